From an optimization exercise on the open Yosys and OpenROAD flow, aimed at small area; shortcuts taken in it are not production practice. In this exercise RTL edits were held to simulation tests only and were not proved equivalent to the original. Order is by start time. A run may have started before the one above it ended, and the first run may already hold edits. Not every run is shown, and edits may drop behaviour that the tests do not exercise. Power is estimated from default activity; no workload was simulated.

--- design/flow/run.sh ---
#!/bin/bash
# synth_recipe.tcl (not shown) runs the flow's synth.tcl, then flattens the netlist and writes it again
# the make line also repeats each setting of config.mk as NAME=value (left out here)
make -C /OpenROAD-flow-scripts/flow DESIGN_CONFIG=/design/flow/config.mk WORK_HOME=/design/flow/orfs CLKGATE_MAP_FILE= SYNTH_SCRIPT=/design/flow/synth_recipe.tcl finish
--- design/flow/constraint.sdc ---
create_clock -name core_clock -period 10.0 [get_ports {CLK_50MHz}]
set_input_delay 2.0000 -clock core_clock [delete_from_list [all_inputs] [get_ports {CLK_50MHz}]]
set_output_delay 2.0000 -clock core_clock [all_outputs]
set_load 0.01 [all_outputs]
--- design/flow/design.v ---
`timescale 1ns / 1ps
module ascii_rom(
  input [7:0] CHAR,    
  input [5:0] POS,     
  output PIXEL        
  );
  logic [59:0] rom [0:94];  
  initial begin
    $readmemh("ascii.mem", rom, 0, 94);
  end
  logic out;
  assign PIXEL = out;
  always_comb begin
    if (CHAR < 32 || CHAR > 126) begin
      out = 0;
    end
    else begin
      if (POS > 59) begin
        out = 0;
      end
      else begin
        out = rom[CHAR-32][POS];
      end
    end
  end
endmodule
`timescale 1ns / 1ps
module ram256_8_13x6(
    input CLK_50MHz,
    input RESET,
    input WE,            
    input [6:0] WA,     
    input [6:0] RA,     
    input [7:0] WD,      
    output [7:0] RD    
    );
    logic [7:0] r_memory [92:0];   
    integer i;
    always_ff @(posedge CLK_50MHz) begin
        if (RESET) begin
            for (i = 0; i < 93; i++) begin
                r_memory[i] <= 32;
            end
        end
        else if (WE) begin
            r_memory[WA] <= WD;
        end
    end
    assign RD = (RA < 93) ? r_memory[RA] : 8'd0;
endmodule
`timescale 1ns / 1ps
module text_driver_80x60 (
  input CLK_50MHz,
  input RESET,
  input [7:0] CHAR,
  input WE,
  output [12:0] DISP_ADDR,  
  output [7:0] DISP_DATA,
  output DISP_WE
  );
  logic [12:0] addr;
  logic [7:0] data;
  logic send;
  logic s_reset;
  logic [6:0] write_cursor;
  logic [3:0] write_col;  
  logic [2:0] write_row;  
  logic [7:0] write_char;
  logic write_en;
  logic [6:0] read_cursor;
  logic [3:0] read_col;  
  logic [2:0] read_row;  
  logic [7:0] read_char;
  logic [5:0] pos;
  logic pixel_status;
  logic [6:0] out_col;  
  logic [5:0] out_row;  
  logic [2:0] px_col;  
  logic [3:0] px_row;  
  assign write_cursor = {write_row, write_col};
  assign read_cursor = {read_row, read_col};
  assign DISP_ADDR = addr;
  assign DISP_DATA = data;
  assign DISP_WE = send;
  ram256_8_13x6 char_buffer(.CLK_50MHz(CLK_50MHz), .RESET(s_reset), .WE(write_en), .WA(write_cursor), 
                            .RA(read_cursor), .WD(write_char), .RD(read_char));
  ascii_rom bitmap(.CHAR(read_char), .POS(pos), .PIXEL(pixel_status));
  always_ff @(posedge CLK_50MHz) begin
    if (RESET || CHAR == 127) begin
      s_reset <= 1;
      write_col <= 0;
      write_row <= 0;
      read_col <= 0;
      read_row <= 0;
      out_col <= 0;
      out_row <= 0;
      px_col <= 0;
      px_row <= 0;
      write_char <= 0;
      pos <= 59;
      send <= 0;
    end
    else begin
      s_reset <= 0;
      write_en <= 0;
      if (WE) begin
        write_char <= CHAR;
        write_en <= 1;
        if (write_char == 10) begin
          if (write_row < 5) begin
            write_row <= write_row + 1;
          end
          else begin
            write_row <= 0;
          end
          write_col <= 0;
        end
        else if (write_char == 13) begin
          write_col <= 0;
        end
        else if (write_char == 9) begin
          if (write_col < 11) begin
            write_col <= write_col + 2;
          end
        end
        else if (write_char == 32) begin
          if (write_col < 12) begin
            write_col <= write_col + 1;
          end
        end
        else if (write_char == 8) begin
          if (write_col > 0) begin
            write_col <= write_col - 1;
          end
        end
        else if (write_char >= 32 && write_char <= 126 && write_col < 13 && write_row < 6) begin
          write_col <= write_col + 1;
        end
      end
      if (pixel_status) begin
        data <= 8'h00;
      end
      else begin
        data <= 8'hFF;
      end
      addr <= {out_row+px_row, out_col+px_col};
      send <= 1;
      if (pos > 0) begin
        pos <= pos - 1;
        px_col <= px_col + 1;
        if (px_col >= 5) begin  
          px_row <= px_row + 1;
          px_col <= 0;
          if (px_row >= 9) begin  
            px_row <= 0;
          end
        end
      end
      else begin
        pos <= 59;
        px_col <= 0;
        px_row <= 0;
        read_col <= read_col + 1;
        out_col <= out_col + 6;  
        if (read_col > 12) begin  
          read_row <= read_row + 1;
          out_row <= out_row + 10;  
          read_col <= 0;
          out_col <= 0;
          if (read_row > 5) begin  
            read_row <= 0;
            out_row <= 0;
          end
        end
      end
    end
  end
endmodule
--- design/flow/config.mk ---
export PLATFORM = sky130hd
export DESIGN_NAME = text_driver_80x60
export DESIGN_NICKNAME = text_driver_80x60
export VERILOG_FILES = /design/flow/design.v
export SDC_FILE = /design/flow/constraint.sdc
export NUM_CORES = 4
export LEC_CHECK = 0
export CAP_MARGIN = 20
export CORE_MARGIN = 2
export CORE_UTILIZATION = 40
export SLEW_MARGIN = 20
export SYNTH_MEMORY_MAX_BITS = 16384
--- design/flow/ascii.mem ---
000000000000000
008208200208000
00a294000000000
01453e53e514000
00021ea1c2bc200
034d08410b2c000
0188207a4918000
004108000000000
004208208204000
008104104108000
028428000000000
00000823e208000
000000000208400
00000001c000000
000000000208000
002084208410000
00001c9aac9c000
00003820823e000
00001c88c43e000
00001c88270289c
00000431493e104
00003e820f020bc
00c420f2289c000
00003e084210410
01c8a272289c000
00001c8a2782118
000008200208000
000008200208400
000004210204000
000000f80f80000
000008102108000
01c882300208000
01c8aedbe81e000
01c8a28be8a2000
03c8a2f228bc000
01c8a082089c000
03c8a28a28bc000
03e820f2083e000
03e820f20820000
01c8a082689e000
0228a2fa28a2000
03e20820823e000
03c104104918000
0228a4e248a2000
02082082083e000
022db6aaa8a2000
022caaaa68a2000
01c8a28a289c000
03c8a28bc820000
01c8a28a2a9c204
03c8a2f248a2000
01e8207020bc000
03e208208208000
0228a28a289c000
0228a2894508000
022aaaaaa514000
0228942148a2000
0228a2508208000
03e08421083e000
00c20820820c000
010408104082000
00c10410410c000
214000000000000
00000000003e000
818000000000000
00001c09e89e000
02082cca28bc000
00001c8a089c000
00209e8a299a000
00001c8be81e000
00621e20823e000
00001e8a299a09c
02083c8a28a2000
00803820823e000
00201e08208289c
020824938922000
03820820823e000
00002afaaaaa000
00002cca28a2000
00001c8a289c000
00002cca28bc820
00001e8a299a082
00003661043c000
00001e81c0bc000
00023e208206000
0000228a299a000
000022894508000
000022aaa514000
00002289c8a2000
000022894508230
00003e10843e000
004208408204000
008208208208000
008104084108000
000010a84000000
==> impl_metrics.toml, run 1 <==
[sta]
period_share_pct = 77.22
clock.fmax_mhz = 129.5
maxSlewHeadroom_pct = 26.87
worst_pin_slew_ps = 1093
setup_viol = 0
rsz0062_at_grt = "no"
finalMaxSlewViolations = 0
skew_ps = 40.28
finalSetupTns_ps = 0
period_needed_ps = 7722
hold_viol = 0

[grt]
grt_pass1_wl_mm = 209.0
grt_use_total_pct = 25.34
gr-total-overflow = 0
grt_max_degree = 87
antenna_found_initial = 0
grt_pass1_vias = 29060

[logic_synthesis]
async_reset_ff_share_pct = 0
syn_avg_cell_area_um2 = 12.38
synth_area_um2 = 43760
synth_edf_count = 783
synthFlopType = "edfxtp_1"
yosysUniqueCellTypes = 99
synth_cells = 3536
syn_nets = 3587
ys_warn_count = 3
ys_seq_elements = 831
ys_seq_area_share_pct = 55.93

[placed_design]
gp_congestion = 1.058
io_buffer_count = 32
dp_hpwl_mm = 93.96

[critical_path]
crit_chain = "buf_4, mux4_2, mux2i_1, nor2_1, o32ai_1, and3_1, nor2_2, inv_2, ha_1, clkinv_1, o211ai_1, a31oi_1, o32ai_1, a2111oi_0, a221oi_1, o32a_1, o2111ai_1, o311a_1"
crit_path_max_incr_delay_ps = 900
startpoint = "read_col[1]"
crit_type = "reg2reg"
startpoint_type = "register"
arrival_ps = 8170
path_buf_inv = 3
crit_top_cell = "o32ai_1"
worstReg2RegStart = "read_col[1]"
end_kind = "register"
crit_path_max_fanout = 50
cp.required_ps = 10450
critPathTopFamily = "compound AO/OA/AOI/OAI gates"
slowest_stage = "dfxtp_4"

[floorplan]
rows = 121
core_um2 = 108700
initial_utilization_pct = 40.26
die_w_um = 334.8
dieHeight_um = 334.8
dieArea_um2 = 112100
ios = 33

[detailed_routing]
drt_iter0_markers = 3778
final_antenna_net_count = 0
wl_per_cell_um = 29.14
viasPerCell = 6.088
drt-pass1-iter-count = 6
vias = 29950
wl_mm = 143.4
remaining_drc_errors = 0

[job]
drv_cap = 0

[final_layout]
area_growth_pct = 9.204
final_core_util_pct = 43.96
antennaDiodeCount = 0
final_cell_mix = "edfxtp_1 (783), and2_1 (655), nor2_1 (244), nand2_1 (159), mux4_2 (146)"
final.fill_count = 9886
final_common_cell = "edfxtp_1"
final_nets = 3485
layout-drive-gt1-share_pct = 15.04

[min_path]
hp-start = "px_col[0]"
hold_path.class = "reg2reg"

[clock_network]
cts_resized = 0
clk_latency_ps = 690
cts_tree = "built"
cts_root_buf = "clkbuf_16"
clk_pin_slew_ps = 90
cts_buffer_depth = 3
postCtsHoldBufs = 0
cts.sinks = 831
cts_max_level = 3
numCtsBuffers = 90
postCtsSetupBuffers = 0

[pwr]
pwr_density_cell_nw_per_um2 = 167.9
switchingPower_mw = 2.029
comb_power_share_pct = 9.5
seqPwrFrac_pct = 49.3
clkPwrFrac_pct = 41.1
p_int_mw = 5.996
p_leak_nw = 15.90
max-vdd-ir-drop_mv = 0.1247
switching_share_pct = 25.28

[status]
status = "finished clean"
## layer usage
layer	up-vias	track usage [%]	part of all wire, %
met5	-	0	0
met4	0	9.579	4.1
met3	357	4.557	8.3
met2	1475	39.39	45
met1	15150	35.43	42
li1	12960	-	-
## sequential cells by signal, indices dropped and copies added (netlist names)
name                  cells
write_en                  1
out_col                   6
write_char                8
write_row                 3
data                      1
write_col                 4
addr                     13
px_col                    3
read_col                  4
s_reset                   1
out_row                   5
px_row                    4
char_buffer.r_memory    768
send                      1
pos                       6
read_row                  3
## logic make-up after synthesis
family,Yosys count,share of synthesized area [%]
buf+inv,335,4.029
mux,285,10.95
flops,831,55.93
compound gates,520,8.286
xor+xnor,22,0.4403
simple gates,1503,19.22
fa+ha+maj,40,1.144
## cell type report
type                       count  area [um2]  share of cell area (%)
inverter                      36       135.1                  0.2828
timing repair buffer         105       938.4                   1.964
clock inverter                52       495.5                   1.037
tap                         1414        1769                   3.702
multi-input combinational   2370       17560                   36.74
sequential                   831       24520                   51.31
clock buffer                 111        2374                   4.967
## per-stage QoR
step           instance area (um2)  setup WS (ps)  hold slack (ps)  cells  total power, mW
4_1_cts                      47780           2463            500.1   4919            8.030
6_report                     47790           2278            488.0   4919            8.025
2_1_floorplan                43760           4506            441.0   3536            4.441
3_5_place_dp                 44920           2459            484.5   4756            4.761
3_3_place_gp                 44890           2474            469.2   4755            4.779
5_1_grt                      47790           2058            511.8   4919            8.222
## cell usage after synthesis, drive strengths merged (7+ instances only)
cell,number,area (um2)
a2111oi,14,141.4
a211oi,30,242.7
a21oi,112,564.3
a221oi,16,146.4
a22o,8,70.07
a22oi,27,202.7
a31o,7,61.31
a31oi,26,162.7
and2,656,4104
and3,12,75.07
buf,119,948.4
clkbuf,180,679.4
dfxtp,48,960.9
edfxtp,783,23510
ha,40,500.5
inv,33,123.9
mux2,25,281.5
mux2i,109,1091
mux4,151,3420
nand2,161,609.3
nand2b,15,93.84
nand3,66,357.9
nand4,17,106.4
nor2,254,987.2
nor2b,34,212.7
nor3,34,201.5
nor4,23,158.9
o2111ai,8,70.07
o211ai,29,217.7
o21ai,93,469.2
o221ai,18,157.7
o22ai,23,143.9
o311a,7,70.07
o31ai,14,105.1
or2,100,625.6
or3,104,650.6
or4,7,52.55
xnor2,13,113.9
xor2,9,78.83
## power by group through the flow
stage / Clock [mW] / Combinational [mW] / Sequential [mW]
floorplan: 0 / 0.448 / 3.99
global placement: 0 / 0.748 / 4.03
detailed placement: 0 / 0.729 / 4.03
CTS: 3.34 / 0.731 / 3.96
global route: 3.47 / 0.781 / 3.97
finish: 3.30 / 0.764 / 3.96
## worst paths after layout
check,endpoint,slack (ps),depth (start not counted)
max,data[6],2280,18
min reg2reg,px_col[0],490,1
max reg2reg,data[6],2280,18
min,px_col[0],490,1
==> run 2: changes to the inputs <==
==> design/flow/design.v (replaced) <==
module ascii_rom(input [6:0] CODE, input [3:0] ROW, input [2:0] COL, output PIXEL);
  reg [5:0] rowbits;
  always @* begin
    case ({CODE, ROW})
      11'd0: rowbits = 6'h00;
      11'd1: rowbits = 6'h0e;
      11'd2: rowbits = 6'h11;
      11'd3: rowbits = 6'h1d;
      11'd4: rowbits = 6'h1b;
      11'd5: rowbits = 6'h1f;
      11'd6: rowbits = 6'h01;
      11'd7: rowbits = 6'h1e;
      11'd8: rowbits = 6'h00;
      11'd9: rowbits = 6'h00;
      11'd10: rowbits = 6'h00;
      11'd11: rowbits = 6'h00;
      11'd12: rowbits = 6'h00;
      11'd13: rowbits = 6'h00;
      11'd14: rowbits = 6'h00;
      11'd15: rowbits = 6'h00;
      11'd16: rowbits = 6'h00;
      11'd17: rowbits = 6'h0e;
      11'd18: rowbits = 6'h11;
      11'd19: rowbits = 6'h11;
      11'd20: rowbits = 6'h11;
      11'd21: rowbits = 6'h1f;
      11'd22: rowbits = 6'h11;
      11'd23: rowbits = 6'h11;
      11'd24: rowbits = 6'h00;
      11'd25: rowbits = 6'h00;
      11'd26: rowbits = 6'h00;
      11'd27: rowbits = 6'h00;
      11'd28: rowbits = 6'h00;
      11'd29: rowbits = 6'h00;
      11'd30: rowbits = 6'h00;
      11'd31: rowbits = 6'h00;
      11'd32: rowbits = 6'h00;
      11'd33: rowbits = 6'h0f;
      11'd34: rowbits = 6'h11;
      11'd35: rowbits = 6'h11;
      11'd36: rowbits = 6'h0f;
      11'd37: rowbits = 6'h11;
      11'd38: rowbits = 6'h11;
      11'd39: rowbits = 6'h0f;
      11'd40: rowbits = 6'h00;
      11'd41: rowbits = 6'h00;
      11'd42: rowbits = 6'h00;
      11'd43: rowbits = 6'h00;
      11'd44: rowbits = 6'h00;
      11'd45: rowbits = 6'h00;
      11'd46: rowbits = 6'h00;
      11'd47: rowbits = 6'h00;
      11'd48: rowbits = 6'h00;
      11'd49: rowbits = 6'h0e;
      11'd50: rowbits = 6'h11;
      11'd51: rowbits = 6'h01;
      11'd52: rowbits = 6'h01;
      11'd53: rowbits = 6'h01;
      11'd54: rowbits = 6'h11;
      11'd55: rowbits = 6'h0e;
      11'd56: rowbits = 6'h00;
      11'd57: rowbits = 6'h00;
      11'd58: rowbits = 6'h00;
      11'd59: rowbits = 6'h00;
      11'd60: rowbits = 6'h00;
      11'd61: rowbits = 6'h00;
      11'd62: rowbits = 6'h00;
      11'd63: rowbits = 6'h00;
      11'd64: rowbits = 6'h00;
      11'd65: rowbits = 6'h0f;
      11'd66: rowbits = 6'h11;
      11'd67: rowbits = 6'h11;
      11'd68: rowbits = 6'h11;
      11'd69: rowbits = 6'h11;
      11'd70: rowbits = 6'h11;
      11'd71: rowbits = 6'h0f;
      11'd72: rowbits = 6'h00;
      11'd73: rowbits = 6'h00;
      11'd74: rowbits = 6'h00;
      11'd75: rowbits = 6'h00;
      11'd76: rowbits = 6'h00;
      11'd77: rowbits = 6'h00;
      11'd78: rowbits = 6'h00;
      11'd79: rowbits = 6'h00;
      11'd80: rowbits = 6'h00;
      11'd81: rowbits = 6'h1f;
      11'd82: rowbits = 6'h01;
      11'd83: rowbits = 6'h01;
      11'd84: rowbits = 6'h0f;
      11'd85: rowbits = 6'h01;
      11'd86: rowbits = 6'h01;
      11'd87: rowbits = 6'h1f;
      11'd88: rowbits = 6'h00;
      11'd89: rowbits = 6'h00;
      11'd90: rowbits = 6'h00;
      11'd91: rowbits = 6'h00;
      11'd92: rowbits = 6'h00;
      11'd93: rowbits = 6'h00;
      11'd94: rowbits = 6'h00;
      11'd95: rowbits = 6'h00;
      11'd96: rowbits = 6'h00;
      11'd97: rowbits = 6'h1f;
      11'd98: rowbits = 6'h01;
      11'd99: rowbits = 6'h01;
      11'd100: rowbits = 6'h0f;
      11'd101: rowbits = 6'h01;
      11'd102: rowbits = 6'h01;
      11'd103: rowbits = 6'h01;
      11'd104: rowbits = 6'h00;
      11'd105: rowbits = 6'h00;
      11'd106: rowbits = 6'h00;
      11'd107: rowbits = 6'h00;
      11'd108: rowbits = 6'h00;
      11'd109: rowbits = 6'h00;
      11'd110: rowbits = 6'h00;
      11'd111: rowbits = 6'h00;
      11'd112: rowbits = 6'h00;
      11'd113: rowbits = 6'h0e;
      11'd114: rowbits = 6'h11;
      11'd115: rowbits = 6'h01;
      11'd116: rowbits = 6'h01;
      11'd117: rowbits = 6'h19;
      11'd118: rowbits = 6'h11;
      11'd119: rowbits = 6'h1e;
      11'd120: rowbits = 6'h00;
      11'd121: rowbits = 6'h00;
      11'd122: rowbits = 6'h00;
      11'd123: rowbits = 6'h00;
      11'd124: rowbits = 6'h00;
      11'd125: rowbits = 6'h00;
      11'd126: rowbits = 6'h00;
      11'd127: rowbits = 6'h00;
      11'd128: rowbits = 6'h00;
      11'd129: rowbits = 6'h11;
      11'd130: rowbits = 6'h11;
      11'd131: rowbits = 6'h11;
      11'd132: rowbits = 6'h1f;
      11'd133: rowbits = 6'h11;
      11'd134: rowbits = 6'h11;
      11'd135: rowbits = 6'h11;
      11'd136: rowbits = 6'h00;
      11'd137: rowbits = 6'h00;
      11'd138: rowbits = 6'h00;
      11'd139: rowbits = 6'h00;
      11'd140: rowbits = 6'h00;
      11'd141: rowbits = 6'h00;
      11'd142: rowbits = 6'h00;
      11'd143: rowbits = 6'h00;
      11'd144: rowbits = 6'h00;
      11'd145: rowbits = 6'h1f;
      11'd146: rowbits = 6'h04;
      11'd147: rowbits = 6'h04;
      11'd148: rowbits = 6'h04;
      11'd149: rowbits = 6'h04;
      11'd150: rowbits = 6'h04;
      11'd151: rowbits = 6'h1f;
      11'd152: rowbits = 6'h00;
      11'd153: rowbits = 6'h00;
      11'd154: rowbits = 6'h00;
      11'd155: rowbits = 6'h00;
      11'd156: rowbits = 6'h00;
      11'd157: rowbits = 6'h00;
      11'd158: rowbits = 6'h00;
      11'd159: rowbits = 6'h00;
      11'd160: rowbits = 6'h00;
      11'd161: rowbits = 6'h0f;
      11'd162: rowbits = 6'h08;
      11'd163: rowbits = 6'h08;
      11'd164: rowbits = 6'h08;
      11'd165: rowbits = 6'h08;
      11'd166: rowbits = 6'h09;
      11'd167: rowbits = 6'h06;
      11'd168: rowbits = 6'h00;
      11'd169: rowbits = 6'h00;
      11'd170: rowbits = 6'h00;
      11'd171: rowbits = 6'h00;
      11'd172: rowbits = 6'h00;
      11'd173: rowbits = 6'h00;
      11'd174: rowbits = 6'h00;
      11'd175: rowbits = 6'h00;
      11'd176: rowbits = 6'h00;
      11'd177: rowbits = 6'h11;
      11'd178: rowbits = 6'h11;
      11'd179: rowbits = 6'h09;
      11'd180: rowbits = 6'h07;
      11'd181: rowbits = 6'h09;
      11'd182: rowbits = 6'h11;
      11'd183: rowbits = 6'h11;
      11'd184: rowbits = 6'h00;
      11'd185: rowbits = 6'h00;
      11'd186: rowbits = 6'h00;
      11'd187: rowbits = 6'h00;
      11'd188: rowbits = 6'h00;
      11'd189: rowbits = 6'h00;
      11'd190: rowbits = 6'h00;
      11'd191: rowbits = 6'h00;
      11'd192: rowbits = 6'h00;
      11'd193: rowbits = 6'h01;
      11'd194: rowbits = 6'h01;
      11'd195: rowbits = 6'h01;
      11'd196: rowbits = 6'h01;
      11'd197: rowbits = 6'h01;
      11'd198: rowbits = 6'h01;
      11'd199: rowbits = 6'h1f;
      11'd200: rowbits = 6'h00;
      11'd201: rowbits = 6'h00;
      11'd202: rowbits = 6'h00;
      11'd203: rowbits = 6'h00;
      11'd204: rowbits = 6'h00;
      11'd205: rowbits = 6'h00;
      11'd206: rowbits = 6'h00;
      11'd207: rowbits = 6'h00;
      11'd208: rowbits = 6'h00;
      11'd209: rowbits = 6'h11;
      11'd210: rowbits = 6'h1b;
      11'd211: rowbits = 6'h1b;
      11'd212: rowbits = 6'h15;
      11'd213: rowbits = 6'h15;
      11'd214: rowbits = 6'h11;
      11'd215: rowbits = 6'h11;
      11'd216: rowbits = 6'h00;
      11'd217: rowbits = 6'h00;
      11'd218: rowbits = 6'h00;
      11'd219: rowbits = 6'h00;
      11'd220: rowbits = 6'h00;
      11'd221: rowbits = 6'h00;
      11'd222: rowbits = 6'h00;
      11'd223: rowbits = 6'h00;
      11'd224: rowbits = 6'h00;
      11'd225: rowbits = 6'h11;
      11'd226: rowbits = 6'h13;
      11'd227: rowbits = 6'h15;
      11'd228: rowbits = 6'h15;
      11'd229: rowbits = 6'h19;
      11'd230: rowbits = 6'h11;
      11'd231: rowbits = 6'h11;
      11'd232: rowbits = 6'h00;
      11'd233: rowbits = 6'h00;
      11'd234: rowbits = 6'h00;
      11'd235: rowbits = 6'h00;
      11'd236: rowbits = 6'h00;
      11'd237: rowbits = 6'h00;
      11'd238: rowbits = 6'h00;
      11'd239: rowbits = 6'h00;
      11'd240: rowbits = 6'h00;
      11'd241: rowbits = 6'h0e;
      11'd242: rowbits = 6'h11;
      11'd243: rowbits = 6'h11;
      11'd244: rowbits = 6'h11;
      11'd245: rowbits = 6'h11;
      11'd246: rowbits = 6'h11;
      11'd247: rowbits = 6'h0e;
      11'd248: rowbits = 6'h00;
      11'd249: rowbits = 6'h00;
      11'd250: rowbits = 6'h00;
      11'd251: rowbits = 6'h00;
      11'd252: rowbits = 6'h00;
      11'd253: rowbits = 6'h00;
      11'd254: rowbits = 6'h00;
      11'd255: rowbits = 6'h00;
      11'd256: rowbits = 6'h00;
      11'd257: rowbits = 6'h0f;
      11'd258: rowbits = 6'h11;
      11'd259: rowbits = 6'h11;
      11'd260: rowbits = 6'h11;
      11'd261: rowbits = 6'h0f;
      11'd262: rowbits = 6'h01;
      11'd263: rowbits = 6'h01;
      11'd264: rowbits = 6'h00;
      11'd265: rowbits = 6'h00;
      11'd266: rowbits = 6'h00;
      11'd267: rowbits = 6'h00;
      11'd268: rowbits = 6'h00;
      11'd269: rowbits = 6'h00;
      11'd270: rowbits = 6'h00;
      11'd271: rowbits = 6'h00;
      11'd272: rowbits = 6'h00;
      11'd273: rowbits = 6'h0e;
      11'd274: rowbits = 6'h11;
      11'd275: rowbits = 6'h11;
      11'd276: rowbits = 6'h11;
      11'd277: rowbits = 6'h11;
      11'd278: rowbits = 6'h15;
      11'd279: rowbits = 6'h0e;
      11'd280: rowbits = 6'h04;
      11'd281: rowbits = 6'h08;
      11'd282: rowbits = 6'h00;
      11'd283: rowbits = 6'h00;
      11'd284: rowbits = 6'h00;
      11'd285: rowbits = 6'h00;
      11'd286: rowbits = 6'h00;
      11'd287: rowbits = 6'h00;
      11'd288: rowbits = 6'h00;
      11'd289: rowbits = 6'h0f;
      11'd290: rowbits = 6'h11;
      11'd291: rowbits = 6'h11;
      11'd292: rowbits = 6'h0f;
      11'd293: rowbits = 6'h09;
      11'd294: rowbits = 6'h11;
      11'd295: rowbits = 6'h11;
      11'd296: rowbits = 6'h00;
      11'd297: rowbits = 6'h00;
      11'd298: rowbits = 6'h00;
      11'd299: rowbits = 6'h00;
      11'd300: rowbits = 6'h00;
      11'd301: rowbits = 6'h00;
      11'd302: rowbits = 6'h00;
      11'd303: rowbits = 6'h00;
      11'd304: rowbits = 6'h00;
      11'd305: rowbits = 6'h1e;
      11'd306: rowbits = 6'h01;
      11'd307: rowbits = 6'h01;
      11'd308: rowbits = 6'h0e;
      11'd309: rowbits = 6'h10;
      11'd310: rowbits = 6'h10;
      11'd311: rowbits = 6'h0f;
      11'd312: rowbits = 6'h00;
      11'd313: rowbits = 6'h00;
      11'd314: rowbits = 6'h00;
      11'd315: rowbits = 6'h00;
      11'd316: rowbits = 6'h00;
      11'd317: rowbits = 6'h00;
      11'd318: rowbits = 6'h00;
      11'd319: rowbits = 6'h00;
      11'd320: rowbits = 6'h00;
      11'd321: rowbits = 6'h1f;
      11'd322: rowbits = 6'h04;
      11'd323: rowbits = 6'h04;
      11'd324: rowbits = 6'h04;
      11'd325: rowbits = 6'h04;
      11'd326: rowbits = 6'h04;
      11'd327: rowbits = 6'h04;
      11'd328: rowbits = 6'h00;
      11'd329: rowbits = 6'h00;
      11'd330: rowbits = 6'h00;
      11'd331: rowbits = 6'h00;
      11'd332: rowbits = 6'h00;
      11'd333: rowbits = 6'h00;
      11'd334: rowbits = 6'h00;
      11'd335: rowbits = 6'h00;
      11'd336: rowbits = 6'h00;
      11'd337: rowbits = 6'h11;
      11'd338: rowbits = 6'h11;
      11'd339: rowbits = 6'h11;
      11'd340: rowbits = 6'h11;
      11'd341: rowbits = 6'h11;
      11'd342: rowbits = 6'h11;
      11'd343: rowbits = 6'h0e;
      11'd344: rowbits = 6'h00;
      11'd345: rowbits = 6'h00;
      11'd346: rowbits = 6'h00;
      11'd347: rowbits = 6'h00;
      11'd348: rowbits = 6'h00;
      11'd349: rowbits = 6'h00;
      11'd350: rowbits = 6'h00;
      11'd351: rowbits = 6'h00;
      11'd352: rowbits = 6'h00;
      11'd353: rowbits = 6'h11;
      11'd354: rowbits = 6'h11;
      11'd355: rowbits = 6'h11;
      11'd356: rowbits = 6'h11;
      11'd357: rowbits = 6'h0a;
      11'd358: rowbits = 6'h0a;
      11'd359: rowbits = 6'h04;
      11'd360: rowbits = 6'h00;
      11'd361: rowbits = 6'h00;
      11'd362: rowbits = 6'h00;
      11'd363: rowbits = 6'h00;
      11'd364: rowbits = 6'h00;
      11'd365: rowbits = 6'h00;
      11'd366: rowbits = 6'h00;
      11'd367: rowbits = 6'h00;
      11'd368: rowbits = 6'h00;
      11'd369: rowbits = 6'h11;
      11'd370: rowbits = 6'h15;
      11'd371: rowbits = 6'h15;
      11'd372: rowbits = 6'h15;
      11'd373: rowbits = 6'h15;
      11'd374: rowbits = 6'h0a;
      11'd375: rowbits = 6'h0a;
      11'd376: rowbits = 6'h00;
      11'd377: rowbits = 6'h00;
      11'd378: rowbits = 6'h00;
      11'd379: rowbits = 6'h00;
      11'd380: rowbits = 6'h00;
      11'd381: rowbits = 6'h00;
      11'd382: rowbits = 6'h00;
      11'd383: rowbits = 6'h00;
      11'd384: rowbits = 6'h00;
      11'd385: rowbits = 6'h11;
      11'd386: rowbits = 6'h11;
      11'd387: rowbits = 6'h0a;
      11'd388: rowbits = 6'h04;
      11'd389: rowbits = 6'h0a;
      11'd390: rowbits = 6'h11;
      11'd391: rowbits = 6'h11;
      11'd392: rowbits = 6'h00;
      11'd393: rowbits = 6'h00;
      11'd394: rowbits = 6'h00;
      11'd395: rowbits = 6'h00;
      11'd396: rowbits = 6'h00;
      11'd397: rowbits = 6'h00;
      11'd398: rowbits = 6'h00;
      11'd399: rowbits = 6'h00;
      11'd400: rowbits = 6'h00;
      11'd401: rowbits = 6'h11;
      11'd402: rowbits = 6'h11;
      11'd403: rowbits = 6'h11;
      11'd404: rowbits = 6'h0a;
      11'd405: rowbits = 6'h04;
      11'd406: rowbits = 6'h04;
      11'd407: rowbits = 6'h04;
      11'd408: rowbits = 6'h00;
      11'd409: rowbits = 6'h00;
      11'd410: rowbits = 6'h00;
      11'd411: rowbits = 6'h00;
      11'd412: rowbits = 6'h00;
      11'd413: rowbits = 6'h00;
      11'd414: rowbits = 6'h00;
      11'd415: rowbits = 6'h00;
      11'd416: rowbits = 6'h00;
      11'd417: rowbits = 6'h1f;
      11'd418: rowbits = 6'h10;
      11'd419: rowbits = 6'h08;
      11'd420: rowbits = 6'h04;
      11'd421: rowbits = 6'h02;
      11'd422: rowbits = 6'h01;
      11'd423: rowbits = 6'h1f;
      11'd424: rowbits = 6'h00;
      11'd425: rowbits = 6'h00;
      11'd426: rowbits = 6'h00;
      11'd427: rowbits = 6'h00;
      11'd428: rowbits = 6'h00;
      11'd429: rowbits = 6'h00;
      11'd430: rowbits = 6'h00;
      11'd431: rowbits = 6'h00;
      11'd432: rowbits = 6'h00;
      11'd433: rowbits = 6'h0c;
      11'd434: rowbits = 6'h04;
      11'd435: rowbits = 6'h04;
      11'd436: rowbits = 6'h04;
      11'd437: rowbits = 6'h04;
      11'd438: rowbits = 6'h04;
      11'd439: rowbits = 6'h0c;
      11'd440: rowbits = 6'h00;
      11'd441: rowbits = 6'h00;
      11'd442: rowbits = 6'h00;
      11'd443: rowbits = 6'h00;
      11'd444: rowbits = 6'h00;
      11'd445: rowbits = 6'h00;
      11'd446: rowbits = 6'h00;
      11'd447: rowbits = 6'h00;
      11'd448: rowbits = 6'h00;
      11'd449: rowbits = 6'h02;
      11'd450: rowbits = 6'h02;
      11'd451: rowbits = 6'h04;
      11'd452: rowbits = 6'h08;
      11'd453: rowbits = 6'h08;
      11'd454: rowbits = 6'h10;
      11'd455: rowbits = 6'h10;
      11'd456: rowbits = 6'h00;
      11'd457: rowbits = 6'h00;
      11'd458: rowbits = 6'h00;
      11'd459: rowbits = 6'h00;
      11'd460: rowbits = 6'h00;
      11'd461: rowbits = 6'h00;
      11'd462: rowbits = 6'h00;
      11'd463: rowbits = 6'h00;
      11'd464: rowbits = 6'h00;
      11'd465: rowbits = 6'h0c;
      11'd466: rowbits = 6'h08;
      11'd467: rowbits = 6'h08;
      11'd468: rowbits = 6'h08;
      11'd469: rowbits = 6'h08;
      11'd470: rowbits = 6'h08;
      11'd471: rowbits = 6'h0c;
      11'd472: rowbits = 6'h00;
      11'd473: rowbits = 6'h00;
      11'd474: rowbits = 6'h00;
      11'd475: rowbits = 6'h00;
      11'd476: rowbits = 6'h00;
      11'd477: rowbits = 6'h00;
      11'd478: rowbits = 6'h00;
      11'd479: rowbits = 6'h00;
      11'd480: rowbits = 6'h04;
      11'd481: rowbits = 6'h0a;
      11'd482: rowbits = 6'h00;
      11'd483: rowbits = 6'h00;
      11'd484: rowbits = 6'h00;
      11'd485: rowbits = 6'h00;
      11'd486: rowbits = 6'h00;
      11'd487: rowbits = 6'h00;
      11'd488: rowbits = 6'h00;
      11'd489: rowbits = 6'h00;
      11'd490: rowbits = 6'h00;
      11'd491: rowbits = 6'h00;
      11'd492: rowbits = 6'h00;
      11'd493: rowbits = 6'h00;
      11'd494: rowbits = 6'h00;
      11'd495: rowbits = 6'h00;
      11'd496: rowbits = 6'h00;
      11'd497: rowbits = 6'h00;
      11'd498: rowbits = 6'h00;
      11'd499: rowbits = 6'h00;
      11'd500: rowbits = 6'h00;
      11'd501: rowbits = 6'h00;
      11'd502: rowbits = 6'h00;
      11'd503: rowbits = 6'h1f;
      11'd504: rowbits = 6'h00;
      11'd505: rowbits = 6'h00;
      11'd506: rowbits = 6'h00;
      11'd507: rowbits = 6'h00;
      11'd508: rowbits = 6'h00;
      11'd509: rowbits = 6'h00;
      11'd510: rowbits = 6'h00;
      11'd511: rowbits = 6'h00;
      11'd512: rowbits = 6'h00;
      11'd513: rowbits = 6'h00;
      11'd514: rowbits = 6'h00;
      11'd515: rowbits = 6'h00;
      11'd516: rowbits = 6'h00;
      11'd517: rowbits = 6'h00;
      11'd518: rowbits = 6'h00;
      11'd519: rowbits = 6'h00;
      11'd520: rowbits = 6'h00;
      11'd521: rowbits = 6'h00;
      11'd522: rowbits = 6'h00;
      11'd523: rowbits = 6'h00;
      11'd524: rowbits = 6'h00;
      11'd525: rowbits = 6'h00;
      11'd526: rowbits = 6'h00;
      11'd527: rowbits = 6'h00;
      11'd528: rowbits = 6'h00;
      11'd529: rowbits = 6'h04;
      11'd530: rowbits = 6'h04;
      11'd531: rowbits = 6'h04;
      11'd532: rowbits = 6'h04;
      11'd533: rowbits = 6'h00;
      11'd534: rowbits = 6'h04;
      11'd535: rowbits = 6'h04;
      11'd536: rowbits = 6'h00;
      11'd537: rowbits = 6'h00;
      11'd538: rowbits = 6'h00;
      11'd539: rowbits = 6'h00;
      11'd540: rowbits = 6'h00;
      11'd541: rowbits = 6'h00;
      11'd542: rowbits = 6'h00;
      11'd543: rowbits = 6'h00;
      11'd544: rowbits = 6'h00;
      11'd545: rowbits = 6'h14;
      11'd546: rowbits = 6'h14;
      11'd547: rowbits = 6'h0a;
      11'd548: rowbits = 6'h00;
      11'd549: rowbits = 6'h00;
      11'd550: rowbits = 6'h00;
      11'd551: rowbits = 6'h00;
      11'd552: rowbits = 6'h00;
      11'd553: rowbits = 6'h00;
      11'd554: rowbits = 6'h00;
      11'd555: rowbits = 6'h00;
      11'd556: rowbits = 6'h00;
      11'd557: rowbits = 6'h00;
      11'd558: rowbits = 6'h00;
      11'd559: rowbits = 6'h00;
      11'd560: rowbits = 6'h00;
      11'd561: rowbits = 6'h0a;
      11'd562: rowbits = 6'h0a;
      11'd563: rowbits = 6'h1f;
      11'd564: rowbits = 6'h0a;
      11'd565: rowbits = 6'h1f;
      11'd566: rowbits = 6'h0a;
      11'd567: rowbits = 6'h0a;
      11'd568: rowbits = 6'h00;
      11'd569: rowbits = 6'h00;
      11'd570: rowbits = 6'h00;
      11'd571: rowbits = 6'h00;
      11'd572: rowbits = 6'h00;
      11'd573: rowbits = 6'h00;
      11'd574: rowbits = 6'h00;
      11'd575: rowbits = 6'h00;
      11'd576: rowbits = 6'h00;
      11'd577: rowbits = 6'h00;
      11'd578: rowbits = 6'h04;
      11'd579: rowbits = 6'h1e;
      11'd580: rowbits = 6'h05;
      11'd581: rowbits = 6'h0e;
      11'd582: rowbits = 6'h14;
      11'd583: rowbits = 6'h0f;
      11'd584: rowbits = 6'h04;
      11'd585: rowbits = 6'h00;
      11'd586: rowbits = 6'h00;
      11'd587: rowbits = 6'h00;
      11'd588: rowbits = 6'h00;
      11'd589: rowbits = 6'h00;
      11'd590: rowbits = 6'h00;
      11'd591: rowbits = 6'h00;
      11'd592: rowbits = 6'h00;
      11'd593: rowbits = 6'h0b;
      11'd594: rowbits = 6'h0b;
      11'd595: rowbits = 6'h04;
      11'd596: rowbits = 6'h02;
      11'd597: rowbits = 6'h02;
      11'd598: rowbits = 6'h0d;
      11'd599: rowbits = 6'h0d;
      11'd600: rowbits = 6'h00;
      11'd601: rowbits = 6'h00;
      11'd602: rowbits = 6'h00;
      11'd603: rowbits = 6'h00;
      11'd604: rowbits = 6'h00;
      11'd605: rowbits = 6'h00;
      11'd606: rowbits = 6'h00;
      11'd607: rowbits = 6'h00;
      11'd608: rowbits = 6'h00;
      11'd609: rowbits = 6'h06;
      11'd610: rowbits = 6'h01;
      11'd611: rowbits = 6'h01;
      11'd612: rowbits = 6'h1e;
      11'd613: rowbits = 6'h09;
      11'd614: rowbits = 6'h09;
      11'd615: rowbits = 6'h06;
      11'd616: rowbits = 6'h00;
      11'd617: rowbits = 6'h00;
      11'd618: rowbits = 6'h00;
      11'd619: rowbits = 6'h00;
      11'd620: rowbits = 6'h00;
      11'd621: rowbits = 6'h00;
      11'd622: rowbits = 6'h00;
      11'd623: rowbits = 6'h00;
      11'd624: rowbits = 6'h00;
      11'd625: rowbits = 6'h08;
      11'd626: rowbits = 6'h08;
      11'd627: rowbits = 6'h04;
      11'd628: rowbits = 6'h00;
      11'd629: rowbits = 6'h00;
      11'd630: rowbits = 6'h00;
      11'd631: rowbits = 6'h00;
      11'd632: rowbits = 6'h00;
      11'd633: rowbits = 6'h00;
      11'd634: rowbits = 6'h00;
      11'd635: rowbits = 6'h00;
      11'd636: rowbits = 6'h00;
      11'd637: rowbits = 6'h00;
      11'd638: rowbits = 6'h00;
      11'd639: rowbits = 6'h00;
      11'd640: rowbits = 6'h00;
      11'd641: rowbits = 6'h08;
      11'd642: rowbits = 6'h04;
      11'd643: rowbits = 6'h04;
      11'd644: rowbits = 6'h04;
      11'd645: rowbits = 6'h04;
      11'd646: rowbits = 6'h04;
      11'd647: rowbits = 6'h08;
      11'd648: rowbits = 6'h00;
      11'd649: rowbits = 6'h00;
      11'd650: rowbits = 6'h00;
      11'd651: rowbits = 6'h00;
      11'd652: rowbits = 6'h00;
      11'd653: rowbits = 6'h00;
      11'd654: rowbits = 6'h00;
      11'd655: rowbits = 6'h00;
      11'd656: rowbits = 6'h00;
      11'd657: rowbits = 6'h04;
      11'd658: rowbits = 6'h08;
      11'd659: rowbits = 6'h08;
      11'd660: rowbits = 6'h08;
      11'd661: rowbits = 6'h08;
      11'd662: rowbits = 6'h08;
      11'd663: rowbits = 6'h04;
      11'd664: rowbits = 6'h00;
      11'd665: rowbits = 6'h00;
      11'd666: rowbits = 6'h00;
      11'd667: rowbits = 6'h00;
      11'd668: rowbits = 6'h00;
      11'd669: rowbits = 6'h00;
      11'd670: rowbits = 6'h00;
      11'd671: rowbits = 6'h00;
      11'd672: rowbits = 6'h00;
      11'd673: rowbits = 6'h05;
      11'd674: rowbits = 6'h02;
      11'd675: rowbits = 6'h05;
      11'd676: rowbits = 6'h00;
      11'd677: rowbits = 6'h00;
      11'd678: rowbits = 6'h00;
      11'd679: rowbits = 6'h00;
      11'd680: rowbits = 6'h00;
      11'd681: rowbits = 6'h00;
      11'd682: rowbits = 6'h00;
      11'd683: rowbits = 6'h00;
      11'd684: rowbits = 6'h00;
      11'd685: rowbits = 6'h00;
      11'd686: rowbits = 6'h00;
      11'd687: rowbits = 6'h00;
      11'd688: rowbits = 6'h00;
      11'd689: rowbits = 6'h00;
      11'd690: rowbits = 6'h00;
      11'd691: rowbits = 6'h04;
      11'd692: rowbits = 6'h04;
      11'd693: rowbits = 6'h1f;
      11'd694: rowbits = 6'h04;
      11'd695: rowbits = 6'h04;
      11'd696: rowbits = 6'h00;
      11'd697: rowbits = 6'h00;
      11'd698: rowbits = 6'h00;
      11'd699: rowbits = 6'h00;
      11'd700: rowbits = 6'h00;
      11'd701: rowbits = 6'h00;
      11'd702: rowbits = 6'h00;
      11'd703: rowbits = 6'h00;
      11'd704: rowbits = 6'h00;
      11'd705: rowbits = 6'h00;
      11'd706: rowbits = 6'h00;
      11'd707: rowbits = 6'h00;
      11'd708: rowbits = 6'h00;
      11'd709: rowbits = 6'h00;
      11'd710: rowbits = 6'h04;
      11'd711: rowbits = 6'h04;
      11'd712: rowbits = 6'h02;
      11'd713: rowbits = 6'h00;
      11'd714: rowbits = 6'h00;
      11'd715: rowbits = 6'h00;
      11'd716: rowbits = 6'h00;
      11'd717: rowbits = 6'h00;
      11'd718: rowbits = 6'h00;
      11'd719: rowbits = 6'h00;
      11'd720: rowbits = 6'h00;
      11'd721: rowbits = 6'h00;
      11'd722: rowbits = 6'h00;
      11'd723: rowbits = 6'h00;
      11'd724: rowbits = 6'h00;
      11'd725: rowbits = 6'h0e;
      11'd726: rowbits = 6'h00;
      11'd727: rowbits = 6'h00;
      11'd728: rowbits = 6'h00;
      11'd729: rowbits = 6'h00;
      11'd730: rowbits = 6'h00;
      11'd731: rowbits = 6'h00;
      11'd732: rowbits = 6'h00;
      11'd733: rowbits = 6'h00;
      11'd734: rowbits = 6'h00;
      11'd735: rowbits = 6'h00;
      11'd736: rowbits = 6'h00;
      11'd737: rowbits = 6'h00;
      11'd738: rowbits = 6'h00;
      11'd739: rowbits = 6'h00;
      11'd740: rowbits = 6'h00;
      11'd741: rowbits = 6'h00;
      11'd742: rowbits = 6'h04;
      11'd743: rowbits = 6'h04;
      11'd744: rowbits = 6'h00;
      11'd745: rowbits = 6'h00;
      11'd746: rowbits = 6'h00;
      11'd747: rowbits = 6'h00;
      11'd748: rowbits = 6'h00;
      11'd749: rowbits = 6'h00;
      11'd750: rowbits = 6'h00;
      11'd751: rowbits = 6'h00;
      11'd752: rowbits = 6'h00;
      11'd753: rowbits = 6'h10;
      11'd754: rowbits = 6'h10;
      11'd755: rowbits = 6'h08;
      11'd756: rowbits = 6'h04;
      11'd757: rowbits = 6'h04;
      11'd758: rowbits = 6'h02;
      11'd759: rowbits = 6'h02;
      11'd760: rowbits = 6'h00;
      11'd761: rowbits = 6'h00;
      11'd762: rowbits = 6'h00;
      11'd763: rowbits = 6'h00;
      11'd764: rowbits = 6'h00;
      11'd765: rowbits = 6'h00;
      11'd766: rowbits = 6'h00;
      11'd767: rowbits = 6'h00;
      11'd768: rowbits = 6'h00;
      11'd769: rowbits = 6'h00;
      11'd770: rowbits = 6'h00;
      11'd771: rowbits = 6'h0e;
      11'd772: rowbits = 6'h19;
      11'd773: rowbits = 6'h15;
      11'd774: rowbits = 6'h13;
      11'd775: rowbits = 6'h0e;
      11'd776: rowbits = 6'h00;
      11'd777: rowbits = 6'h00;
      11'd778: rowbits = 6'h00;
      11'd779: rowbits = 6'h00;
      11'd780: rowbits = 6'h00;
      11'd781: rowbits = 6'h00;
      11'd782: rowbits = 6'h00;
      11'd783: rowbits = 6'h00;
      11'd784: rowbits = 6'h00;
      11'd785: rowbits = 6'h00;
      11'd786: rowbits = 6'h00;
      11'd787: rowbits = 6'h07;
      11'd788: rowbits = 6'h04;
      11'd789: rowbits = 6'h04;
      11'd790: rowbits = 6'h04;
      11'd791: rowbits = 6'h1f;
      11'd792: rowbits = 6'h00;
      11'd793: rowbits = 6'h00;
      11'd794: rowbits = 6'h00;
      11'd795: rowbits = 6'h00;
      11'd796: rowbits = 6'h00;
      11'd797: rowbits = 6'h00;
      11'd798: rowbits = 6'h00;
      11'd799: rowbits = 6'h00;
      11'd800: rowbits = 6'h00;
      11'd801: rowbits = 6'h00;
      11'd802: rowbits = 6'h00;
      11'd803: rowbits = 6'h0e;
      11'd804: rowbits = 6'h11;
      11'd805: rowbits = 6'h0c;
      11'd806: rowbits = 6'h02;
      11'd807: rowbits = 6'h1f;
      11'd808: rowbits = 6'h00;
      11'd809: rowbits = 6'h00;
      11'd810: rowbits = 6'h00;
      11'd811: rowbits = 6'h00;
      11'd812: rowbits = 6'h00;
      11'd813: rowbits = 6'h00;
      11'd814: rowbits = 6'h00;
      11'd815: rowbits = 6'h00;
      11'd816: rowbits = 6'h00;
      11'd817: rowbits = 6'h00;
      11'd818: rowbits = 6'h00;
      11'd819: rowbits = 6'h0e;
      11'd820: rowbits = 6'h11;
      11'd821: rowbits = 6'h10;
      11'd822: rowbits = 6'h0e;
      11'd823: rowbits = 6'h10;
      11'd824: rowbits = 6'h11;
      11'd825: rowbits = 6'h0e;
      11'd826: rowbits = 6'h00;
      11'd827: rowbits = 6'h00;
      11'd828: rowbits = 6'h00;
      11'd829: rowbits = 6'h00;
      11'd830: rowbits = 6'h00;
      11'd831: rowbits = 6'h00;
      11'd832: rowbits = 6'h00;
      11'd833: rowbits = 6'h00;
      11'd834: rowbits = 6'h00;
      11'd835: rowbits = 6'h08;
      11'd836: rowbits = 6'h0c;
      11'd837: rowbits = 6'h0a;
      11'd838: rowbits = 6'h09;
      11'd839: rowbits = 6'h1f;
      11'd840: rowbits = 6'h08;
      11'd841: rowbits = 6'h08;
      11'd842: rowbits = 6'h00;
      11'd843: rowbits = 6'h00;
      11'd844: rowbits = 6'h00;
      11'd845: rowbits = 6'h00;
      11'd846: rowbits = 6'h00;
      11'd847: rowbits = 6'h00;
      11'd848: rowbits = 6'h00;
      11'd849: rowbits = 6'h00;
      11'd850: rowbits = 6'h00;
      11'd851: rowbits = 6'h1f;
      11'd852: rowbits = 6'h01;
      11'd853: rowbits = 6'h01;
      11'd854: rowbits = 6'h0f;
      11'd855: rowbits = 6'h10;
      11'd856: rowbits = 6'h10;
      11'd857: rowbits = 6'h0f;
      11'd858: rowbits = 6'h00;
      11'd859: rowbits = 6'h00;
      11'd860: rowbits = 6'h00;
      11'd861: rowbits = 6'h00;
      11'd862: rowbits = 6'h00;
      11'd863: rowbits = 6'h00;
      11'd864: rowbits = 6'h00;
      11'd865: rowbits = 6'h0c;
      11'd866: rowbits = 6'h02;
      11'd867: rowbits = 6'h01;
      11'd868: rowbits = 6'h0f;
      11'd869: rowbits = 6'h11;
      11'd870: rowbits = 6'h11;
      11'd871: rowbits = 6'h0e;
      11'd872: rowbits = 6'h00;
      11'd873: rowbits = 6'h00;
      11'd874: rowbits = 6'h00;
      11'd875: rowbits = 6'h00;
      11'd876: rowbits = 6'h00;
      11'd877: rowbits = 6'h00;
      11'd878: rowbits = 6'h00;
      11'd879: rowbits = 6'h00;
      11'd880: rowbits = 6'h00;
      11'd881: rowbits = 6'h00;
      11'd882: rowbits = 6'h00;
      11'd883: rowbits = 6'h1f;
      11'd884: rowbits = 6'h10;
      11'd885: rowbits = 6'h08;
      11'd886: rowbits = 6'h04;
      11'd887: rowbits = 6'h02;
      11'd888: rowbits = 6'h02;
      11'd889: rowbits = 6'h02;
      11'd890: rowbits = 6'h00;
      11'd891: rowbits = 6'h00;
      11'd892: rowbits = 6'h00;
      11'd893: rowbits = 6'h00;
      11'd894: rowbits = 6'h00;
      11'd895: rowbits = 6'h00;
      11'd896: rowbits = 6'h00;
      11'd897: rowbits = 6'h0e;
      11'd898: rowbits = 6'h11;
      11'd899: rowbits = 6'h11;
      11'd900: rowbits = 6'h0e;
      11'd901: rowbits = 6'h11;
      11'd902: rowbits = 6'h11;
      11'd903: rowbits = 6'h0e;
      11'd904: rowbits = 6'h00;
      11'd905: rowbits = 6'h00;
      11'd906: rowbits = 6'h00;
      11'd907: rowbits = 6'h00;
      11'd908: rowbits = 6'h00;
      11'd909: rowbits = 6'h00;
      11'd910: rowbits = 6'h00;
      11'd911: rowbits = 6'h00;
      11'd912: rowbits = 6'h00;
      11'd913: rowbits = 6'h00;
      11'd914: rowbits = 6'h00;
      11'd915: rowbits = 6'h0e;
      11'd916: rowbits = 6'h11;
      11'd917: rowbits = 6'h11;
      11'd918: rowbits = 6'h1e;
      11'd919: rowbits = 6'h10;
      11'd920: rowbits = 6'h08;
      11'd921: rowbits = 6'h06;
      11'd922: rowbits = 6'h00;
      11'd923: rowbits = 6'h00;
      11'd924: rowbits = 6'h00;
      11'd925: rowbits = 6'h00;
      11'd926: rowbits = 6'h00;
      11'd927: rowbits = 6'h00;
      11'd928: rowbits = 6'h00;
      11'd929: rowbits = 6'h00;
      11'd930: rowbits = 6'h00;
      11'd931: rowbits = 6'h04;
      11'd932: rowbits = 6'h04;
      11'd933: rowbits = 6'h00;
      11'd934: rowbits = 6'h04;
      11'd935: rowbits = 6'h04;
      11'd936: rowbits = 6'h00;
      11'd937: rowbits = 6'h00;
      11'd938: rowbits = 6'h00;
      11'd939: rowbits = 6'h00;
      11'd940: rowbits = 6'h00;
      11'd941: rowbits = 6'h00;
      11'd942: rowbits = 6'h00;
      11'd943: rowbits = 6'h00;
      11'd944: rowbits = 6'h00;
      11'd945: rowbits = 6'h00;
      11'd946: rowbits = 6'h00;
      11'd947: rowbits = 6'h04;
      11'd948: rowbits = 6'h04;
      11'd949: rowbits = 6'h00;
      11'd950: rowbits = 6'h04;
      11'd951: rowbits = 6'h04;
      11'd952: rowbits = 6'h02;
      11'd953: rowbits = 6'h00;
      11'd954: rowbits = 6'h00;
      11'd955: rowbits = 6'h00;
      11'd956: rowbits = 6'h00;
      11'd957: rowbits = 6'h00;
      11'd958: rowbits = 6'h00;
      11'd959: rowbits = 6'h00;
      11'd960: rowbits = 6'h00;
      11'd961: rowbits = 6'h00;
      11'd962: rowbits = 6'h00;
      11'd963: rowbits = 6'h08;
      11'd964: rowbits = 6'h04;
      11'd965: rowbits = 6'h02;
      11'd966: rowbits = 6'h04;
      11'd967: rowbits = 6'h08;
      11'd968: rowbits = 6'h00;
      11'd969: rowbits = 6'h00;
      11'd970: rowbits = 6'h00;
      11'd971: rowbits = 6'h00;
      11'd972: rowbits = 6'h00;
      11'd973: rowbits = 6'h00;
      11'd974: rowbits = 6'h00;
      11'd975: rowbits = 6'h00;
      11'd976: rowbits = 6'h00;
      11'd977: rowbits = 6'h00;
      11'd978: rowbits = 6'h00;
      11'd979: rowbits = 6'h00;
      11'd980: rowbits = 6'h1f;
      11'd981: rowbits = 6'h00;
      11'd982: rowbits = 6'h1f;
      11'd983: rowbits = 6'h00;
      11'd984: rowbits = 6'h00;
      11'd985: rowbits = 6'h00;
      11'd986: rowbits = 6'h00;
      11'd987: rowbits = 6'h00;
      11'd988: rowbits = 6'h00;
      11'd989: rowbits = 6'h00;
      11'd990: rowbits = 6'h00;
      11'd991: rowbits = 6'h00;
      11'd992: rowbits = 6'h00;
      11'd993: rowbits = 6'h00;
      11'd994: rowbits = 6'h00;
      11'd995: rowbits = 6'h04;
      11'd996: rowbits = 6'h08;
      11'd997: rowbits = 6'h10;
      11'd998: rowbits = 6'h08;
      11'd999: rowbits = 6'h04;
      11'd1000: rowbits = 6'h00;
      11'd1001: rowbits = 6'h00;
      11'd1002: rowbits = 6'h00;
      11'd1003: rowbits = 6'h00;
      11'd1004: rowbits = 6'h00;
      11'd1005: rowbits = 6'h00;
      11'd1006: rowbits = 6'h00;
      11'd1007: rowbits = 6'h00;
      11'd1008: rowbits = 6'h00;
      11'd1009: rowbits = 6'h0e;
      11'd1010: rowbits = 6'h11;
      11'd1011: rowbits = 6'h10;
      11'd1012: rowbits = 6'h0c;
      11'd1013: rowbits = 6'h00;
      11'd1014: rowbits = 6'h04;
      11'd1015: rowbits = 6'h04;
      11'd1016: rowbits = 6'h00;
      11'd1017: rowbits = 6'h00;
      11'd1018: rowbits = 6'h00;
      11'd1019: rowbits = 6'h00;
      11'd1020: rowbits = 6'h00;
      11'd1021: rowbits = 6'h00;
      11'd1022: rowbits = 6'h00;
      11'd1023: rowbits = 6'h00;
      11'd1024: rowbits = 6'h00;
      11'd1025: rowbits = 6'h0e;
      11'd1026: rowbits = 6'h11;
      11'd1027: rowbits = 6'h1d;
      11'd1028: rowbits = 6'h1b;
      11'd1029: rowbits = 6'h1f;
      11'd1030: rowbits = 6'h01;
      11'd1031: rowbits = 6'h1e;
      11'd1032: rowbits = 6'h00;
      11'd1033: rowbits = 6'h00;
      11'd1034: rowbits = 6'h00;
      11'd1035: rowbits = 6'h00;
      11'd1036: rowbits = 6'h00;
      11'd1037: rowbits = 6'h00;
      11'd1038: rowbits = 6'h00;
      11'd1039: rowbits = 6'h00;
      11'd1040: rowbits = 6'h00;
      11'd1041: rowbits = 6'h0e;
      11'd1042: rowbits = 6'h11;
      11'd1043: rowbits = 6'h11;
      11'd1044: rowbits = 6'h11;
      11'd1045: rowbits = 6'h1f;
      11'd1046: rowbits = 6'h11;
      11'd1047: rowbits = 6'h11;
      11'd1048: rowbits = 6'h00;
      11'd1049: rowbits = 6'h00;
      11'd1050: rowbits = 6'h00;
      11'd1051: rowbits = 6'h00;
      11'd1052: rowbits = 6'h00;
      11'd1053: rowbits = 6'h00;
      11'd1054: rowbits = 6'h00;
      11'd1055: rowbits = 6'h00;
      11'd1056: rowbits = 6'h00;
      11'd1057: rowbits = 6'h0f;
      11'd1058: rowbits = 6'h11;
      11'd1059: rowbits = 6'h11;
      11'd1060: rowbits = 6'h0f;
      11'd1061: rowbits = 6'h11;
      11'd1062: rowbits = 6'h11;
      11'd1063: rowbits = 6'h0f;
      11'd1064: rowbits = 6'h00;
      11'd1065: rowbits = 6'h00;
      11'd1066: rowbits = 6'h00;
      11'd1067: rowbits = 6'h00;
      11'd1068: rowbits = 6'h00;
      11'd1069: rowbits = 6'h00;
      11'd1070: rowbits = 6'h00;
      11'd1071: rowbits = 6'h00;
      11'd1072: rowbits = 6'h00;
      11'd1073: rowbits = 6'h0e;
      11'd1074: rowbits = 6'h11;
      11'd1075: rowbits = 6'h01;
      11'd1076: rowbits = 6'h01;
      11'd1077: rowbits = 6'h01;
      11'd1078: rowbits = 6'h11;
      11'd1079: rowbits = 6'h0e;
      11'd1080: rowbits = 6'h00;
      11'd1081: rowbits = 6'h00;
      11'd1082: rowbits = 6'h00;
      11'd1083: rowbits = 6'h00;
      11'd1084: rowbits = 6'h00;
      11'd1085: rowbits = 6'h00;
      11'd1086: rowbits = 6'h00;
      11'd1087: rowbits = 6'h00;
      11'd1088: rowbits = 6'h00;
      11'd1089: rowbits = 6'h0f;
      11'd1090: rowbits = 6'h11;
      11'd1091: rowbits = 6'h11;
      11'd1092: rowbits = 6'h11;
      11'd1093: rowbits = 6'h11;
      11'd1094: rowbits = 6'h11;
      11'd1095: rowbits = 6'h0f;
      11'd1096: rowbits = 6'h00;
      11'd1097: rowbits = 6'h00;
      11'd1098: rowbits = 6'h00;
      11'd1099: rowbits = 6'h00;
      11'd1100: rowbits = 6'h00;
      11'd1101: rowbits = 6'h00;
      11'd1102: rowbits = 6'h00;
      11'd1103: rowbits = 6'h00;
      11'd1104: rowbits = 6'h00;
      11'd1105: rowbits = 6'h1f;
      11'd1106: rowbits = 6'h01;
      11'd1107: rowbits = 6'h01;
      11'd1108: rowbits = 6'h0f;
      11'd1109: rowbits = 6'h01;
      11'd1110: rowbits = 6'h01;
      11'd1111: rowbits = 6'h1f;
      11'd1112: rowbits = 6'h00;
      11'd1113: rowbits = 6'h00;
      11'd1114: rowbits = 6'h00;
      11'd1115: rowbits = 6'h00;
      11'd1116: rowbits = 6'h00;
      11'd1117: rowbits = 6'h00;
      11'd1118: rowbits = 6'h00;
      11'd1119: rowbits = 6'h00;
      11'd1120: rowbits = 6'h00;
      11'd1121: rowbits = 6'h1f;
      11'd1122: rowbits = 6'h01;
      11'd1123: rowbits = 6'h01;
      11'd1124: rowbits = 6'h0f;
      11'd1125: rowbits = 6'h01;
      11'd1126: rowbits = 6'h01;
      11'd1127: rowbits = 6'h01;
      11'd1128: rowbits = 6'h00;
      11'd1129: rowbits = 6'h00;
      11'd1130: rowbits = 6'h00;
      11'd1131: rowbits = 6'h00;
      11'd1132: rowbits = 6'h00;
      11'd1133: rowbits = 6'h00;
      11'd1134: rowbits = 6'h00;
      11'd1135: rowbits = 6'h00;
      11'd1136: rowbits = 6'h00;
      11'd1137: rowbits = 6'h0e;
      11'd1138: rowbits = 6'h11;
      11'd1139: rowbits = 6'h01;
      11'd1140: rowbits = 6'h01;
      11'd1141: rowbits = 6'h19;
      11'd1142: rowbits = 6'h11;
      11'd1143: rowbits = 6'h1e;
      11'd1144: rowbits = 6'h00;
      11'd1145: rowbits = 6'h00;
      11'd1146: rowbits = 6'h00;
      11'd1147: rowbits = 6'h00;
      11'd1148: rowbits = 6'h00;
      11'd1149: rowbits = 6'h00;
      11'd1150: rowbits = 6'h00;
      11'd1151: rowbits = 6'h00;
      11'd1152: rowbits = 6'h00;
      11'd1153: rowbits = 6'h11;
      11'd1154: rowbits = 6'h11;
      11'd1155: rowbits = 6'h11;
      11'd1156: rowbits = 6'h1f;
      11'd1157: rowbits = 6'h11;
      11'd1158: rowbits = 6'h11;
      11'd1159: rowbits = 6'h11;
      11'd1160: rowbits = 6'h00;
      11'd1161: rowbits = 6'h00;
      11'd1162: rowbits = 6'h00;
      11'd1163: rowbits = 6'h00;
      11'd1164: rowbits = 6'h00;
      11'd1165: rowbits = 6'h00;
      11'd1166: rowbits = 6'h00;
      11'd1167: rowbits = 6'h00;
      11'd1168: rowbits = 6'h00;
      11'd1169: rowbits = 6'h1f;
      11'd1170: rowbits = 6'h04;
      11'd1171: rowbits = 6'h04;
      11'd1172: rowbits = 6'h04;
      11'd1173: rowbits = 6'h04;
      11'd1174: rowbits = 6'h04;
      11'd1175: rowbits = 6'h1f;
      11'd1176: rowbits = 6'h00;
      11'd1177: rowbits = 6'h00;
      11'd1178: rowbits = 6'h00;
      11'd1179: rowbits = 6'h00;
      11'd1180: rowbits = 6'h00;
      11'd1181: rowbits = 6'h00;
      11'd1182: rowbits = 6'h00;
      11'd1183: rowbits = 6'h00;
      11'd1184: rowbits = 6'h00;
      11'd1185: rowbits = 6'h0f;
      11'd1186: rowbits = 6'h08;
      11'd1187: rowbits = 6'h08;
      11'd1188: rowbits = 6'h08;
      11'd1189: rowbits = 6'h08;
      11'd1190: rowbits = 6'h09;
      11'd1191: rowbits = 6'h06;
      11'd1192: rowbits = 6'h00;
      11'd1193: rowbits = 6'h00;
      11'd1194: rowbits = 6'h00;
      11'd1195: rowbits = 6'h00;
      11'd1196: rowbits = 6'h00;
      11'd1197: rowbits = 6'h00;
      11'd1198: rowbits = 6'h00;
      11'd1199: rowbits = 6'h00;
      11'd1200: rowbits = 6'h00;
      11'd1201: rowbits = 6'h11;
      11'd1202: rowbits = 6'h11;
      11'd1203: rowbits = 6'h09;
      11'd1204: rowbits = 6'h07;
      11'd1205: rowbits = 6'h09;
      11'd1206: rowbits = 6'h11;
      11'd1207: rowbits = 6'h11;
      11'd1208: rowbits = 6'h00;
      11'd1209: rowbits = 6'h00;
      11'd1210: rowbits = 6'h00;
      11'd1211: rowbits = 6'h00;
      11'd1212: rowbits = 6'h00;
      11'd1213: rowbits = 6'h00;
      11'd1214: rowbits = 6'h00;
      11'd1215: rowbits = 6'h00;
      11'd1216: rowbits = 6'h00;
      11'd1217: rowbits = 6'h01;
      11'd1218: rowbits = 6'h01;
      11'd1219: rowbits = 6'h01;
      11'd1220: rowbits = 6'h01;
      11'd1221: rowbits = 6'h01;
      11'd1222: rowbits = 6'h01;
      11'd1223: rowbits = 6'h1f;
      11'd1224: rowbits = 6'h00;
      11'd1225: rowbits = 6'h00;
      11'd1226: rowbits = 6'h00;
      11'd1227: rowbits = 6'h00;
      11'd1228: rowbits = 6'h00;
      11'd1229: rowbits = 6'h00;
      11'd1230: rowbits = 6'h00;
      11'd1231: rowbits = 6'h00;
      11'd1232: rowbits = 6'h00;
      11'd1233: rowbits = 6'h11;
      11'd1234: rowbits = 6'h1b;
      11'd1235: rowbits = 6'h1b;
      11'd1236: rowbits = 6'h15;
      11'd1237: rowbits = 6'h15;
      11'd1238: rowbits = 6'h11;
      11'd1239: rowbits = 6'h11;
      11'd1240: rowbits = 6'h00;
      11'd1241: rowbits = 6'h00;
      11'd1242: rowbits = 6'h00;
      11'd1243: rowbits = 6'h00;
      11'd1244: rowbits = 6'h00;
      11'd1245: rowbits = 6'h00;
      11'd1246: rowbits = 6'h00;
      11'd1247: rowbits = 6'h00;
      11'd1248: rowbits = 6'h00;
      11'd1249: rowbits = 6'h11;
      11'd1250: rowbits = 6'h13;
      11'd1251: rowbits = 6'h15;
      11'd1252: rowbits = 6'h15;
      11'd1253: rowbits = 6'h19;
      11'd1254: rowbits = 6'h11;
      11'd1255: rowbits = 6'h11;
      11'd1256: rowbits = 6'h00;
      11'd1257: rowbits = 6'h00;
      11'd1258: rowbits = 6'h00;
      11'd1259: rowbits = 6'h00;
      11'd1260: rowbits = 6'h00;
      11'd1261: rowbits = 6'h00;
      11'd1262: rowbits = 6'h00;
      11'd1263: rowbits = 6'h00;
      11'd1264: rowbits = 6'h00;
      11'd1265: rowbits = 6'h0e;
      11'd1266: rowbits = 6'h11;
      11'd1267: rowbits = 6'h11;
      11'd1268: rowbits = 6'h11;
      11'd1269: rowbits = 6'h11;
      11'd1270: rowbits = 6'h11;
      11'd1271: rowbits = 6'h0e;
      11'd1272: rowbits = 6'h00;
      11'd1273: rowbits = 6'h00;
      11'd1274: rowbits = 6'h00;
      11'd1275: rowbits = 6'h00;
      11'd1276: rowbits = 6'h00;
      11'd1277: rowbits = 6'h00;
      11'd1278: rowbits = 6'h00;
      11'd1279: rowbits = 6'h00;
      11'd1280: rowbits = 6'h00;
      11'd1281: rowbits = 6'h0f;
      11'd1282: rowbits = 6'h11;
      11'd1283: rowbits = 6'h11;
      11'd1284: rowbits = 6'h11;
      11'd1285: rowbits = 6'h0f;
      11'd1286: rowbits = 6'h01;
      11'd1287: rowbits = 6'h01;
      11'd1288: rowbits = 6'h00;
      11'd1289: rowbits = 6'h00;
      11'd1290: rowbits = 6'h00;
      11'd1291: rowbits = 6'h00;
      11'd1292: rowbits = 6'h00;
      11'd1293: rowbits = 6'h00;
      11'd1294: rowbits = 6'h00;
      11'd1295: rowbits = 6'h00;
      11'd1296: rowbits = 6'h00;
      11'd1297: rowbits = 6'h0e;
      11'd1298: rowbits = 6'h11;
      11'd1299: rowbits = 6'h11;
      11'd1300: rowbits = 6'h11;
      11'd1301: rowbits = 6'h11;
      11'd1302: rowbits = 6'h15;
      11'd1303: rowbits = 6'h0e;
      11'd1304: rowbits = 6'h04;
      11'd1305: rowbits = 6'h08;
      11'd1306: rowbits = 6'h00;
      11'd1307: rowbits = 6'h00;
      11'd1308: rowbits = 6'h00;
      11'd1309: rowbits = 6'h00;
      11'd1310: rowbits = 6'h00;
      11'd1311: rowbits = 6'h00;
      11'd1312: rowbits = 6'h00;
      11'd1313: rowbits = 6'h0f;
      11'd1314: rowbits = 6'h11;
      11'd1315: rowbits = 6'h11;
      11'd1316: rowbits = 6'h0f;
      11'd1317: rowbits = 6'h09;
      11'd1318: rowbits = 6'h11;
      11'd1319: rowbits = 6'h11;
      11'd1320: rowbits = 6'h00;
      11'd1321: rowbits = 6'h00;
      11'd1322: rowbits = 6'h00;
      11'd1323: rowbits = 6'h00;
      11'd1324: rowbits = 6'h00;
      11'd1325: rowbits = 6'h00;
      11'd1326: rowbits = 6'h00;
      11'd1327: rowbits = 6'h00;
      11'd1328: rowbits = 6'h00;
      11'd1329: rowbits = 6'h1e;
      11'd1330: rowbits = 6'h01;
      11'd1331: rowbits = 6'h01;
      11'd1332: rowbits = 6'h0e;
      11'd1333: rowbits = 6'h10;
      11'd1334: rowbits = 6'h10;
      11'd1335: rowbits = 6'h0f;
      11'd1336: rowbits = 6'h00;
      11'd1337: rowbits = 6'h00;
      11'd1338: rowbits = 6'h00;
      11'd1339: rowbits = 6'h00;
      11'd1340: rowbits = 6'h00;
      11'd1341: rowbits = 6'h00;
      11'd1342: rowbits = 6'h00;
      11'd1343: rowbits = 6'h00;
      11'd1344: rowbits = 6'h00;
      11'd1345: rowbits = 6'h1f;
      11'd1346: rowbits = 6'h04;
      11'd1347: rowbits = 6'h04;
      11'd1348: rowbits = 6'h04;
      11'd1349: rowbits = 6'h04;
      11'd1350: rowbits = 6'h04;
      11'd1351: rowbits = 6'h04;
      11'd1352: rowbits = 6'h00;
      11'd1353: rowbits = 6'h00;
      11'd1354: rowbits = 6'h00;
      11'd1355: rowbits = 6'h00;
      11'd1356: rowbits = 6'h00;
      11'd1357: rowbits = 6'h00;
      11'd1358: rowbits = 6'h00;
      11'd1359: rowbits = 6'h00;
      11'd1360: rowbits = 6'h00;
      11'd1361: rowbits = 6'h11;
      11'd1362: rowbits = 6'h11;
      11'd1363: rowbits = 6'h11;
      11'd1364: rowbits = 6'h11;
      11'd1365: rowbits = 6'h11;
      11'd1366: rowbits = 6'h11;
      11'd1367: rowbits = 6'h0e;
      11'd1368: rowbits = 6'h00;
      11'd1369: rowbits = 6'h00;
      11'd1370: rowbits = 6'h00;
      11'd1371: rowbits = 6'h00;
      11'd1372: rowbits = 6'h00;
      11'd1373: rowbits = 6'h00;
      11'd1374: rowbits = 6'h00;
      11'd1375: rowbits = 6'h00;
      11'd1376: rowbits = 6'h00;
      11'd1377: rowbits = 6'h11;
      11'd1378: rowbits = 6'h11;
      11'd1379: rowbits = 6'h11;
      11'd1380: rowbits = 6'h11;
      11'd1381: rowbits = 6'h0a;
      11'd1382: rowbits = 6'h0a;
      11'd1383: rowbits = 6'h04;
      11'd1384: rowbits = 6'h00;
      11'd1385: rowbits = 6'h00;
      11'd1386: rowbits = 6'h00;
      11'd1387: rowbits = 6'h00;
      11'd1388: rowbits = 6'h00;
      11'd1389: rowbits = 6'h00;
      11'd1390: rowbits = 6'h00;
      11'd1391: rowbits = 6'h00;
      11'd1392: rowbits = 6'h00;
      11'd1393: rowbits = 6'h11;
      11'd1394: rowbits = 6'h15;
      11'd1395: rowbits = 6'h15;
      11'd1396: rowbits = 6'h15;
      11'd1397: rowbits = 6'h15;
      11'd1398: rowbits = 6'h0a;
      11'd1399: rowbits = 6'h0a;
      11'd1400: rowbits = 6'h00;
      11'd1401: rowbits = 6'h00;
      11'd1402: rowbits = 6'h00;
      11'd1403: rowbits = 6'h00;
      11'd1404: rowbits = 6'h00;
      11'd1405: rowbits = 6'h00;
      11'd1406: rowbits = 6'h00;
      11'd1407: rowbits = 6'h00;
      11'd1408: rowbits = 6'h00;
      11'd1409: rowbits = 6'h11;
      11'd1410: rowbits = 6'h11;
      11'd1411: rowbits = 6'h0a;
      11'd1412: rowbits = 6'h04;
      11'd1413: rowbits = 6'h0a;
      11'd1414: rowbits = 6'h11;
      11'd1415: rowbits = 6'h11;
      11'd1416: rowbits = 6'h00;
      11'd1417: rowbits = 6'h00;
      11'd1418: rowbits = 6'h00;
      11'd1419: rowbits = 6'h00;
      11'd1420: rowbits = 6'h00;
      11'd1421: rowbits = 6'h00;
      11'd1422: rowbits = 6'h00;
      11'd1423: rowbits = 6'h00;
      11'd1424: rowbits = 6'h00;
      11'd1425: rowbits = 6'h11;
      11'd1426: rowbits = 6'h11;
      11'd1427: rowbits = 6'h11;
      11'd1428: rowbits = 6'h0a;
      11'd1429: rowbits = 6'h04;
      11'd1430: rowbits = 6'h04;
      11'd1431: rowbits = 6'h04;
      11'd1432: rowbits = 6'h00;
      11'd1433: rowbits = 6'h00;
      11'd1434: rowbits = 6'h00;
      11'd1435: rowbits = 6'h00;
      11'd1436: rowbits = 6'h00;
      11'd1437: rowbits = 6'h00;
      11'd1438: rowbits = 6'h00;
      11'd1439: rowbits = 6'h00;
      11'd1440: rowbits = 6'h00;
      11'd1441: rowbits = 6'h1f;
      11'd1442: rowbits = 6'h10;
      11'd1443: rowbits = 6'h08;
      11'd1444: rowbits = 6'h04;
      11'd1445: rowbits = 6'h02;
      11'd1446: rowbits = 6'h01;
      11'd1447: rowbits = 6'h1f;
      11'd1448: rowbits = 6'h00;
      11'd1449: rowbits = 6'h00;
      11'd1450: rowbits = 6'h00;
      11'd1451: rowbits = 6'h00;
      11'd1452: rowbits = 6'h00;
      11'd1453: rowbits = 6'h00;
      11'd1454: rowbits = 6'h00;
      11'd1455: rowbits = 6'h00;
      11'd1456: rowbits = 6'h00;
      11'd1457: rowbits = 6'h0c;
      11'd1458: rowbits = 6'h04;
      11'd1459: rowbits = 6'h04;
      11'd1460: rowbits = 6'h04;
      11'd1461: rowbits = 6'h04;
      11'd1462: rowbits = 6'h04;
      11'd1463: rowbits = 6'h0c;
      11'd1464: rowbits = 6'h00;
      11'd1465: rowbits = 6'h00;
      11'd1466: rowbits = 6'h00;
      11'd1467: rowbits = 6'h00;
      11'd1468: rowbits = 6'h00;
      11'd1469: rowbits = 6'h00;
      11'd1470: rowbits = 6'h00;
      11'd1471: rowbits = 6'h00;
      11'd1472: rowbits = 6'h00;
      11'd1473: rowbits = 6'h02;
      11'd1474: rowbits = 6'h02;
      11'd1475: rowbits = 6'h04;
      11'd1476: rowbits = 6'h08;
      11'd1477: rowbits = 6'h08;
      11'd1478: rowbits = 6'h10;
      11'd1479: rowbits = 6'h10;
      11'd1480: rowbits = 6'h00;
      11'd1481: rowbits = 6'h00;
      11'd1482: rowbits = 6'h00;
      11'd1483: rowbits = 6'h00;
      11'd1484: rowbits = 6'h00;
      11'd1485: rowbits = 6'h00;
      11'd1486: rowbits = 6'h00;
      11'd1487: rowbits = 6'h00;
      11'd1488: rowbits = 6'h00;
      11'd1489: rowbits = 6'h0c;
      11'd1490: rowbits = 6'h08;
      11'd1491: rowbits = 6'h08;
      11'd1492: rowbits = 6'h08;
      11'd1493: rowbits = 6'h08;
      11'd1494: rowbits = 6'h08;
      11'd1495: rowbits = 6'h0c;
      11'd1496: rowbits = 6'h00;
      11'd1497: rowbits = 6'h00;
      11'd1498: rowbits = 6'h00;
      11'd1499: rowbits = 6'h00;
      11'd1500: rowbits = 6'h00;
      11'd1501: rowbits = 6'h00;
      11'd1502: rowbits = 6'h00;
      11'd1503: rowbits = 6'h00;
      11'd1504: rowbits = 6'h04;
      11'd1505: rowbits = 6'h0a;
      11'd1506: rowbits = 6'h00;
      11'd1507: rowbits = 6'h00;
      11'd1508: rowbits = 6'h00;
      11'd1509: rowbits = 6'h00;
      11'd1510: rowbits = 6'h00;
      11'd1511: rowbits = 6'h00;
      11'd1512: rowbits = 6'h00;
      11'd1513: rowbits = 6'h00;
      11'd1514: rowbits = 6'h00;
      11'd1515: rowbits = 6'h00;
      11'd1516: rowbits = 6'h00;
      11'd1517: rowbits = 6'h00;
      11'd1518: rowbits = 6'h00;
      11'd1519: rowbits = 6'h00;
      11'd1520: rowbits = 6'h00;
      11'd1521: rowbits = 6'h00;
      11'd1522: rowbits = 6'h00;
      11'd1523: rowbits = 6'h00;
      11'd1524: rowbits = 6'h00;
      11'd1525: rowbits = 6'h00;
      11'd1526: rowbits = 6'h00;
      11'd1527: rowbits = 6'h1f;
      11'd1528: rowbits = 6'h00;
      11'd1529: rowbits = 6'h00;
      11'd1530: rowbits = 6'h00;
      11'd1531: rowbits = 6'h00;
      11'd1532: rowbits = 6'h00;
      11'd1533: rowbits = 6'h00;
      11'd1534: rowbits = 6'h00;
      11'd1535: rowbits = 6'h00;
      11'd1536: rowbits = 6'h01;
      11'd1537: rowbits = 6'h06;
      11'd1538: rowbits = 6'h00;
      11'd1539: rowbits = 6'h00;
      11'd1540: rowbits = 6'h00;
      11'd1541: rowbits = 6'h00;
      11'd1542: rowbits = 6'h00;
      11'd1543: rowbits = 6'h00;
      11'd1544: rowbits = 6'h00;
      11'd1545: rowbits = 6'h00;
      11'd1546: rowbits = 6'h00;
      11'd1547: rowbits = 6'h00;
      11'd1548: rowbits = 6'h00;
      11'd1549: rowbits = 6'h00;
      11'd1550: rowbits = 6'h00;
      11'd1551: rowbits = 6'h00;
      11'd1552: rowbits = 6'h00;
      11'd1553: rowbits = 6'h00;
      11'd1554: rowbits = 6'h00;
      11'd1555: rowbits = 6'h0e;
      11'd1556: rowbits = 6'h10;
      11'd1557: rowbits = 6'h1e;
      11'd1558: rowbits = 6'h11;
      11'd1559: rowbits = 6'h1e;
      11'd1560: rowbits = 6'h00;
      11'd1561: rowbits = 6'h00;
      11'd1562: rowbits = 6'h00;
      11'd1563: rowbits = 6'h00;
      11'd1564: rowbits = 6'h00;
      11'd1565: rowbits = 6'h00;
      11'd1566: rowbits = 6'h00;
      11'd1567: rowbits = 6'h00;
      11'd1568: rowbits = 6'h00;
      11'd1569: rowbits = 6'h01;
      11'd1570: rowbits = 6'h01;
      11'd1571: rowbits = 6'h0d;
      11'd1572: rowbits = 6'h13;
      11'd1573: rowbits = 6'h11;
      11'd1574: rowbits = 6'h11;
      11'd1575: rowbits = 6'h0f;
      11'd1576: rowbits = 6'h00;
      11'd1577: rowbits = 6'h00;
      11'd1578: rowbits = 6'h00;
      11'd1579: rowbits = 6'h00;
      11'd1580: rowbits = 6'h00;
      11'd1581: rowbits = 6'h00;
      11'd1582: rowbits = 6'h00;
      11'd1583: rowbits = 6'h00;
      11'd1584: rowbits = 6'h00;
      11'd1585: rowbits = 6'h00;
      11'd1586: rowbits = 6'h00;
      11'd1587: rowbits = 6'h0e;
      11'd1588: rowbits = 6'h11;
      11'd1589: rowbits = 6'h01;
      11'd1590: rowbits = 6'h11;
      11'd1591: rowbits = 6'h0e;
      11'd1592: rowbits = 6'h00;
      11'd1593: rowbits = 6'h00;
      11'd1594: rowbits = 6'h00;
      11'd1595: rowbits = 6'h00;
      11'd1596: rowbits = 6'h00;
      11'd1597: rowbits = 6'h00;
      11'd1598: rowbits = 6'h00;
      11'd1599: rowbits = 6'h00;
      11'd1600: rowbits = 6'h00;
      11'd1601: rowbits = 6'h10;
      11'd1602: rowbits = 6'h10;
      11'd1603: rowbits = 6'h1e;
      11'd1604: rowbits = 6'h11;
      11'd1605: rowbits = 6'h11;
      11'd1606: rowbits = 6'h19;
      11'd1607: rowbits = 6'h16;
      11'd1608: rowbits = 6'h00;
      11'd1609: rowbits = 6'h00;
      11'd1610: rowbits = 6'h00;
      11'd1611: rowbits = 6'h00;
      11'd1612: rowbits = 6'h00;
      11'd1613: rowbits = 6'h00;
      11'd1614: rowbits = 6'h00;
      11'd1615: rowbits = 6'h00;
      11'd1616: rowbits = 6'h00;
      11'd1617: rowbits = 6'h00;
      11'd1618: rowbits = 6'h00;
      11'd1619: rowbits = 6'h0e;
      11'd1620: rowbits = 6'h11;
      11'd1621: rowbits = 6'h1f;
      11'd1622: rowbits = 6'h01;
      11'd1623: rowbits = 6'h1e;
      11'd1624: rowbits = 6'h00;
      11'd1625: rowbits = 6'h00;
      11'd1626: rowbits = 6'h00;
      11'd1627: rowbits = 6'h00;
      11'd1628: rowbits = 6'h00;
      11'd1629: rowbits = 6'h00;
      11'd1630: rowbits = 6'h00;
      11'd1631: rowbits = 6'h00;
      11'd1632: rowbits = 6'h00;
      11'd1633: rowbits = 6'h18;
      11'd1634: rowbits = 6'h04;
      11'd1635: rowbits = 6'h1e;
      11'd1636: rowbits = 6'h04;
      11'd1637: rowbits = 6'h04;
      11'd1638: rowbits = 6'h04;
      11'd1639: rowbits = 6'h1f;
      11'd1640: rowbits = 6'h00;
      11'd1641: rowbits = 6'h00;
      11'd1642: rowbits = 6'h00;
      11'd1643: rowbits = 6'h00;
      11'd1644: rowbits = 6'h00;
      11'd1645: rowbits = 6'h00;
      11'd1646: rowbits = 6'h00;
      11'd1647: rowbits = 6'h00;
      11'd1648: rowbits = 6'h00;
      11'd1649: rowbits = 6'h00;
      11'd1650: rowbits = 6'h00;
      11'd1651: rowbits = 6'h1e;
      11'd1652: rowbits = 6'h11;
      11'd1653: rowbits = 6'h11;
      11'd1654: rowbits = 6'h19;
      11'd1655: rowbits = 6'h16;
      11'd1656: rowbits = 6'h10;
      11'd1657: rowbits = 6'h0e;
      11'd1658: rowbits = 6'h00;
      11'd1659: rowbits = 6'h00;
      11'd1660: rowbits = 6'h00;
      11'd1661: rowbits = 6'h00;
      11'd1662: rowbits = 6'h00;
      11'd1663: rowbits = 6'h00;
      11'd1664: rowbits = 6'h00;
      11'd1665: rowbits = 6'h01;
      11'd1666: rowbits = 6'h01;
      11'd1667: rowbits = 6'h0f;
      11'd1668: rowbits = 6'h11;
      11'd1669: rowbits = 6'h11;
      11'd1670: rowbits = 6'h11;
      11'd1671: rowbits = 6'h11;
      11'd1672: rowbits = 6'h00;
      11'd1673: rowbits = 6'h00;
      11'd1674: rowbits = 6'h00;
      11'd1675: rowbits = 6'h00;
      11'd1676: rowbits = 6'h00;
      11'd1677: rowbits = 6'h00;
      11'd1678: rowbits = 6'h00;
      11'd1679: rowbits = 6'h00;
      11'd1680: rowbits = 6'h00;
      11'd1681: rowbits = 6'h04;
      11'd1682: rowbits = 6'h00;
      11'd1683: rowbits = 6'h07;
      11'd1684: rowbits = 6'h04;
      11'd1685: rowbits = 6'h04;
      11'd1686: rowbits = 6'h04;
      11'd1687: rowbits = 6'h1f;
      11'd1688: rowbits = 6'h00;
      11'd1689: rowbits = 6'h00;
      11'd1690: rowbits = 6'h00;
      11'd1691: rowbits = 6'h00;
      11'd1692: rowbits = 6'h00;
      11'd1693: rowbits = 6'h00;
      11'd1694: rowbits = 6'h00;
      11'd1695: rowbits = 6'h00;
      11'd1696: rowbits = 6'h00;
      11'd1697: rowbits = 6'h10;
      11'd1698: rowbits = 6'h00;
      11'd1699: rowbits = 6'h1e;
      11'd1700: rowbits = 6'h10;
      11'd1701: rowbits = 6'h10;
      11'd1702: rowbits = 6'h10;
      11'd1703: rowbits = 6'h10;
      11'd1704: rowbits = 6'h11;
      11'd1705: rowbits = 6'h0e;
      11'd1706: rowbits = 6'h00;
      11'd1707: rowbits = 6'h00;
      11'd1708: rowbits = 6'h00;
      11'd1709: rowbits = 6'h00;
      11'd1710: rowbits = 6'h00;
      11'd1711: rowbits = 6'h00;
      11'd1712: rowbits = 6'h00;
      11'd1713: rowbits = 6'h01;
      11'd1714: rowbits = 6'h01;
      11'd1715: rowbits = 6'h09;
      11'd1716: rowbits = 6'h09;
      11'd1717: rowbits = 6'h07;
      11'd1718: rowbits = 6'h09;
      11'd1719: rowbits = 6'h11;
      11'd1720: rowbits = 6'h00;
      11'd1721: rowbits = 6'h00;
      11'd1722: rowbits = 6'h00;
      11'd1723: rowbits = 6'h00;
      11'd1724: rowbits = 6'h00;
      11'd1725: rowbits = 6'h00;
      11'd1726: rowbits = 6'h00;
      11'd1727: rowbits = 6'h00;
      11'd1728: rowbits = 6'h00;
      11'd1729: rowbits = 6'h07;
      11'd1730: rowbits = 6'h04;
      11'd1731: rowbits = 6'h04;
      11'd1732: rowbits = 6'h04;
      11'd1733: rowbits = 6'h04;
      11'd1734: rowbits = 6'h04;
      11'd1735: rowbits = 6'h1f;
      11'd1736: rowbits = 6'h00;
      11'd1737: rowbits = 6'h00;
      11'd1738: rowbits = 6'h00;
      11'd1739: rowbits = 6'h00;
      11'd1740: rowbits = 6'h00;
      11'd1741: rowbits = 6'h00;
      11'd1742: rowbits = 6'h00;
      11'd1743: rowbits = 6'h00;
      11'd1744: rowbits = 6'h00;
      11'd1745: rowbits = 6'h00;
      11'd1746: rowbits = 6'h00;
      11'd1747: rowbits = 6'h15;
      11'd1748: rowbits = 6'h1f;
      11'd1749: rowbits = 6'h15;
      11'd1750: rowbits = 6'h15;
      11'd1751: rowbits = 6'h15;
      11'd1752: rowbits = 6'h00;
      11'd1753: rowbits = 6'h00;
      11'd1754: rowbits = 6'h00;
      11'd1755: rowbits = 6'h00;
      11'd1756: rowbits = 6'h00;
      11'd1757: rowbits = 6'h00;
      11'd1758: rowbits = 6'h00;
      11'd1759: rowbits = 6'h00;
      11'd1760: rowbits = 6'h00;
      11'd1761: rowbits = 6'h00;
      11'd1762: rowbits = 6'h00;
      11'd1763: rowbits = 6'h0d;
      11'd1764: rowbits = 6'h13;
      11'd1765: rowbits = 6'h11;
      11'd1766: rowbits = 6'h11;
      11'd1767: rowbits = 6'h11;
      11'd1768: rowbits = 6'h00;
      11'd1769: rowbits = 6'h00;
      11'd1770: rowbits = 6'h00;
      11'd1771: rowbits = 6'h00;
      11'd1772: rowbits = 6'h00;
      11'd1773: rowbits = 6'h00;
      11'd1774: rowbits = 6'h00;
      11'd1775: rowbits = 6'h00;
      11'd1776: rowbits = 6'h00;
      11'd1777: rowbits = 6'h00;
      11'd1778: rowbits = 6'h00;
      11'd1779: rowbits = 6'h0e;
      11'd1780: rowbits = 6'h11;
      11'd1781: rowbits = 6'h11;
      11'd1782: rowbits = 6'h11;
      11'd1783: rowbits = 6'h0e;
      11'd1784: rowbits = 6'h00;
      11'd1785: rowbits = 6'h00;
      11'd1786: rowbits = 6'h00;
      11'd1787: rowbits = 6'h00;
      11'd1788: rowbits = 6'h00;
      11'd1789: rowbits = 6'h00;
      11'd1790: rowbits = 6'h00;
      11'd1791: rowbits = 6'h00;
      11'd1792: rowbits = 6'h00;
      11'd1793: rowbits = 6'h00;
      11'd1794: rowbits = 6'h00;
      11'd1795: rowbits = 6'h0d;
      11'd1796: rowbits = 6'h13;
      11'd1797: rowbits = 6'h11;
      11'd1798: rowbits = 6'h11;
      11'd1799: rowbits = 6'h0f;
      11'd1800: rowbits = 6'h01;
      11'd1801: rowbits = 6'h01;
      11'd1802: rowbits = 6'h00;
      11'd1803: rowbits = 6'h00;
      11'd1804: rowbits = 6'h00;
      11'd1805: rowbits = 6'h00;
      11'd1806: rowbits = 6'h00;
      11'd1807: rowbits = 6'h00;
      11'd1808: rowbits = 6'h00;
      11'd1809: rowbits = 6'h00;
      11'd1810: rowbits = 6'h00;
      11'd1811: rowbits = 6'h1e;
      11'd1812: rowbits = 6'h11;
      11'd1813: rowbits = 6'h11;
      11'd1814: rowbits = 6'h19;
      11'd1815: rowbits = 6'h16;
      11'd1816: rowbits = 6'h10;
      11'd1817: rowbits = 6'h10;
      11'd1818: rowbits = 6'h00;
      11'd1819: rowbits = 6'h00;
      11'd1820: rowbits = 6'h00;
      11'd1821: rowbits = 6'h00;
      11'd1822: rowbits = 6'h00;
      11'd1823: rowbits = 6'h00;
      11'd1824: rowbits = 6'h00;
      11'd1825: rowbits = 6'h00;
      11'd1826: rowbits = 6'h00;
      11'd1827: rowbits = 6'h1b;
      11'd1828: rowbits = 6'h06;
      11'd1829: rowbits = 6'h02;
      11'd1830: rowbits = 6'h02;
      11'd1831: rowbits = 6'h0f;
      11'd1832: rowbits = 6'h00;
      11'd1833: rowbits = 6'h00;
      11'd1834: rowbits = 6'h00;
      11'd1835: rowbits = 6'h00;
      11'd1836: rowbits = 6'h00;
      11'd1837: rowbits = 6'h00;
      11'd1838: rowbits = 6'h00;
      11'd1839: rowbits = 6'h00;
      11'd1840: rowbits = 6'h00;
      11'd1841: rowbits = 6'h00;
      11'd1842: rowbits = 6'h00;
      11'd1843: rowbits = 6'h1e;
      11'd1844: rowbits = 6'h01;
      11'd1845: rowbits = 6'h0e;
      11'd1846: rowbits = 6'h10;
      11'd1847: rowbits = 6'h0f;
      11'd1848: rowbits = 6'h00;
      11'd1849: rowbits = 6'h00;
      11'd1850: rowbits = 6'h00;
      11'd1851: rowbits = 6'h00;
      11'd1852: rowbits = 6'h00;
      11'd1853: rowbits = 6'h00;
      11'd1854: rowbits = 6'h00;
      11'd1855: rowbits = 6'h00;
      11'd1856: rowbits = 6'h00;
      11'd1857: rowbits = 6'h00;
      11'd1858: rowbits = 6'h04;
      11'd1859: rowbits = 6'h1f;
      11'd1860: rowbits = 6'h04;
      11'd1861: rowbits = 6'h04;
      11'd1862: rowbits = 6'h04;
      11'd1863: rowbits = 6'h18;
      11'd1864: rowbits = 6'h00;
      11'd1865: rowbits = 6'h00;
      11'd1866: rowbits = 6'h00;
      11'd1867: rowbits = 6'h00;
      11'd1868: rowbits = 6'h00;
      11'd1869: rowbits = 6'h00;
      11'd1870: rowbits = 6'h00;
      11'd1871: rowbits = 6'h00;
      11'd1872: rowbits = 6'h00;
      11'd1873: rowbits = 6'h00;
      11'd1874: rowbits = 6'h00;
      11'd1875: rowbits = 6'h11;
      11'd1876: rowbits = 6'h11;
      11'd1877: rowbits = 6'h11;
      11'd1878: rowbits = 6'h19;
      11'd1879: rowbits = 6'h16;
      11'd1880: rowbits = 6'h00;
      11'd1881: rowbits = 6'h00;
      11'd1882: rowbits = 6'h00;
      11'd1883: rowbits = 6'h00;
      11'd1884: rowbits = 6'h00;
      11'd1885: rowbits = 6'h00;
      11'd1886: rowbits = 6'h00;
      11'd1887: rowbits = 6'h00;
      11'd1888: rowbits = 6'h00;
      11'd1889: rowbits = 6'h00;
      11'd1890: rowbits = 6'h00;
      11'd1891: rowbits = 6'h11;
      11'd1892: rowbits = 6'h11;
      11'd1893: rowbits = 6'h0a;
      11'd1894: rowbits = 6'h0a;
      11'd1895: rowbits = 6'h04;
      11'd1896: rowbits = 6'h00;
      11'd1897: rowbits = 6'h00;
      11'd1898: rowbits = 6'h00;
      11'd1899: rowbits = 6'h00;
      11'd1900: rowbits = 6'h00;
      11'd1901: rowbits = 6'h00;
      11'd1902: rowbits = 6'h00;
      11'd1903: rowbits = 6'h00;
      11'd1904: rowbits = 6'h00;
      11'd1905: rowbits = 6'h00;
      11'd1906: rowbits = 6'h00;
      11'd1907: rowbits = 6'h11;
      11'd1908: rowbits = 6'h15;
      11'd1909: rowbits = 6'h15;
      11'd1910: rowbits = 6'h0a;
      11'd1911: rowbits = 6'h0a;
      11'd1912: rowbits = 6'h00;
      11'd1913: rowbits = 6'h00;
      11'd1914: rowbits = 6'h00;
      11'd1915: rowbits = 6'h00;
      11'd1916: rowbits = 6'h00;
      11'd1917: rowbits = 6'h00;
      11'd1918: rowbits = 6'h00;
      11'd1919: rowbits = 6'h00;
      11'd1920: rowbits = 6'h00;
      11'd1921: rowbits = 6'h00;
      11'd1922: rowbits = 6'h00;
      11'd1923: rowbits = 6'h11;
      11'd1924: rowbits = 6'h11;
      11'd1925: rowbits = 6'h0e;
      11'd1926: rowbits = 6'h11;
      11'd1927: rowbits = 6'h11;
      11'd1928: rowbits = 6'h00;
      11'd1929: rowbits = 6'h00;
      11'd1930: rowbits = 6'h00;
      11'd1931: rowbits = 6'h00;
      11'd1932: rowbits = 6'h00;
      11'd1933: rowbits = 6'h00;
      11'd1934: rowbits = 6'h00;
      11'd1935: rowbits = 6'h00;
      11'd1936: rowbits = 6'h00;
      11'd1937: rowbits = 6'h00;
      11'd1938: rowbits = 6'h00;
      11'd1939: rowbits = 6'h11;
      11'd1940: rowbits = 6'h11;
      11'd1941: rowbits = 6'h0a;
      11'd1942: rowbits = 6'h0a;
      11'd1943: rowbits = 6'h04;
      11'd1944: rowbits = 6'h04;
      11'd1945: rowbits = 6'h03;
      11'd1946: rowbits = 6'h00;
      11'd1947: rowbits = 6'h00;
      11'd1948: rowbits = 6'h00;
      11'd1949: rowbits = 6'h00;
      11'd1950: rowbits = 6'h00;
      11'd1951: rowbits = 6'h00;
      11'd1952: rowbits = 6'h00;
      11'd1953: rowbits = 6'h00;
      11'd1954: rowbits = 6'h00;
      11'd1955: rowbits = 6'h1f;
      11'd1956: rowbits = 6'h08;
      11'd1957: rowbits = 6'h04;
      11'd1958: rowbits = 6'h02;
      11'd1959: rowbits = 6'h1f;
      11'd1960: rowbits = 6'h00;
      11'd1961: rowbits = 6'h00;
      11'd1962: rowbits = 6'h00;
      11'd1963: rowbits = 6'h00;
      11'd1964: rowbits = 6'h00;
      11'd1965: rowbits = 6'h00;
      11'd1966: rowbits = 6'h00;
      11'd1967: rowbits = 6'h00;
      11'd1968: rowbits = 6'h00;
      11'd1969: rowbits = 6'h08;
      11'd1970: rowbits = 6'h04;
      11'd1971: rowbits = 6'h04;
      11'd1972: rowbits = 6'h02;
      11'd1973: rowbits = 6'h04;
      11'd1974: rowbits = 6'h04;
      11'd1975: rowbits = 6'h08;
      11'd1976: rowbits = 6'h00;
      11'd1977: rowbits = 6'h00;
      11'd1978: rowbits = 6'h00;
      11'd1979: rowbits = 6'h00;
      11'd1980: rowbits = 6'h00;
      11'd1981: rowbits = 6'h00;
      11'd1982: rowbits = 6'h00;
      11'd1983: rowbits = 6'h00;
      11'd1984: rowbits = 6'h00;
      11'd1985: rowbits = 6'h04;
      11'd1986: rowbits = 6'h04;
      11'd1987: rowbits = 6'h04;
      11'd1988: rowbits = 6'h04;
      11'd1989: rowbits = 6'h04;
      11'd1990: rowbits = 6'h04;
      11'd1991: rowbits = 6'h04;
      11'd1992: rowbits = 6'h00;
      11'd1993: rowbits = 6'h00;
      11'd1994: rowbits = 6'h00;
      11'd1995: rowbits = 6'h00;
      11'd1996: rowbits = 6'h00;
      11'd1997: rowbits = 6'h00;
      11'd1998: rowbits = 6'h00;
      11'd1999: rowbits = 6'h00;
      11'd2000: rowbits = 6'h00;
      11'd2001: rowbits = 6'h04;
      11'd2002: rowbits = 6'h08;
      11'd2003: rowbits = 6'h08;
      11'd2004: rowbits = 6'h10;
      11'd2005: rowbits = 6'h08;
      11'd2006: rowbits = 6'h08;
      11'd2007: rowbits = 6'h04;
      11'd2008: rowbits = 6'h00;
      11'd2009: rowbits = 6'h00;
      11'd2010: rowbits = 6'h00;
      11'd2011: rowbits = 6'h00;
      11'd2012: rowbits = 6'h00;
      11'd2013: rowbits = 6'h00;
      11'd2014: rowbits = 6'h00;
      11'd2015: rowbits = 6'h00;
      11'd2016: rowbits = 6'h00;
      11'd2017: rowbits = 6'h00;
      11'd2018: rowbits = 6'h00;
      11'd2019: rowbits = 6'h02;
      11'd2020: rowbits = 6'h15;
      11'd2021: rowbits = 6'h08;
      11'd2022: rowbits = 6'h00;
      11'd2023: rowbits = 6'h00;
      11'd2024: rowbits = 6'h00;
      11'd2025: rowbits = 6'h00;
      11'd2026: rowbits = 6'h00;
      11'd2027: rowbits = 6'h00;
      11'd2028: rowbits = 6'h00;
      11'd2029: rowbits = 6'h00;
      11'd2030: rowbits = 6'h00;
      11'd2031: rowbits = 6'h00;
      11'd2032: rowbits = 6'h00;
      11'd2033: rowbits = 6'h00;
      11'd2034: rowbits = 6'h00;
      11'd2035: rowbits = 6'h02;
      11'd2036: rowbits = 6'h15;
      11'd2037: rowbits = 6'h08;
      11'd2038: rowbits = 6'h00;
      11'd2039: rowbits = 6'h00;
      11'd2040: rowbits = 6'h00;
      11'd2041: rowbits = 6'h00;
      11'd2042: rowbits = 6'h00;
      11'd2043: rowbits = 6'h00;
      11'd2044: rowbits = 6'h00;
      11'd2045: rowbits = 6'h00;
      11'd2046: rowbits = 6'h00;
      11'd2047: rowbits = 6'h00;
    endcase
  end
  assign PIXEL = rowbits[COL];
endmodule
module ram256_8_13x6(
    input CLK_50MHz,
    input FILL,
    input WE,
    input [2:0] WROW,
    input [3:0] WCOL,
    input [6:0] WD,
    input [2:0] RROW,
    input [3:0] RCOL,
    output [6:0] RD
    );
    wire [6:0] mem [0:5][0:13];
    genvar r, c;
    generate
      for (r = 0; r < 6; r++) begin : g_row
        for (c = 0; c < 14; c++) begin : g_col
          if (r < 5 || c < 13) begin : g_cell
            logic [6:0] q;
            always_ff @(posedge CLK_50MHz)
              if (FILL || (WE && WROW == r && WCOL == c))
                q <= WD;
            assign mem[r][c] = q;
          end
          else begin : g_none
            assign mem[r][c] = 7'd32;
          end
        end
      end
    endgenerate
    assign RD = (RROW < 6 && RCOL < 14) ? mem[RROW][RCOL] : 7'd32;
endmodule
module text_driver_80x60 (
  input CLK_50MHz,
  input RESET,
  input [7:0] CHAR,
  input WE,
  output [12:0] DISP_ADDR,  
  output [7:0] DISP_DATA,
  output DISP_WE
  );
  wire clear = RESET || CHAR == 8'd127;
  logic send;
  logic data;
  logic [6:0] last;
  logic wen;
  logic [2:0] wrow;  
  logic [3:0] wcol;  
  logic [2:0] px_col;  
  logic [3:0] px_row;  
  logic [3:0] rcol;    
  logic [2:0] rrow;    
  wire printable = CHAR[7] == 1'b0 && CHAR[6:5] != 2'b00;
  wire ctl = CHAR == 8'd8 || CHAR == 8'd9 || CHAR == 8'd10 || CHAR == 8'd13;
  wire [6:0] code = printable ? CHAR[6:0] : (ctl ? {3'b000, CHAR[3:0]} : 7'd0);
  wire l_lf  = last == 7'd10;
  wire l_cr  = last == 7'd13;
  wire l_tab = last == 7'd9;
  wire l_sp  = last == 7'd32;
  wire l_bs  = last == 7'd8;
  wire l_chr = last[6:5] != 2'b00 && !l_sp;
  always_ff @(posedge CLK_50MHz) begin
    wen <= WE;
    if (clear) begin
      wrow <= 0;
      wcol <= 0;
      last <= 0;
    end
    else if (WE) begin
      last <= code;
      if (l_lf) begin
        wrow <= (wrow == 5) ? 3'd0 : wrow + 3'd1;
        wcol <= 0;
      end
      else if (l_cr)
        wcol <= 0;
      else if (l_tab) begin
        if (wcol < 11) wcol <= wcol + 4'd2;
      end
      else if (l_sp) begin
        if (wcol < 12) wcol <= wcol + 4'd1;
      end
      else if (l_bs) begin
        if (wcol > 0) wcol <= wcol - 4'd1;
      end
      else if (l_chr) begin
        if (wcol < 13) wcol <= wcol + 4'd1;
      end
    end
  end
  wire [6:0] wd = (!send || last[6:5] == 2'b00) ? 7'd32 : last;
  logic [3:0] n_rcol;
  logic [2:0] n_rrow;
  wire [6:0] rd;
  ram256_8_13x6 char_buffer(.CLK_50MHz(CLK_50MHz), .FILL(!send), .WE(wen),
                            .WROW(wrow), .WCOL(wcol), .WD(wd),
                            .RROW(n_rrow), .RCOL(n_rcol), .RD(rd));
  logic [2:0] n_px_col;
  logic [3:0] n_px_row;
  always_comb begin
    n_px_col = px_col + 3'd1;
    n_px_row = px_row;
    n_rcol = rcol;
    n_rrow = rrow;
    if (px_col == 5) begin
      n_px_col = 0;
      n_px_row = px_row + 4'd1;
      if (px_row == 9) begin
        n_px_row = 0;
        n_rcol = rcol + 4'd1;
        if (rcol == 13) begin
          n_rcol = 0;
          n_rrow = (rrow == 6) ? 3'd0 : rrow + 3'd1;
        end
      end
    end
    if (!send) begin
      n_px_col = 0;
      n_px_row = 0;
      n_rcol = 0;
      n_rrow = 0;
    end
  end
  wire pixel;
  ascii_rom bitmap(.CODE(rd), .ROW(n_px_row), .COL(n_px_col), .PIXEL(pixel));
  always_ff @(posedge CLK_50MHz) begin
    send <= !clear;
    data <= pixel;
    px_col <= n_px_col;
    px_row <= n_px_row;
    rcol <= n_rcol;
    rrow <= n_rrow;
  end
  wire [6:0] out_col = {rcol, 1'b0} + {rcol, 2'b00} + {4'b0000, px_col};
  wire [5:0] out_row = {rrow, 1'b0} + {rrow, 3'b000} + {2'b00, px_row};
  assign DISP_ADDR = {out_row, out_col};
  assign DISP_DATA = {8{~data}};
  assign DISP_WE = send;
endmodule
--- a/design/flow/config.mk
+++ b/design/flow/config.mk
@@ -5,6 +5,7 @@
 export SDC_FILE = /design/flow/constraint.sdc
 export NUM_CORES = 4
 export LEC_CHECK = 0
+export ABC_AREA = 1
 export CAP_MARGIN = 20
 export CORE_MARGIN = 2
 export CORE_UTILIZATION = 40
removed: design/flow/ascii.mem
==> impl_metrics.toml, run 2 <==
[logic_synthesis]
synth_top_area_cell = "edfxtp_1"
synth_area_leaders = "edfxtp_1 (59%), nand2_1 (12%), nand3_1 (6.2%)"
synth-simple-area-share_pct = 24.65
synth_area_um2 = 29790
yosys.area.top_type_share_pct = 58.56
syn_nets = 3142
yosys.cell_count.top_type = "nand2_1"
synth_adder_area_share_pct = 2.511
ys_warn_count = 3
synthFlopType = "edfxtp_1"
synth_top_family_by_area = "simple AND/OR/NAND/NOR gates"
synth_commonest_cells = "nand2_1 (917), edfxtp_1 (581), nand3_1 (367)"
ys_seq_elements = 612
async_reset_ff_share_pct = 0
synth_compound_area_share_pct = 7.194
synthMuxAreaShare_pct = 0
syn_avg_cell_area_um2 = 9.686
yosysUniqueCellTypes = 55
synth_cells = 3076
ys_seq_area_share_pct = 60.64
synth_xor_xnor_area_share_pct = 0.3822
synth_edf_count = 581

[critical_path]
cp.required_ps = 10580
crit_path_max_fanout = 24
slowest_stage = "nor2_1"
arrival_ps = 9050
startpoint_type = "register"
path_buf_inv = 7
crit_path_max_incr_delay_ps = 870
crit_top_cell = "nand2_1"
end_kind = "register"
crit_type = "reg2reg"
critPathTopFamily = "simple AND/OR/NAND/NOR gates"

[final_layout]
area_growth_pct = 12.71
regMostFlops = "char_buffer.g_row.g_col.g_cell.q"
fin_cells = 4180
final_common_cell = "nand2_1"
final_cell_mix = "nand2_1 (917), edfxtp_1 (581), nand3_1 (367), nor2_1 (319), inv_1 (189)"
layout-drive-gt1-share_pct = 8.383
reg_top3 = "char_buffer.g_row.g_col.g_cell.q: 581 flops, last: 7 flops"
final.fill_count = 7076
largest_reg_flops = 581
final_nets = 3237

[placed_design]
dp.cells = 4078
dp_hpwl_mm = 87.19
io_buffer_count = 32
gp_congestion = 1.043

[floorplan]
dieArea_um2 = 76680
dieHeight_um = 276.9
core_um2 = 74070
ios = 33
die_w_um = 276.9
rows = 100
initial_utilization_pct = 40.22

[sta]
clock.fmax_mhz = 118.0
finalSetupTns_ps = 0
whs_ps = 496.4
setup_viol = 0
period_needed_ps = 8476
skew_ps = 28.13
finalMaxSlewViolations = 0
maxSlewHeadroom_pct = 15.38
rsz0062_at_grt = "no"
hold_viol = 0
period_share_pct = 84.76
worst_pin_slew_ps = 1261

[detailed_routing]
final_antenna_net_count = 0
wl_per_cell_um = 29.58
drt_iter0_markers = 4312
wl_mm = 123.6
remaining_drc_errors = 0
drt-pass1-iter-count = 6
viasPerCell = 5.996
vias = 25060

[clock_network]
cts_max_level = 2
cts_root_buf = "clkbuf_16"
cts_buffer_depth = 3
clk_latency_ps = 640
clk_pin_slew_ps = 70
numCtsBuffers = 60
cts_tree = "built"
postCtsHoldBufs = 0
postCtsSetupBuffers = 0
cts.sinks = 612
cts_resized = 0

[grt]
grt_pass1_wl_mm = 172.4
gr-total-overflow = 0
antenna_found_initial = 4
grt_pass1_vias = 23160
grt_max_degree = 84
grt_use_total_pct = 31.54

[min_path]
hold_path.class = "reg2reg"

[job]
drv_cap = 0

[pwr]
pwr_density_cell_nw_per_um2 = 166.9
p_total_mw = 5.604
max-vdd-ir-drop_mv = 0.1800
p_leak_nw = 13.80

[status]
status = "finished clean"
## run 2: cell count changes in the layout (fill, tap and decap cells not counted), moves of 38 or more
cell	previous run	this run
nand2_1	159	917
and2_1	655	0
nand3_1	62	367
edfxtp_1	783	581
inv_1	30	189
mux4_2	146	0
mux2i_1	109	0
or3_1	104	0
or2_2	99	0
nor2_1	244	319
buf_4	67	113
a21oi_1	110	67
o21ai_1	10	48
## run 2: final cells by class
type	instances	area, um2	area share [%]
flip-flops and latches	612	18070	53.81
multi-input cells	2149	10490	31.22
clock buffers	75	1639	4.881
well taps	969	1212	3.610
repair buffers	146	1180	3.514
inverters	202	758.2	2.258
clock inverters	25	232.7	0.6930
diodes	2	5.005	0.01490
## run 2: path summary, 6_finish.rpt
check / slack [ps] / to / start / cells past startpoint
setup / recovery: 1520 / data / px_row[0] / 42
hold / removal: 500 / last[6] / last[6] / 2
setup reg to reg: 1520 / data / px_row[0] / 42
hold reg to reg: 500 / last[6] / last[6] / 2
## run 2: metal layers
metal  vias up  share of wire (%)  track usage, %
met4         4                5.8           15.76
met2      1933                 42           46.03
met5         -              0.022               0
met1     11970                 37           42.49
li1      10830                  -               -
met3       330                 14           9.702
## run 2: where the power goes
part | internal [mW] | total, mW | switching [mW]
clock network | 1.23 | 2.22 | 0.991
logic | 0.112 | 0.433 | 0.321
registers | 2.91 | 2.95 | 0.0381
## run 2: stage by stage
| step | setup WS [ps] | util (%) | area, um2 |
|---|---|---|---|
| 2_1_floorplan | 4338 | - | 29790 |
| 3_3_place_gp | 1801 | 42.73 | 31650 |
| 3_5_place_dp | 1739 | 42.78 | 31680 |
| 4_1_cts | 1707 | 45.30 | 33560 |
| 5_1_grt | 830.2 | 45.33 | 33580 |
| 6_report | 1524 | 45.34 | 33580 |
## run 2: cell families after synthesis
| logic type | Yosys count |
|---|---|
| AO/OA/AOI/OAI | 343 |
| XOR/XNOR | 13 |
| adder cells (fa/ha/maj) | 55 |
| buffers and inverters | 315 |
| flip-flops | 612 |
| AND/OR/NAND/NOR | 1738 |
## run 2: worst min-delay path: cells and delay by family, from the launching register on
family | cells | cell delay (ps)
simple gates | 1 | 70
flops | 1 | 330
compound gates | 1 | 50
==> run 3: changes to the inputs <==
==> design/flow/flow/run.sh (new file) <==
#!/bin/bash
# The standard layout, with one change: synthesis maps the logic with an
# area-only ABC script (flow/abc_area.script) in place of ORFS's.
set -euo pipefail
rm -rf scripts_area
cp -r "$FLOW_HOME/scripts" scripts_area
cp flow/abc_area.script scripts_area/abc_area.script
bash standard.sh SCRIPTS_DIR="$PWD/scripts_area" synth > synth.log 2>&1
bash standard.sh > layout.log 2>&1
==> design/flow/flow/abc_area.script (new file) <==
&get -n
&st
&dch -f
&nf -a -F 20 -A 20 -E 100
&put
topo
==> design/flow/standard.sh (new file) <==
#!/bin/bash
# synth_recipe.tcl (not shown) runs the flow's synth.tcl, then flattens the netlist and writes it again
# the make line also repeats each setting of config.mk as NAME=value (left out here)
make -C /OpenROAD-flow-scripts/flow DESIGN_CONFIG=/design/flow/config.mk WORK_HOME=/design/flow/orfs CLKGATE_MAP_FILE= SYNTH_SCRIPT=/design/flow/synth_recipe.tcl "${@:-finish}"
removed: design/flow/run.sh
==> impl_metrics.toml, run 3 <==
[clock_network]
cts_tree = "built"
postCtsHoldBufs = 0
cts.sinks = 612
clk_pin_slew_ps = 70
clk_latency_ps = 640
postCtsSetupBuffers = 0
numCtsBuffers = 61
cts_root_buf = "clkbuf_16"
cts_max_level = 2
cts_resized = 0
cts_buffer_depth = 3

[final_layout]
regMostFlops = "char_buffer.g_row.g_col.g_cell.q"
area_growth_pct = 16.30
final_nets = 2349
post-route-cell-area_um2 = 31950
final_core_util_pct = 46.74
reg_top3 = "char_buffer.g_row.g_col.g_cell.q: 581 flops, last: 7 flops"
layout-drive-gt1-share_pct = 10.12
final_cell_mix = "edfxtp_1 (581), nor2_1 (142), nand2_1 (131), nor3_1 (121), o21ai_0 (120)"
largest_reg_flops = 581
fin_cells = 3214
final_common_cell = "edfxtp_1"
antennaDiodeCount = 0
final.fill_count = 6008

[critical_path]
arrival_ps = 10190
critPathTopFamily = "compound AO/OA/AOI/OAI gates"
crit_path_max_fanout = 56
cp.required_ps = 10570
r2r_slack_ps = 390
crit_type = "reg2reg"
path_buf_inv = 3
slowest_stage = "a2111oi_0"
timing.rr.end = "data"
worstReg2RegStart = "px_col[1]"
crit_path_max_incr_delay_ps = 1010
end_kind = "register"
reg2reg_depth = 29
startpoint_type = "register"

[placed_design]
dp_hpwl_mm = 62.16
placed_cell_area_um2 = 29880
gp_congestion = 0.9928
io_buffer_count = 32
dp.cells = 3100

[logic_synthesis]
synth_cells = 2097
synth_edf_count = 581
ys_warn_count = 3
synth_top_area_cell = "edfxtp_1"
ys_seq_elements = 612
synthFlopType = "edfxtp_1"
yosysUniqueCellTypes = 66
synth_commonest_cells = "edfxtp_1 (581), o21ai_0 (170), nor2_1 (143)"
synth_area_um2 = 27470
yosys.cell_count.top_type = "edfxtp_1"
ys_seq_area_share_pct = 65.77
syn_nets = 2163
synth_area_leaders = "edfxtp_1 (64%), a222oi_1 (3.1%), o21ai_0 (3.1%)"
yosys.area.top_type_share_pct = 63.51
syn_avg_cell_area_um2 = 13.10
async_reset_ff_share_pct = 0

[sta]
setup_viol = 0
clock.fmax_mhz = 104.0
finalMaxSlewViolations = 0
rsz0062_at_grt = "no"
period_share_pct = 96.15
skew_ps = 22.16
maxSlewHeadroom_pct = 23.20
worst_pin_slew_ps = 1140
period_needed_ps = 9615
hold_viol = 0

[status]
status = "finished clean"

[pwr]
p_leak_nw = 10.69
max-vdd-ir-drop_mv = 0.1272
p_total_mw = 5.692
pwr_density_cell_nw_per_um2 = 178.2

[floorplan]
die_w_um = 266.1
dieHeight_um = 266.1
rows = 96
initial_utilization_pct = 40.19
ios = 33
dieArea_um2 = 70790
core_um2 = 68350

[detailed_routing]
drt_iter0_markers = 3031
final_antenna_net_count = 0
viasPerCell = 6.582
wl_mm = 93.02
drt-pass1-iter-count = 6
vias = 21160
wl_per_cell_um = 28.94
remaining_drc_errors = 0

[grt]
gr-total-overflow = 0
grt_max_degree = 84
antenna_found_initial = 4
grt_pass1_vias = 19910
grt_use_total_pct = 25.79
grt_pass1_wl_mm = 135.4

[min_path]
hold_path.class = "reg2reg"
min_delay_worst_endpoint = "last[4]"
hp-start = "last[4]"
hold-path-cell-count = 2

[job]
drv_cap = 0
## run 3: cell types whose count changed in the layout (fill, tap and decap cells not counted), sizes merged, moves of 19 or more
cell	before	now
nand3	372	51
nor4	4	43
a22oi	0	30
inv	198	3
mux2i	0	20
nand2	932	133
a222oi	0	86
a2111oi	1	31
nor2	347	143
nor4b	0	19
o21ai	151	170
nor3	30	128
clkinv	25	124
## run 3: where the power goes
part           switching [mW]  internal, mW  total [mW]
Combinational           0.275         0.113       0.388
Clock                   0.990          1.36        2.36
Sequential             0.0385          2.91        2.95
Total                    1.30          4.39        5.69
## run 3: layout make-up
class	count	area [um2]	share of cell area, %
flip-flops and latches	612	18080	56.58
multi-input cells	1375	9235	28.91
clock buffers	70	1582	4.950
repair buffers	132	1106	3.462
well taps	882	1104	3.454
clock inverters	42	464.2	1.453
inverters	101	380.4	1.191
## run 3: worst min-delay path, cell delays in order, from the launching register on
cell and delay, ps:
dfxtp_1 340, nand2b_1 80, a21oi_1 50
## run 3: layer usage
| metal | vias up | routed length, um | track usage [%] |
|---|---|---|---|
| li1 | 9089 | - | - |
| met3 | 239 | 8635 | 4.556 |
| met1 | 10530 | 38450 | 36.42 |
| met2 | 1293 | 41830 | 39.73 |
| met4 | 8 | 4039 | 10.04 |
| met5 | - | 69 | 0 |
## run 3: worst max path at each step
| stage | from | endpoint | slack, ps | cells after the start |
|---|---|---|---|---|
| after floorplan | px_row[1] | data | -1610 | 27 |
| after global placement | px_col[1] | data | 750 | 29 |
| after detailed placement | px_col[1] | data | 670 | 29 |
| after CTS | px_col[1] | data | 630 | 29 |
| after global routing | px_col[1] | data | 160 | 29 |
| final | px_col[1] | data | 390 | 29 |
## run 3: logic make-up (layout without fill, tap and decap cells)
kind of cell	Yosys count	after routing	share of synthesized area (%)
compound gates	649	649	17.08
xor+xnor	20	20	0.6377
fa+ha+maj	55	55	2.724
buf+inv	110	345	1.626
flops	612	612	65.77
mux	23	23	0.8518
simple gates	628	628	11.31
## run 3: through the flow
stage	worst slack [ps]	hold WS [ps]	TNS (ps)
after detailed placement	666.0	512.8	0
after floorplan	-1611	468.3	-1611
after global placement	745.7	510.3	0
after CTS	628.8	524.5	0
after global routing	155.3	560.1	0
final	385.2	524.7	0
==> run 4: changes to the inputs <==
==> design/flow/design.v (replaced) <==
module ascii_rom(input [6:0] CODE, input [3:0] ROW, input [2:0] COL, output PIXEL);
  reg [5:0] rowbits;
  always @* begin
    case ({CODE, ROW})
      11'd0: rowbits = 6'h00;
      11'd1: rowbits = 6'h0e;
      11'd2: rowbits = 6'h11;
      11'd3: rowbits = 6'h1d;
      11'd4: rowbits = 6'h1b;
      11'd5: rowbits = 6'h1f;
      11'd6: rowbits = 6'h01;
      11'd7: rowbits = 6'h1e;
      11'd8: rowbits = 6'h00;
      11'd9: rowbits = 6'h00;
      11'd10: rowbits = 6'h11;
      11'd11: rowbits = 6'h1d;
      11'd12: rowbits = 6'h1b;
      11'd13: rowbits = 6'h1f;
      11'd14: rowbits = 6'h01;
      11'd15: rowbits = 6'h1e;
      11'd16: rowbits = 6'h00;
      11'd17: rowbits = 6'h0e;
      11'd18: rowbits = 6'h11;
      11'd19: rowbits = 6'h11;
      11'd20: rowbits = 6'h11;
      11'd21: rowbits = 6'h1f;
      11'd22: rowbits = 6'h11;
      11'd23: rowbits = 6'h11;
      11'd24: rowbits = 6'h00;
      11'd25: rowbits = 6'h00;
      11'd26: rowbits = 6'h11;
      11'd27: rowbits = 6'h11;
      11'd28: rowbits = 6'h11;
      11'd29: rowbits = 6'h1f;
      11'd30: rowbits = 6'h11;
      11'd31: rowbits = 6'h11;
      11'd32: rowbits = 6'h00;
      11'd33: rowbits = 6'h0f;
      11'd34: rowbits = 6'h11;
      11'd35: rowbits = 6'h11;
      11'd36: rowbits = 6'h0f;
      11'd37: rowbits = 6'h11;
      11'd38: rowbits = 6'h11;
      11'd39: rowbits = 6'h0f;
      11'd40: rowbits = 6'h00;
      11'd41: rowbits = 6'h00;
      11'd42: rowbits = 6'h11;
      11'd43: rowbits = 6'h11;
      11'd44: rowbits = 6'h0f;
      11'd45: rowbits = 6'h11;
      11'd46: rowbits = 6'h11;
      11'd47: rowbits = 6'h0f;
      11'd48: rowbits = 6'h00;
      11'd49: rowbits = 6'h0e;
      11'd50: rowbits = 6'h11;
      11'd51: rowbits = 6'h01;
      11'd52: rowbits = 6'h01;
      11'd53: rowbits = 6'h01;
      11'd54: rowbits = 6'h11;
      11'd55: rowbits = 6'h0e;
      11'd56: rowbits = 6'h00;
      11'd57: rowbits = 6'h00;
      11'd58: rowbits = 6'h11;
      11'd59: rowbits = 6'h01;
      11'd60: rowbits = 6'h01;
      11'd61: rowbits = 6'h01;
      11'd62: rowbits = 6'h11;
      11'd63: rowbits = 6'h0e;
      11'd64: rowbits = 6'h00;
      11'd65: rowbits = 6'h0f;
      11'd66: rowbits = 6'h11;
      11'd67: rowbits = 6'h11;
      11'd68: rowbits = 6'h11;
      11'd69: rowbits = 6'h11;
      11'd70: rowbits = 6'h11;
      11'd71: rowbits = 6'h0f;
      11'd72: rowbits = 6'h00;
      11'd73: rowbits = 6'h00;
      11'd74: rowbits = 6'h11;
      11'd75: rowbits = 6'h11;
      11'd76: rowbits = 6'h11;
      11'd77: rowbits = 6'h11;
      11'd78: rowbits = 6'h11;
      11'd79: rowbits = 6'h0f;
      11'd80: rowbits = 6'h00;
      11'd81: rowbits = 6'h1f;
      11'd82: rowbits = 6'h01;
      11'd83: rowbits = 6'h01;
      11'd84: rowbits = 6'h0f;
      11'd85: rowbits = 6'h01;
      11'd86: rowbits = 6'h01;
      11'd87: rowbits = 6'h1f;
      11'd88: rowbits = 6'h00;
      11'd89: rowbits = 6'h00;
      11'd90: rowbits = 6'h01;
      11'd91: rowbits = 6'h01;
      11'd92: rowbits = 6'h0f;
      11'd93: rowbits = 6'h01;
      11'd94: rowbits = 6'h01;
      11'd95: rowbits = 6'h1f;
      11'd96: rowbits = 6'h00;
      11'd97: rowbits = 6'h1f;
      11'd98: rowbits = 6'h01;
      11'd99: rowbits = 6'h01;
      11'd100: rowbits = 6'h0f;
      11'd101: rowbits = 6'h01;
      11'd102: rowbits = 6'h01;
      11'd103: rowbits = 6'h01;
      11'd104: rowbits = 6'h00;
      11'd105: rowbits = 6'h00;
      11'd106: rowbits = 6'h01;
      11'd107: rowbits = 6'h01;
      11'd108: rowbits = 6'h0f;
      11'd109: rowbits = 6'h01;
      11'd110: rowbits = 6'h01;
      11'd111: rowbits = 6'h01;
      11'd112: rowbits = 6'h00;
      11'd113: rowbits = 6'h0e;
      11'd114: rowbits = 6'h11;
      11'd115: rowbits = 6'h01;
      11'd116: rowbits = 6'h01;
      11'd117: rowbits = 6'h19;
      11'd118: rowbits = 6'h11;
      11'd119: rowbits = 6'h1e;
      11'd120: rowbits = 6'h00;
      11'd121: rowbits = 6'h00;
      11'd122: rowbits = 6'h11;
      11'd123: rowbits = 6'h01;
      11'd124: rowbits = 6'h01;
      11'd125: rowbits = 6'h19;
      11'd126: rowbits = 6'h11;
      11'd127: rowbits = 6'h1e;
      11'd128: rowbits = 6'h00;
      11'd129: rowbits = 6'h11;
      11'd130: rowbits = 6'h11;
      11'd131: rowbits = 6'h11;
      11'd132: rowbits = 6'h1f;
      11'd133: rowbits = 6'h11;
      11'd134: rowbits = 6'h11;
      11'd135: rowbits = 6'h11;
      11'd136: rowbits = 6'h00;
      11'd137: rowbits = 6'h00;
      11'd138: rowbits = 6'h11;
      11'd139: rowbits = 6'h11;
      11'd140: rowbits = 6'h1f;
      11'd141: rowbits = 6'h11;
      11'd142: rowbits = 6'h11;
      11'd143: rowbits = 6'h11;
      11'd144: rowbits = 6'h00;
      11'd145: rowbits = 6'h1f;
      11'd146: rowbits = 6'h04;
      11'd147: rowbits = 6'h04;
      11'd148: rowbits = 6'h04;
      11'd149: rowbits = 6'h04;
      11'd150: rowbits = 6'h04;
      11'd151: rowbits = 6'h1f;
      11'd152: rowbits = 6'h00;
      11'd153: rowbits = 6'h00;
      11'd154: rowbits = 6'h04;
      11'd155: rowbits = 6'h04;
      11'd156: rowbits = 6'h04;
      11'd157: rowbits = 6'h04;
      11'd158: rowbits = 6'h04;
      11'd159: rowbits = 6'h1f;
      11'd160: rowbits = 6'h00;
      11'd161: rowbits = 6'h0f;
      11'd162: rowbits = 6'h08;
      11'd163: rowbits = 6'h08;
      11'd164: rowbits = 6'h08;
      11'd165: rowbits = 6'h08;
      11'd166: rowbits = 6'h09;
      11'd167: rowbits = 6'h06;
      11'd168: rowbits = 6'h00;
      11'd169: rowbits = 6'h00;
      11'd170: rowbits = 6'h08;
      11'd171: rowbits = 6'h08;
      11'd172: rowbits = 6'h08;
      11'd173: rowbits = 6'h08;
      11'd174: rowbits = 6'h09;
      11'd175: rowbits = 6'h06;
      11'd176: rowbits = 6'h00;
      11'd177: rowbits = 6'h11;
      11'd178: rowbits = 6'h11;
      11'd179: rowbits = 6'h09;
      11'd180: rowbits = 6'h07;
      11'd181: rowbits = 6'h09;
      11'd182: rowbits = 6'h11;
      11'd183: rowbits = 6'h11;
      11'd184: rowbits = 6'h00;
      11'd185: rowbits = 6'h00;
      11'd186: rowbits = 6'h11;
      11'd187: rowbits = 6'h09;
      11'd188: rowbits = 6'h07;
      11'd189: rowbits = 6'h09;
      11'd190: rowbits = 6'h11;
      11'd191: rowbits = 6'h11;
      11'd192: rowbits = 6'h00;
      11'd193: rowbits = 6'h01;
      11'd194: rowbits = 6'h01;
      11'd195: rowbits = 6'h01;
      11'd196: rowbits = 6'h01;
      11'd197: rowbits = 6'h01;
      11'd198: rowbits = 6'h01;
      11'd199: rowbits = 6'h1f;
      11'd200: rowbits = 6'h00;
      11'd201: rowbits = 6'h00;
      11'd202: rowbits = 6'h01;
      11'd203: rowbits = 6'h01;
      11'd204: rowbits = 6'h01;
      11'd205: rowbits = 6'h01;
      11'd206: rowbits = 6'h01;
      11'd207: rowbits = 6'h1f;
      11'd208: rowbits = 6'h00;
      11'd209: rowbits = 6'h11;
      11'd210: rowbits = 6'h1b;
      11'd211: rowbits = 6'h1b;
      11'd212: rowbits = 6'h15;
      11'd213: rowbits = 6'h15;
      11'd214: rowbits = 6'h11;
      11'd215: rowbits = 6'h11;
      11'd216: rowbits = 6'h00;
      11'd217: rowbits = 6'h00;
      11'd218: rowbits = 6'h1b;
      11'd219: rowbits = 6'h1b;
      11'd220: rowbits = 6'h15;
      11'd221: rowbits = 6'h15;
      11'd222: rowbits = 6'h11;
      11'd223: rowbits = 6'h11;
      11'd224: rowbits = 6'h00;
      11'd225: rowbits = 6'h11;
      11'd226: rowbits = 6'h13;
      11'd227: rowbits = 6'h15;
      11'd228: rowbits = 6'h15;
      11'd229: rowbits = 6'h19;
      11'd230: rowbits = 6'h11;
      11'd231: rowbits = 6'h11;
      11'd232: rowbits = 6'h00;
      11'd233: rowbits = 6'h00;
      11'd234: rowbits = 6'h13;
      11'd235: rowbits = 6'h15;
      11'd236: rowbits = 6'h15;
      11'd237: rowbits = 6'h19;
      11'd238: rowbits = 6'h11;
      11'd239: rowbits = 6'h11;
      11'd240: rowbits = 6'h00;
      11'd241: rowbits = 6'h0e;
      11'd242: rowbits = 6'h11;
      11'd243: rowbits = 6'h11;
      11'd244: rowbits = 6'h11;
      11'd245: rowbits = 6'h11;
      11'd246: rowbits = 6'h11;
      11'd247: rowbits = 6'h0e;
      11'd248: rowbits = 6'h00;
      11'd249: rowbits = 6'h00;
      11'd250: rowbits = 6'h11;
      11'd251: rowbits = 6'h11;
      11'd252: rowbits = 6'h11;
      11'd253: rowbits = 6'h11;
      11'd254: rowbits = 6'h11;
      11'd255: rowbits = 6'h0e;
      11'd256: rowbits = 6'h00;
      11'd257: rowbits = 6'h0f;
      11'd258: rowbits = 6'h11;
      11'd259: rowbits = 6'h11;
      11'd260: rowbits = 6'h11;
      11'd261: rowbits = 6'h0f;
      11'd262: rowbits = 6'h01;
      11'd263: rowbits = 6'h01;
      11'd264: rowbits = 6'h00;
      11'd265: rowbits = 6'h00;
      11'd266: rowbits = 6'h11;
      11'd267: rowbits = 6'h11;
      11'd268: rowbits = 6'h11;
      11'd269: rowbits = 6'h0f;
      11'd270: rowbits = 6'h01;
      11'd271: rowbits = 6'h01;
      11'd272: rowbits = 6'h00;
      11'd273: rowbits = 6'h0e;
      11'd274: rowbits = 6'h11;
      11'd275: rowbits = 6'h11;
      11'd276: rowbits = 6'h11;
      11'd277: rowbits = 6'h11;
      11'd278: rowbits = 6'h15;
      11'd279: rowbits = 6'h0e;
      11'd280: rowbits = 6'h04;
      11'd281: rowbits = 6'h08;
      11'd282: rowbits = 6'h11;
      11'd283: rowbits = 6'h11;
      11'd284: rowbits = 6'h11;
      11'd285: rowbits = 6'h11;
      11'd286: rowbits = 6'h15;
      11'd287: rowbits = 6'h0e;
      11'd288: rowbits = 6'h00;
      11'd289: rowbits = 6'h0f;
      11'd290: rowbits = 6'h11;
      11'd291: rowbits = 6'h11;
      11'd292: rowbits = 6'h0f;
      11'd293: rowbits = 6'h09;
      11'd294: rowbits = 6'h11;
      11'd295: rowbits = 6'h11;
      11'd296: rowbits = 6'h00;
      11'd297: rowbits = 6'h00;
      11'd298: rowbits = 6'h11;
      11'd299: rowbits = 6'h11;
      11'd300: rowbits = 6'h0f;
      11'd301: rowbits = 6'h09;
      11'd302: rowbits = 6'h11;
      11'd303: rowbits = 6'h11;
      11'd304: rowbits = 6'h00;
      11'd305: rowbits = 6'h1e;
      11'd306: rowbits = 6'h01;
      11'd307: rowbits = 6'h01;
      11'd308: rowbits = 6'h0e;
      11'd309: rowbits = 6'h10;
      11'd310: rowbits = 6'h10;
      11'd311: rowbits = 6'h0f;
      11'd312: rowbits = 6'h00;
      11'd313: rowbits = 6'h00;
      11'd314: rowbits = 6'h01;
      11'd315: rowbits = 6'h01;
      11'd316: rowbits = 6'h0e;
      11'd317: rowbits = 6'h10;
      11'd318: rowbits = 6'h10;
      11'd319: rowbits = 6'h0f;
      11'd320: rowbits = 6'h00;
      11'd321: rowbits = 6'h1f;
      11'd322: rowbits = 6'h04;
      11'd323: rowbits = 6'h04;
      11'd324: rowbits = 6'h04;
      11'd325: rowbits = 6'h04;
      11'd326: rowbits = 6'h04;
      11'd327: rowbits = 6'h04;
      11'd328: rowbits = 6'h00;
      11'd329: rowbits = 6'h00;
      11'd330: rowbits = 6'h04;
      11'd331: rowbits = 6'h04;
      11'd332: rowbits = 6'h04;
      11'd333: rowbits = 6'h04;
      11'd334: rowbits = 6'h04;
      11'd335: rowbits = 6'h04;
      11'd336: rowbits = 6'h00;
      11'd337: rowbits = 6'h11;
      11'd338: rowbits = 6'h11;
      11'd339: rowbits = 6'h11;
      11'd340: rowbits = 6'h11;
      11'd341: rowbits = 6'h11;
      11'd342: rowbits = 6'h11;
      11'd343: rowbits = 6'h0e;
      11'd344: rowbits = 6'h00;
      11'd345: rowbits = 6'h00;
      11'd346: rowbits = 6'h11;
      11'd347: rowbits = 6'h11;
      11'd348: rowbits = 6'h11;
      11'd349: rowbits = 6'h11;
      11'd350: rowbits = 6'h11;
      11'd351: rowbits = 6'h0e;
      11'd352: rowbits = 6'h00;
      11'd353: rowbits = 6'h11;
      11'd354: rowbits = 6'h11;
      11'd355: rowbits = 6'h11;
      11'd356: rowbits = 6'h11;
      11'd357: rowbits = 6'h0a;
      11'd358: rowbits = 6'h0a;
      11'd359: rowbits = 6'h04;
      11'd360: rowbits = 6'h00;
      11'd361: rowbits = 6'h00;
      11'd362: rowbits = 6'h11;
      11'd363: rowbits = 6'h11;
      11'd364: rowbits = 6'h11;
      11'd365: rowbits = 6'h0a;
      11'd366: rowbits = 6'h0a;
      11'd367: rowbits = 6'h04;
      11'd368: rowbits = 6'h00;
      11'd369: rowbits = 6'h11;
      11'd370: rowbits = 6'h15;
      11'd371: rowbits = 6'h15;
      11'd372: rowbits = 6'h15;
      11'd373: rowbits = 6'h15;
      11'd374: rowbits = 6'h0a;
      11'd375: rowbits = 6'h0a;
      11'd376: rowbits = 6'h00;
      11'd377: rowbits = 6'h00;
      11'd378: rowbits = 6'h15;
      11'd379: rowbits = 6'h15;
      11'd380: rowbits = 6'h15;
      11'd381: rowbits = 6'h15;
      11'd382: rowbits = 6'h0a;
      11'd383: rowbits = 6'h0a;
      11'd384: rowbits = 6'h00;
      11'd385: rowbits = 6'h11;
      11'd386: rowbits = 6'h11;
      11'd387: rowbits = 6'h0a;
      11'd388: rowbits = 6'h04;
      11'd389: rowbits = 6'h0a;
      11'd390: rowbits = 6'h11;
      11'd391: rowbits = 6'h11;
      11'd392: rowbits = 6'h00;
      11'd393: rowbits = 6'h00;
      11'd394: rowbits = 6'h11;
      11'd395: rowbits = 6'h0a;
      11'd396: rowbits = 6'h04;
      11'd397: rowbits = 6'h0a;
      11'd398: rowbits = 6'h11;
      11'd399: rowbits = 6'h11;
      11'd400: rowbits = 6'h00;
      11'd401: rowbits = 6'h11;
      11'd402: rowbits = 6'h11;
      11'd403: rowbits = 6'h11;
      11'd404: rowbits = 6'h0a;
      11'd405: rowbits = 6'h04;
      11'd406: rowbits = 6'h04;
      11'd407: rowbits = 6'h04;
      11'd408: rowbits = 6'h00;
      11'd409: rowbits = 6'h00;
      11'd410: rowbits = 6'h11;
      11'd411: rowbits = 6'h11;
      11'd412: rowbits = 6'h0a;
      11'd413: rowbits = 6'h04;
      11'd414: rowbits = 6'h04;
      11'd415: rowbits = 6'h04;
      11'd416: rowbits = 6'h00;
      11'd417: rowbits = 6'h1f;
      11'd418: rowbits = 6'h10;
      11'd419: rowbits = 6'h08;
      11'd420: rowbits = 6'h04;
      11'd421: rowbits = 6'h02;
      11'd422: rowbits = 6'h01;
      11'd423: rowbits = 6'h1f;
      11'd424: rowbits = 6'h00;
      11'd425: rowbits = 6'h00;
      11'd426: rowbits = 6'h10;
      11'd427: rowbits = 6'h08;
      11'd428: rowbits = 6'h04;
      11'd429: rowbits = 6'h02;
      11'd430: rowbits = 6'h01;
      11'd431: rowbits = 6'h1f;
      11'd432: rowbits = 6'h00;
      11'd433: rowbits = 6'h0c;
      11'd434: rowbits = 6'h04;
      11'd435: rowbits = 6'h04;
      11'd436: rowbits = 6'h04;
      11'd437: rowbits = 6'h04;
      11'd438: rowbits = 6'h04;
      11'd439: rowbits = 6'h0c;
      11'd440: rowbits = 6'h00;
      11'd441: rowbits = 6'h00;
      11'd442: rowbits = 6'h04;
      11'd443: rowbits = 6'h04;
      11'd444: rowbits = 6'h04;
      11'd445: rowbits = 6'h04;
      11'd446: rowbits = 6'h04;
      11'd447: rowbits = 6'h0c;
      11'd448: rowbits = 6'h00;
      11'd449: rowbits = 6'h02;
      11'd450: rowbits = 6'h02;
      11'd451: rowbits = 6'h04;
      11'd452: rowbits = 6'h08;
      11'd453: rowbits = 6'h08;
      11'd454: rowbits = 6'h10;
      11'd455: rowbits = 6'h10;
      11'd456: rowbits = 6'h00;
      11'd457: rowbits = 6'h00;
      11'd458: rowbits = 6'h02;
      11'd459: rowbits = 6'h04;
      11'd460: rowbits = 6'h08;
      11'd461: rowbits = 6'h08;
      11'd462: rowbits = 6'h10;
      11'd463: rowbits = 6'h10;
      11'd464: rowbits = 6'h00;
      11'd465: rowbits = 6'h0c;
      11'd466: rowbits = 6'h08;
      11'd467: rowbits = 6'h08;
      11'd468: rowbits = 6'h08;
      11'd469: rowbits = 6'h08;
      11'd470: rowbits = 6'h08;
      11'd471: rowbits = 6'h0c;
      11'd472: rowbits = 6'h00;
      11'd473: rowbits = 6'h00;
      11'd474: rowbits = 6'h08;
      11'd475: rowbits = 6'h08;
      11'd476: rowbits = 6'h08;
      11'd477: rowbits = 6'h08;
      11'd478: rowbits = 6'h08;
      11'd479: rowbits = 6'h0c;
      11'd480: rowbits = 6'h04;
      11'd481: rowbits = 6'h0a;
      11'd482: rowbits = 6'h00;
      11'd483: rowbits = 6'h00;
      11'd484: rowbits = 6'h00;
      11'd485: rowbits = 6'h00;
      11'd486: rowbits = 6'h00;
      11'd487: rowbits = 6'h00;
      11'd488: rowbits = 6'h00;
      11'd489: rowbits = 6'h00;
      11'd490: rowbits = 6'h00;
      11'd491: rowbits = 6'h00;
      11'd492: rowbits = 6'h00;
      11'd493: rowbits = 6'h00;
      11'd494: rowbits = 6'h00;
      11'd495: rowbits = 6'h00;
      11'd496: rowbits = 6'h00;
      11'd497: rowbits = 6'h00;
      11'd498: rowbits = 6'h00;
      11'd499: rowbits = 6'h00;
      11'd500: rowbits = 6'h00;
      11'd501: rowbits = 6'h00;
      11'd502: rowbits = 6'h00;
      11'd503: rowbits = 6'h1f;
      11'd504: rowbits = 6'h00;
      11'd505: rowbits = 6'h00;
      11'd506: rowbits = 6'h00;
      11'd507: rowbits = 6'h00;
      11'd508: rowbits = 6'h00;
      11'd509: rowbits = 6'h00;
      11'd510: rowbits = 6'h00;
      11'd511: rowbits = 6'h1f;
      11'd512: rowbits = 6'h01;
      11'd513: rowbits = 6'h06;
      11'd514: rowbits = 6'h00;
      11'd515: rowbits = 6'h00;
      11'd516: rowbits = 6'h00;
      11'd517: rowbits = 6'h00;
      11'd518: rowbits = 6'h00;
      11'd519: rowbits = 6'h00;
      11'd520: rowbits = 6'h00;
      11'd521: rowbits = 6'h00;
      11'd522: rowbits = 6'h00;
      11'd523: rowbits = 6'h00;
      11'd524: rowbits = 6'h00;
      11'd525: rowbits = 6'h00;
      11'd526: rowbits = 6'h00;
      11'd527: rowbits = 6'h00;
      11'd528: rowbits = 6'h00;
      11'd529: rowbits = 6'h04;
      11'd530: rowbits = 6'h04;
      11'd531: rowbits = 6'h04;
      11'd532: rowbits = 6'h04;
      11'd533: rowbits = 6'h00;
      11'd534: rowbits = 6'h04;
      11'd535: rowbits = 6'h04;
      11'd536: rowbits = 6'h00;
      11'd537: rowbits = 6'h00;
      11'd538: rowbits = 6'h04;
      11'd539: rowbits = 6'h04;
      11'd540: rowbits = 6'h04;
      11'd541: rowbits = 6'h00;
      11'd542: rowbits = 6'h04;
      11'd543: rowbits = 6'h04;
      11'd544: rowbits = 6'h00;
      11'd545: rowbits = 6'h14;
      11'd546: rowbits = 6'h14;
      11'd547: rowbits = 6'h0a;
      11'd548: rowbits = 6'h00;
      11'd549: rowbits = 6'h00;
      11'd550: rowbits = 6'h00;
      11'd551: rowbits = 6'h00;
      11'd552: rowbits = 6'h00;
      11'd553: rowbits = 6'h00;
      11'd554: rowbits = 6'h14;
      11'd555: rowbits = 6'h0a;
      11'd556: rowbits = 6'h00;
      11'd557: rowbits = 6'h00;
      11'd558: rowbits = 6'h00;
      11'd559: rowbits = 6'h00;
      11'd560: rowbits = 6'h00;
      11'd561: rowbits = 6'h0a;
      11'd562: rowbits = 6'h0a;
      11'd563: rowbits = 6'h1f;
      11'd564: rowbits = 6'h0a;
      11'd565: rowbits = 6'h1f;
      11'd566: rowbits = 6'h0a;
      11'd567: rowbits = 6'h0a;
      11'd568: rowbits = 6'h00;
      11'd569: rowbits = 6'h00;
      11'd570: rowbits = 6'h0a;
      11'd571: rowbits = 6'h1f;
      11'd572: rowbits = 6'h0a;
      11'd573: rowbits = 6'h1f;
      11'd574: rowbits = 6'h0a;
      11'd575: rowbits = 6'h0a;
      11'd576: rowbits = 6'h00;
      11'd577: rowbits = 6'h00;
      11'd578: rowbits = 6'h04;
      11'd579: rowbits = 6'h1e;
      11'd580: rowbits = 6'h05;
      11'd581: rowbits = 6'h0e;
      11'd582: rowbits = 6'h14;
      11'd583: rowbits = 6'h0f;
      11'd584: rowbits = 6'h04;
      11'd585: rowbits = 6'h00;
      11'd586: rowbits = 6'h04;
      11'd587: rowbits = 6'h1e;
      11'd588: rowbits = 6'h05;
      11'd589: rowbits = 6'h0e;
      11'd590: rowbits = 6'h14;
      11'd591: rowbits = 6'h0f;
      11'd592: rowbits = 6'h00;
      11'd593: rowbits = 6'h0b;
      11'd594: rowbits = 6'h0b;
      11'd595: rowbits = 6'h04;
      11'd596: rowbits = 6'h02;
      11'd597: rowbits = 6'h02;
      11'd598: rowbits = 6'h0d;
      11'd599: rowbits = 6'h0d;
      11'd600: rowbits = 6'h00;
      11'd601: rowbits = 6'h00;
      11'd602: rowbits = 6'h0b;
      11'd603: rowbits = 6'h04;
      11'd604: rowbits = 6'h02;
      11'd605: rowbits = 6'h02;
      11'd606: rowbits = 6'h0d;
      11'd607: rowbits = 6'h0d;
      11'd608: rowbits = 6'h00;
      11'd609: rowbits = 6'h06;
      11'd610: rowbits = 6'h01;
      11'd611: rowbits = 6'h01;
      11'd612: rowbits = 6'h1e;
      11'd613: rowbits = 6'h09;
      11'd614: rowbits = 6'h09;
      11'd615: rowbits = 6'h06;
      11'd616: rowbits = 6'h00;
      11'd617: rowbits = 6'h00;
      11'd618: rowbits = 6'h01;
      11'd619: rowbits = 6'h01;
      11'd620: rowbits = 6'h1e;
      11'd621: rowbits = 6'h09;
      11'd622: rowbits = 6'h09;
      11'd623: rowbits = 6'h06;
      11'd624: rowbits = 6'h00;
      11'd625: rowbits = 6'h08;
      11'd626: rowbits = 6'h08;
      11'd627: rowbits = 6'h04;
      11'd628: rowbits = 6'h00;
      11'd629: rowbits = 6'h00;
      11'd630: rowbits = 6'h00;
      11'd631: rowbits = 6'h00;
      11'd632: rowbits = 6'h00;
      11'd633: rowbits = 6'h00;
      11'd634: rowbits = 6'h08;
      11'd635: rowbits = 6'h04;
      11'd636: rowbits = 6'h00;
      11'd637: rowbits = 6'h00;
      11'd638: rowbits = 6'h00;
      11'd639: rowbits = 6'h00;
      11'd640: rowbits = 6'h00;
      11'd641: rowbits = 6'h08;
      11'd642: rowbits = 6'h04;
      11'd643: rowbits = 6'h04;
      11'd644: rowbits = 6'h04;
      11'd645: rowbits = 6'h04;
      11'd646: rowbits = 6'h04;
      11'd647: rowbits = 6'h08;
      11'd648: rowbits = 6'h00;
      11'd649: rowbits = 6'h00;
      11'd650: rowbits = 6'h04;
      11'd651: rowbits = 6'h04;
      11'd652: rowbits = 6'h04;
      11'd653: rowbits = 6'h04;
      11'd654: rowbits = 6'h04;
      11'd655: rowbits = 6'h08;
      11'd656: rowbits = 6'h00;
      11'd657: rowbits = 6'h04;
      11'd658: rowbits = 6'h08;
      11'd659: rowbits = 6'h08;
      11'd660: rowbits = 6'h08;
      11'd661: rowbits = 6'h08;
      11'd662: rowbits = 6'h08;
      11'd663: rowbits = 6'h04;
      11'd664: rowbits = 6'h00;
      11'd665: rowbits = 6'h00;
      11'd666: rowbits = 6'h08;
      11'd667: rowbits = 6'h08;
      11'd668: rowbits = 6'h08;
      11'd669: rowbits = 6'h08;
      11'd670: rowbits = 6'h08;
      11'd671: rowbits = 6'h04;
      11'd672: rowbits = 6'h00;
      11'd673: rowbits = 6'h05;
      11'd674: rowbits = 6'h02;
      11'd675: rowbits = 6'h05;
      11'd676: rowbits = 6'h00;
      11'd677: rowbits = 6'h00;
      11'd678: rowbits = 6'h00;
      11'd679: rowbits = 6'h00;
      11'd680: rowbits = 6'h00;
      11'd681: rowbits = 6'h00;
      11'd682: rowbits = 6'h02;
      11'd683: rowbits = 6'h05;
      11'd684: rowbits = 6'h00;
      11'd685: rowbits = 6'h00;
      11'd686: rowbits = 6'h00;
      11'd687: rowbits = 6'h00;
      11'd688: rowbits = 6'h00;
      11'd689: rowbits = 6'h00;
      11'd690: rowbits = 6'h00;
      11'd691: rowbits = 6'h04;
      11'd692: rowbits = 6'h04;
      11'd693: rowbits = 6'h1f;
      11'd694: rowbits = 6'h04;
      11'd695: rowbits = 6'h04;
      11'd696: rowbits = 6'h00;
      11'd697: rowbits = 6'h00;
      11'd698: rowbits = 6'h00;
      11'd699: rowbits = 6'h04;
      11'd700: rowbits = 6'h04;
      11'd701: rowbits = 6'h1f;
      11'd702: rowbits = 6'h04;
      11'd703: rowbits = 6'h04;
      11'd704: rowbits = 6'h00;
      11'd705: rowbits = 6'h00;
      11'd706: rowbits = 6'h00;
      11'd707: rowbits = 6'h00;
      11'd708: rowbits = 6'h00;
      11'd709: rowbits = 6'h00;
      11'd710: rowbits = 6'h04;
      11'd711: rowbits = 6'h04;
      11'd712: rowbits = 6'h02;
      11'd713: rowbits = 6'h00;
      11'd714: rowbits = 6'h00;
      11'd715: rowbits = 6'h00;
      11'd716: rowbits = 6'h00;
      11'd717: rowbits = 6'h00;
      11'd718: rowbits = 6'h04;
      11'd719: rowbits = 6'h04;
      11'd720: rowbits = 6'h00;
      11'd721: rowbits = 6'h00;
      11'd722: rowbits = 6'h00;
      11'd723: rowbits = 6'h00;
      11'd724: rowbits = 6'h00;
      11'd725: rowbits = 6'h0e;
      11'd726: rowbits = 6'h00;
      11'd727: rowbits = 6'h00;
      11'd728: rowbits = 6'h00;
      11'd729: rowbits = 6'h00;
      11'd730: rowbits = 6'h00;
      11'd731: rowbits = 6'h00;
      11'd732: rowbits = 6'h00;
      11'd733: rowbits = 6'h0e;
      11'd734: rowbits = 6'h00;
      11'd735: rowbits = 6'h00;
      11'd736: rowbits = 6'h00;
      11'd737: rowbits = 6'h00;
      11'd738: rowbits = 6'h00;
      11'd739: rowbits = 6'h00;
      11'd740: rowbits = 6'h00;
      11'd741: rowbits = 6'h00;
      11'd742: rowbits = 6'h04;
      11'd743: rowbits = 6'h04;
      11'd744: rowbits = 6'h00;
      11'd745: rowbits = 6'h00;
      11'd746: rowbits = 6'h00;
      11'd747: rowbits = 6'h00;
      11'd748: rowbits = 6'h00;
      11'd749: rowbits = 6'h00;
      11'd750: rowbits = 6'h04;
      11'd751: rowbits = 6'h04;
      11'd752: rowbits = 6'h00;
      11'd753: rowbits = 6'h10;
      11'd754: rowbits = 6'h10;
      11'd755: rowbits = 6'h08;
      11'd756: rowbits = 6'h04;
      11'd757: rowbits = 6'h04;
      11'd758: rowbits = 6'h02;
      11'd759: rowbits = 6'h02;
      11'd760: rowbits = 6'h00;
      11'd761: rowbits = 6'h00;
      11'd762: rowbits = 6'h10;
      11'd763: rowbits = 6'h08;
      11'd764: rowbits = 6'h04;
      11'd765: rowbits = 6'h04;
      11'd766: rowbits = 6'h02;
      11'd767: rowbits = 6'h02;
      11'd768: rowbits = 6'h00;
      11'd769: rowbits = 6'h00;
      11'd770: rowbits = 6'h00;
      11'd771: rowbits = 6'h0e;
      11'd772: rowbits = 6'h19;
      11'd773: rowbits = 6'h15;
      11'd774: rowbits = 6'h13;
      11'd775: rowbits = 6'h0e;
      11'd776: rowbits = 6'h00;
      11'd777: rowbits = 6'h00;
      11'd778: rowbits = 6'h00;
      11'd779: rowbits = 6'h0e;
      11'd780: rowbits = 6'h19;
      11'd781: rowbits = 6'h15;
      11'd782: rowbits = 6'h13;
      11'd783: rowbits = 6'h0e;
      11'd784: rowbits = 6'h00;
      11'd785: rowbits = 6'h00;
      11'd786: rowbits = 6'h00;
      11'd787: rowbits = 6'h07;
      11'd788: rowbits = 6'h04;
      11'd789: rowbits = 6'h04;
      11'd790: rowbits = 6'h04;
      11'd791: rowbits = 6'h1f;
      11'd792: rowbits = 6'h00;
      11'd793: rowbits = 6'h00;
      11'd794: rowbits = 6'h00;
      11'd795: rowbits = 6'h07;
      11'd796: rowbits = 6'h04;
      11'd797: rowbits = 6'h04;
      11'd798: rowbits = 6'h04;
      11'd799: rowbits = 6'h1f;
      11'd800: rowbits = 6'h00;
      11'd801: rowbits = 6'h00;
      11'd802: rowbits = 6'h00;
      11'd803: rowbits = 6'h0e;
      11'd804: rowbits = 6'h11;
      11'd805: rowbits = 6'h0c;
      11'd806: rowbits = 6'h02;
      11'd807: rowbits = 6'h1f;
      11'd808: rowbits = 6'h00;
      11'd809: rowbits = 6'h00;
      11'd810: rowbits = 6'h00;
      11'd811: rowbits = 6'h0e;
      11'd812: rowbits = 6'h11;
      11'd813: rowbits = 6'h0c;
      11'd814: rowbits = 6'h02;
      11'd815: rowbits = 6'h1f;
      11'd816: rowbits = 6'h00;
      11'd817: rowbits = 6'h00;
      11'd818: rowbits = 6'h00;
      11'd819: rowbits = 6'h0e;
      11'd820: rowbits = 6'h11;
      11'd821: rowbits = 6'h10;
      11'd822: rowbits = 6'h0e;
      11'd823: rowbits = 6'h10;
      11'd824: rowbits = 6'h11;
      11'd825: rowbits = 6'h0e;
      11'd826: rowbits = 6'h00;
      11'd827: rowbits = 6'h0e;
      11'd828: rowbits = 6'h11;
      11'd829: rowbits = 6'h10;
      11'd830: rowbits = 6'h0e;
      11'd831: rowbits = 6'h10;
      11'd832: rowbits = 6'h00;
      11'd833: rowbits = 6'h00;
      11'd834: rowbits = 6'h00;
      11'd835: rowbits = 6'h08;
      11'd836: rowbits = 6'h0c;
      11'd837: rowbits = 6'h0a;
      11'd838: rowbits = 6'h09;
      11'd839: rowbits = 6'h1f;
      11'd840: rowbits = 6'h08;
      11'd841: rowbits = 6'h08;
      11'd842: rowbits = 6'h00;
      11'd843: rowbits = 6'h08;
      11'd844: rowbits = 6'h0c;
      11'd845: rowbits = 6'h0a;
      11'd846: rowbits = 6'h09;
      11'd847: rowbits = 6'h1f;
      11'd848: rowbits = 6'h00;
      11'd849: rowbits = 6'h00;
      11'd850: rowbits = 6'h00;
      11'd851: rowbits = 6'h1f;
      11'd852: rowbits = 6'h01;
      11'd853: rowbits = 6'h01;
      11'd854: rowbits = 6'h0f;
      11'd855: rowbits = 6'h10;
      11'd856: rowbits = 6'h10;
      11'd857: rowbits = 6'h0f;
      11'd858: rowbits = 6'h00;
      11'd859: rowbits = 6'h1f;
      11'd860: rowbits = 6'h01;
      11'd861: rowbits = 6'h01;
      11'd862: rowbits = 6'h0f;
      11'd863: rowbits = 6'h10;
      11'd864: rowbits = 6'h00;
      11'd865: rowbits = 6'h0c;
      11'd866: rowbits = 6'h02;
      11'd867: rowbits = 6'h01;
      11'd868: rowbits = 6'h0f;
      11'd869: rowbits = 6'h11;
      11'd870: rowbits = 6'h11;
      11'd871: rowbits = 6'h0e;
      11'd872: rowbits = 6'h00;
      11'd873: rowbits = 6'h00;
      11'd874: rowbits = 6'h02;
      11'd875: rowbits = 6'h01;
      11'd876: rowbits = 6'h0f;
      11'd877: rowbits = 6'h11;
      11'd878: rowbits = 6'h11;
      11'd879: rowbits = 6'h0e;
      11'd880: rowbits = 6'h00;
      11'd881: rowbits = 6'h00;
      11'd882: rowbits = 6'h00;
      11'd883: rowbits = 6'h1f;
      11'd884: rowbits = 6'h10;
      11'd885: rowbits = 6'h08;
      11'd886: rowbits = 6'h04;
      11'd887: rowbits = 6'h02;
      11'd888: rowbits = 6'h02;
      11'd889: rowbits = 6'h02;
      11'd890: rowbits = 6'h00;
      11'd891: rowbits = 6'h1f;
      11'd892: rowbits = 6'h10;
      11'd893: rowbits = 6'h08;
      11'd894: rowbits = 6'h04;
      11'd895: rowbits = 6'h02;
      11'd896: rowbits = 6'h00;
      11'd897: rowbits = 6'h0e;
      11'd898: rowbits = 6'h11;
      11'd899: rowbits = 6'h11;
      11'd900: rowbits = 6'h0e;
      11'd901: rowbits = 6'h11;
      11'd902: rowbits = 6'h11;
      11'd903: rowbits = 6'h0e;
      11'd904: rowbits = 6'h00;
      11'd905: rowbits = 6'h00;
      11'd906: rowbits = 6'h11;
      11'd907: rowbits = 6'h11;
      11'd908: rowbits = 6'h0e;
      11'd909: rowbits = 6'h11;
      11'd910: rowbits = 6'h11;
      11'd911: rowbits = 6'h0e;
      11'd912: rowbits = 6'h00;
      11'd913: rowbits = 6'h00;
      11'd914: rowbits = 6'h00;
      11'd915: rowbits = 6'h0e;
      11'd916: rowbits = 6'h11;
      11'd917: rowbits = 6'h11;
      11'd918: rowbits = 6'h1e;
      11'd919: rowbits = 6'h10;
      11'd920: rowbits = 6'h08;
      11'd921: rowbits = 6'h06;
      11'd922: rowbits = 6'h00;
      11'd923: rowbits = 6'h0e;
      11'd924: rowbits = 6'h11;
      11'd925: rowbits = 6'h11;
      11'd926: rowbits = 6'h1e;
      11'd927: rowbits = 6'h10;
      11'd928: rowbits = 6'h00;
      11'd929: rowbits = 6'h00;
      11'd930: rowbits = 6'h00;
      11'd931: rowbits = 6'h04;
      11'd932: rowbits = 6'h04;
      11'd933: rowbits = 6'h00;
      11'd934: rowbits = 6'h04;
      11'd935: rowbits = 6'h04;
      11'd936: rowbits = 6'h00;
      11'd937: rowbits = 6'h00;
      11'd938: rowbits = 6'h00;
      11'd939: rowbits = 6'h04;
      11'd940: rowbits = 6'h04;
      11'd941: rowbits = 6'h00;
      11'd942: rowbits = 6'h04;
      11'd943: rowbits = 6'h04;
      11'd944: rowbits = 6'h00;
      11'd945: rowbits = 6'h00;
      11'd946: rowbits = 6'h00;
      11'd947: rowbits = 6'h04;
      11'd948: rowbits = 6'h04;
      11'd949: rowbits = 6'h00;
      11'd950: rowbits = 6'h04;
      11'd951: rowbits = 6'h04;
      11'd952: rowbits = 6'h02;
      11'd953: rowbits = 6'h00;
      11'd954: rowbits = 6'h00;
      11'd955: rowbits = 6'h04;
      11'd956: rowbits = 6'h04;
      11'd957: rowbits = 6'h00;
      11'd958: rowbits = 6'h04;
      11'd959: rowbits = 6'h04;
      11'd960: rowbits = 6'h00;
      11'd961: rowbits = 6'h00;
      11'd962: rowbits = 6'h00;
      11'd963: rowbits = 6'h08;
      11'd964: rowbits = 6'h04;
      11'd965: rowbits = 6'h02;
      11'd966: rowbits = 6'h04;
      11'd967: rowbits = 6'h08;
      11'd968: rowbits = 6'h00;
      11'd969: rowbits = 6'h00;
      11'd970: rowbits = 6'h00;
      11'd971: rowbits = 6'h08;
      11'd972: rowbits = 6'h04;
      11'd973: rowbits = 6'h02;
      11'd974: rowbits = 6'h04;
      11'd975: rowbits = 6'h08;
      11'd976: rowbits = 6'h00;
      11'd977: rowbits = 6'h00;
      11'd978: rowbits = 6'h00;
      11'd979: rowbits = 6'h00;
      11'd980: rowbits = 6'h1f;
      11'd981: rowbits = 6'h00;
      11'd982: rowbits = 6'h1f;
      11'd983: rowbits = 6'h00;
      11'd984: rowbits = 6'h00;
      11'd985: rowbits = 6'h00;
      11'd986: rowbits = 6'h00;
      11'd987: rowbits = 6'h00;
      11'd988: rowbits = 6'h1f;
      11'd989: rowbits = 6'h00;
      11'd990: rowbits = 6'h1f;
      11'd991: rowbits = 6'h00;
      11'd992: rowbits = 6'h00;
      11'd993: rowbits = 6'h00;
      11'd994: rowbits = 6'h00;
      11'd995: rowbits = 6'h04;
      11'd996: rowbits = 6'h08;
      11'd997: rowbits = 6'h10;
      11'd998: rowbits = 6'h08;
      11'd999: rowbits = 6'h04;
      11'd1000: rowbits = 6'h00;
      11'd1001: rowbits = 6'h00;
      11'd1002: rowbits = 6'h00;
      11'd1003: rowbits = 6'h04;
      11'd1004: rowbits = 6'h08;
      11'd1005: rowbits = 6'h10;
      11'd1006: rowbits = 6'h08;
      11'd1007: rowbits = 6'h04;
      11'd1008: rowbits = 6'h00;
      11'd1009: rowbits = 6'h0e;
      11'd1010: rowbits = 6'h11;
      11'd1011: rowbits = 6'h10;
      11'd1012: rowbits = 6'h0c;
      11'd1013: rowbits = 6'h00;
      11'd1014: rowbits = 6'h04;
      11'd1015: rowbits = 6'h04;
      11'd1016: rowbits = 6'h00;
      11'd1017: rowbits = 6'h00;
      11'd1018: rowbits = 6'h11;
      11'd1019: rowbits = 6'h10;
      11'd1020: rowbits = 6'h0c;
      11'd1021: rowbits = 6'h00;
      11'd1022: rowbits = 6'h04;
      11'd1023: rowbits = 6'h04;
      11'd1024: rowbits = 6'h00;
      11'd1025: rowbits = 6'h0e;
      11'd1026: rowbits = 6'h11;
      11'd1027: rowbits = 6'h1d;
      11'd1028: rowbits = 6'h1b;
      11'd1029: rowbits = 6'h1f;
      11'd1030: rowbits = 6'h01;
      11'd1031: rowbits = 6'h1e;
      11'd1032: rowbits = 6'h00;
      11'd1033: rowbits = 6'h00;
      11'd1034: rowbits = 6'h11;
      11'd1035: rowbits = 6'h1d;
      11'd1036: rowbits = 6'h1b;
      11'd1037: rowbits = 6'h1f;
      11'd1038: rowbits = 6'h01;
      11'd1039: rowbits = 6'h1e;
      11'd1040: rowbits = 6'h00;
      11'd1041: rowbits = 6'h0e;
      11'd1042: rowbits = 6'h11;
      11'd1043: rowbits = 6'h11;
      11'd1044: rowbits = 6'h11;
      11'd1045: rowbits = 6'h1f;
      11'd1046: rowbits = 6'h11;
      11'd1047: rowbits = 6'h11;
      11'd1048: rowbits = 6'h00;
      11'd1049: rowbits = 6'h00;
      11'd1050: rowbits = 6'h11;
      11'd1051: rowbits = 6'h11;
      11'd1052: rowbits = 6'h11;
      11'd1053: rowbits = 6'h1f;
      11'd1054: rowbits = 6'h11;
      11'd1055: rowbits = 6'h11;
      11'd1056: rowbits = 6'h00;
      11'd1057: rowbits = 6'h0f;
      11'd1058: rowbits = 6'h11;
      11'd1059: rowbits = 6'h11;
      11'd1060: rowbits = 6'h0f;
      11'd1061: rowbits = 6'h11;
      11'd1062: rowbits = 6'h11;
      11'd1063: rowbits = 6'h0f;
      11'd1064: rowbits = 6'h00;
      11'd1065: rowbits = 6'h00;
      11'd1066: rowbits = 6'h11;
      11'd1067: rowbits = 6'h11;
      11'd1068: rowbits = 6'h0f;
      11'd1069: rowbits = 6'h11;
      11'd1070: rowbits = 6'h11;
      11'd1071: rowbits = 6'h0f;
      11'd1072: rowbits = 6'h00;
      11'd1073: rowbits = 6'h0e;
      11'd1074: rowbits = 6'h11;
      11'd1075: rowbits = 6'h01;
      11'd1076: rowbits = 6'h01;
      11'd1077: rowbits = 6'h01;
      11'd1078: rowbits = 6'h11;
      11'd1079: rowbits = 6'h0e;
      11'd1080: rowbits = 6'h00;
      11'd1081: rowbits = 6'h00;
      11'd1082: rowbits = 6'h11;
      11'd1083: rowbits = 6'h01;
      11'd1084: rowbits = 6'h01;
      11'd1085: rowbits = 6'h01;
      11'd1086: rowbits = 6'h11;
      11'd1087: rowbits = 6'h0e;
      11'd1088: rowbits = 6'h00;
      11'd1089: rowbits = 6'h0f;
      11'd1090: rowbits = 6'h11;
      11'd1091: rowbits = 6'h11;
      11'd1092: rowbits = 6'h11;
      11'd1093: rowbits = 6'h11;
      11'd1094: rowbits = 6'h11;
      11'd1095: rowbits = 6'h0f;
      11'd1096: rowbits = 6'h00;
      11'd1097: rowbits = 6'h00;
      11'd1098: rowbits = 6'h11;
      11'd1099: rowbits = 6'h11;
      11'd1100: rowbits = 6'h11;
      11'd1101: rowbits = 6'h11;
      11'd1102: rowbits = 6'h11;
      11'd1103: rowbits = 6'h0f;
      11'd1104: rowbits = 6'h00;
      11'd1105: rowbits = 6'h1f;
      11'd1106: rowbits = 6'h01;
      11'd1107: rowbits = 6'h01;
      11'd1108: rowbits = 6'h0f;
      11'd1109: rowbits = 6'h01;
      11'd1110: rowbits = 6'h01;
      11'd1111: rowbits = 6'h1f;
      11'd1112: rowbits = 6'h00;
      11'd1113: rowbits = 6'h00;
      11'd1114: rowbits = 6'h01;
      11'd1115: rowbits = 6'h01;
      11'd1116: rowbits = 6'h0f;
      11'd1117: rowbits = 6'h01;
      11'd1118: rowbits = 6'h01;
      11'd1119: rowbits = 6'h1f;
      11'd1120: rowbits = 6'h00;
      11'd1121: rowbits = 6'h1f;
      11'd1122: rowbits = 6'h01;
      11'd1123: rowbits = 6'h01;
      11'd1124: rowbits = 6'h0f;
      11'd1125: rowbits = 6'h01;
      11'd1126: rowbits = 6'h01;
      11'd1127: rowbits = 6'h01;
      11'd1128: rowbits = 6'h00;
      11'd1129: rowbits = 6'h00;
      11'd1130: rowbits = 6'h01;
      11'd1131: rowbits = 6'h01;
      11'd1132: rowbits = 6'h0f;
      11'd1133: rowbits = 6'h01;
      11'd1134: rowbits = 6'h01;
      11'd1135: rowbits = 6'h01;
      11'd1136: rowbits = 6'h00;
      11'd1137: rowbits = 6'h0e;
      11'd1138: rowbits = 6'h11;
      11'd1139: rowbits = 6'h01;
      11'd1140: rowbits = 6'h01;
      11'd1141: rowbits = 6'h19;
      11'd1142: rowbits = 6'h11;
      11'd1143: rowbits = 6'h1e;
      11'd1144: rowbits = 6'h00;
      11'd1145: rowbits = 6'h00;
      11'd1146: rowbits = 6'h11;
      11'd1147: rowbits = 6'h01;
      11'd1148: rowbits = 6'h01;
      11'd1149: rowbits = 6'h19;
      11'd1150: rowbits = 6'h11;
      11'd1151: rowbits = 6'h1e;
      11'd1152: rowbits = 6'h00;
      11'd1153: rowbits = 6'h11;
      11'd1154: rowbits = 6'h11;
      11'd1155: rowbits = 6'h11;
      11'd1156: rowbits = 6'h1f;
      11'd1157: rowbits = 6'h11;
      11'd1158: rowbits = 6'h11;
      11'd1159: rowbits = 6'h11;
      11'd1160: rowbits = 6'h00;
      11'd1161: rowbits = 6'h00;
      11'd1162: rowbits = 6'h11;
      11'd1163: rowbits = 6'h11;
      11'd1164: rowbits = 6'h1f;
      11'd1165: rowbits = 6'h11;
      11'd1166: rowbits = 6'h11;
      11'd1167: rowbits = 6'h11;
      11'd1168: rowbits = 6'h00;
      11'd1169: rowbits = 6'h1f;
      11'd1170: rowbits = 6'h04;
      11'd1171: rowbits = 6'h04;
      11'd1172: rowbits = 6'h04;
      11'd1173: rowbits = 6'h04;
      11'd1174: rowbits = 6'h04;
      11'd1175: rowbits = 6'h1f;
      11'd1176: rowbits = 6'h00;
      11'd1177: rowbits = 6'h00;
      11'd1178: rowbits = 6'h04;
      11'd1179: rowbits = 6'h04;
      11'd1180: rowbits = 6'h04;
      11'd1181: rowbits = 6'h04;
      11'd1182: rowbits = 6'h04;
      11'd1183: rowbits = 6'h1f;
      11'd1184: rowbits = 6'h00;
      11'd1185: rowbits = 6'h0f;
      11'd1186: rowbits = 6'h08;
      11'd1187: rowbits = 6'h08;
      11'd1188: rowbits = 6'h08;
      11'd1189: rowbits = 6'h08;
      11'd1190: rowbits = 6'h09;
      11'd1191: rowbits = 6'h06;
      11'd1192: rowbits = 6'h00;
      11'd1193: rowbits = 6'h00;
      11'd1194: rowbits = 6'h08;
      11'd1195: rowbits = 6'h08;
      11'd1196: rowbits = 6'h08;
      11'd1197: rowbits = 6'h08;
      11'd1198: rowbits = 6'h09;
      11'd1199: rowbits = 6'h06;
      11'd1200: rowbits = 6'h00;
      11'd1201: rowbits = 6'h11;
      11'd1202: rowbits = 6'h11;
      11'd1203: rowbits = 6'h09;
      11'd1204: rowbits = 6'h07;
      11'd1205: rowbits = 6'h09;
      11'd1206: rowbits = 6'h11;
      11'd1207: rowbits = 6'h11;
      11'd1208: rowbits = 6'h00;
      11'd1209: rowbits = 6'h00;
      11'd1210: rowbits = 6'h11;
      11'd1211: rowbits = 6'h09;
      11'd1212: rowbits = 6'h07;
      11'd1213: rowbits = 6'h09;
      11'd1214: rowbits = 6'h11;
      11'd1215: rowbits = 6'h11;
      11'd1216: rowbits = 6'h00;
      11'd1217: rowbits = 6'h01;
      11'd1218: rowbits = 6'h01;
      11'd1219: rowbits = 6'h01;
      11'd1220: rowbits = 6'h01;
      11'd1221: rowbits = 6'h01;
      11'd1222: rowbits = 6'h01;
      11'd1223: rowbits = 6'h1f;
      11'd1224: rowbits = 6'h00;
      11'd1225: rowbits = 6'h00;
      11'd1226: rowbits = 6'h01;
      11'd1227: rowbits = 6'h01;
      11'd1228: rowbits = 6'h01;
      11'd1229: rowbits = 6'h01;
      11'd1230: rowbits = 6'h01;
      11'd1231: rowbits = 6'h1f;
      11'd1232: rowbits = 6'h00;
      11'd1233: rowbits = 6'h11;
      11'd1234: rowbits = 6'h1b;
      11'd1235: rowbits = 6'h1b;
      11'd1236: rowbits = 6'h15;
      11'd1237: rowbits = 6'h15;
      11'd1238: rowbits = 6'h11;
      11'd1239: rowbits = 6'h11;
      11'd1240: rowbits = 6'h00;
      11'd1241: rowbits = 6'h00;
      11'd1242: rowbits = 6'h1b;
      11'd1243: rowbits = 6'h1b;
      11'd1244: rowbits = 6'h15;
      11'd1245: rowbits = 6'h15;
      11'd1246: rowbits = 6'h11;
      11'd1247: rowbits = 6'h11;
      11'd1248: rowbits = 6'h00;
      11'd1249: rowbits = 6'h11;
      11'd1250: rowbits = 6'h13;
      11'd1251: rowbits = 6'h15;
      11'd1252: rowbits = 6'h15;
      11'd1253: rowbits = 6'h19;
      11'd1254: rowbits = 6'h11;
      11'd1255: rowbits = 6'h11;
      11'd1256: rowbits = 6'h00;
      11'd1257: rowbits = 6'h00;
      11'd1258: rowbits = 6'h13;
      11'd1259: rowbits = 6'h15;
      11'd1260: rowbits = 6'h15;
      11'd1261: rowbits = 6'h19;
      11'd1262: rowbits = 6'h11;
      11'd1263: rowbits = 6'h11;
      11'd1264: rowbits = 6'h00;
      11'd1265: rowbits = 6'h0e;
      11'd1266: rowbits = 6'h11;
      11'd1267: rowbits = 6'h11;
      11'd1268: rowbits = 6'h11;
      11'd1269: rowbits = 6'h11;
      11'd1270: rowbits = 6'h11;
      11'd1271: rowbits = 6'h0e;
      11'd1272: rowbits = 6'h00;
      11'd1273: rowbits = 6'h00;
      11'd1274: rowbits = 6'h11;
      11'd1275: rowbits = 6'h11;
      11'd1276: rowbits = 6'h11;
      11'd1277: rowbits = 6'h11;
      11'd1278: rowbits = 6'h11;
      11'd1279: rowbits = 6'h0e;
      11'd1280: rowbits = 6'h00;
      11'd1281: rowbits = 6'h0f;
      11'd1282: rowbits = 6'h11;
      11'd1283: rowbits = 6'h11;
      11'd1284: rowbits = 6'h11;
      11'd1285: rowbits = 6'h0f;
      11'd1286: rowbits = 6'h01;
      11'd1287: rowbits = 6'h01;
      11'd1288: rowbits = 6'h00;
      11'd1289: rowbits = 6'h00;
      11'd1290: rowbits = 6'h11;
      11'd1291: rowbits = 6'h11;
      11'd1292: rowbits = 6'h11;
      11'd1293: rowbits = 6'h0f;
      11'd1294: rowbits = 6'h01;
      11'd1295: rowbits = 6'h01;
      11'd1296: rowbits = 6'h00;
      11'd1297: rowbits = 6'h0e;
      11'd1298: rowbits = 6'h11;
      11'd1299: rowbits = 6'h11;
      11'd1300: rowbits = 6'h11;
      11'd1301: rowbits = 6'h11;
      11'd1302: rowbits = 6'h15;
      11'd1303: rowbits = 6'h0e;
      11'd1304: rowbits = 6'h04;
      11'd1305: rowbits = 6'h08;
      11'd1306: rowbits = 6'h11;
      11'd1307: rowbits = 6'h11;
      11'd1308: rowbits = 6'h11;
      11'd1309: rowbits = 6'h11;
      11'd1310: rowbits = 6'h15;
      11'd1311: rowbits = 6'h0e;
      11'd1312: rowbits = 6'h00;
      11'd1313: rowbits = 6'h0f;
      11'd1314: rowbits = 6'h11;
      11'd1315: rowbits = 6'h11;
      11'd1316: rowbits = 6'h0f;
      11'd1317: rowbits = 6'h09;
      11'd1318: rowbits = 6'h11;
      11'd1319: rowbits = 6'h11;
      11'd1320: rowbits = 6'h00;
      11'd1321: rowbits = 6'h00;
      11'd1322: rowbits = 6'h11;
      11'd1323: rowbits = 6'h11;
      11'd1324: rowbits = 6'h0f;
      11'd1325: rowbits = 6'h09;
      11'd1326: rowbits = 6'h11;
      11'd1327: rowbits = 6'h11;
      11'd1328: rowbits = 6'h00;
      11'd1329: rowbits = 6'h1e;
      11'd1330: rowbits = 6'h01;
      11'd1331: rowbits = 6'h01;
      11'd1332: rowbits = 6'h0e;
      11'd1333: rowbits = 6'h10;
      11'd1334: rowbits = 6'h10;
      11'd1335: rowbits = 6'h0f;
      11'd1336: rowbits = 6'h00;
      11'd1337: rowbits = 6'h00;
      11'd1338: rowbits = 6'h01;
      11'd1339: rowbits = 6'h01;
      11'd1340: rowbits = 6'h0e;
      11'd1341: rowbits = 6'h10;
      11'd1342: rowbits = 6'h10;
      11'd1343: rowbits = 6'h0f;
      11'd1344: rowbits = 6'h00;
      11'd1345: rowbits = 6'h1f;
      11'd1346: rowbits = 6'h04;
      11'd1347: rowbits = 6'h04;
      11'd1348: rowbits = 6'h04;
      11'd1349: rowbits = 6'h04;
      11'd1350: rowbits = 6'h04;
      11'd1351: rowbits = 6'h04;
      11'd1352: rowbits = 6'h00;
      11'd1353: rowbits = 6'h00;
      11'd1354: rowbits = 6'h04;
      11'd1355: rowbits = 6'h04;
      11'd1356: rowbits = 6'h04;
      11'd1357: rowbits = 6'h04;
      11'd1358: rowbits = 6'h04;
      11'd1359: rowbits = 6'h04;
      11'd1360: rowbits = 6'h00;
      11'd1361: rowbits = 6'h11;
      11'd1362: rowbits = 6'h11;
      11'd1363: rowbits = 6'h11;
      11'd1364: rowbits = 6'h11;
      11'd1365: rowbits = 6'h11;
      11'd1366: rowbits = 6'h11;
      11'd1367: rowbits = 6'h0e;
      11'd1368: rowbits = 6'h00;
      11'd1369: rowbits = 6'h00;
      11'd1370: rowbits = 6'h11;
      11'd1371: rowbits = 6'h11;
      11'd1372: rowbits = 6'h11;
      11'd1373: rowbits = 6'h11;
      11'd1374: rowbits = 6'h11;
      11'd1375: rowbits = 6'h0e;
      11'd1376: rowbits = 6'h00;
      11'd1377: rowbits = 6'h11;
      11'd1378: rowbits = 6'h11;
      11'd1379: rowbits = 6'h11;
      11'd1380: rowbits = 6'h11;
      11'd1381: rowbits = 6'h0a;
      11'd1382: rowbits = 6'h0a;
      11'd1383: rowbits = 6'h04;
      11'd1384: rowbits = 6'h00;
      11'd1385: rowbits = 6'h00;
      11'd1386: rowbits = 6'h11;
      11'd1387: rowbits = 6'h11;
      11'd1388: rowbits = 6'h11;
      11'd1389: rowbits = 6'h0a;
      11'd1390: rowbits = 6'h0a;
      11'd1391: rowbits = 6'h04;
      11'd1392: rowbits = 6'h00;
      11'd1393: rowbits = 6'h11;
      11'd1394: rowbits = 6'h15;
      11'd1395: rowbits = 6'h15;
      11'd1396: rowbits = 6'h15;
      11'd1397: rowbits = 6'h15;
      11'd1398: rowbits = 6'h0a;
      11'd1399: rowbits = 6'h0a;
      11'd1400: rowbits = 6'h00;
      11'd1401: rowbits = 6'h00;
      11'd1402: rowbits = 6'h15;
      11'd1403: rowbits = 6'h15;
      11'd1404: rowbits = 6'h15;
      11'd1405: rowbits = 6'h15;
      11'd1406: rowbits = 6'h0a;
      11'd1407: rowbits = 6'h0a;
      11'd1408: rowbits = 6'h00;
      11'd1409: rowbits = 6'h11;
      11'd1410: rowbits = 6'h11;
      11'd1411: rowbits = 6'h0a;
      11'd1412: rowbits = 6'h04;
      11'd1413: rowbits = 6'h0a;
      11'd1414: rowbits = 6'h11;
      11'd1415: rowbits = 6'h11;
      11'd1416: rowbits = 6'h00;
      11'd1417: rowbits = 6'h00;
      11'd1418: rowbits = 6'h11;
      11'd1419: rowbits = 6'h0a;
      11'd1420: rowbits = 6'h04;
      11'd1421: rowbits = 6'h0a;
      11'd1422: rowbits = 6'h11;
      11'd1423: rowbits = 6'h11;
      11'd1424: rowbits = 6'h00;
      11'd1425: rowbits = 6'h11;
      11'd1426: rowbits = 6'h11;
      11'd1427: rowbits = 6'h11;
      11'd1428: rowbits = 6'h0a;
      11'd1429: rowbits = 6'h04;
      11'd1430: rowbits = 6'h04;
      11'd1431: rowbits = 6'h04;
      11'd1432: rowbits = 6'h00;
      11'd1433: rowbits = 6'h00;
      11'd1434: rowbits = 6'h11;
      11'd1435: rowbits = 6'h11;
      11'd1436: rowbits = 6'h0a;
      11'd1437: rowbits = 6'h04;
      11'd1438: rowbits = 6'h04;
      11'd1439: rowbits = 6'h04;
      11'd1440: rowbits = 6'h00;
      11'd1441: rowbits = 6'h1f;
      11'd1442: rowbits = 6'h10;
      11'd1443: rowbits = 6'h08;
      11'd1444: rowbits = 6'h04;
      11'd1445: rowbits = 6'h02;
      11'd1446: rowbits = 6'h01;
      11'd1447: rowbits = 6'h1f;
      11'd1448: rowbits = 6'h00;
      11'd1449: rowbits = 6'h00;
      11'd1450: rowbits = 6'h10;
      11'd1451: rowbits = 6'h08;
      11'd1452: rowbits = 6'h04;
      11'd1453: rowbits = 6'h02;
      11'd1454: rowbits = 6'h01;
      11'd1455: rowbits = 6'h1f;
      11'd1456: rowbits = 6'h00;
      11'd1457: rowbits = 6'h0c;
      11'd1458: rowbits = 6'h04;
      11'd1459: rowbits = 6'h04;
      11'd1460: rowbits = 6'h04;
      11'd1461: rowbits = 6'h04;
      11'd1462: rowbits = 6'h04;
      11'd1463: rowbits = 6'h0c;
      11'd1464: rowbits = 6'h00;
      11'd1465: rowbits = 6'h00;
      11'd1466: rowbits = 6'h04;
      11'd1467: rowbits = 6'h04;
      11'd1468: rowbits = 6'h04;
      11'd1469: rowbits = 6'h04;
      11'd1470: rowbits = 6'h04;
      11'd1471: rowbits = 6'h0c;
      11'd1472: rowbits = 6'h00;
      11'd1473: rowbits = 6'h02;
      11'd1474: rowbits = 6'h02;
      11'd1475: rowbits = 6'h04;
      11'd1476: rowbits = 6'h08;
      11'd1477: rowbits = 6'h08;
      11'd1478: rowbits = 6'h10;
      11'd1479: rowbits = 6'h10;
      11'd1480: rowbits = 6'h00;
      11'd1481: rowbits = 6'h00;
      11'd1482: rowbits = 6'h02;
      11'd1483: rowbits = 6'h04;
      11'd1484: rowbits = 6'h08;
      11'd1485: rowbits = 6'h08;
      11'd1486: rowbits = 6'h10;
      11'd1487: rowbits = 6'h10;
      11'd1488: rowbits = 6'h00;
      11'd1489: rowbits = 6'h0c;
      11'd1490: rowbits = 6'h08;
      11'd1491: rowbits = 6'h08;
      11'd1492: rowbits = 6'h08;
      11'd1493: rowbits = 6'h08;
      11'd1494: rowbits = 6'h08;
      11'd1495: rowbits = 6'h0c;
      11'd1496: rowbits = 6'h00;
      11'd1497: rowbits = 6'h00;
      11'd1498: rowbits = 6'h08;
      11'd1499: rowbits = 6'h08;
      11'd1500: rowbits = 6'h08;
      11'd1501: rowbits = 6'h08;
      11'd1502: rowbits = 6'h08;
      11'd1503: rowbits = 6'h0c;
      11'd1504: rowbits = 6'h04;
      11'd1505: rowbits = 6'h0a;
      11'd1506: rowbits = 6'h00;
      11'd1507: rowbits = 6'h00;
      11'd1508: rowbits = 6'h00;
      11'd1509: rowbits = 6'h00;
      11'd1510: rowbits = 6'h00;
      11'd1511: rowbits = 6'h00;
      11'd1512: rowbits = 6'h00;
      11'd1513: rowbits = 6'h00;
      11'd1514: rowbits = 6'h00;
      11'd1515: rowbits = 6'h00;
      11'd1516: rowbits = 6'h00;
      11'd1517: rowbits = 6'h00;
      11'd1518: rowbits = 6'h00;
      11'd1519: rowbits = 6'h00;
      11'd1520: rowbits = 6'h00;
      11'd1521: rowbits = 6'h00;
      11'd1522: rowbits = 6'h00;
      11'd1523: rowbits = 6'h00;
      11'd1524: rowbits = 6'h00;
      11'd1525: rowbits = 6'h00;
      11'd1526: rowbits = 6'h00;
      11'd1527: rowbits = 6'h1f;
      11'd1528: rowbits = 6'h00;
      11'd1529: rowbits = 6'h00;
      11'd1530: rowbits = 6'h00;
      11'd1531: rowbits = 6'h00;
      11'd1532: rowbits = 6'h00;
      11'd1533: rowbits = 6'h00;
      11'd1534: rowbits = 6'h00;
      11'd1535: rowbits = 6'h1f;
      11'd1536: rowbits = 6'h01;
      11'd1537: rowbits = 6'h06;
      11'd1538: rowbits = 6'h00;
      11'd1539: rowbits = 6'h00;
      11'd1540: rowbits = 6'h00;
      11'd1541: rowbits = 6'h00;
      11'd1542: rowbits = 6'h00;
      11'd1543: rowbits = 6'h00;
      11'd1544: rowbits = 6'h00;
      11'd1545: rowbits = 6'h00;
      11'd1546: rowbits = 6'h00;
      11'd1547: rowbits = 6'h00;
      11'd1548: rowbits = 6'h00;
      11'd1549: rowbits = 6'h00;
      11'd1550: rowbits = 6'h00;
      11'd1551: rowbits = 6'h00;
      11'd1552: rowbits = 6'h00;
      11'd1553: rowbits = 6'h00;
      11'd1554: rowbits = 6'h00;
      11'd1555: rowbits = 6'h0e;
      11'd1556: rowbits = 6'h10;
      11'd1557: rowbits = 6'h1e;
      11'd1558: rowbits = 6'h11;
      11'd1559: rowbits = 6'h1e;
      11'd1560: rowbits = 6'h00;
      11'd1561: rowbits = 6'h00;
      11'd1562: rowbits = 6'h00;
      11'd1563: rowbits = 6'h0e;
      11'd1564: rowbits = 6'h10;
      11'd1565: rowbits = 6'h1e;
      11'd1566: rowbits = 6'h11;
      11'd1567: rowbits = 6'h1e;
      11'd1568: rowbits = 6'h00;
      11'd1569: rowbits = 6'h01;
      11'd1570: rowbits = 6'h01;
      11'd1571: rowbits = 6'h0d;
      11'd1572: rowbits = 6'h13;
      11'd1573: rowbits = 6'h11;
      11'd1574: rowbits = 6'h11;
      11'd1575: rowbits = 6'h0f;
      11'd1576: rowbits = 6'h00;
      11'd1577: rowbits = 6'h00;
      11'd1578: rowbits = 6'h01;
      11'd1579: rowbits = 6'h0d;
      11'd1580: rowbits = 6'h13;
      11'd1581: rowbits = 6'h11;
      11'd1582: rowbits = 6'h11;
      11'd1583: rowbits = 6'h0f;
      11'd1584: rowbits = 6'h00;
      11'd1585: rowbits = 6'h00;
      11'd1586: rowbits = 6'h00;
      11'd1587: rowbits = 6'h0e;
      11'd1588: rowbits = 6'h11;
      11'd1589: rowbits = 6'h01;
      11'd1590: rowbits = 6'h11;
      11'd1591: rowbits = 6'h0e;
      11'd1592: rowbits = 6'h00;
      11'd1593: rowbits = 6'h00;
      11'd1594: rowbits = 6'h00;
      11'd1595: rowbits = 6'h0e;
      11'd1596: rowbits = 6'h11;
      11'd1597: rowbits = 6'h01;
      11'd1598: rowbits = 6'h11;
      11'd1599: rowbits = 6'h0e;
      11'd1600: rowbits = 6'h00;
      11'd1601: rowbits = 6'h10;
      11'd1602: rowbits = 6'h10;
      11'd1603: rowbits = 6'h1e;
      11'd1604: rowbits = 6'h11;
      11'd1605: rowbits = 6'h11;
      11'd1606: rowbits = 6'h19;
      11'd1607: rowbits = 6'h16;
      11'd1608: rowbits = 6'h00;
      11'd1609: rowbits = 6'h00;
      11'd1610: rowbits = 6'h10;
      11'd1611: rowbits = 6'h1e;
      11'd1612: rowbits = 6'h11;
      11'd1613: rowbits = 6'h11;
      11'd1614: rowbits = 6'h19;
      11'd1615: rowbits = 6'h16;
      11'd1616: rowbits = 6'h00;
      11'd1617: rowbits = 6'h00;
      11'd1618: rowbits = 6'h00;
      11'd1619: rowbits = 6'h0e;
      11'd1620: rowbits = 6'h11;
      11'd1621: rowbits = 6'h1f;
      11'd1622: rowbits = 6'h01;
      11'd1623: rowbits = 6'h1e;
      11'd1624: rowbits = 6'h00;
      11'd1625: rowbits = 6'h00;
      11'd1626: rowbits = 6'h00;
      11'd1627: rowbits = 6'h0e;
      11'd1628: rowbits = 6'h11;
      11'd1629: rowbits = 6'h1f;
      11'd1630: rowbits = 6'h01;
      11'd1631: rowbits = 6'h1e;
      11'd1632: rowbits = 6'h00;
      11'd1633: rowbits = 6'h18;
      11'd1634: rowbits = 6'h04;
      11'd1635: rowbits = 6'h1e;
      11'd1636: rowbits = 6'h04;
      11'd1637: rowbits = 6'h04;
      11'd1638: rowbits = 6'h04;
      11'd1639: rowbits = 6'h1f;
      11'd1640: rowbits = 6'h00;
      11'd1641: rowbits = 6'h00;
      11'd1642: rowbits = 6'h04;
      11'd1643: rowbits = 6'h1e;
      11'd1644: rowbits = 6'h04;
      11'd1645: rowbits = 6'h04;
      11'd1646: rowbits = 6'h04;
      11'd1647: rowbits = 6'h1f;
      11'd1648: rowbits = 6'h00;
      11'd1649: rowbits = 6'h00;
      11'd1650: rowbits = 6'h00;
      11'd1651: rowbits = 6'h1e;
      11'd1652: rowbits = 6'h11;
      11'd1653: rowbits = 6'h11;
      11'd1654: rowbits = 6'h19;
      11'd1655: rowbits = 6'h16;
      11'd1656: rowbits = 6'h10;
      11'd1657: rowbits = 6'h0e;
      11'd1658: rowbits = 6'h00;
      11'd1659: rowbits = 6'h1e;
      11'd1660: rowbits = 6'h11;
      11'd1661: rowbits = 6'h11;
      11'd1662: rowbits = 6'h19;
      11'd1663: rowbits = 6'h16;
      11'd1664: rowbits = 6'h00;
      11'd1665: rowbits = 6'h01;
      11'd1666: rowbits = 6'h01;
      11'd1667: rowbits = 6'h0f;
      11'd1668: rowbits = 6'h11;
      11'd1669: rowbits = 6'h11;
      11'd1670: rowbits = 6'h11;
      11'd1671: rowbits = 6'h11;
      11'd1672: rowbits = 6'h00;
      11'd1673: rowbits = 6'h00;
      11'd1674: rowbits = 6'h01;
      11'd1675: rowbits = 6'h0f;
      11'd1676: rowbits = 6'h11;
      11'd1677: rowbits = 6'h11;
      11'd1678: rowbits = 6'h11;
      11'd1679: rowbits = 6'h11;
      11'd1680: rowbits = 6'h00;
      11'd1681: rowbits = 6'h04;
      11'd1682: rowbits = 6'h00;
      11'd1683: rowbits = 6'h07;
      11'd1684: rowbits = 6'h04;
      11'd1685: rowbits = 6'h04;
      11'd1686: rowbits = 6'h04;
      11'd1687: rowbits = 6'h1f;
      11'd1688: rowbits = 6'h00;
      11'd1689: rowbits = 6'h00;
      11'd1690: rowbits = 6'h00;
      11'd1691: rowbits = 6'h07;
      11'd1692: rowbits = 6'h04;
      11'd1693: rowbits = 6'h04;
      11'd1694: rowbits = 6'h04;
      11'd1695: rowbits = 6'h1f;
      11'd1696: rowbits = 6'h00;
      11'd1697: rowbits = 6'h10;
      11'd1698: rowbits = 6'h00;
      11'd1699: rowbits = 6'h1e;
      11'd1700: rowbits = 6'h10;
      11'd1701: rowbits = 6'h10;
      11'd1702: rowbits = 6'h10;
      11'd1703: rowbits = 6'h10;
      11'd1704: rowbits = 6'h11;
      11'd1705: rowbits = 6'h0e;
      11'd1706: rowbits = 6'h00;
      11'd1707: rowbits = 6'h1e;
      11'd1708: rowbits = 6'h10;
      11'd1709: rowbits = 6'h10;
      11'd1710: rowbits = 6'h10;
      11'd1711: rowbits = 6'h10;
      11'd1712: rowbits = 6'h00;
      11'd1713: rowbits = 6'h01;
      11'd1714: rowbits = 6'h01;
      11'd1715: rowbits = 6'h09;
      11'd1716: rowbits = 6'h09;
      11'd1717: rowbits = 6'h07;
      11'd1718: rowbits = 6'h09;
      11'd1719: rowbits = 6'h11;
      11'd1720: rowbits = 6'h00;
      11'd1721: rowbits = 6'h00;
      11'd1722: rowbits = 6'h01;
      11'd1723: rowbits = 6'h09;
      11'd1724: rowbits = 6'h09;
      11'd1725: rowbits = 6'h07;
      11'd1726: rowbits = 6'h09;
      11'd1727: rowbits = 6'h11;
      11'd1728: rowbits = 6'h00;
      11'd1729: rowbits = 6'h07;
      11'd1730: rowbits = 6'h04;
      11'd1731: rowbits = 6'h04;
      11'd1732: rowbits = 6'h04;
      11'd1733: rowbits = 6'h04;
      11'd1734: rowbits = 6'h04;
      11'd1735: rowbits = 6'h1f;
      11'd1736: rowbits = 6'h00;
      11'd1737: rowbits = 6'h00;
      11'd1738: rowbits = 6'h04;
      11'd1739: rowbits = 6'h04;
      11'd1740: rowbits = 6'h04;
      11'd1741: rowbits = 6'h04;
      11'd1742: rowbits = 6'h04;
      11'd1743: rowbits = 6'h1f;
      11'd1744: rowbits = 6'h00;
      11'd1745: rowbits = 6'h00;
      11'd1746: rowbits = 6'h00;
      11'd1747: rowbits = 6'h15;
      11'd1748: rowbits = 6'h1f;
      11'd1749: rowbits = 6'h15;
      11'd1750: rowbits = 6'h15;
      11'd1751: rowbits = 6'h15;
      11'd1752: rowbits = 6'h00;
      11'd1753: rowbits = 6'h00;
      11'd1754: rowbits = 6'h00;
      11'd1755: rowbits = 6'h15;
      11'd1756: rowbits = 6'h1f;
      11'd1757: rowbits = 6'h15;
      11'd1758: rowbits = 6'h15;
      11'd1759: rowbits = 6'h15;
      11'd1760: rowbits = 6'h00;
      11'd1761: rowbits = 6'h00;
      11'd1762: rowbits = 6'h00;
      11'd1763: rowbits = 6'h0d;
      11'd1764: rowbits = 6'h13;
      11'd1765: rowbits = 6'h11;
      11'd1766: rowbits = 6'h11;
      11'd1767: rowbits = 6'h11;
      11'd1768: rowbits = 6'h00;
      11'd1769: rowbits = 6'h00;
      11'd1770: rowbits = 6'h00;
      11'd1771: rowbits = 6'h0d;
      11'd1772: rowbits = 6'h13;
      11'd1773: rowbits = 6'h11;
      11'd1774: rowbits = 6'h11;
      11'd1775: rowbits = 6'h11;
      11'd1776: rowbits = 6'h00;
      11'd1777: rowbits = 6'h00;
      11'd1778: rowbits = 6'h00;
      11'd1779: rowbits = 6'h0e;
      11'd1780: rowbits = 6'h11;
      11'd1781: rowbits = 6'h11;
      11'd1782: rowbits = 6'h11;
      11'd1783: rowbits = 6'h0e;
      11'd1784: rowbits = 6'h00;
      11'd1785: rowbits = 6'h00;
      11'd1786: rowbits = 6'h00;
      11'd1787: rowbits = 6'h0e;
      11'd1788: rowbits = 6'h11;
      11'd1789: rowbits = 6'h11;
      11'd1790: rowbits = 6'h11;
      11'd1791: rowbits = 6'h0e;
      11'd1792: rowbits = 6'h00;
      11'd1793: rowbits = 6'h00;
      11'd1794: rowbits = 6'h00;
      11'd1795: rowbits = 6'h0d;
      11'd1796: rowbits = 6'h13;
      11'd1797: rowbits = 6'h11;
      11'd1798: rowbits = 6'h11;
      11'd1799: rowbits = 6'h0f;
      11'd1800: rowbits = 6'h01;
      11'd1801: rowbits = 6'h01;
      11'd1802: rowbits = 6'h00;
      11'd1803: rowbits = 6'h0d;
      11'd1804: rowbits = 6'h13;
      11'd1805: rowbits = 6'h11;
      11'd1806: rowbits = 6'h11;
      11'd1807: rowbits = 6'h0f;
      11'd1808: rowbits = 6'h00;
      11'd1809: rowbits = 6'h00;
      11'd1810: rowbits = 6'h00;
      11'd1811: rowbits = 6'h1e;
      11'd1812: rowbits = 6'h11;
      11'd1813: rowbits = 6'h11;
      11'd1814: rowbits = 6'h19;
      11'd1815: rowbits = 6'h16;
      11'd1816: rowbits = 6'h10;
      11'd1817: rowbits = 6'h10;
      11'd1818: rowbits = 6'h00;
      11'd1819: rowbits = 6'h1e;
      11'd1820: rowbits = 6'h11;
      11'd1821: rowbits = 6'h11;
      11'd1822: rowbits = 6'h19;
      11'd1823: rowbits = 6'h16;
      11'd1824: rowbits = 6'h00;
      11'd1825: rowbits = 6'h00;
      11'd1826: rowbits = 6'h00;
      11'd1827: rowbits = 6'h1b;
      11'd1828: rowbits = 6'h06;
      11'd1829: rowbits = 6'h02;
      11'd1830: rowbits = 6'h02;
      11'd1831: rowbits = 6'h0f;
      11'd1832: rowbits = 6'h00;
      11'd1833: rowbits = 6'h00;
      11'd1834: rowbits = 6'h00;
      11'd1835: rowbits = 6'h1b;
      11'd1836: rowbits = 6'h06;
      11'd1837: rowbits = 6'h02;
      11'd1838: rowbits = 6'h02;
      11'd1839: rowbits = 6'h0f;
      11'd1840: rowbits = 6'h00;
      11'd1841: rowbits = 6'h00;
      11'd1842: rowbits = 6'h00;
      11'd1843: rowbits = 6'h1e;
      11'd1844: rowbits = 6'h01;
      11'd1845: rowbits = 6'h0e;
      11'd1846: rowbits = 6'h10;
      11'd1847: rowbits = 6'h0f;
      11'd1848: rowbits = 6'h00;
      11'd1849: rowbits = 6'h00;
      11'd1850: rowbits = 6'h00;
      11'd1851: rowbits = 6'h1e;
      11'd1852: rowbits = 6'h01;
      11'd1853: rowbits = 6'h0e;
      11'd1854: rowbits = 6'h10;
      11'd1855: rowbits = 6'h0f;
      11'd1856: rowbits = 6'h00;
      11'd1857: rowbits = 6'h00;
      11'd1858: rowbits = 6'h04;
      11'd1859: rowbits = 6'h1f;
      11'd1860: rowbits = 6'h04;
      11'd1861: rowbits = 6'h04;
      11'd1862: rowbits = 6'h04;
      11'd1863: rowbits = 6'h18;
      11'd1864: rowbits = 6'h00;
      11'd1865: rowbits = 6'h00;
      11'd1866: rowbits = 6'h04;
      11'd1867: rowbits = 6'h1f;
      11'd1868: rowbits = 6'h04;
      11'd1869: rowbits = 6'h04;
      11'd1870: rowbits = 6'h04;
      11'd1871: rowbits = 6'h18;
      11'd1872: rowbits = 6'h00;
      11'd1873: rowbits = 6'h00;
      11'd1874: rowbits = 6'h00;
      11'd1875: rowbits = 6'h11;
      11'd1876: rowbits = 6'h11;
      11'd1877: rowbits = 6'h11;
      11'd1878: rowbits = 6'h19;
      11'd1879: rowbits = 6'h16;
      11'd1880: rowbits = 6'h00;
      11'd1881: rowbits = 6'h00;
      11'd1882: rowbits = 6'h00;
      11'd1883: rowbits = 6'h11;
      11'd1884: rowbits = 6'h11;
      11'd1885: rowbits = 6'h11;
      11'd1886: rowbits = 6'h19;
      11'd1887: rowbits = 6'h16;
      11'd1888: rowbits = 6'h00;
      11'd1889: rowbits = 6'h00;
      11'd1890: rowbits = 6'h00;
      11'd1891: rowbits = 6'h11;
      11'd1892: rowbits = 6'h11;
      11'd1893: rowbits = 6'h0a;
      11'd1894: rowbits = 6'h0a;
      11'd1895: rowbits = 6'h04;
      11'd1896: rowbits = 6'h00;
      11'd1897: rowbits = 6'h00;
      11'd1898: rowbits = 6'h00;
      11'd1899: rowbits = 6'h11;
      11'd1900: rowbits = 6'h11;
      11'd1901: rowbits = 6'h0a;
      11'd1902: rowbits = 6'h0a;
      11'd1903: rowbits = 6'h04;
      11'd1904: rowbits = 6'h00;
      11'd1905: rowbits = 6'h00;
      11'd1906: rowbits = 6'h00;
      11'd1907: rowbits = 6'h11;
      11'd1908: rowbits = 6'h15;
      11'd1909: rowbits = 6'h15;
      11'd1910: rowbits = 6'h0a;
      11'd1911: rowbits = 6'h0a;
      11'd1912: rowbits = 6'h00;
      11'd1913: rowbits = 6'h00;
      11'd1914: rowbits = 6'h00;
      11'd1915: rowbits = 6'h11;
      11'd1916: rowbits = 6'h15;
      11'd1917: rowbits = 6'h15;
      11'd1918: rowbits = 6'h0a;
      11'd1919: rowbits = 6'h0a;
      11'd1920: rowbits = 6'h00;
      11'd1921: rowbits = 6'h00;
      11'd1922: rowbits = 6'h00;
      11'd1923: rowbits = 6'h11;
      11'd1924: rowbits = 6'h11;
      11'd1925: rowbits = 6'h0e;
      11'd1926: rowbits = 6'h11;
      11'd1927: rowbits = 6'h11;
      11'd1928: rowbits = 6'h00;
      11'd1929: rowbits = 6'h00;
      11'd1930: rowbits = 6'h00;
      11'd1931: rowbits = 6'h11;
      11'd1932: rowbits = 6'h11;
      11'd1933: rowbits = 6'h0e;
      11'd1934: rowbits = 6'h11;
      11'd1935: rowbits = 6'h11;
      11'd1936: rowbits = 6'h00;
      11'd1937: rowbits = 6'h00;
      11'd1938: rowbits = 6'h00;
      11'd1939: rowbits = 6'h11;
      11'd1940: rowbits = 6'h11;
      11'd1941: rowbits = 6'h0a;
      11'd1942: rowbits = 6'h0a;
      11'd1943: rowbits = 6'h04;
      11'd1944: rowbits = 6'h04;
      11'd1945: rowbits = 6'h03;
      11'd1946: rowbits = 6'h00;
      11'd1947: rowbits = 6'h11;
      11'd1948: rowbits = 6'h11;
      11'd1949: rowbits = 6'h0a;
      11'd1950: rowbits = 6'h0a;
      11'd1951: rowbits = 6'h04;
      11'd1952: rowbits = 6'h00;
      11'd1953: rowbits = 6'h00;
      11'd1954: rowbits = 6'h00;
      11'd1955: rowbits = 6'h1f;
      11'd1956: rowbits = 6'h08;
      11'd1957: rowbits = 6'h04;
      11'd1958: rowbits = 6'h02;
      11'd1959: rowbits = 6'h1f;
      11'd1960: rowbits = 6'h00;
      11'd1961: rowbits = 6'h00;
      11'd1962: rowbits = 6'h00;
      11'd1963: rowbits = 6'h1f;
      11'd1964: rowbits = 6'h08;
      11'd1965: rowbits = 6'h04;
      11'd1966: rowbits = 6'h02;
      11'd1967: rowbits = 6'h1f;
      11'd1968: rowbits = 6'h00;
      11'd1969: rowbits = 6'h08;
      11'd1970: rowbits = 6'h04;
      11'd1971: rowbits = 6'h04;
      11'd1972: rowbits = 6'h02;
      11'd1973: rowbits = 6'h04;
      11'd1974: rowbits = 6'h04;
      11'd1975: rowbits = 6'h08;
      11'd1976: rowbits = 6'h00;
      11'd1977: rowbits = 6'h00;
      11'd1978: rowbits = 6'h04;
      11'd1979: rowbits = 6'h04;
      11'd1980: rowbits = 6'h02;
      11'd1981: rowbits = 6'h04;
      11'd1982: rowbits = 6'h04;
      11'd1983: rowbits = 6'h08;
      11'd1984: rowbits = 6'h00;
      11'd1985: rowbits = 6'h04;
      11'd1986: rowbits = 6'h04;
      11'd1987: rowbits = 6'h04;
      11'd1988: rowbits = 6'h04;
      11'd1989: rowbits = 6'h04;
      11'd1990: rowbits = 6'h04;
      11'd1991: rowbits = 6'h04;
      11'd1992: rowbits = 6'h00;
      11'd1993: rowbits = 6'h00;
      11'd1994: rowbits = 6'h04;
      11'd1995: rowbits = 6'h04;
      11'd1996: rowbits = 6'h04;
      11'd1997: rowbits = 6'h04;
      11'd1998: rowbits = 6'h04;
      11'd1999: rowbits = 6'h04;
      11'd2000: rowbits = 6'h00;
      11'd2001: rowbits = 6'h04;
      11'd2002: rowbits = 6'h08;
      11'd2003: rowbits = 6'h08;
      11'd2004: rowbits = 6'h10;
      11'd2005: rowbits = 6'h08;
      11'd2006: rowbits = 6'h08;
      11'd2007: rowbits = 6'h04;
      11'd2008: rowbits = 6'h00;
      11'd2009: rowbits = 6'h00;
      11'd2010: rowbits = 6'h08;
      11'd2011: rowbits = 6'h08;
      11'd2012: rowbits = 6'h10;
      11'd2013: rowbits = 6'h08;
      11'd2014: rowbits = 6'h08;
      11'd2015: rowbits = 6'h04;
      11'd2016: rowbits = 6'h00;
      11'd2017: rowbits = 6'h00;
      11'd2018: rowbits = 6'h00;
      11'd2019: rowbits = 6'h02;
      11'd2020: rowbits = 6'h15;
      11'd2021: rowbits = 6'h08;
      11'd2022: rowbits = 6'h00;
      11'd2023: rowbits = 6'h00;
      11'd2024: rowbits = 6'h00;
      11'd2025: rowbits = 6'h00;
      11'd2026: rowbits = 6'h00;
      11'd2027: rowbits = 6'h02;
      11'd2028: rowbits = 6'h15;
      11'd2029: rowbits = 6'h08;
      11'd2030: rowbits = 6'h00;
      11'd2031: rowbits = 6'h00;
      11'd2032: rowbits = 6'h00;
      11'd2033: rowbits = 6'h00;
      11'd2034: rowbits = 6'h00;
      11'd2035: rowbits = 6'h00;
      11'd2036: rowbits = 6'h00;
      11'd2037: rowbits = 6'h00;
      11'd2038: rowbits = 6'h00;
      11'd2039: rowbits = 6'h00;
      11'd2040: rowbits = 6'h00;
      11'd2041: rowbits = 6'h00;
      11'd2042: rowbits = 6'h00;
      11'd2043: rowbits = 6'h00;
      11'd2044: rowbits = 6'h00;
      11'd2045: rowbits = 6'h00;
      11'd2046: rowbits = 6'h00;
      11'd2047: rowbits = 6'h00;
    endcase
  end
  assign PIXEL = rowbits[COL];
endmodule
module ram256_8_13x6(
    input CLK_50MHz,
    input FILL,
    input WE,
    input [2:0] WROW,
    input [3:0] WCOL,
    input [6:0] WD,
    input [2:0] RROW,
    input [3:0] RCOL,
    output [6:0] RD
    );
    wire [6:0] rowv [0:7];
    genvar r, c;
    generate
      for (r = 0; r < 6; r++) begin : g_row
        wire [6:0] mem [0:15];
        for (c = 0; c < 16; c++) begin : g_col
          if (c < 14 && (r < 5 || c < 13)) begin : g_cell
            logic [6:0] q;
            wire sel = WE && WROW == r && WCOL == c;
            always_ff @(posedge CLK_50MHz)
              q <= (q & {7{~sel}}) | (WD & {7{sel | FILL}});
            assign mem[c] = q;
          end
          else begin : g_none
            assign mem[c] = 7'h7f;
          end
        end
        assign rowv[r] = mem[RCOL];
      end
    endgenerate
    assign rowv[6] = 7'h7f;
    assign rowv[7] = 7'h7f;
    assign RD = rowv[RROW];
endmodule
module text_driver_80x60 (
  input CLK_50MHz,
  input RESET,
  input [7:0] CHAR,
  input WE,
  output [12:0] DISP_ADDR,  
  output [7:0] DISP_DATA,
  output DISP_WE
  );
  wire clear = RESET || CHAR == 8'd127;
  logic send;
  logic data;
  logic [6:0] last;
  logic wen;
  logic [2:0] wrow;  
  logic [3:0] wcol;  
  logic [2:0] px_col;  
  logic [3:0] px_row;  
  logic [3:0] rcol;    
  logic [2:0] rrow;    
  wire printable = CHAR[7] == 1'b0 && CHAR[6:5] != 2'b00;
  wire ctl = CHAR == 8'd8 || CHAR == 8'd9 || CHAR == 8'd10 || CHAR == 8'd13;
  wire [6:0] code = printable ? CHAR[6:0] : (ctl ? {3'b000, CHAR[3:0]} : 7'd0);
  wire l_lf  = last == 7'd10;
  wire l_cr  = last == 7'd13;
  wire l_tab = last == 7'd9;
  wire l_sp  = last == 7'd32;
  wire l_bs  = last == 7'd8;
  wire l_chr = last[6:5] != 2'b00 && !l_sp;
  always_ff @(posedge CLK_50MHz) begin
    wen <= WE;
    if (clear) begin
      wrow <= 0;
      wcol <= 0;
      last <= 0;
    end
    else if (WE) begin
      last <= code;
      if (l_lf) begin
        wrow <= (wrow == 5) ? 3'd0 : wrow + 3'd1;
        wcol <= 0;
      end
      else if (l_cr)
        wcol <= 0;
      else if (l_tab) begin
        if (wcol < 11) wcol <= wcol + 4'd2;
      end
      else if (l_sp) begin
        if (wcol < 12) wcol <= wcol + 4'd1;
      end
      else if (l_bs) begin
        if (wcol > 0) wcol <= wcol - 4'd1;
      end
      else if (l_chr) begin
        if (wcol < 13) wcol <= wcol + 4'd1;
      end
    end
  end
  wire [6:0] wd = (!send || !l_chr) ? 7'h7f : last;
  logic [3:0] n_rcol;
  logic [2:0] n_rrow;
  wire [6:0] rd;
  ram256_8_13x6 char_buffer(.CLK_50MHz(CLK_50MHz), .FILL(!send), .WE(wen),
                            .WROW(wrow), .WCOL(wcol), .WD(wd),
                            .RROW(n_rrow), .RCOL(n_rcol), .RD(rd));
  logic [2:0] n_px_col;
  logic [3:0] n_px_row;
  always_comb begin
    n_px_col = px_col + 3'd1;
    n_px_row = px_row;
    n_rcol = rcol;
    n_rrow = rrow;
    if (px_col == 5) begin
      n_px_col = 0;
      n_px_row = px_row + 4'd1;
      if (px_row == 9) begin
        n_px_row = 0;
        n_rcol = rcol + 4'd1;
        if (rcol == 13) begin
          n_rcol = 0;
          n_rrow = (rrow == 6) ? 3'd0 : rrow + 3'd1;
        end
      end
    end
    if (!send) begin
      n_px_col = 0;
      n_px_row = 0;
      n_rcol = 0;
      n_rrow = 0;
    end
  end
  wire pixel;
  ascii_rom bitmap(.CODE(rd), .ROW(n_px_row), .COL(n_px_col), .PIXEL(pixel));
  always_ff @(posedge CLK_50MHz) begin
    send <= !clear;
    data <= pixel;
    px_col <= n_px_col;
    px_row <= n_px_row;
    rcol <= n_rcol;
    rrow <= n_rrow;
  end
  wire [6:0] out_col = {rcol, 1'b0} + {rcol, 2'b00} + {4'b0000, px_col};
  wire [5:0] out_row = {rrow, 1'b0} + {rrow, 3'b000} + {2'b00, px_row};
  assign DISP_ADDR = {out_row, out_col};
  assign DISP_DATA = {8{~data}};
  assign DISP_WE = send;
endmodule
==> design/flow/flow/run.sh (replaced) <==
#!/bin/bash
# The standard layout with these changes:
#  - synthesis maps the logic with an area-oriented ABC script
#    (flow/abc_area.script) in place of ORFS's, and leaves adders to ABC
#    (no ADDER_MAP_FILE) instead of mapping them to full/half-adder cells;
#  - clock tree synthesis uses clkbuf_8 for the leaf clusters, clkbuf_16
#    above them, and inserts no dummy loads.
set -euo pipefail
rm -rf scripts_area
cp -r "$FLOW_HOME/scripts" scripts_area
cp flow/abc_area.script scripts_area/abc_area.script
bash standard.sh SCRIPTS_DIR="$PWD/scripts_area" ADDER_MAP_FILE= synth > synth.log 2>&1
CTS="-sink_clustering_enable -repair_clock_nets -sink_clustering_size 15 -sink_clustering_max_diameter 50"
CTS="$CTS -buf_list {sky130_fd_sc_hd__clkbuf_16 sky130_fd_sc_hd__clkbuf_8} -root_buf sky130_fd_sc_hd__clkbuf_16"
CTS="$CTS -sink_clustering_buffer sky130_fd_sc_hd__clkbuf_8 -dont_use_dummy_load"
bash standard.sh CTS_ARGS="$CTS" > layout.log 2>&1
==> design/flow/flow/abc_area.script (replaced) <==
&get -n
&st
&deepsyn -T 30
&dch -f
&nf -a
&st
&deepsyn -T 30
&dch -f
&nf -a
&put
topo
--- a/design/flow/config.mk
+++ b/design/flow/config.mk
@@ -6,8 +6,11 @@
 export NUM_CORES = 4
 export LEC_CHECK = 0
 export ABC_AREA = 1
-export CAP_MARGIN = 20
+export CAP_MARGIN = 10
 export CORE_MARGIN = 2
-export CORE_UTILIZATION = 40
-export SLEW_MARGIN = 20
+export CORE_UTILIZATION = 45
+export CTS_BUF_LIST = sky130_fd_sc_hd__clkbuf_8 sky130_fd_sc_hd__clkbuf_4
+export CTS_CLUSTER_DIAMETER = 60
+export CTS_CLUSTER_SIZE = 30
+export SLEW_MARGIN = 10
 export SYNTH_MEMORY_MAX_BITS = 16384
==> impl_metrics.toml, run 4 <==
[status]
status = "finished clean"

[job]
drv_cap = 0

[sta]
skew_ps = 107.6
rsz0062_at_grt = "no"
hold_viol = 0
clock.fmax_mhz = 129.0
finalSetupTns_ps = 0
maxSlewHeadroom_pct = 13.49
worst_pin_slew_ps = 1298
finalMaxSlewViolations = 0
setup_viol = 0
period_needed_ps = 7753
period_share_pct = 77.53

[logic_synthesis]
synth-simple-area-share_pct = 18.31
synth_cells = 3011
ys_seq_elements = 612
ys_warn_count = 3
synth_adder_area_share_pct = 0
synthFlopType = "dfxtp_1"
synth_top_family_by_area = "compound AO/OA/AOI/OAI gates"
synth_area_um2 = 24890
ys_seq_area_share_pct = 49.22
async_reset_ff_share_pct = 0
yosysUniqueCellTypes = 66
yosys.area.top_type_share_pct = 49.22
syn_avg_cell_area_um2 = 8.268
synth_top_area_cell = "dfxtp_1"
yosys.cell_count.top_type = "nor2_1"
synth_edf_count = 0
synth_compound_area_share_pct = 31.39
synth_commonest_cells = "nor2_1 (734), a21oi_1 (690), dfxtp_1 (612)"
syn_nets = 3022
synth_area_leaders = "dfxtp_1 (49%), a21oi_1 (14%), nor2_1 (11%)"
synth_xor_xnor_area_share_pct = 0.4222
synthMuxAreaShare_pct = 0.1206

[critical_path]
slowest_stage = "o41a_2"
path_buf_inv = 1
crit_top_cell = "a211oi_1"
crit_chain = "and4b_1, nand4_1, o21ai_0, nor4_1, and2_2, buf_4, a22oi_1, nand4_1, a2111oi_0, a21oi_1, o41a_2, a21oi_1, a221oi_1, a211oi_1, o311ai_0, a2111oi_0, a211oi_1, a211oi_1, o32ai_1"
critPathTopFamily = "compound AO/OA/AOI/OAI gates"
end_kind = "register"
startpoint_type = "register"
crit_path_max_incr_delay_ps = 860
crit_type = "reg2reg"
crit_path_max_fanout = 33
cp.required_ps = 10370
arrival_ps = 8120

[final_layout]
reg_top3 = "char_buffer.g_row.g_col.g_cell.q: 581 flops, last: 7 flops"
final_nets = 3195
fin_cells = 3886
regMostFlops = "char_buffer.g_row.g_col.g_cell.q"
final_common_cell = "nor2_1"
layout-drive-gt1-share_pct = 5.531
antennaDiodeCount = 0
largest_reg_flops = 581
area_growth_pct = 11.13
final_cell_mix = "nor2_1 (727), a21oi_1 (688), dfxtp_1 (611), o21ai_0 (143), a22oi_1 (127)"
final.fill_count = 5372

[clock_network]
numCtsBuffers = 56
postCtsSetupBuffers = 0
clk_latency_ps = 610
cts_tree = "built"
cts_buffer_depth = 3
cts_root_buf = "clkbuf_16"
cts.sinks = 612
cts_max_level = 2
clk_pin_slew_ps = 60
postCtsHoldBufs = 0
cts_resized = 0

[floorplan]
core_um2 = 54880
die_w_um = 239.2
initial_utilization_pct = 45.36
dieHeight_um = 239.2
dieArea_um2 = 57220
rows = 86
ios = 33

[placed_design]
gp_congestion = 1.026
dp.cells = 3830
io_buffer_count = 32
dp_hpwl_mm = 72.81

[pwr]
p_leak_nw = 9.432
pwr_density_cell_nw_per_um2 = 150.8
max-vdd-ir-drop_mv = 0.1123

[detailed_routing]
drt-pass1-iter-count = 8
remaining_drc_errors = 0
viasPerCell = 6.757
drt_iter0_markers = 3853
wl_per_cell_um = 27.85
vias = 26260
wl_mm = 108.2
final_antenna_net_count = 0

[grt]
grt_use_total_pct = 37.06
grt_pass1_wl_mm = 159.5
gr-total-overflow = 0
grt_max_degree = 84
grt_pass1_vias = 24530
antenna_found_initial = 2

[min_path]
hold_path.class = "reg2reg"
run 4: through the flow:
step / hold WS, ps / util (%) / area, um2 / power (mW) / setup slack [ps]
4_1_cts: 485.5 / 50.41 / 27660 / 4.169 / 2423
2_1_floorplan: 462.6 / - / 24900 / 2.713 / 179.3
3_3_place_gp: 470.4 / 48.90 / 26840 / 2.851 / 2576
3_5_place_dp: 475.6 / 48.90 / 26840 / 2.851 / 2532
5_1_grt: 498.8 / 50.41 / 27660 / 4.287 / 1796
6_report: 490.6 / 50.41 / 27660 / 4.173 / 2247
run 4: cell families after synthesis:
| group | after synthesis |
|---|---|
| AO/OA/AOI/OAI | 1274 |
| XOR/XNOR | 12 |
| buffers and inverters | 27 |
| flip-flops | 612 |
| multiplexers | 3 |
| AND/OR/NAND/NOR | 1083 |
run 4: power breakdown:
part / total, mW / leakage (nW) / switching, mW / internal [mW]
Combinational: 0.295 / 4.04 / 0.221 / 0.0734
Sequential: 2.51 / 4.97 / 0.0343 / 2.48
Clock: 1.37 / 0.428 / 0.819 / 0.546
run 4: final timing paths:
kind                                                                start                                         to  slack (ps)  depth (start not counted)
worst min-delay path            char_buffer.g_row[1].g_col[4].g_cell.q[6]  char_buffer.g_row[1].g_col[4].g_cell.q[6]         490                          2
worst max register to register                                  px_col[0]                                       data        2250                         19
worst max-delay path                                            px_col[0]                                       data        2250                         19
worst min register to register  char_buffer.g_row[1].g_col[4].g_cell.q[6]  char_buffer.g_row[1].g_col[4].g_cell.q[6]         490                          2
run 4: cell type report:
type                    count  area (um2)  area share (%)
flip-flops and latches    612       12250           44.29
well taps                 704       880.8           3.184
clock buffers              56       827.0           2.990
multi-input cells        2372       12620           45.64
inverters                  18       67.56          0.2442
repair buffers            124        1011           3.654
run 4: metal layers:
| layer | wire [um] | global-route usage (%) | vias up | share of wire, % |
|---|---|---|---|---|
| li1 | - | - | 11650 | - |
| met1 | 43220 | 49.73 | 12580 | 40 |
| met2 | 47280 | 56.48 | 1672 | 44 |
| met3 | 11950 | 7.768 | 354 | 11 |
| met4 | 5744 | 18.56 | 4 | 5.3 |
| met5 | 31 | 0 | - | 0.029 |
run 4: worst reg2reg max path: cells and delay by family, from the launching register on:
family                 cells  cell delay, ps
AOI/OAI and AO/OA         13            5320
buffers and inverters      1             330
DFF                        1             450
and+or+nand+nor            5            1460
==> run 5: changes to the inputs <==
==> design/flow/flow/run.sh (replaced) <==
#!/bin/bash
# The standard layout with these changes:
#  - synthesis maps the logic with an area-oriented ABC script
#    (flow/abc_area.script) in place of ORFS's, and leaves adders to ABC
#    (no ADDER_MAP_FILE) instead of mapping them to full/half-adder cells;
#  - clock tree synthesis clusters up to 20 flip-flops per clkbuf_16 and
#    inserts no dummy loads.
set -euo pipefail
rm -rf scripts_area
cp -r "$FLOW_HOME/scripts" scripts_area
cp flow/abc_area.script scripts_area/abc_area.script
bash standard.sh SCRIPTS_DIR="$PWD/scripts_area" ADDER_MAP_FILE= synth > synth.log 2>&1
CTS="-sink_clustering_enable -repair_clock_nets -sink_clustering_size 20 -sink_clustering_max_diameter 60"
CTS="$CTS -buf_list {sky130_fd_sc_hd__clkbuf_16} -dont_use_dummy_load"
bash standard.sh CTS_ARGS="$CTS" > layout.log 2>&1
==> impl_metrics.toml, run 5 <==
[logic_synthesis]
syn_avg_cell_area_um2 = 8.268
yosysUniqueCellTypes = 66
yosys.area.top_type_share_pct = 49.22
synth_cells = 3011
synth_top_area_cell = "dfxtp_1"
ys_seq_area_share_pct = 49.22
synth_area_leaders = "dfxtp_1 (49%), a21oi_1 (14%), nor2_1 (11%)"
synth_edf_count = 0
ys_warn_count = 3
syn_nets = 3022
synth_area_um2 = 24890
yosys.cell_count.top_type = "nor2_1"
synth_commonest_cells = "nor2_1 (734), a21oi_1 (690), dfxtp_1 (612)"
async_reset_ff_share_pct = 0
ys_seq_elements = 612
synthFlopType = "dfxtp_1"

[clock_network]
clk_pin_slew_ps = 70
postCtsSetupBuffers = 0
postCtsHoldBufs = 0
cts_buffer_depth = 3
cts_resized = 0
clk_latency_ps = 620
cts_tree = "built"
cts_root_buf = "clkbuf_16"
numCtsBuffers = 42
cts.sinks = 612
cts_max_level = 2

[critical_path]
crit_chain = "and4b_1, nand4_1, o21ai_0, nor4_1, and2_2, buf_4, a22oi_1, nand4_1, a2111oi_0, a21oi_1, o41a_2, a21oi_1, a221oi_1, a211oi_1, o311ai_0, a2111oi_0, a211oi_1, a211oi_1, o32ai_1"
critPathTopFamily = "compound AO/OA/AOI/OAI gates"
cp.required_ps = 10370
worstReg2RegStart = "px_col[2]"
r2r_slack_ps = 2210
timing.rr.end = "data"
startpoint_type = "register"
crit_type = "reg2reg"
crit_path_max_incr_delay_ps = 870
arrival_ps = 8160
end_kind = "register"
crit_top_cell = "a211oi_1"
crit_path_max_fanout = 33
path_buf_inv = 1
reg2reg_depth = 19
slowest_stage = "o41a_2"

[floorplan]
dieHeight_um = 239.2
die_w_um = 239.2
core_um2 = 54880
dieArea_um2 = 57220
initial_utilization_pct = 45.36
ios = 33
rows = 86

[placed_design]
dp.cells = 3830
placed_cell_area_um2 = 26840
dp_hpwl_mm = 72.81
io_buffer_count = 32
gp_congestion = 1.026

[pwr]
seqPwrFrac_pct = 57.4
p_total_mw = 4.375
comb_power_share_pct = 6.7
switching_share_pct = 24.69
p_leak_nw = 9.521
max-vdd-ir-drop_mv = 0.1514
pwr_density_cell_nw_per_um2 = 156.9
clkPwrFrac_pct = 35.8
switchingPower_mw = 1.080
p_int_mw = 3.295

[grt]
grt_use_total_pct = 37.03
grt_pass1_vias = 24480
antenna_found_initial = 1
grt_pass1_wl_mm = 159.6
grt_max_degree = 84
gr-total-overflow = 0

[sta]
period_share_pct = 77.89
maxSlewHeadroom_pct = 13.63
worst_pin_slew_ps = 1296
skew_ps = 104.9
period_needed_ps = 7789
finalMaxSlewViolations = 0
hold_viol = 0
finalSetupTns_ps = 0
clock.fmax_mhz = 128.4
rsz0062_at_grt = "no"
setup_viol = 0

[min_path]
hp-start = "char_buffer.g_row[5].g_col[0].g_cell.q[1]"
min_delay_worst_endpoint = "char_buffer.g_row[5].g_col[0].g_cell.q[1]"
hold_path.class = "reg2reg"
hold-path-cell-count = 2

[detailed_routing]
final_antenna_net_count = 0
drt-pass1-iter-count = 8
viasPerCell = 6.784
wl_mm = 108.1
vias = 26280
wl_per_cell_um = 27.89
remaining_drc_errors = 0
drt_iter0_markers = 3791

[final_layout]
final_common_cell = "nor2_1"
final.fill_count = 5341
regMostFlops = "char_buffer.g_row.g_col.g_cell.q"
fin_cells = 3874
layout-drive-gt1-share_pct = 5.114
area_growth_pct = 12.05
final_cell_mix = "nor2_1 (727), a21oi_1 (688), dfxtp_1 (611), o21ai_0 (143), a22oi_1 (127)"
reg_top3 = "char_buffer.g_row.g_col.g_cell.q: 581 flops, last: 7 flops"
post-route-cell-area_um2 = 27890
largest_reg_flops = 581
final_nets = 3181
final_core_util_pct = 50.83

[job]
drv_cap = 0

[status]
status = "finished clean"
## run 5: cell count changes in the layout (fill, tap and decap cells not counted)
| cell | delta |
|---|---|
| clkbuf_8 | -51 |
| clkbuf_16 | +37 |
| diode_2 | +2 |
## run 5: kinds of logic after synthesis
| family | count (synthesis) | synth area share, % |
|---|---|---|
| AND/OR/NAND/NOR | 1083 | 18.31 |
| AO/OA/AOI/OAI | 1274 | 31.39 |
| XOR/XNOR | 12 | 0.4222 |
| flip-flops | 612 | 49.22 |
| buffers and inverters | 27 | 0.5428 |
| multiplexers | 3 | 0.1206 |
## run 5: tightest hold or removal path: cells and delay by family, from the launching register on
kind	cells	cell delay [ps]
flip-flops	1	310
AO/OA/AOI/OAI	1	40
AND/OR/NAND/NOR	1	90
## run 5: area by class of cell
cell class	instances	area, um2	area share (%)
timing repair buffer	124	1011	3.624
inverter	18	67.56	0.2422
sequential	612	12250	43.93
clock buffer	42	1051	3.768
multi-input combinational	2372	12620	45.26
tap	704	880.8	3.158
antenna	2	5.005	0.01794
## run 5: power by group through the flow
| stage | sequential, mW | clock (mW) | combinational, mW |
|---|---|---|---|
| 3_5_place_dp | 2.57 | 0 | 0.283 |
| 4_1_cts | 2.51 | 1.58 | 0.285 |
| 5_1_grt | 2.52 | 1.66 | 0.310 |
| 2_1_floorplan | 2.56 | 0 | 0.154 |
| 6_report | 2.51 | 1.57 | 0.294 |
| 3_3_place_gp | 2.57 | 0 | 0.283 |
## run 5: stage by stage
| stage | setup slack [ps] | hold WS [ps] |
|---|---|---|
| 2_1_floorplan | 179.3 | 462.6 |
| 3_3_place_gp | 2576 | 470.4 |
| 3_5_place_dp | 2532 | 475.6 |
| 4_1_cts | 2408 | 488.0 |
| 5_1_grt | 1773 | 496.5 |
| 6_report | 2211 | 487.8 |
## run 5: worst max-delay path by stage
stage,slack (ps),endpoint,cells past startpoint,start
2_1_floorplan,180,data,15,send
3_3_place_gp,2580,data,19,px_col[1]
3_5_place_dp,2530,data,19,px_col[0]
4_1_cts,2410,data,19,px_col[2]
5_1_grt,1770,data,19,px_col[2]
6_report,2210,data,19,px_col[2]
## run 5: routing by layer
metal  share of wire [%]  wire length (um)  global-route usage, %  vias up
met5                   0                 0                      0        -
met4                 5.5              5925                  17.77        0
met3                  10             11260                  7.722      364
met2                  44             47490                  56.92     1596
met1                  40             43390                  49.62    12680
li1                    -                 -                      -    11640
==> run 6: changes to the inputs <==
==> design/flow/flow/run.sh (replaced) <==
#!/bin/bash
# The standard layout with these changes:
#  - synthesis maps the logic with an area-oriented ABC script
#    (flow/abc_area.script) in place of ORFS's, and leaves adders to ABC
#    (no ADDER_MAP_FILE) instead of mapping them to full/half-adder cells;
#  - clock tree synthesis uses clkbuf_8 for the leaf clusters, clkbuf_16
#    above them, and inserts no dummy loads;
#  - every input and output port is buffered with buf_1 (the standard flow
#    picks a larger buffer).
set -euo pipefail
rm -rf scripts_area
cp -r "$FLOW_HOME/scripts" scripts_area
cp flow/abc_area.script scripts_area/abc_area.script
bash standard.sh SCRIPTS_DIR="$PWD/scripts_area" ADDER_MAP_FILE= synth > synth.log 2>&1
CTS="-sink_clustering_enable -repair_clock_nets -sink_clustering_size 15 -sink_clustering_max_diameter 50"
CTS="$CTS -buf_list {sky130_fd_sc_hd__clkbuf_16 sky130_fd_sc_hd__clkbuf_8} -root_buf sky130_fd_sc_hd__clkbuf_16"
CTS="$CTS -sink_clustering_buffer sky130_fd_sc_hd__clkbuf_8 -dont_use_dummy_load"
bash standard.sh CTS_ARGS="$CTS" \
  BUFFER_PORTS_ARGS="-inputs -outputs -buffer_cell sky130_fd_sc_hd__buf_1" > layout.log 2>&1
==> impl_metrics.toml, run 6 <==
[floorplan]
initial_utilization_pct = 45.36
ios = 33
rows = 86
dieArea_um2 = 57220
dieHeight_um = 239.2
die_w_um = 239.2
core_um2 = 54880

[final_layout]
final_core_util_pct = 50.15
final_cell_mix = "nor2_1 (727), a21oi_1 (688), dfxtp_1 (611), o21ai_0 (140), a22oi_1 (127)"
final.fill_count = 5380
area_growth_pct = 10.56
regMostFlops = "char_buffer.g_row.g_col.g_cell.q"
final_nets = 3203
antennaDiodeCount = 0
reg_top3 = "char_buffer.g_row.g_col.g_cell.q: 581 flops, last: 7 flops"
largest_reg_flops = 581
final_common_cell = "nor2_1"
layout-drive-gt1-share_pct = 5.705

[grt]
gr-total-overflow = 0
antenna_found_initial = 1
busiest_layer = "met2"
grtUsageMet1_pct = 49.74
grt_pass1_vias = 24150
grt_use_total_pct = 37.16
grtUsageMet3_pct = 7.272
grt_max_degree = 84
grt_pass1_wl_mm = 159.4
met2_usage_pct = 57.76

[critical_path]
crit_end = "data"
cp.required_ps = 10410
crit_path_max_fanout = 33
startpoint = "px_col[1]"
worstReg2RegStart = "px_col[1]"
r2r_slack_ps = 2080
slowest_stage = "o21ai_0"
reg2reg_depth = 20
timing.rr.end = "data"
end_kind = "register"
crit_path_max_incr_delay_ps = 780
crit_type = "reg2reg"
arrival_ps = 8330
startpoint_type = "register"
crit_chain = "and4b_1, nand4_1, o21ai_0, a211oi_1, and2_2, buf_4, a22oi_1, nand4_1, a2111oi_0, a21oi_1, o41a_2, buf_4, nand2_1, o311ai_0, a221oi_1, o311ai_0, a2111oi_0, a211oi_1, a211oi_1, o32ai_1"
crit_top_cell = "a211oi_1"

[logic_synthesis]
synth_top_area_cell = "dfxtp_1"
synthFlopType = "dfxtp_1"
ys_seq_area_share_pct = 49.22
ys_warn_count = 3
synth_area_um2 = 24890
yosys.area.top_type_share_pct = 49.22
synth_area_leaders = "dfxtp_1 (49%), a21oi_1 (14%), nor2_1 (11%)"
ys_seq_elements = 612
synth_commonest_cells = "nor2_1 (734), a21oi_1 (690), dfxtp_1 (612)"
synth_edf_count = 0
synth_cells = 3011
yosysUniqueCellTypes = 66
yosys.cell_count.top_type = "nor2_1"
syn_nets = 3022
async_reset_ff_share_pct = 0
syn_avg_cell_area_um2 = 8.268

[detailed_routing]
wl_per_cell_um = 27.95
final_antenna_net_count = 0
wl_mm = 108.8
drt_iter0_markers = 3810
remaining_drc_errors = 0
drt-pass1-iter-count = 9
vias = 26070
viasPerCell = 6.695

[sta]
maxSlewHeadroom_pct = 18.04
skew_ps = 85.10
clock.fmax_mhz = 126.2
period_share_pct = 79.24
rsz0062_at_grt = "no"
fin_ws_ps = 2076
finalSetupTns_ps = 0
hold_viol = 0
finalMaxSlewViolations = 0
period_needed_ps = 7924
setup_viol = 0
worst_pin_slew_ps = 1229

[min_path]
hold_path.class = "reg2reg"

[placed_design]
gp_congestion = 1.013
dp_hpwl_mm = 74.08
io_buffer_count = 32
dp_slack_ps = 2544

[clock_network]
cts.sinks = 612
postCtsHoldBufs = 0
cts_resized = 0
cts_max_level = 2
numCtsBuffers = 56
clk_pin_slew_ps = 70
cts_buffer_depth = 3
postCtsSetupBuffers = 0
cts_tree = "built"
cts_root_buf = "clkbuf_16"
clk_latency_ps = 620

[pwr]
pwr_density_cell_nw_per_um2 = 150.8
max-vdd-ir-drop_mv = 0.1136
p_leak_nw = 9.386

[job]
drv_cap = 0

[status]
status = "finished clean"
==> run 6: power breakdown <==
group,leakage (nW),switching [mW],internal (mW)
combinational,3.99,0.216,0.0631
clock,0.428,0.812,0.546
sequential,4.97,0.0352,2.48
total,9.39,1.06,3.09
==> run 6: worst max-delay path: cells and delay by family (launching register included) <==
family / cells / cell delay (ps)
AOI/OAI and AO/OA: 13 / 4670
buffers and inverters: 2 / 600
DFF: 1 / 390
and+or+nand+nor: 5 / 2010
==> run 6: logic make-up after synthesis <==
family | synth area share, %
buffers and inverters | 0.5428
and+or+nand+nor | 18.31
AOI/OAI and AO/OA | 31.39
DFF | 49.22
muxes | 0.1206
xor gates and xnor gates | 0.4222
==> run 6: how the worst min path moves through the flow <==
stage,start,end,slack [ps],depth (start not counted)
6_report,char_buffer.g_row[1].g_col[2].g_cell.q[5],char_buffer.g_row[1].g_col[2].g_cell.q[5],490,2
4_1_cts,char_buffer.g_row[4].g_col[9].g_cell.q[5],char_buffer.g_row[4].g_col[9].g_cell.q[5],490,2
2_1_floorplan,char_buffer.g_row[0].g_col[0].g_cell.q[5],char_buffer.g_row[0].g_col[0].g_cell.q[5],460,2
3_3_place_gp,char_buffer.g_row[0].g_col[0].g_cell.q[5],char_buffer.g_row[0].g_col[0].g_cell.q[5],470,2
3_5_place_dp,char_buffer.g_row[3].g_col[4].g_cell.q[4],char_buffer.g_row[3].g_col[4].g_cell.q[4],480,2
5_1_grt,char_buffer.g_row[4].g_col[0].g_cell.q[3],char_buffer.g_row[4].g_col[0].g_cell.q[3],500,2
==> run 6: per-stage QoR <==
step | area (um2) | total power, mW | hold slack (ps) | cells
final | 27520 | 4.151 | 489.3 | 3894
after detailed placement | 26700 | 2.837 | 475.7 | 3838
after CTS | 27520 | 4.152 | 488.1 | 3894
after floorplan | 24900 | 2.713 | 462.6 | 3011
after global placement | 26690 | 2.833 | 470.7 | 3837
after global routing | 27520 | 4.269 | 502.1 | 3894
==> run 6: metal layers <==
layer	vias up	wire (um)
li1	11640	-
met4	2	5860
met5	-	13
met1	12460	43660
met2	1641	47780
met3	325	11530
==> run 6: cell type report <==
type / instances / area [um2] / area share (%)
multi-input cells: 2372 / 12620 / 45.87
flip-flops and latches: 612 / 12250 / 44.52
clock buffers: 56 / 827.0 / 3.005
inverters: 18 / 67.56 / 0.2455
repair buffers: 132 / 870.8 / 3.164
well taps: 704 / 880.8 / 3.200
==> run 7: changes to the inputs <==
--- a/design/flow/flow/run.sh
+++ b/design/flow/flow/run.sh
@@ -12,7 +12,7 @@
 cp -r "$FLOW_HOME/scripts" scripts_area
 cp flow/abc_area.script scripts_area/abc_area.script
 bash standard.sh SCRIPTS_DIR="$PWD/scripts_area" ADDER_MAP_FILE= synth > synth.log 2>&1
-CTS="-sink_clustering_enable -repair_clock_nets -sink_clustering_size 15 -sink_clustering_max_diameter 50"
+CTS="-sink_clustering_enable -repair_clock_nets -sink_clustering_size 18 -sink_clustering_max_diameter 50"
 CTS="$CTS -buf_list {sky130_fd_sc_hd__clkbuf_16 sky130_fd_sc_hd__clkbuf_8} -root_buf sky130_fd_sc_hd__clkbuf_16"
 CTS="$CTS -sink_clustering_buffer sky130_fd_sc_hd__clkbuf_8 -dont_use_dummy_load"
 bash standard.sh CTS_ARGS="$CTS" \
==> design/flow/config.mk (replaced) <==
export PLATFORM = sky130hd
export DESIGN_NAME = text_driver_80x60
export DESIGN_NICKNAME = text_driver_80x60
export VERILOG_FILES = /design/flow/design.v
export SDC_FILE = /design/flow/constraint.sdc
export NUM_CORES = 4
export LEC_CHECK = 0
export ABC_AREA = 1
export CAP_MARGIN = 10
export CORE_MARGIN = 2
export CORE_UTILIZATION = 50
export SLEW_MARGIN = 10
export SYNTH_MEMORY_MAX_BITS = 16384
==> impl_metrics.toml, run 7 <==
[status]
status = "finished clean"

[floorplan]
core_um2 = 49050
dieArea_um2 = 51590
die_w_um = 227.1
dieHeight_um = 227.1
ios = 33
rows = 81
initial_utilization_pct = 50.75

[final_layout]
multiInputGateArea_um2 = 12620
final_nets = 3181
fin_cells = 3832
layout-drive-gt1-share_pct = 5.114
final_cell_mix = "nor2_1 (727), a21oi_1 (688), dfxtp_1 (611), o21ai_0 (142), a22oi_1 (127)"
area_growth_pct = 9.499
largest_reg_flops = 581
seqCellArea_um2 = 12250
final_common_cell = "nor2_1"
reg_top3 = "char_buffer.g_row.g_col.g_cell.q: 581 flops, last: 7 flops"
final_core_util_pct = 55.57
regMostFlops = "char_buffer.g_row.g_col.g_cell.q"
antennaDiodeCount = 0
final.fill_count = 4643
post-route-cell-area_um2 = 27260

[sta]
period_share_pct = 77.41
period_needed_ps = 7741
hold_viol = 0
skew_ps = 130.5
maxSlewHeadroom_pct = 15.82
whs_ps = 490.6
setup_viol = 0
worst_pin_slew_ps = 1249
finalSetupTns_ps = 0
finalMaxSlewViolations = 0
rsz0062_at_grt = "no"
fin_ws_ps = 2259
clock.fmax_mhz = 129.2

[placed_design]
dp.cells = 3784
io_buffer_count = 32
placed_cell_area_um2 = 26540
gp_congestion = 1.033
dp_slack_ps = 2557
dp_hpwl_mm = 71.91

[logic_synthesis]
async_reset_ff_share_pct = 0
syn_avg_cell_area_um2 = 8.268
synth_edf_count = 0
ys_seq_elements = 612
syn_nets = 3022
yosys.cell_count.top_type = "nor2_1"
yosysUniqueCellTypes = 66
ys_seq_area_share_pct = 49.22
synth_area_um2 = 24890
synthFlopType = "dfxtp_1"
yosys.area.top_type_share_pct = 49.22
synth_commonest_cells = "nor2_1 (734), a21oi_1 (690), dfxtp_1 (612)"
synth_top_area_cell = "dfxtp_1"
synth_cells = 3011
synth_area_leaders = "dfxtp_1 (49%), a21oi_1 (14%), nor2_1 (11%)"
ys_warn_count = 3

[pwr]
p_leak_nw = 9.264
switchingPower_mw = 1.031
max-vdd-ir-drop_mv = 0.1596
switching_share_pct = 25.47
pwr_density_cell_nw_per_um2 = 148.6
p_int_mw = 3.018
clkPwrFrac_pct = 31.1
p_total_mw = 4.050
seqPwrFrac_pct = 62.1
comb_power_share_pct = 6.8

[critical_path]
crit_path_max_fanout = 29
end_kind = "register"
crit_type = "reg2reg"
arrival_ps = 8100
startpoint_type = "register"
r2r_slack_ps = 2260
cp.required_ps = 10360

[grt]
gr-total-overflow = 0
grt_pass1_wl_mm = 156.1
grt_max_degree = 84
grt_pass1_vias = 24400
grt_use_total_pct = 40.34
antenna_found_initial = 6

[detailed_routing]
wl_mm = 106.8
viasPerCell = 6.961
drt_iter0_markers = 4767
remaining_drc_errors = 0
final_antenna_net_count = 0
drt-pass1-iter-count = 8
vias = 26680
wl_per_cell_um = 27.86

[job]
drv_cap = 0

[clock_network]
cts_tree = "built"
cts.sinks = 612
postCtsSetupBuffers = 0
cts_root_buf = "clkbuf_16"
cts_buffer_depth = 3
postCtsHoldBufs = 0
cts_resized = 0
clk_latency_ps = 600
numCtsBuffers = 48
cts_max_level = 2
clk_pin_slew_ps = 60

[min_path]
hold_path.class = "reg2reg"
-- run 7: cell counts after synthesis --
No cell type changed its count.
-- run 7: final cells by class --
type,instances,area share (%)
Clock buffer,48,2.630
Inverter,18,0.2479
Multi-Input combinational cell,2372,46.31
Sequential cell,612,44.95
Tap cell,664,3.048
Timing Repair Buffer,118,2.809
-- run 7: final timing paths --
check	start	cells after the start	endpoint
setup / recovery	px_col[1]	19	data
hold / removal	char_buffer.g_row[1].g_col[8].g_cell.q[5]	2	char_buffer.g_row[1].g_col[8].g_cell.q[5]
setup reg to reg	px_col[1]	19	data
hold reg to reg	char_buffer.g_row[1].g_col[8].g_cell.q[5]	2	char_buffer.g_row[1].g_col[8].g_cell.q[5]
-- run 7: power groups by stage --
stage / Combinational, mW / Sequential (mW) / Clock [mW]
6_report: 0.276 / 2.52 / 1.26
3_3_place_gp: 0.261 / 2.57 / 0
2_1_floorplan: 0.154 / 2.56 / 0
4_1_cts: 0.263 / 2.51 / 1.25
5_1_grt: 0.289 / 2.52 / 1.34
3_5_place_dp: 0.263 / 2.57 / 0
-- run 7: worst max-delay path: stages, from the launching register on --
cell,delay (ps)
dfxtp_1,490
and4b_1,340
nand4_1,240
o21ai_0,360
nor4_1,620
and2_2,900
buf_4,400
a221oi_1,110
and3_1,200
a211oi_1,670
nor4_1,210
a21o_1,420
nor2_1,930
o22ai_1,330
a32o_1,330
a21o_1,150
o211ai_1,140
a41oi_1,160
a211oi_1,450
o32ai_1,140
-- run 7: cell families after synthesis --
| kind of cell | share of synthesized area (%) |
|---|---|
| xor+xnor | 0.4222 |
| simple gates | 18.31 |
| mux | 0.1206 |
| compound gates | 31.39 |
| flops | 49.22 |
| buf+inv | 0.5428 |
-- run 7: per-layer routing --
| layer | track usage (%) | share of wire (%) | vias to the layer above | wire [um] |
|---|---|---|---|---|
| li1 | - | - | 11620 | - |
| met1 | 53.95 | 39 | 12620 | 41170 |
| met5 | 0 | 0.046 | - | 49 |
| met2 | 60.56 | 43 | 1971 | 45430 |
| met4 | 19.92 | 5.9 | 8 | 6315 |
| met3 | 10.29 | 13 | 453 | 13810 |
==> run 8: changes to the inputs <==
--- a/design/flow/flow/run.sh
+++ b/design/flow/flow/run.sh
@@ -12,7 +12,7 @@
 cp -r "$FLOW_HOME/scripts" scripts_area
 cp flow/abc_area.script scripts_area/abc_area.script
 bash standard.sh SCRIPTS_DIR="$PWD/scripts_area" ADDER_MAP_FILE= synth > synth.log 2>&1
-CTS="-sink_clustering_enable -repair_clock_nets -sink_clustering_size 18 -sink_clustering_max_diameter 50"
+CTS="-sink_clustering_enable -repair_clock_nets -sink_clustering_size 15 -sink_clustering_max_diameter 50"
 CTS="$CTS -buf_list {sky130_fd_sc_hd__clkbuf_16 sky130_fd_sc_hd__clkbuf_8} -root_buf sky130_fd_sc_hd__clkbuf_16"
 CTS="$CTS -sink_clustering_buffer sky130_fd_sc_hd__clkbuf_8 -dont_use_dummy_load"
 bash standard.sh CTS_ARGS="$CTS" \
--- a/design/flow/config.mk
+++ b/design/flow/config.mk
@@ -8,6 +8,7 @@
 export ABC_AREA = 1
 export CAP_MARGIN = 10
 export CORE_MARGIN = 2
-export CORE_UTILIZATION = 50
+export CORE_UTILIZATION = 45
+export GPL_TIMING_DRIVEN = 0
 export SLEW_MARGIN = 10
 export SYNTH_MEMORY_MAX_BITS = 16384
==> impl_metrics.toml, run 8 <==
[status]
status = "finished clean"

[clock_network]
cts_tree = "built"
cts_root_buf = "clkbuf_16"
cts_max_level = 2
cts_resized = 0
clk_pin_slew_ps = 60
numCtsBuffers = 57
postCtsHoldBufs = 0
cts.sinks = 612
cts_buffer_depth = 3
postCtsSetupBuffers = 0
clk_latency_ps = 620

[sta]
finalMaxSlewViolations = 0
clock.fmax_mhz = 110.5
whs_ps = 486.4
maxSlewHeadroom_pct = 13.14
setup_viol = 0
period_needed_ps = 9047
fin_ws_ps = 953.3
skew_ps = 106.5
period_share_pct = 90.47
finalSetupTns_ps = 0
rsz0062_at_grt = "no"
hold_viol = 0
worst_pin_slew_ps = 1303

[logic_synthesis]
syn_nets = 3022
yosysUniqueCellTypes = 66
syn_avg_cell_area_um2 = 8.268
ys_seq_elements = 612
synth_cells = 3011
synth_area_um2 = 24890
yosys.area.top_type_share_pct = 49.22
async_reset_ff_share_pct = 0
synth_commonest_cells = "nor2_1 (734), a21oi_1 (690), dfxtp_1 (612)"
synthFlopType = "dfxtp_1"
synth_area_leaders = "dfxtp_1 (49%), a21oi_1 (14%), nor2_1 (11%)"
yosys.cell_count.top_type = "nor2_1"
ys_warn_count = 3
synth_top_area_cell = "dfxtp_1"
synth_edf_count = 0
ys_seq_area_share_pct = 49.22

[detailed_routing]
drt_iter0_markers = 3364
remaining_drc_errors = 0
wl_mm = 103.7
viasPerCell = 6.610
vias = 25730
drt-pass1-iter-count = 7
final_antenna_net_count = 0
wl_per_cell_um = 26.63

[grt]
grt_use_total_pct = 35.39
grt_pass1_vias = 23960
grt_max_degree = 48
gr-total-overflow = 0
grt_pass1_wl_mm = 153.2
antenna_found_initial = 1

[critical_path]
end_kind = "register"
crit_path_max_fanout = 29
crit_type = "reg2reg"
worstReg2RegStart = "px_row[2]"
cp.required_ps = 10410
arrival_ps = 9450
startpoint_type = "register"
startpoint = "px_row[2]"

[final_layout]
reg_top3 = "char_buffer.g_row.g_col.g_cell.q: 581 flops, last: 7 flops"
fin_cells = 3893
post-route-cell-area_um2 = 28110
antennaDiodeCount = 0
final_nets = 3202
area_growth_pct = 12.91
final_cell_mix = "nor2_1 (725), a21oi_1 (687), dfxtp_1 (611), a22oi_1 (127), nand2_1 (124)"
layout-drive-gt1-share_pct = 6.021
multiInputGateArea_um2 = 12660
seqCellArea_um2 = 12260
final_core_util_pct = 51.22
largest_reg_flops = 581
final.fill_count = 5220
final_common_cell = "nor2_1"
regMostFlops = "char_buffer.g_row.g_col.g_cell.q"

[floorplan]
ios = 33
rows = 86
dieHeight_um = 239.2
core_um2 = 54880
initial_utilization_pct = 45.36
dieArea_um2 = 57220
die_w_um = 239.2

[placed_design]
dp.cells = 3835
dp_slack_ps = 1366
dp_hpwl_mm = 71.36
placed_cell_area_um2 = 27260
gp_congestion = 1.002
io_buffer_count = 32

[job]
drv_cap = 0

[pwr]
p_total_mw = 4.173
pwr_density_cell_nw_per_um2 = 148.5
max-vdd-ir-drop_mv = 0.1182
p_leak_nw = 9.550

[min_path]
hp-start = "char_buffer.g_row[3].g_col[6].g_cell.q[4]"
hold_path.class = "reg2reg"
run 8: cell counts after synthesis:
No cell type changed its count.
run 8: power by group:
part / switching, mW / internal, mW
sequential: 0.0335 / 2.48
clock: 0.814 / 0.554
combinational: 0.216 / 0.0764
total: 1.06 / 3.11
run 8: logic make-up after synthesis:
family,after synthesis,share of synthesized area (%)
xor+xnor,12,0.4222
buf+inv,27,0.5428
mux,3,0.1206
flops,612,49.22
simple gates,1083,18.31
compound gates,1274,31.39
run 8: layer usage:
metal,GRT usage [%],share of wire [%]
met5,0,0
met4,16.52,5.0
met3,5.313,9.5
met2,55.42,45
met1,48.07,41
run 8: layout make-up:
class                      count  share of cell area (%)
timing repair buffer         121                   4.745
tap                          704                   3.134
inverter                      18                  0.2404
sequential                   612                   43.60
multi-input combinational   2372                   45.05
buffer                         9                  0.2404
clock buffer                  57                   2.991
run 8: critical path, cell delays in order (launching register included):
cell and delay [ps]:
dfxtp_1 610, nor2_1 330, nand4_1 240, o21ai_0 810, nor4_1 200, and2_2 420
or2_0 450, nor4_1 660, a211oi_1 340, nor4_1 770, a21o_1 1100, nand2_1 810
a311oi_1 890, o32ai_1 210, a21oi_1 230, o211ai_1 110, a41oi_1 190, a211oi_1 200
o32ai_1 340
run 8: final timing paths:
path | endpoint | cells past startpoint | slack [ps]
max | data | 18 | 950
min | char_buffer.g_row[3].g_col[6].g_cell.q[4] | 2 | 490
max reg2reg | data | 18 | 950
min reg2reg | char_buffer.g_row[3].g_col[6].g_cell.q[4] | 2 | 490
==> run 9: changes to the inputs <==
--- a/design/flow/flow/run.sh
+++ b/design/flow/flow/run.sh
@@ -12,7 +12,7 @@
 cp -r "$FLOW_HOME/scripts" scripts_area
 cp flow/abc_area.script scripts_area/abc_area.script
 bash standard.sh SCRIPTS_DIR="$PWD/scripts_area" ADDER_MAP_FILE= synth > synth.log 2>&1
-CTS="-sink_clustering_enable -repair_clock_nets -sink_clustering_size 15 -sink_clustering_max_diameter 50"
+CTS="-sink_clustering_enable -repair_clock_nets -sink_clustering_size 16 -sink_clustering_max_diameter 45"
 CTS="$CTS -buf_list {sky130_fd_sc_hd__clkbuf_16 sky130_fd_sc_hd__clkbuf_8} -root_buf sky130_fd_sc_hd__clkbuf_16"
 CTS="$CTS -sink_clustering_buffer sky130_fd_sc_hd__clkbuf_8 -dont_use_dummy_load"
 bash standard.sh CTS_ARGS="$CTS" \
--- a/design/flow/config.mk
+++ b/design/flow/config.mk
@@ -8,7 +8,6 @@
 export ABC_AREA = 1
 export CAP_MARGIN = 10
 export CORE_MARGIN = 2
-export CORE_UTILIZATION = 45
-export GPL_TIMING_DRIVEN = 0
+export CORE_UTILIZATION = 50
 export SLEW_MARGIN = 10
 export SYNTH_MEMORY_MAX_BITS = 16384
==> impl_metrics.toml, run 9 <==
[status]
status = "finished clean"

[placed_design]
gp_congestion = 1.033
dp_slack_ps = 2557
dp_hpwl_mm = 71.91
io_buffer_count = 32
dp.cells = 3784

[pwr]
comb_power_share_pct = 6.6
p_int_mw = 3.103
switchingPower_mw = 1.054
p_leak_nw = 9.336
seqPwrFrac_pct = 60.5
max-vdd-ir-drop_mv = 0.1439
clkPwrFrac_pct = 32.9
p_total_mw = 4.157
pwr_density_cell_nw_per_um2 = 151.7
switching_share_pct = 25.36

[grt]
grt_use_total_pct = 40.48
grt_max_degree = 84
grt_pass1_wl_mm = 156.3
antenna_found_initial = 7
grt_pass1_vias = 24450
gr-total-overflow = 0

[logic_synthesis]
yosys.cell_count.top_type = "nor2_1"
yosys.area.top_type_share_pct = 49.22
synth_top_area_cell = "dfxtp_1"
syn_avg_cell_area_um2 = 8.268
ys_warn_count = 3
syn_nets = 3022
synth_area_um2 = 24890
synth_area_leaders = "dfxtp_1 (49%), a21oi_1 (14%), nor2_1 (11%)"
synth_commonest_cells = "nor2_1 (734), a21oi_1 (690), dfxtp_1 (612)"
synth_edf_count = 0
ys_seq_area_share_pct = 49.22
synth_cells = 3011
synthFlopType = "dfxtp_1"
yosysUniqueCellTypes = 66
async_reset_ff_share_pct = 0
ys_seq_elements = 612

[final_layout]
area_growth_pct = 10.10
largest_reg_flops = 581
regMostFlops = "char_buffer.g_row.g_col.g_cell.q"
final_nets = 3191
final_cell_mix = "nor2_1 (727), a21oi_1 (688), dfxtp_1 (611), o21ai_0 (142), a22oi_1 (127)"
final_common_cell = "nor2_1"
fin_cells = 3847
layout-drive-gt1-share_pct = 5.412
reg_top3 = "char_buffer.g_row.g_col.g_cell.q: 581 flops, last: 7 flops"

[sta]
finalSetupTns_ps = 0
worst_pin_slew_ps = 1292
hold_viol = 0
fin_ws_ps = 2197
maxSlewHeadroom_pct = 12.94
period_share_pct = 78.03
rsz0062_at_grt = "no"
setup_viol = 0
period_needed_ps = 7803
clock.fmax_mhz = 128.2
skew_ps = 96.89
finalMaxSlewViolations = 0

[detailed_routing]
drt_iter0_markers = 4496
final_antenna_net_count = 0
wl_mm = 107.0
wl_per_cell_um = 27.81
remaining_drc_errors = 0
vias = 26590
drt-pass1-iter-count = 7
viasPerCell = 6.912

[critical_path]
crit_path_max_fanout = 33
crit_type = "reg2reg"
startpoint_type = "register"
cp.required_ps = 10390
end_kind = "register"
slowest_stage = "o41a_2"
crit_path_max_incr_delay_ps = 870
arrival_ps = 8200
crit_chain = "and4b_1, nand4_1, o21ai_0, nor4_1, and2_2, or2_0, a221oi_1, and3_1, a31oi_1, o41a_2, a21oi_1, a21oi_1, o41ai_1, o21ai_0, a221o_1, a32o_1, a221oi_1, o32ai_1"

[clock_network]
cts_buffer_depth = 3
cts_tree = "built"
clk_latency_ps = 620
postCtsSetupBuffers = 0
numCtsBuffers = 58
cts_max_level = 2
clk_pin_slew_ps = 70
cts_resized = 0
cts.sinks = 612
postCtsHoldBufs = 0
cts_root_buf = "clkbuf_16"

[floorplan]
die_w_um = 227.1
initial_utilization_pct = 50.75
dieArea_um2 = 51590
ios = 33
core_um2 = 49050
rows = 81
dieHeight_um = 227.1

[min_path]
hold_path.class = "reg2reg"

[job]
drv_cap = 0
==> run 9: cell counts after synthesis <==
No cell type changed its count.
==> run 9: worst paths after layout <==
kind / start / to / slack, ps / cells past startpoint
setup / recovery: px_col[1] / data / 2200 / 18
hold / removal: char_buffer.g_row[2].g_col[2].g_cell.q[1] / char_buffer.g_row[2].g_col[2].g_cell.q[1] / 490 / 2
setup reg to reg: px_col[1] / data / 2200 / 18
hold reg to reg: char_buffer.g_row[2].g_col[2].g_cell.q[1] / char_buffer.g_row[2].g_col[2].g_cell.q[1] / 490 / 2
==> run 9: cell type report <==
| class | count | area [um2] |
|---|---|---|
| Tap cell | 664 | 830.8 |
| Antenna cell | 5 | 12.51 |
| Clock buffer | 58 | 854.6 |
| Multi-Input combinational cell | 2372 | 12620 |
| Fill cell | 4637 | 21640 |
| Inverter | 18 | 67.56 |
| Timing Repair Buffer | 118 | 765.7 |
| Sequential cell | 612 | 12250 |
==> run 9: per-layer routing <==
layer | wire length [um] | part of all wire [%] | global-route usage, % | up-vias
met5 | 55 | 0.051 | 0 | -
met4 | 6363 | 5.9 | 21.23 | 8
met3 | 14110 | 13 | 10.48 | 435
met2 | 45280 | 42 | 60.19 | 1902
met1 | 41200 | 38 | 54.04 | 12620
li1 | - | - | - | 11630
==> run 9: power groups by stage <==
| stage | combinational (mW) | sequential (mW) | clock [mW] |
|---|---|---|---|
| after floorplan | 0.154 | 2.56 | 0 |
| after global placement | 0.261 | 2.57 | 0 |
| after detailed placement | 0.263 | 2.57 | 0 |
| after CTS | 0.263 | 2.51 | 1.37 |
| after global routing | 0.289 | 2.52 | 1.46 |
| final | 0.275 | 2.52 | 1.37 |
==> run 9: logic make-up (layout without fill, tap and decap cells) <==
kind of cell,after synthesis,count (layout),share of synthesized area (%)
XOR/XNOR,12,12,0.4222
AND/OR/NAND/NOR,1083,1083,18.31
flip-flops,612,612,49.22
buffers and inverters,27,194,0.5428
AO/OA/AOI/OAI,1274,1274,31.39
multiplexers,3,3,0.1206
other,0,5,0
==> run 9: metrics by stage <==
stage	util, %	cell area (um2)	hold slack [ps]
2_1_floorplan	-	24900	462.6
3_3_place_gp	54.11	26540	473.2
3_5_place_dp	54.11	26540	476.7
4_1_cts	55.85	27400	488.0
5_1_grt	55.85	27400	500.2
6_report	55.88	27410	488.4
==> run 9: worst max-delay path: cells and delay by family (launching register included) <==
family / cells / cell delay [ps]
AND/OR/NAND/NOR: 6 / 2150
flip-flops: 1 / 390
AO/OA/AOI/OAI: 12 / 5060
==> run 10: changes to the inputs <==
--- a/design/flow/config.mk
+++ b/design/flow/config.mk
@@ -8,6 +8,6 @@
 export ABC_AREA = 1
 export CAP_MARGIN = 10
 export CORE_MARGIN = 2
-export CORE_UTILIZATION = 50
+export CORE_UTILIZATION = 55
 export SLEW_MARGIN = 10
 export SYNTH_MEMORY_MAX_BITS = 16384
==> impl_metrics.toml, run 10 <==
[clock_network]
postCtsHoldBufs = 0
cts.sinks = 612
cts_max_level = 2
postCtsSetupBuffers = 0
clk_pin_slew_ps = 70
numCtsBuffers = 56
cts_root_buf = "clkbuf_16"
cts_resized = 0
clk_latency_ps = 630
cts_buffer_depth = 3
cts_tree = "built"

[logic_synthesis]
ys_warn_count = 3
synth_area_um2 = 24890
async_reset_ff_share_pct = 0
synth_cells = 3011
synth_commonest_cells = "nor2_1 (734), a21oi_1 (690), dfxtp_1 (612)"
yosys.area.top_type_share_pct = 49.22
syn_nets = 3022
yosys.cell_count.top_type = "nor2_1"
syn_avg_cell_area_um2 = 8.268
ys_seq_area_share_pct = 49.22
synth_top_area_cell = "dfxtp_1"
yosysUniqueCellTypes = 66
synth_edf_count = 0
synth_area_leaders = "dfxtp_1 (49%), a21oi_1 (14%), nor2_1 (11%)"
synthFlopType = "dfxtp_1"
ys_seq_elements = 612

[final_layout]
antennaDiodeCount = 0
regMostFlops = "char_buffer.g_row.g_col.g_cell.q"
final_cell_mix = "nor2_1 (727), a21oi_1 (688), dfxtp_1 (611), o21ai_0 (143), a22oi_1 (127)"
final_common_cell = "nor2_1"
largest_reg_flops = 581
reg_top3 = "char_buffer.g_row.g_col.g_cell.q: 581 flops, last: 7 flops"
layout-drive-gt1-share_pct = 5.587
post-route-cell-area_um2 = 27350
area_growth_pct = 9.876
final_nets = 3199

[sta]
rsz0062_at_grt = "no"
fin_ws_ps = 1873
setup_viol = 0
period_share_pct = 81.27
hold_viol = 0
finalSetupTns_ps = 0
period_needed_ps = 8127
clock.fmax_mhz = 123.0
worst_pin_slew_ps = 1252
finalMaxSlewViolations = 0
maxSlewHeadroom_pct = 15.62
skew_ps = 110.2

[pwr]
p_total_mw = 4.146
p_leak_nw = 9.368
pwr_density_cell_nw_per_um2 = 151.6
max-vdd-ir-drop_mv = 0.1707

[job]
drv_cap = 0

[detailed_routing]
vias = 26870
wl_per_cell_um = 27.43
final_antenna_net_count = 0
viasPerCell = 7.112
remaining_drc_errors = 0
wl_mm = 103.6
drt_iter0_markers = 4435
drt-pass1-iter-count = 9

[min_path]
min_delay_worst_endpoint = "char_buffer.g_row[3].g_col[7].g_cell.q[5]"
hp-start = "char_buffer.g_row[3].g_col[7].g_cell.q[5]"
hold_path.class = "reg2reg"
hold-path-cell-count = 2

[floorplan]
dieArea_um2 = 46980
initial_utilization_pct = 56.05
rows = 77
ios = 33
dieHeight_um = 216.7
die_w_um = 216.7
core_um2 = 44410

[critical_path]
arrival_ps = 8520
timing.rr.end = "data"
r2r_slack_ps = 1870
startpoint_type = "register"
crit_path_max_fanout = 24
reg2reg_depth = 19
cp.required_ps = 10390
crit_type = "reg2reg"
worstReg2RegStart = "px_col[2]"
end_kind = "register"

[status]
status = "finished clean"

[placed_design]
gp_congestion = 1.062
dp_hpwl_mm = 69.50
io_buffer_count = 32
placed_cell_area_um2 = 26530
dp_slack_ps = 2544

[grt]
grt_use_total_pct = 42.76
grt_pass1_vias = 24990
grt_max_degree = 84
gr-total-overflow = 0
antenna_found_initial = 2
grt_pass1_wl_mm = 153.6
-- run 10: worst max-delay path by stage --
| stage | from | endpoint | slack (ps) | cells past startpoint |
|---|---|---|---|---|
| 2_1_floorplan | send | data | 180 | 15 |
| 3_5_place_dp | px_col[2] | data | 2540 | 19 |
| 4_1_cts | px_col[2] | data | 2400 | 19 |
| 3_3_place_gp | px_col[2] | data | 2650 | 19 |
| 6_report | px_col[2] | data | 1870 | 19 |
| 5_1_grt | px_col[2] | data | 1750 | 19 |
-- run 10: metal layers --
metal  global-route usage (%)  vias to the layer above  share of wire (%)  wire [um]
li1                         -                    11630                  -          -
met1                    56.55                    12540                 37      38090
met2                    63.08                     2201                 42      43430
met3                    10.93                      490                 15      15070
met4                    25.55                        0                6.8       7044
met5                        0                        -                  0          0
-- run 10: kinds of logic after synthesis --
family,count (synthesis),share of synthesized area [%]
buffers and inverters,27,0.5428
XOR/XNOR,12,0.4222
multiplexers,3,0.1206
AND/OR/NAND/NOR,1083,18.31
AO/OA/AOI/OAI,1274,31.39
flip-flops,612,49.22
-- run 10: worst max-delay path, stage by stage, from the launching register on --
cell and delay [ps]:
dfxtp_1 460, and4b_1 450, nand4_1 240, o21ai_0 770, a211oi_1 200, and2_2 510
buf_4 360, a222oi_1 430, nand3_1 120, o21ai_0 400, nand2_1 240, o41a_1 700
a21oi_1 940, a21oi_1 150, o41ai_1 610, o21ai_0 310, a221o_1 360, a32o_1 200
a221oi_1 310, o32ai_1 110
-- run 10: power by group --
group | total (mW) | internal, mW | switching [mW]
logic | 0.275 | 0.0623 | 0.213
registers | 2.51 | 2.48 | 0.0342
clock network | 1.36 | 0.546 | 0.812
-- run 10: per-stage QoR --
step / cells / util, % / hold slack, ps
6_report: 3778 / 61.59 / 487.5
5_1_grt: 3778 / 61.59 / 503.3
4_1_cts: 3778 / 61.59 / 488.3
3_5_place_dp: 3722 / 59.72 / 476.4
3_3_place_gp: 3722 / 59.72 / 471.8
2_1_floorplan: 3011 / - / 462.6
-- run 10: cell type report --
cell class | count | area [um2]
sequential | 612 | 12250
inverter | 18 | 67.56
tap | 592 | 740.7
fill | 3839 | 17060
clock buffer | 56 | 827.0
multi-input combinational | 2372 | 12620
timing repair buffer | 128 | 840.8
==> run 11: changes to the inputs <==
--- a/design/flow/flow/run.sh
+++ b/design/flow/flow/run.sh
@@ -12,7 +12,7 @@
 cp -r "$FLOW_HOME/scripts" scripts_area
 cp flow/abc_area.script scripts_area/abc_area.script
 bash standard.sh SCRIPTS_DIR="$PWD/scripts_area" ADDER_MAP_FILE= synth > synth.log 2>&1
-CTS="-sink_clustering_enable -repair_clock_nets -sink_clustering_size 16 -sink_clustering_max_diameter 45"
+CTS="-sink_clustering_enable -repair_clock_nets -sink_clustering_size 18 -sink_clustering_max_diameter 50"
 CTS="$CTS -buf_list {sky130_fd_sc_hd__clkbuf_16 sky130_fd_sc_hd__clkbuf_8} -root_buf sky130_fd_sc_hd__clkbuf_16"
 CTS="$CTS -sink_clustering_buffer sky130_fd_sc_hd__clkbuf_8 -dont_use_dummy_load"
 bash standard.sh CTS_ARGS="$CTS" \
--- a/design/flow/config.mk
+++ b/design/flow/config.mk
@@ -8,6 +8,7 @@
 export ABC_AREA = 1
 export CAP_MARGIN = 10
 export CORE_MARGIN = 2
-export CORE_UTILIZATION = 55
+export CORE_UTILIZATION = 50
+export PLACE_DENSITY = 0.7
 export SLEW_MARGIN = 10
 export SYNTH_MEMORY_MAX_BITS = 16384
==> impl_metrics.toml, run 11 <==
[status]
status = "finished clean"

[pwr]
pwr_density_cell_nw_per_um2 = 148.5
comb_power_share_pct = 6.9
seqPwrFrac_pct = 61.8
max-vdd-ir-drop_mv = 0.1472
clkPwrFrac_pct = 31.3
p_total_mw = 4.071
p_leak_nw = 9.357
switching_share_pct = 25.62
p_int_mw = 3.028
switchingPower_mw = 1.043

[clock_network]
cts_root_buf = "clkbuf_16"
cts_buffer_depth = 3
postCtsSetupBuffers = 0
clk_pin_slew_ps = 60
cts.sinks = 612
cts_tree = "built"
numCtsBuffers = 49
cts_resized = 0
clk_latency_ps = 610
postCtsHoldBufs = 0
cts_max_level = 2

[sta]
setup_viol = 0
skew_ps = 106.3
hold_viol = 0
worst_pin_slew_ps = 1242
maxSlewHeadroom_pct = 17.17
clock.fmax_mhz = 119.7
rsz0062_at_grt = "no"
period_needed_ps = 8355
finalSetupTns_ps = 0
period_share_pct = 83.55
finalMaxSlewViolations = 0
fin_ws_ps = 1645
whs_ps = 488.7

[grt]
antenna_found_initial = 2
grt_pass1_vias = 25010
gr-total-overflow = 0
grt_use_total_pct = 41.26
grt_pass1_wl_mm = 159.6
grt_max_degree = 84

[min_path]
min_delay_worst_endpoint = "char_buffer.g_row[4].g_col[2].g_cell.q[1]"
hp-start = "char_buffer.g_row[4].g_col[2].g_cell.q[1]"
hold_path.class = "reg2reg"
hold-path-cell-count = 2

[critical_path]
worstReg2RegStart = "px_col[2]"
reg2reg_depth = 18
crit_path_max_incr_delay_ps = 890
crit_chain = "and4b_1, nand4_1, o21ai_0, a211oi_1, and2_2, buf_4, a222oi_1, and3_1, a41oi_1, o41a_2, nand2_1, o311ai_0, a221oi_1, o311ai_0, a2111oi_0, a211oi_1, a211oi_1, o32ai_1"
crit_path_max_fanout = 19
crit_top_cell = "a211oi_1"
startpoint_type = "register"
timing.rr.end = "data"
slowest_stage = "o41a_2"
r2r_slack_ps = 1650
cp.required_ps = 10350
end_kind = "register"
crit_type = "reg2reg"
arrival_ps = 8700

[logic_synthesis]
ys_seq_elements = 612
syn_avg_cell_area_um2 = 8.268
yosys.area.top_type_share_pct = 49.22
synth_area_leaders = "dfxtp_1 (49%), a21oi_1 (14%), nor2_1 (11%)"
syn_nets = 3022
synthFlopType = "dfxtp_1"
synth_area_um2 = 24890
yosysUniqueCellTypes = 66
ys_seq_area_share_pct = 49.22
ys_warn_count = 3
synth_cells = 3011
async_reset_ff_share_pct = 0
synth_edf_count = 0
synth_commonest_cells = "nor2_1 (734), a21oi_1 (690), dfxtp_1 (612)"
synth_top_area_cell = "dfxtp_1"
yosys.cell_count.top_type = "nor2_1"

[detailed_routing]
final_antenna_net_count = 0
drt_iter0_markers = 4390
wl_mm = 108.4
vias = 26940
remaining_drc_errors = 0
drt-pass1-iter-count = 10
wl_per_cell_um = 28.15
viasPerCell = 6.995

[final_layout]
post-route-cell-area_um2 = 27410
multiInputGateArea_um2 = 12620
area_growth_pct = 10.12
final_cell_mix = "nor2_1 (727), a21oi_1 (688), dfxtp_1 (611), o21ai_0 (146), a22oi_1 (127)"
regMostFlops = "char_buffer.g_row.g_col.g_cell.q"
final_common_cell = "nor2_1"
largest_reg_flops = 581
final_core_util_pct = 55.88
reg_top3 = "char_buffer.g_row.g_col.g_cell.q: 581 flops, last: 7 flops"
seqCellArea_um2 = 12250
fin_cells = 3851
layout-drive-gt1-share_pct = 5.587
final.fill_count = 4561
final_nets = 3199

[floorplan]
dieArea_um2 = 51590
core_um2 = 49050
die_w_um = 227.1
rows = 81
ios = 33
dieHeight_um = 227.1
initial_utilization_pct = 50.75

[placed_design]
dp_slack_ps = 2242
dp.cells = 3801
dp_hpwl_mm = 74.44
io_buffer_count = 32
gp_congestion = 1.036
placed_cell_area_um2 = 26680

[job]
drv_cap = 0
==> run 11: layer usage <==
metal | GRT usage, % | routed length (um) | vias to the layer above
met2 | 63.87 | 46960 | 2105
met4 | 24.63 | 7912 | 2
li1 | - | - | 11670
met3 | 8.815 | 13910 | 482
met5 | 0 | 14 | -
met1 | 53.02 | 39600 | 12680
==> run 11: layout make-up <==
class / instances / area share, %
tap: 664 / 3.031
timing repair buffer: 135 / 3.305
clock buffer: 49 / 2.666
multi-input combinational: 2372 / 46.05
sequential: 612 / 44.70
antenna: 1 / 0.009129
inverter: 18 / 0.2465
==> run 11: worst max-delay path by stage <==
stage	start	endpoint	slack, ps	cells past startpoint
after floorplan	send	data	180	15
after global placement	px_col[2]	data	2430	18
after detailed placement	px_col[2]	data	2240	18
after CTS	px_col[2]	data	2200	18
after global routing	px_col[2]	data	1500	18
final	px_col[2]	data	1650	18
==> run 11: critical path: cells and delay by family (launching register included) <==
family,cells,cell delay [ps]
compound gates,12,5130
simple gates,5,2250
flops,1,450
buf+inv,1,330
==> run 11: kinds of logic after synthesis <==
group           after synthesis  share of synthesized area [%]
compound gates             1274                          31.39
simple gates               1083                          18.31
flops                       612                          49.22
buf+inv                      27                         0.5428
xor+xnor                     12                         0.4222
mux                           3                         0.1206
==> run 11: power groups by stage <==
stage	clock network (mW)	registers (mW)	logic, mW
4_1_cts	1.27	2.51	0.267
3_5_place_dp	0	2.57	0.267
3_3_place_gp	0	2.57	0.264
5_1_grt	1.35	2.52	0.295
6_report	1.27	2.51	0.281
2_1_floorplan	0	2.56	0.154
==> run 12: changes to the inputs <==
--- a/design/flow/config.mk
+++ b/design/flow/config.mk
@@ -6,9 +6,8 @@
 export NUM_CORES = 4
 export LEC_CHECK = 0
 export ABC_AREA = 1
-export CAP_MARGIN = 10
+export CAP_MARGIN = 5
 export CORE_MARGIN = 2
 export CORE_UTILIZATION = 50
-export PLACE_DENSITY = 0.7
-export SLEW_MARGIN = 10
+export SLEW_MARGIN = 5
 export SYNTH_MEMORY_MAX_BITS = 16384
==> impl_metrics.toml, run 12 <==
[placed_design]
dp_slack_ps = 2557
dp_hpwl_mm = 71.91
gp_congestion = 1.033
dp.cells = 3784
io_buffer_count = 32

[clock_network]
numCtsBuffers = 48
cts_max_level = 2
clk_latency_ps = 600
postCtsSetupBuffers = 0
postCtsHoldBufs = 0
cts_tree = "built"
cts_root_buf = "clkbuf_16"
cts_buffer_depth = 3
cts.sinks = 612
cts_resized = 0
clk_pin_slew_ps = 60

[detailed_routing]
wl_per_cell_um = 27.86
viasPerCell = 6.961
remaining_drc_errors = 0
drt-pass1-iter-count = 8
final_antenna_net_count = 0
wl_mm = 106.8
vias = 26680
drt_iter0_markers = 4767

[logic_synthesis]
yosysUniqueCellTypes = 66
synthFlopType = "dfxtp_1"
syn_nets = 3022
async_reset_ff_share_pct = 0
ys_warn_count = 3
yosys.cell_count.top_type = "nor2_1"
synth_commonest_cells = "nor2_1 (734), a21oi_1 (690), dfxtp_1 (612)"
synth_cells = 3011
synth_edf_count = 0
ys_seq_area_share_pct = 49.22
synth_top_area_cell = "dfxtp_1"
synth_area_leaders = "dfxtp_1 (49%), a21oi_1 (14%), nor2_1 (11%)"
ys_seq_elements = 612
syn_avg_cell_area_um2 = 8.268
synth_area_um2 = 24890
yosys.area.top_type_share_pct = 49.22

[sta]
clock.fmax_mhz = 129.2
hold_viol = 0
maxSlewHeadroom_pct = 15.82
period_needed_ps = 7741
finalSetupTns_ps = 0
finalMaxSlewViolations = 0
skew_ps = 130.5
worst_pin_slew_ps = 1249
rsz0062_at_grt = "no"
setup_viol = 0
period_share_pct = 77.41
whs_ps = 490.6
fin_ws_ps = 2259

[critical_path]
critPathTopFamily = "simple AND/OR/NAND/NOR gates"
crit_path_max_incr_delay_ps = 930
path_buf_inv = 1
reg2reg_depth = 19
arrival_ps = 8100
r2r_slack_ps = 2260
timing.rr.end = "data"
end_kind = "register"
cp.required_ps = 10360
crit_path_max_fanout = 29
worstReg2RegStart = "px_col[1]"
crit_chain = "and4b_1, nand4_1, o21ai_0, nor4_1, and2_2, buf_4, a221oi_1, and3_1, a211oi_1, nor4_1, a21o_1, nor2_1, o22ai_1, a32o_1, a21o_1, o211ai_1, a41oi_1, a211oi_1, o32ai_1"
startpoint_type = "register"
slowest_stage = "nor2_1"
crit_type = "reg2reg"

[pwr]
switching_share_pct = 25.47
max-vdd-ir-drop_mv = 0.1596
pwr_density_cell_nw_per_um2 = 148.6
clkPwrFrac_pct = 31.1
switchingPower_mw = 1.031
p_int_mw = 3.018
p_leak_nw = 9.264
seqPwrFrac_pct = 62.1
comb_power_share_pct = 6.8

[min_path]
min_delay_worst_endpoint = "char_buffer.g_row[1].g_col[8].g_cell.q[5]"
hold-path-cell-count = 2
hold_path.class = "reg2reg"
hp-start = "char_buffer.g_row[1].g_col[8].g_cell.q[5]"

[grt]
antenna_found_initial = 6
grt_use_total_pct = 40.34
grt_pass1_vias = 24400
gr-total-overflow = 0
grt_pass1_wl_mm = 156.1
grt_max_degree = 84

[final_layout]
final_nets = 3181
layout-drive-gt1-share_pct = 5.114
final_common_cell = "nor2_1"
largest_reg_flops = 581
fin_cells = 3832
area_growth_pct = 9.499
antennaDiodeCount = 0
final.fill_count = 4643
final_cell_mix = "nor2_1 (727), a21oi_1 (688), dfxtp_1 (611), o21ai_0 (142), a22oi_1 (127)"
reg_top3 = "char_buffer.g_row.g_col.g_cell.q: 581 flops, last: 7 flops"
regMostFlops = "char_buffer.g_row.g_col.g_cell.q"

[floorplan]
core_um2 = 49050
dieArea_um2 = 51590
ios = 33
initial_utilization_pct = 50.75
dieHeight_um = 227.1
die_w_um = 227.1
rows = 81

[status]
status = "finished clean"

[job]
drv_cap = 0
[run 12: cell types whose count changed in the layout (fill, tap and decap cells not counted), sizes merged]
cell    delta
diode      -1
buf       -17
clkbuf     -1
[run 12: how the worst max path moves through the flow]
stage                     cells past startpoint  endpoint  startpoint  slack (ps)
final                                        19      data   px_col[1]        2260
after CTS                                    18      data   px_col[2]        2550
after global routing                         18      data   px_col[2]        1830
after floorplan                              15      data        send         180
after global placement                       18      data   px_col[2]        2610
after detailed placement                     18      data   px_col[2]        2560
[run 12: cell type report]
| class | instances | area [um2] | area share [%] |
|---|---|---|---|
| Sequential cell | 612 | 12250 | 44.95 |
| Multi-Input combinational cell | 2372 | 12620 | 46.31 |
| Inverter | 18 | 67.56 | 0.2479 |
| Timing Repair Buffer | 118 | 765.7 | 2.809 |
| Clock buffer | 48 | 716.9 | 2.630 |
| Tap cell | 664 | 830.8 | 3.048 |
[run 12: cells by family after synthesis]
logic type | share of synthesized area, %
AOI/OAI and AO/OA | 31.39
DFF | 49.22
buffers and inverters | 0.5428
xor gates and xnor gates | 0.4222
muxes | 0.1206
and+or+nand+nor | 18.31
[run 12: worst min-delay path: stages (launching register included)]
cell and delay, ps:
dfxtp_1 310, nor2_1 100, a21oi_1 40
[run 12: layer usage]
metal | track usage (%) | up-vias | share of wire (%)
met5 | 0 | - | 0.046
met4 | 19.92 | 8 | 5.9
met3 | 10.29 | 453 | 13
met1 | 53.95 | 12620 | 39
met2 | 60.56 | 1971 | 43
li1 | - | 11620 | -
[run 12: metrics by stage]
stage	power, mW	utilization, %	area (um2)
6_report	4.050	55.57	27260
5_1_grt	4.147	55.57	27260
4_1_cts	4.032	55.57	27260
3_5_place_dp	2.833	54.11	26540
3_3_place_gp	2.830	54.11	26540
2_1_floorplan	2.713	-	24900
[run 12: power by group through the flow]
stage               clock network [mW]  logic [mW]  registers (mW)
floorplan                            0       0.154            2.56
global placement                     0       0.261            2.57
detailed placement                   0       0.263            2.57
CTS                               1.25       0.263            2.51
finish                            1.26       0.276            2.52
global route                      1.34       0.289            2.52
==> run 13: changes to the inputs <==
--- a/design/flow/flow/run.sh
+++ b/design/flow/flow/run.sh
@@ -12,7 +12,7 @@
 cp -r "$FLOW_HOME/scripts" scripts_area
 cp flow/abc_area.script scripts_area/abc_area.script
 bash standard.sh SCRIPTS_DIR="$PWD/scripts_area" ADDER_MAP_FILE= synth > synth.log 2>&1
-CTS="-sink_clustering_enable -repair_clock_nets -sink_clustering_size 18 -sink_clustering_max_diameter 50"
+CTS="-sink_clustering_enable -repair_clock_nets -sink_clustering_size 17 -sink_clustering_max_diameter 50"
 CTS="$CTS -buf_list {sky130_fd_sc_hd__clkbuf_16 sky130_fd_sc_hd__clkbuf_8} -root_buf sky130_fd_sc_hd__clkbuf_16"
 CTS="$CTS -sink_clustering_buffer sky130_fd_sc_hd__clkbuf_8 -dont_use_dummy_load"
 bash standard.sh CTS_ARGS="$CTS" \
--- a/design/flow/config.mk
+++ b/design/flow/config.mk
@@ -6,8 +6,8 @@
 export NUM_CORES = 4
 export LEC_CHECK = 0
 export ABC_AREA = 1
-export CAP_MARGIN = 5
+export CAP_MARGIN = 10
 export CORE_MARGIN = 2
 export CORE_UTILIZATION = 50
-export SLEW_MARGIN = 5
+export SLEW_MARGIN = 10
 export SYNTH_MEMORY_MAX_BITS = 16384
==> impl_metrics.toml, run 13 <==
[pwr]
p_int_mw = 3.018
pwr_density_cell_nw_per_um2 = 148.4
clkPwrFrac_pct = 31.0
switchingPower_mw = 1.029
p_leak_nw = 9.264
switching_share_pct = 25.42
comb_power_share_pct = 6.8
max-vdd-ir-drop_mv = 0.1559
seqPwrFrac_pct = 62.2

[grt]
gr-total-overflow = 0
grt_use_total_pct = 40.43
antenna_found_initial = 2
grt_max_degree = 84
grt_pass1_vias = 24360
grt_pass1_wl_mm = 156.3

[clock_network]
clk_latency_ps = 600
cts_tree = "built"
numCtsBuffers = 48
clk_pin_slew_ps = 80
cts_buffer_depth = 3
cts_max_level = 2
postCtsHoldBufs = 0
cts.sinks = 612
cts_root_buf = "clkbuf_16"
postCtsSetupBuffers = 0
cts_resized = 0

[sta]
hold_viol = 0
fin_ws_ps = 2255
period_share_pct = 77.45
maxSlewHeadroom_pct = 15.31
clock.fmax_mhz = 129.1
finalMaxSlewViolations = 0
finalSetupTns_ps = 0
setup_viol = 0
skew_ps = 124.9
period_needed_ps = 7745
worst_pin_slew_ps = 1270
rsz0062_at_grt = "no"

[detailed_routing]
viasPerCell = 6.933
wl_mm = 106.8
final_antenna_net_count = 0
remaining_drc_errors = 0
wl_per_cell_um = 27.86
drt-pass1-iter-count = 9
vias = 26570
drt_iter0_markers = 4791

[placed_design]
dp.cells = 3784
dp_hpwl_mm = 71.91
gp_congestion = 1.033
dp_slack_ps = 2557
io_buffer_count = 32

[logic_synthesis]
synth_top_area_cell = "dfxtp_1"
ys_warn_count = 3
synth_edf_count = 0
synthFlopType = "dfxtp_1"
async_reset_ff_share_pct = 0
synth_area_leaders = "dfxtp_1 (49%), a21oi_1 (14%), nor2_1 (11%)"
yosys.area.top_type_share_pct = 49.22
yosysUniqueCellTypes = 66
syn_avg_cell_area_um2 = 8.268
ys_seq_area_share_pct = 49.22
yosys.cell_count.top_type = "nor2_1"
ys_seq_elements = 612
synth_cells = 3011
syn_nets = 3022
synth_area_um2 = 24890
synth_commonest_cells = "nor2_1 (734), a21oi_1 (690), dfxtp_1 (612)"

[final_layout]
regMostFlops = "char_buffer.g_row.g_col.g_cell.q"
final.fill_count = 4641
area_growth_pct = 9.509
final_nets = 3181
final_cell_mix = "nor2_1 (727), a21oi_1 (688), dfxtp_1 (611), o21ai_0 (142), a22oi_1 (127)"
final_common_cell = "nor2_1"
largest_reg_flops = 581
reg_top3 = "char_buffer.g_row.g_col.g_cell.q: 581 flops, last: 7 flops"
fin_cells = 3833
layout-drive-gt1-share_pct = 5.114

[critical_path]
arrival_ps = 8110
crit_path_max_fanout = 33
crit_type = "reg2reg"
slowest_stage = "o41a_2"
crit_path_max_incr_delay_ps = 930
crit_chain = "and4b_1, nand4_1, o21ai_0, a211oi_1, and2_2, buf_4, a222oi_1, and3_1, a41oi_1, o41a_2, a21oi_1, a21oi_1, o41ai_1, o21ai_0, a221o_1, a32o_1, a221oi_1, o32ai_1"
cp.required_ps = 10360
end_kind = "register"
startpoint_type = "register"

[status]
status = "finished clean"

[min_path]
hold_path.class = "reg2reg"

[floorplan]
dieArea_um2 = 51590
die_w_um = 227.1
core_um2 = 49050
ios = 33
dieHeight_um = 227.1
initial_utilization_pct = 50.75
rows = 81

[job]
drv_cap = 0
run 13: cell count changes in the layout (fill, tap and decap cells not counted), sizes merged:
cell	delta
diode	+1
run 13: final cells by class:
class                           instances  area (um2)  share of cell area [%]
Clock buffer                           48       716.9                   2.630
Timing Repair Buffer                  118       765.7                   2.809
Sequential cell                       612       12250                   44.95
Multi-Input combinational cell       2372       12620                   46.31
Tap cell                              664       830.8                   3.048
Inverter                               18       67.56                  0.2478
Antenna cell                            1       2.502                0.009179
run 13: worst max-delay path, delay by kind of cell, from the launching register on:
kind | cells | cell delay, ps
compound gates | 13 | 5450
buf+inv | 1 | 330
flops | 1 | 460
simple gates | 4 | 1340
run 13: cell families (layout without fill, tap and decap cells):
logic type / count (synthesis) / after routing / synth area share (%)
AO/OA/AOI/OAI: 1274 / 1274 / 31.39
buffers and inverters: 27 / 184 / 0.5428
multiplexers: 3 / 3 / 0.1206
other: 0 / 1 / 0
XOR/XNOR: 12 / 12 / 0.4222
flip-flops: 612 / 612 / 49.22
AND/OR/NAND/NOR: 1083 / 1083 / 18.31
run 13: per-layer routing:
metal	part of all wire, %	global-route usage [%]	vias to the layer above
met5	0	0	-
met4	5.7	19.92	0
met3	13	10.49	421
met2	43	60.21	1914
met1	39	54.36	12610
li1	-	-	11630
run 13: worst paths after layout:
path,end,slack [ps],from,cells after the start
min reg2reg,char_buffer.g_row[2].g_col[2].g_cell.q[1],490,char_buffer.g_row[2].g_col[2].g_cell.q[1],2
max reg2reg,data,2260,px_col[2],18
min,char_buffer.g_row[2].g_col[2].g_cell.q[1],490,char_buffer.g_row[2].g_col[2].g_cell.q[1],2
max,data,2260,px_col[2],18
run 13: power groups by stage:
stage                     sequential (mW)  combinational [mW]  clock (mW)
after floorplan                      2.56               0.154           0
after global placement               2.57               0.261           0
after detailed placement             2.57               0.263           0
after CTS                            2.51               0.263        1.26
after global routing                 2.52               0.289        1.34
final                                2.52               0.276        1.25
run 13: stage by stage:
stage | power, mW | util (%) | instance area, um2 | hold WS, ps
6_report | 4.047 | 55.58 | 27260 | 490.0
4_1_cts | 4.033 | 55.57 | 27260 | 489.5
5_1_grt | 4.152 | 55.57 | 27260 | 500.5
3_5_place_dp | 2.833 | 54.11 | 26540 | 476.7
3_3_place_gp | 2.830 | 54.11 | 26540 | 473.2
2_1_floorplan | 2.713 | - | 24900 | 462.6

[port drivers added, routing unchanged]
In the flow no input, the clock included, has a driving cell. The finished layouts below were timed again as built, in two steps. Step 1 (the two cells are an assumption about what drives the block):
set clk [get_ports {CLK_50MHz}]
set_driving_cell -lib_cell sky130_fd_sc_hd__clkbuf_16 $clk
set_driving_cell -lib_cell sky130_fd_sc_hd__buf_2 [delete_from_list [all_inputs] $clk]
Step 2 times the ports against the registers' clock, not the clock port: input delays grow and output delays shrink by t, the midpoint of the rising clock arrivals with the driver on. Three values: no drivers, after step 1, after step 2; two values: the first two.
| run | shift t [ns] | slack for setup (ns) | worst setup path at the end | worst slew at a driven data input, ns |
|---|---|---|---|---|
| run 1 | 0.741 | 2.278 / 2.278 / 2.278 | register to register | 0.03 |
| run 2 | 0.690 | 1.524 / 1.524 / 1.524 | register to register | 0.03 |
| run 3 | 0.684 | 0.385 / 0.385 / 0.385 | register to register | 0.03 |
| run 4 | 0.623 | 2.247 / 2.247 / 2.247 | register to register | 0.04 |
| run 5 | 0.627 | 2.211 / 2.211 / 2.211 | register to register | 0.04 |
| run 6 | 0.635 | 2.076 / 2.076 / 2.076 | register to register | 0.03 |
| run 7 | 0.596 | 2.259 / 2.259 / 2.259 | register to register | 0.03 |
| run 8 | 0.616 | 0.953 / 0.953 / 0.953 | register to register | 0.03 |
| run 9 | 0.629 | 2.197 / 2.197 / 2.197 | register to register | 0.03 |
| run 10 | 0.635 | 1.873 / 1.873 / 1.873 | register to register | 0.03 |
| run 11 | 0.618 | 1.645 / 1.645 / 1.645 | register to register | 0.03 |
| run 12 | 0.596 | 2.259 / 2.259 / 2.259 | register to register | 0.03 |
| run 13 | 0.600 | 2.255 / 2.255 / 2.255 | register to register | 0.03 |
After both steps every run listed still meets setup and hold.
